Background: an optimization exercise with open tools, aiming at small area. Do not read the settings as production practice.
RTL that was checked went through simulation tests only; none was proved equivalent to the original.
Runs are listed by start time; runs that overlapped did not see each other's results, and the first one shown may already differ from the original design.
The series may have gaps, and a smaller design here may also do less where the tests do not look.
No functional check of the RTL was part of runs 4 and 11.

$ cat flow/config.mk
export PLATFORM = sky130hd
export DESIGN_NAME = NfiVe32_CORE
export DESIGN_NICKNAME = NfiVe32_CORE
export VERILOG_FILES = /design/flow/design.v
export SDC_FILE = /design/flow/constraint.sdc
export NUM_CORES = 4
export LEC_CHECK = 0
export ABC_AREA = 1
export CAP_MARGIN = 30
export CORE_MARGIN = 2
export CORE_UTILIZATION = 45
export SLEW_MARGIN = 20
$ cat flow/constraint.sdc
create_clock -name core_clock -period 15.0 [get_ports {HCLK}]
set_input_delay 3.0000 -clock core_clock [delete_from_list [all_inputs] [get_ports {HCLK}]]
set_output_delay 3.0000 -clock core_clock [all_outputs]
set_load 0.01 [all_outputs]
$ cat flow/design.v
`timescale          1ns/1ps
`default_nettype    none
module RV32_DECOMP	(	
		input	wire [15:0]  IRi,
		output	wire [31:0]  IRo
);
	reg	[31:0]  Instout;
	wire[15:0]  InstIn;
	assign	InstIn	= 	IRi; 
	assign	IRo		=  	Instout;
	wire [1:0] op   =   InstIn[1:0];
	wire [2:0] fun3 =   InstIn[15:13];
	wire [1:0] fun2 =   InstIn[11:10];
	wire [1:0] fun  =   InstIn[6:5];
	wire [4:0] Brs1 =   InstIn[11:7];
	wire [4:0] Brs2 =   InstIn[6:2];
	always @(*) begin
		Instout = 32'd0;
	    case(op)
	        2'b00:	 
	            	case(fun3)
	                	3'b000:	 
							Instout = {	2'b00, InstIn[10:7], InstIn[12:11], InstIn[5], InstIn[6], 2'b00, 5'b00010, 3'b000, 2'b01, InstIn[4:2], 7'b0010011 };
	                	3'b010:	 
	                    	Instout = { 5'd0, InstIn[5], InstIn[12:10], InstIn[6], 2'b00,2'b01, InstIn[9:7], 3'b010,2'b01, InstIn[4:2], 7'b0000011 };
	                	3'b110:	 
	                    	Instout = { 5'd0, InstIn[5], InstIn[12], 2'b01, InstIn[4:2], 2'b01, InstIn[9:7], 3'b010, InstIn[11:10], InstIn[6], 2'b00, 7'b0100011 };
	            	endcase
	        2'b01:	 
	            	case(fun3)
	                	3'b000:  
	                    	Instout = { {6{InstIn[12]}}, InstIn[12], InstIn[6:2], InstIn[11:7], 3'b000, InstIn[11:7], 7'b0010011 };
	                	3'b001:	 
	                    	Instout = { InstIn[12], InstIn[8], InstIn[10:9], InstIn[6], InstIn[7], InstIn[2], InstIn[11], InstIn[5:3], InstIn[12], {8{InstIn[12]}}, 5'b00001, 7'b1101111 };
	                	3'b010:	 
	                    	Instout = { {6{InstIn[12]}}, InstIn[12], InstIn[6:2], 5'b00000, 3'b000, InstIn[11:7], 7'b0010011 };
	                	3'b011:	 
							case(Brs1)
								5'b00010:  
									Instout = { {3{InstIn[12]}}, InstIn[12], InstIn[4:3], InstIn[5], InstIn[2], InstIn[6], 4'd0, Brs1, 3'b000, Brs1, 7'b0010011 };
								default:   
									Instout = { {14{InstIn[12]}}, InstIn[12], InstIn[6:2], Brs1, 7'b0110111 };
							endcase
	                	3'b100:	 
	                    	case(fun2)
	                    		2'b00:	 
	                        		Instout = { 7'b0000000, InstIn[6:2], 2'b01, InstIn[9:7], 3'b101, 2'b01, InstIn[9:7], 7'b0010011 };
	                    		2'b01:	 
	                        		Instout = { 7'b0100000, InstIn[6:2], 2'b01, InstIn[9:7], 3'b101, 2'b01, InstIn[9:7], 7'b0010011 };
	                    		2'b10:	 
	                        		Instout = { {6{InstIn[12]}}, InstIn[12], InstIn[6:2], 2'b01, InstIn[9:7], 3'b111,2'b01, InstIn[9:7], 7'b0010011	};
	                    		2'b11:
	                        		if(!InstIn[12]) begin
										case(fun)
											2'b11:	 
												Instout = { 7'b0000000, 2'b01, InstIn[4:2], 2'b01, InstIn[9:7], 3'b111,2'b01, InstIn[9:7], 7'b0110011 };
											2'b10:	 
												Instout = { 7'b0000000, 2'b01, InstIn[4:2], 2'b01, InstIn[9:7], 3'b110, 2'b01, InstIn[9:7], 7'b0110011 };
											2'b01:	 
												Instout = { 7'b0000000, 2'b01, InstIn[4:2], 2'b01, InstIn[9:7], 3'b100, 2'b01, InstIn[9:7], 7'b0110011 };
											2'b00:	 
												Instout = { 7'b0100000, 2'b01, InstIn[4:2], 2'b01, InstIn[9:7], 3'b000, 2'b01, InstIn[9:7], 7'b0110011 };
										endcase
	                        		end
	                    	endcase
	                	3'b101:	 
	                    	Instout = { InstIn[12], InstIn[8], InstIn[10:9], InstIn[6], InstIn[7], InstIn[2], InstIn[11], InstIn[5:3], InstIn[12], {8{InstIn[12]}}, 5'b00000, 7'b1101111 };
	                	3'b110:	 
	                    	Instout = { InstIn[12], {2{InstIn[12]}}, InstIn[12], InstIn[6:5], InstIn[2], 5'b00000, 2'b01, InstIn[9:7], 3'b000, InstIn[11:10], InstIn[4:3], InstIn[12], 7'b1100011 };
	                	3'b111:	 
	                    	Instout = { InstIn[12], {2{InstIn[12]}}, InstIn[12], InstIn[6:5], InstIn[2], 5'b00000, 2'b01, InstIn[9:7], 3'b001, InstIn[11:10], InstIn[4:3], InstIn[12], 7'b1100011 };
	            	endcase
	        2'b10:	 
	            	case(fun3)
	                	3'b000:	 
	                    	Instout = { 7'b0000000, InstIn[6:2], InstIn[11:7], 3'b001, InstIn[11:7], 7'b0010011 };
	                	3'b010:	 
	                    	Instout = {	4'd0, InstIn[3:2], InstIn[12], InstIn[6:4],	2'b00, 5'b00010, 3'b010, InstIn[11:7], 7'b000011 };	                
	                	3'b100:	 
	                    	case(InstIn[12])
								1'b0: 
									if(!Brs2)	 
										Instout = {12'd0,Brs1,3'b000,5'b00000,7'b1100111};
									else		 
										Instout = { 7'b0000000,Brs2,5'b00000,3'b000,Brs1,7'b0110011 };
								1'b1: 
									if(!Brs2&&!Brs1)	 
										Instout = { 12'd1,5'd0,3'b000,5'd0,7'b1110011 };
									else if(!Brs2)		 
										Instout = { 12'd0,Brs1,3'b000,5'b00001,7'b1100111 };
									else 				 
										Instout = { 7'b0000000,Brs2,Brs1,3'b000,Brs1,7'b0110011 };
							endcase
	                	3'b110:	 
	                    	Instout = {	4'd0,InstIn[8:7], InstIn[12], InstIn[6:2], 5'b00010,3'b010,	InstIn[11:9], 2'b00,7'b0100011 };
					endcase
	    endcase
	end
endmodule
module mirror (
	input [31:0] in, 
	output reg [31:0] out
);
    integer i;
    always @ *
        for(i=0; i<32; i=i+1)
            out[i] = in[31-i];
endmodule
module shr(
	input [31:0] a, 
	output [31:0] r, 
	input [4:0] shamt, 
	input ar 
);
    wire [31:0] r1, r2, r3, r4;
    wire fill = ar ? a[31] : 1'b0;
    assign r1 = shamt[0] ? {{1{fill}}, a[31:1]} : a;
    assign r2 = shamt[1] ? {{2{fill}}, r1[31:2]} : r1;
    assign r3 = shamt[2] ? {{4{fill}}, r2[31:4]} : r2;
    assign r4 = shamt[3] ? {{8{fill}}, r3[31:8]} : r3;
    assign r = shamt[4] ? {{16{fill}}, r4[31:16]} : r4;
endmodule
module shift(
	input wire [31:0] a,
	input wire [4:0] shamt,
	input wire [1:0] typ,	 
	output wire [31:0] r
);
    wire [31 : 0] ma, my, y, x, sy;
    mirror m1(.in(a), .out(ma));
    mirror m2(.in(y), .out(my));
    assign x = typ[0] ? ma : a;
    shr sh0(.a(x), .r(y), .shamt(shamt), .ar(typ[1]));
    assign r = typ[0] ? my : y;
endmodule
module ALU(
	input   wire [31:0] a, b,
	input   wire [4:0]  shamt,
	output  reg  [31:0] r,
	output  wire        cf, zf, vf, sf,
	input   wire [3:0]  alufn
);
    wire [31:0] add, sub, op_b;
    wire cfa, cfs;
    assign op_b = (~b);
    assign {cf, add} = alufn[0] ? (a + op_b + 1'b1) : (a + b);
    assign zf = (add == 0);
    assign sf = add[31];
    assign vf = (a[31] ^ (op_b[31]) ^ add[31] ^ cf);
    wire[31:0] sh;
    shift shift0 (
        .a(a),
        .shamt(shamt),
        .typ(alufn[1:0]),
        .r(sh)
	);
    always @ * begin
				(* full_case *)
				(* parallel_case *)
        case (alufn)
            4'b00_00 : r = add;
            4'b00_01 : r = add;
            4'b00_11 : r = b;
            4'b01_00:  r = a | b;
            4'b01_01:  r = a & b;
            4'b01_11:  r = a ^ b;
            4'b10_00:  r=sh;
            4'b10_01:  r=sh;
            4'b10_10:  r=sh;
            4'b11_01:  r = {31'b0,(sf != vf)};
            4'b11_11:  r = {31'b0,(~cf)};
			default:	r = add;
        endcase
    end
endmodule
module IMMGEN (
    input  wire [31:0]  INSTR,
    output reg  [31:0]  IMM
);
always @(*) begin
	case (INSTR[6:2])
		5'b00_100   : 	IMM = { {21{INSTR[31]}}, INSTR[30:25], INSTR[24:21], INSTR[20] };
		5'b01_000     :   	IMM = { {21{INSTR[31]}}, INSTR[30:25], INSTR[11:8], INSTR[7] };
		5'b01_101       :   	IMM = { INSTR[31], INSTR[30:20], INSTR[19:12], 12'b0 };
		5'b00_101     :   	IMM = { INSTR[31], INSTR[30:20], INSTR[19:12], 12'b0 };
		5'b11_011       : 	IMM = { {12{INSTR[31]}}, INSTR[19:12], INSTR[20], INSTR[30:25], INSTR[24:21], 1'b0 };
		5'b11_001      : 	IMM = { {21{INSTR[31]}}, INSTR[30:25], INSTR[24:21], INSTR[20] };
		5'b11_000    : 	IMM = { {20{INSTR[31]}}, INSTR[7], INSTR[30:25], INSTR[11:8], 1'b0};
		default           : 	IMM = { {21{INSTR[31]}}, INSTR[30:25], INSTR[24:21], INSTR[20] }; 
	endcase
end
endmodule
module RV32_DEC(
    input [31:0] INSTR,
    output	reg  [3:0]	  alu_fn,
    output alu_op2_src
);
    wire [2:0]  func3       =   INSTR[14:12];
    wire [6:0]  func7       =   INSTR[31:25];
    wire [11:0] csr         =   INSTR[31:20];
    wire [4:0]  opcode      =   INSTR[6:2];
    wire        W32         =   1; 
    wire        I           =   W32 & (opcode == 5'b00_100);
	wire        R           =   W32 & (opcode == 5'b01_100);
	wire        IorR        =   I | R;
	wire        instr_logic = 	((IorR==1'b1) && ((func3==3'b100) || (func3==3'b111) || (func3==3'b110)));
	wire        instr_shift = 	((IorR==1'b1) && ((func3==3'b001) || (func3==3'b101) ));
    wire        instr_slt   = 	((IorR==1'b1) && (func3==3'b010));
	wire        instr_sltu  = 	((IorR==1'b1) && (func3==3'b011));
	wire        instr_store = 	W32 & (opcode == 5'b01_000);
	wire        instr_load  = 	W32 & (opcode == 5'b00_000);
	wire        instr_add   = 	R & (func3 == 3'b000) & (~func7[5]);
	wire        instr_sub   = 	R & (func3 == 3'b000) & (func7[5]);
	wire        instr_addi  = 	I & (func3 == 3'b000);
	wire        instr_lui   = 	W32 & (opcode == 5'b01_101);
	wire        instr_auipc = 	W32 & (opcode == 5'b00_101);
	wire        instr_branch= 	W32 & (opcode == 5'b11_000);
	wire        instr_jalr  = 	W32 & (INSTR[6:2] == 5'b11_001);
	wire        instr_jal   = 	W32 & (INSTR[6:2] == 5'b11_011);
	wire        instr_sll   = 	((IorR==1'b1) && (func3 == 3'b001) && (func7 == 7'b0));
	wire        instr_srl   = 	((IorR==1'b1) && (func3 == 3'b101) && (func7 == 7'b0));
	wire        instr_sra   = 	((IorR==1'b1) && (func3 == 3'b101) && (func7 != 7'b0));
	wire        instr_and   = 	((IorR==1'b1) && (func3 == 3'b111));
	wire        instr_or    = 	((IorR==1'b1) && (func3 == 3'b110));
	wire        instr_xor   = 	((IorR==1'b1) && (func3 == 3'b100));
    assign      alu_op2_src =   R;
    always @ * begin
            case (1'b1)
                instr_load  :   alu_fn = 4'b00_00;
                instr_addi  :   alu_fn = 4'b00_00;
                instr_store :   alu_fn = 4'b00_00;
                instr_add   :   alu_fn = 4'b00_00;
                instr_jalr  :   alu_fn = 4'b00_00;
                instr_lui   :   alu_fn = 4'b00_11;
                instr_sll   :   alu_fn = 4'b10_01;
                instr_srl   :   alu_fn = 4'b10_00;
                instr_sra   :   alu_fn = 4'b10_10;
                instr_slt   :   alu_fn = 4'b11_01;
                instr_sltu  :   alu_fn = 4'b11_11;
                instr_and   :   alu_fn = 4'b01_01;
                instr_or    :   alu_fn = 4'b01_00;
                instr_xor   :   alu_fn = 4'b01_11;
                default     :   alu_fn = 4'b00_01;
            endcase
        end
endmodule
module BRANCH (
		input [2:0] 	cond,
		input [31:0] 	R1, R2,
		output reg		taken
);
	wire 		zf, cf, vf, sf;
	wire [31:0] add, op_b;
	assign op_b         = (~R2);
    assign {cf, add}    = (R1 + op_b + 1'b1);
    assign zf           = (add == 0);
    assign sf           = add[31];
    assign vf           = (R1[31] ^ (op_b[31]) ^ add[31] ^ cf);
	always @ * begin
      (* full_case *)
      case(cond)
          3'b000: 	taken = zf;          	 
          3'b001: 	taken = ~zf;         	 
          3'b100: 	taken = (sf != vf);  	 
          3'b101: 	taken = (sf == vf);  	 
          3'b110: taken = (~cf);      	 
          3'b111: taken = (cf);       	 
          default: 	taken = 1'b0;
      endcase
	end
endmodule
module mrdata_align(
    input wire [31:0] d,
    output wire [31:0] ed,
    input wire [1:0] size,
    input wire [1:0] A,
    input wire sign
);
    wire [31:0] s_ext, u_ext;
    wire [7:0] b;
    wire [15:0] hword;
    assign b = 	(A==2'd0) ? d[7:0] :
                	(A==2'd1) ? d[15:8] :
                	(A==2'd2) ? d[23:16] : d[31:24];
    assign hword = 	(A[1]==0) ? d[15:0] : d[31:16];
    assign u_ext =  (size==2'd0)  ? {24'd0,b}  :
                    (size==2'd1)  ? {16'd0,hword} : d;
    assign s_ext =  (size==2'd0)  ? {{24{b[7]}},b}   :
                    (size==2'd1)  ? {{24{hword[15]}},hword} : d;
    assign ed = sign ? u_ext : s_ext;
endmodule
module mwdata_align(
    input wire [31:0] d,
    output wire [31:0] fd,
    input wire [1:0] size,
    input wire [1:0] A
  );
    wire [7:0] b = d[7:0];
    wire [15:0] hword = d[15:0];
    wire [31:0] byte_word, hw_word;
    assign  byte_word = (A==2'd0) ? d :
                        (A==2'd1) ? {16'd0, b, 8'd0} :
                        (A==2'd2) ? {8'd0, b, 16'd0} : {b, 24'd0} ;
    assign  hw_word   = (~A[1])  ? d : {hword, 16'd0};
    assign fd = (size==2'd0) ? byte_word :
                (size==2'd1) ? hw_word : d;
endmodule
module NfiVe32_FU(
    input wire [31:0]   IDATA0,
    input wire [31:0]   IDATA1,
    input wire [31:0]   PC,
    input wire          C1,
    output wire [31:0]  INSTR,
    output wire         IS32
);
    wire [31:0] instr32;
    wire [31:0] instr   =   (~C1 & ~PC[1]) ? IDATA0 :                    
                            (~C1 & PC[1]) ? {16'h0, IDATA0[31:16]} :     
                            {IDATA0[15:0], IDATA1[31:16]} ;              
    wire        is32    =   instr[0] & instr[1];
    RV32_DECOMP nfive_decomp (.IRi(instr[15:0]), .IRo(instr32));
    assign INSTR    =   is32 ? instr : instr32;
    assign IS32     =   is32;
endmodule
module NfiVe32_XU(
    output wire [31:0]  ALUR,
    output wire [31:0]  NPC,
    output wire [31:0]  PC24,
    output wire [31:0]  PCI,
    input wire [31:0]   PC,
    input wire [31:0]   INSTR,
    input wire [31:0]   R1,
    input wire [31:0]   R2, 
    input wire          IS32
);
    wire        instr_branch    = 	(INSTR[6:2] == 5'b11_000);
	wire        instr_jalr      = 	(INSTR[6:2] == 5'b11_001);
	wire        instr_jal       = 	(INSTR[6:2] == 5'b11_011);
    wire        alu_op2_src;
    wire [31:0] imm;
    wire [31:0] pc4         = PC + 32'h4;
    wire [31:0] pc2         = PC + 32'h2;
    wire [31:0] pci         = PC + imm;
    wire [31:0] alu_op2     = alu_op2_src ? R2 : imm;
    wire [4:0]  alu_shamt 	= alu_op2[4:0]; 
    wire [3:0]  alu_fn;
    wire        branch_taken;
    IMMGEN      immgen      (.INSTR(INSTR), .IMM(imm));
	ALU
				alu         (.a(R1), .b(alu_op2),.shamt(alu_shamt),.r(ALUR),.alufn(alu_fn));
	BRANCH      brunint     (.cond(INSTR[14:12]),.R1(R1),.R2(R2),.taken(branch_taken));
	RV32_DEC    decoder     (.INSTR(INSTR),.alu_fn(alu_fn),.alu_op2_src(alu_op2_src));
    assign NPC = ((branch_taken & instr_branch) | (instr_jal)) ? pci :  (instr_jalr) ? ALUR : IS32 ? pc4 : pc2;
    assign PC24 = IS32 ? pc4 : pc2;
    assign PCI = pci;
endmodule
module NfiVe32_RF (
	input			HCLK,							 
	input			WR,
	input [ 4:0]	RA,
	input [ 4:0]	RB,
	input [ 4:0]	RW,
	input [31:0]	DW, 
	output [31:0]	DA, 
	output [31:0]	DB
);
 	reg [31:0] RF [31:0];
	assign DA = RF[RA] & {32{~(RA==5'd0)}};
	assign DB = RF[RB] & {32{~(RB==5'd0)}};
	always @ (posedge HCLK) 
		if(WR)
			if(RW!=5'd0) begin 
				RF[RW] <= DW;
			end
endmodule
module NfiVe_MDU (
	input clk,
	input rst_n,
	input start,
	output done,
	input [2:0] op,
	input mul_div,
	input [31:0] op1, op2,
	output [31:0] result
);
	wire [31:0] result_m, result_d;
	wire done_m, done_d;
	wire start_m, start_d;
	assign result = mul_div ? result_m : result_d;
	assign done = mul_div ? done_m : done_d;
	assign start_m = mul_div & start;
	assign start_d = ~mul_div & start;
	div div_unit (
		.clk(clk),
		.rst(rst_n),
		.dividend_i(op1),      
		.divisor_i(op2),       
		.start_i(start_d),                 
		.op_i(op),                
		.reg_waddr_i(5'd0),
		.result_o(result_d),        
		.ready_o(done_d)             
	);
	mul mul_unit (
    	.clk(clk),
		.rst_n(rst_n),
    	.op1(op1), 
		.op2(op2),
    	.op(op),
    	.result(result_m),
    	.done(done_m),
    	.start(start_m)
	);
endmodule
module NfiVe32_CORE (
	input					HCLK,							 
	input					HRESETn,						 
	output 	wire [31:0]		HADDR,				 
	output 	wire [ 2:0]  	HSIZE,				 
	output 	wire [ 1:0]  	HTRANS,				 
	output 	wire [31:0]  	HWDATA,				 
	output 	wire         	HWRITE,				 
	input  	wire [31:0]  	HRDATA,				 
	input  	wire         	HREADY,				 
	output	wire			SLEEP,
  	input  	wire         	NMI,				 
  	input  	wire         	IRQ,				 
    input  	wire [4:0]   	IRQ_NUM,			 
  	input  	wire 	    	SYSTICKCLK,			 
	output	wire			SYSTICKINT,
  	output 	wire [31:0]		IRQ_MASK,
	output	wire			SAFE_TO_HALT
);
    reg [1:0]   CYC, NCYC;
    reg         RUN;
    reg         IS32;
    reg         INEXCEPTION;
    reg [31:0]  PC;
	reg [31:0]  PCI;
    reg [31:0]  IDATA;
    reg [31:0]  PC24;
    reg [31:0]  INSTR;
	reg [31:0] ALU_R;
    reg [31:0]  CSR_CYCLE; 
    reg [31:0]  CSR_INSTRET;
    reg [31:0]  CSR_TIME;
    reg [31:0]  CSR_TIMELOAD;
    reg [31:0]  CSR_MIE;
    reg [31:0]  CSR_IRQMASK;
    reg [31:0]  CSR_EPC;
    wire [31:0] instr;
    wire [31:0] hrdata;
    wire [31:0] hwdata;
    wire [31:0] alur;
    wire [31:0] npc;
    wire [31:0] pc24, pci;
    wire        is32;
    wire        tmr_int;
    wire        unaligned = PC[1] & HRDATA[16] & HRDATA[17];
    wire        C0 = (CYC==2'h0), C1 = (CYC==2'h1), C2 = (CYC==2'h2), C3 = (CYC==2'h3);
    wire        shamt 	    =   INSTR[24:20];
	wire [6:0]	func7		=	INSTR[31:25];
	wire [2:0]	func3		=	INSTR[14:12];
    wire        instr_i     =   (INSTR[6:2] == 5'b00_100);
	wire        instr_r     =   (INSTR[6:2] == 5'b01_100);
    wire        instr_lui   = 	(INSTR[6:2] == 5'b01_101);
	wire        instr_auipc = 	(INSTR[6:2] == 5'b00_101);
	wire        instr_branch = 	(INSTR[6:2] == 5'b11_000);
	wire        instr_jalr  = 	(INSTR[6:2] == 5'b11_001);
	wire        instr_jal   = 	(INSTR[6:2] == 5'b11_011);
    wire        instr_store = 	(INSTR[6:2] == 5'b01_000);
	wire        instr_load  = 	(INSTR[6:2] == 5'b00_000);
	wire		instr_muldiv	=	instr_r & (INSTR[31:25] == 7'b1);
    wire [11:0] csr_num     =   INSTR[31:20]; 
    wire        instr_priv  =   (INSTR[6:2] ==  5'h1C);
    wire	    instr_rdcsr	=	instr_priv & (INSTR[14:12] == 3'd2);
    wire        instr_wrcsr =   instr_priv & (INSTR[14:12] == 3'd1);
    wire        instr_ecall =   instr_priv & (INSTR[14:12] == 3'b0) & (csr_num == 12'h0);
    wire        instr_ebreak=   instr_priv & (INSTR[14:12] == 3'b0) & (csr_num == 12'h1);
	wire        instr_mret  =   instr_priv & (INSTR[14:12] == 3'b0) & (csr_num == 12'h302);
	wire        instr_wfi   =   instr_priv & (INSTR[14:12] == 3'b0) & (csr_num == 12'h105);
    wire        rf_wr       =   instr_load | instr_r | instr_i | instr_jal | instr_jalr | instr_lui | instr_auipc;
    wire        exception   =   (CSR_MIE[0] & ((tmr_int & CSR_MIE[1]) | (IRQ & CSR_MIE[2]))) | NMI | instr_ecall;
    wire [31:0] pc_ex       =   instr_ecall ?   32'd12              :
								instr_ebreak?	32'd16				:
                                NMI         ?   32'd4               :
                                tmr_int     ?   32'd8               :
                                IRQ         ?   (32'd64+(IRQ_NUM<<2)) :   32'd60;
    assign IRQ_MASK = CSR_IRQMASK;
	wire [4:0] rs1 	    = 	INSTR[19:15];
	wire [4:0] rs2 	    = 	INSTR[24:20];
	wire [4:0] rd 	    = 	INSTR[11:7];
	wire [31:0] r1, r2;
	wire [31:0] rf_dw	= 	(instr_jal | instr_jalr)    ?   PC24    : 
                            (instr_auipc)               ?   PCI     : 
                            (instr_load)                ?   hrdata  : 
                            (instr_rdcsr)               ?   csr     :   
							(instr_muldiv)				?	mul_div_r : alur;
	NfiVe32_RF RF (
		.HCLK(HCLK),
		.WR(rf_wr & C3),
		.RA(rs1),
		.RB(rs2),
		.RW(rd),
		.DW(rf_dw),
		.DA(r1),
		.DB(r2)
	);
    wire [31:0] csr =   (csr_num==12'hC00) ? CSR_CYCLE      :
                        (csr_num==12'hC01) ? CSR_TIME       :
                        (csr_num==12'hC02) ? CSR_INSTRET    :
                        (csr_num==12'hC03) ? CSR_TIMELOAD   :   
                        (csr_num==12'h304) ? CSR_MIE        :   
                        (csr_num==12'h310) ? CSR_IRQMASK    :   
                        32'hBAAAAAAD;
    assign HADDR        = ~RUN ? 32'h0 : C3 ? {PC[31:2],2'b0} : C0 ? ({PC[31:2],2'b0}+32'h4) : C2 ? alur : 32'd0;
    assign HTRANS[0]    = 1'h0;
    assign HTRANS[1]    = ~RUN | C3 | (C0 & unaligned) | (C2 & (instr_load | instr_store));
    assign HWRITE       = C2 & instr_store;
    assign HSIZE        = {1'b0,INSTR[13:12]};
    assign HWDATA       = (C3 & instr_store) ? hwdata : 32'd0;
	assign SLEEP = C3 & instr_wfi;
    mrdata_align mralign(
        .d(HRDATA),
        .ed(hrdata),
        .size(HSIZE[1:0]),
		.A(ALU_R[1:0]),
        .sign(INSTR[14])
    );
    mwdata_align mwalign(
        .d(r2),
        .fd(hwdata),
        .size(HSIZE[1:0]),
        .A(alur[1:0])
    );
	NfiVe32_FU fetch_unit(
        .IDATA0(HRDATA),
        .IDATA1(IDATA),
        .PC(PC),
        .C1(C1),
        .INSTR(instr),
        .IS32(is32)
    );
    NfiVe32_XU exec_unit(
        .ALUR(alur),
        .NPC(npc),
        .PC24(pc24),
        .PCI(pci),
        .PC(PC),
        .INSTR(INSTR),
        .R1(r1),
        .R2(r2), 
        .IS32(IS32)
    );
	wire [31:0] mul_div_r;
	wire mul_div_start = C2 & instr_muldiv;
	wire mul_div_done;
	NfiVe_MDU MULDIV(
		.clk(HCLK), 
		.rst_n(HRESETn), 
		.start(mul_div_start), 
		.done(mul_div_done), 
		.mul_div(~func3[2]), 
		.op(func3), 
		.op1(r1), 
		.op2(r2), 
		.result(mul_div_r)
	);
    always @*
        case (CYC)
            2'h0:   	if(HREADY) begin
	            			if(~PC[1]) NCYC = 2'h2;                          
	                    	else if(HRDATA[16]&HRDATA[17]) NCYC = 2'h1;      
	                    	else NCYC = 2'h2;                                
                    	end 
                    	else 
                    		NCYC = 2'h0;
            2'h1:   	if(HREADY) 
            				NCYC = 2'h2; 
            			else 
            				NCYC = 2'h1;
            2'h2:   	if(instr_muldiv) begin
							if(mul_div_done)
								NCYC = 2'h3;
							else 
								NCYC = 2'h2;
						end else 
							NCYC = 2'h3;
            2'h3:   	if(HREADY) 
            				NCYC = 2'h0; 
            			else 
            				NCYC = 2'h3; 
            default: 	NCYC = 2'h0;
        endcase
    always @(posedge HCLK or negedge HRESETn)
		if(!HRESETn) RUN <= 0;
		else RUN <= 1;
    always @ (posedge HCLK or negedge HRESETn) if(!HRESETn) CYC <= 2'h0; else begin
        if(RUN) CYC <= NCYC;
    end
    always @ (posedge HCLK or negedge HRESETn) if(!HRESETn) INEXCEPTION <= 1'h0; else begin
		if(exception & C3 & !INEXCEPTION) INEXCEPTION <= 1'h1;
        else if(instr_mret & C3) INEXCEPTION <= 1'h0;
    end
    always @ (posedge HCLK or negedge HRESETn) if(!HRESETn) IDATA <= 32'h0; else begin
        if(C0)    
            IDATA <= HRDATA; 
    end
	always @(posedge HCLK or negedge HRESETn)
		if(!HRESETn) ALU_R <= 0;
		else if(C2) ALU_R <= alur;
    always @ (posedge HCLK or negedge HRESETn) if(!HRESETn) INSTR <= 32'h0; else begin
        if(C0 | C1)    
            INSTR <= instr; 
    end
    always @ (posedge HCLK or negedge HRESETn) if(!HRESETn) IS32 <= 1'h0; else begin
        if(C0 | C1) IS32 <= is32;
    end
    always @ (posedge HCLK or negedge HRESETn) if(!HRESETn) PC24 <= 32'h0; else begin
        if(C2)    
            PC24 <= pc24; 
    end
	always @ (posedge HCLK or negedge HRESETn) if(!HRESETn) PCI <= 32'h0; else begin
        if(C2)    
            PCI <= pci; 
    end
    always @ (posedge HCLK or negedge HRESETn) if(!HRESETn) PC <= 32'h0; else begin
        if(C2 & instr_mret)
            PC <= CSR_EPC;
		else if(C2 & exception & !INEXCEPTION)
            PC <= pc_ex;
        else if(C2 & ~mul_div_start)    
            PC <= npc; 
		else if(C2 & mul_div_start & mul_div_done)    
            PC <= npc; 
    end
    always @ (posedge HCLK or negedge HRESETn) if(!HRESETn) CSR_INSTRET <= 32'h0; else begin
        if(C3 & HREADY)    
            CSR_INSTRET <= CSR_INSTRET + 32'h1;
    end
    always @ (posedge HCLK or negedge HRESETn) if(!HRESETn) CSR_CYCLE <= 32'h0; else begin   
            if(RUN) CSR_CYCLE <= CSR_CYCLE + 32'h1;
    end
    wire    csr_time_zero   =   (CSR_TIME == 32'h0);
    assign  tmr_int         =   csr_time_zero;
	assign	SYSTICKINT		=	tmr_int;
    always @ (posedge HCLK or negedge HRESETn) if(!HRESETn) CSR_TIME <= 32'hFFFF_FFFF; else begin   
        if(instr_wrcsr & (csr_num == 12'hC03))
			CSR_TIME <= r1;	
		else if(SYSTICKCLK)
            if(csr_time_zero)
                CSR_TIME <= CSR_TIMELOAD;
            else 
                CSR_TIME <= CSR_TIME - 32'h1;
    end
    always @ (posedge HCLK or negedge HRESETn) if(!HRESETn) CSR_TIMELOAD <= 32'hFFFF_FFFF; else begin   
        if(instr_wrcsr & (csr_num == 12'hC03))
            CSR_TIMELOAD <= r1;
    end
    always @ (posedge HCLK or negedge HRESETn) if(!HRESETn) CSR_MIE <= 32'h0; else begin   
        if(instr_wrcsr & (csr_num == 12'h304))
            CSR_MIE <= r1;
    end
    always @ (posedge HCLK or negedge HRESETn) if(!HRESETn) CSR_IRQMASK <= 32'h0; else begin   
        if(instr_wrcsr & (csr_num == 12'h310))
            CSR_IRQMASK <= r1;
    end
    always @ (posedge HCLK or negedge HRESETn) if(!HRESETn) CSR_EPC <= 32'h0; else begin   
        if(exception & C2 & !INEXCEPTION)
            CSR_EPC <= npc;
    end
	assign SAFE_TO_HALT = (~(instr_store | instr_load)) & C2;
endmodule
module mul #(parameter size = 32) (
    input clk, 
    input rst_n,
    input [size-1:0] op1, op2,
    input [2:0] op,
    output wire [size-1:0] result,
    output done,
    input start
);
    reg[2*size-1:0] mul_temp;
    reg[2*size-1:0] mul_temp_invert;
    reg [size-1:0] mul_op1, mul_op2;
    wire [size-1:0] reg1_data_invert = ~op1 + 1;
    wire [size-1:0] reg2_data_invert = ~op2 + 1;
    reg [1:0] cntr;
    always @(posedge clk or negedge rst_n)
        if(~rst_n) cntr <= 2'b00;
        else 
            if(start) 
                cntr <= cntr + 1'b1; 
            else 
                cntr <= 2'b00;
    always @ (posedge clk) if(start) begin
        case (op)
                3'b000, 3'b011: begin
                    mul_op1 <= op1;
                    mul_op2 <= op2;
                end
                3'b010: begin
                    mul_op1 <= (op1[31] == 1'b1)? (reg1_data_invert): op1;
                    mul_op2 <= op2;
                end
                3'b001: begin
                    mul_op1 <= (op1[31] == 1'b1)? (reg1_data_invert): op1;
                    mul_op2 <= (op2[31] == 1'b1)? (reg2_data_invert): op2;
                end
                default: begin
                    mul_op1 <= op1;
                    mul_op2 <= op2;
                end
        endcase
    end
    always @(posedge clk) begin
        mul_temp <= mul_op1 * mul_op2;
        mul_temp_invert <= ~mul_temp + 1;
    end
    reg [31:0] reg_wdata;
    always @* begin
        case (op)
            3'b000: reg_wdata = mul_temp[31:0];
            3'b011: reg_wdata = mul_temp[63:32];
            3'b001: 
                case ({op1[31], op2[31]})
                    2'b00: reg_wdata = mul_temp[63:32];
                    2'b11: reg_wdata = mul_temp[63:32];
                    2'b10: reg_wdata = mul_temp_invert[63:32];
                    default: reg_wdata = mul_temp_invert[63:32];
                endcase
            3'b010: begin
                if (op1[31] == 1'b1) begin
                    reg_wdata = mul_temp_invert[63:32];
                end else begin
                    reg_wdata = mul_temp[63:32];
                end
            end
            default: reg_wdata = mul_temp[31:0];
        endcase
    end
    assign result = reg_wdata;
    assign done = (cntr == 2'b10);
endmodule
module div(
    input wire clk,
    input wire rst,
    input wire[31:0] dividend_i,       
    input wire[31:0] divisor_i,        
    input wire start_i,                   
    input wire[2:0] op_i,                 
    input wire[4:0] reg_waddr_i,  
    output reg[31:0] result_o,         
    output reg ready_o,                   
    output reg busy_o,                   
    output reg[4:0] reg_waddr_o   
    );
    localparam STATE_IDLE  = 4'b0001;
    localparam STATE_START = 4'b0010;
    localparam STATE_CALC  = 4'b0100;
    localparam STATE_END   = 4'b1000;
    reg[31:0] dividend_r;
    reg[31:0] divisor_r;
    reg[2:0] op_r;
    reg[3:0] state;
    reg[31:0] count;
    reg[31:0] div_result;
    reg[31:0] div_remain;
    reg[31:0] minuend;
    reg invert_result;
    wire op_div = (op_r == 3'b100);
    wire op_divu = (op_r == 3'b101);
    wire op_rem = (op_r == 3'b110);
    wire op_remu = (op_r == 3'b111);
    wire[31:0] dividend_invert = (-dividend_r);
    wire[31:0] divisor_invert = (-divisor_r);
    wire minuend_ge_divisor = minuend >= divisor_r;
    wire[31:0] minuend_sub_res = minuend - divisor_r;
    wire[31:0] div_result_tmp = minuend_ge_divisor? ({div_result[30:0], 1'b1}): ({div_result[30:0], 1'b0});
    wire[31:0] minuend_tmp = minuend_ge_divisor? minuend_sub_res[30:0]: minuend[30:0];
    always @ (posedge clk) begin
        if (rst == 1'b0) begin
            state <= STATE_IDLE;
            ready_o <= 1'b0;
            result_o <= 32'h0;
            div_result <= 32'h0;
            div_remain <= 32'h0;
            op_r <= 3'h0;
            reg_waddr_o <= 32'h0;
            dividend_r <= 32'h0;
            divisor_r <= 32'h0;
            minuend <= 32'h0;
            invert_result <= 1'b0;
            busy_o <= 1'b0;
            count <= 32'h0;
        end else begin
            case (state)
                STATE_IDLE: begin
                    if (start_i == 1'b1) begin
                        op_r <= op_i;
                        dividend_r <= dividend_i;
                        divisor_r <= divisor_i;
                        reg_waddr_o <= reg_waddr_i;
                        state <= STATE_START;
                        busy_o <= 1'b1;
                    end else begin
                        op_r <= 3'h0;
                        reg_waddr_o <= 32'h0;
                        dividend_r <= 32'h0;
                        divisor_r <= 32'h0;
                        ready_o <= 1'b0;
                        result_o <= 32'h0;
                        busy_o <= 1'b0;
                    end
                end
                STATE_START: begin
                    if (start_i == 1'b1) begin
                        if (divisor_r == 32'h0) begin
                            if (op_div | op_divu) begin
                                result_o <= 32'hffffffff;
                            end else begin
                                result_o <= dividend_r;
                            end
                            ready_o <= 1'b1;
                            state <= STATE_IDLE;
                            busy_o <= 1'b0;
                        end else begin
                            busy_o <= 1'b1;
                            count <= 32'h40000000;
                            state <= STATE_CALC;
                            div_result <= 32'h0;
                            div_remain <= 32'h0;
                            if (op_div | op_rem) begin
                                if (dividend_r[31] == 1'b1) begin
                                    dividend_r <= dividend_invert;
                                    minuend <= dividend_invert[31];
                                end else begin
                                    minuend <= dividend_r[31];
                                end
                                if (divisor_r[31] == 1'b1) begin
                                    divisor_r <= divisor_invert;
                                end
                            end else begin
                                minuend <= dividend_r[31];
                            end
                            if ((op_div && (dividend_r[31] ^ divisor_r[31] == 1'b1))
                                || (op_rem && (dividend_r[31] == 1'b1))) begin
                                invert_result <= 1'b1;
                            end else begin
                                invert_result <= 1'b0;
                            end
                        end
                    end else begin
                        state <= STATE_IDLE;
                        result_o <= 32'h0;
                        ready_o <= 1'b0;
                        busy_o <= 1'b0;
                    end
                end
                STATE_CALC: begin
                    if (start_i == 1'b1) begin
                        dividend_r <= {dividend_r[30:0], 1'b0};
                        div_result <= div_result_tmp;
                        count <= {1'b0, count[31:1]};
                        if (|count) begin
                            minuend <= {minuend_tmp[30:0], dividend_r[30]};
                        end else begin
                            state <= STATE_END;
                            if (minuend_ge_divisor) begin
                                div_remain <= minuend_sub_res;
                            end else begin
                                div_remain <= minuend;
                            end
                        end
                    end else begin
                        state <= STATE_IDLE;
                        result_o <= 32'h0;
                        ready_o <= 1'b0;
                        busy_o <= 1'b0;
                    end
                end
                STATE_END: begin
                    if (start_i == 1'b1) begin
                        ready_o <= 1'b1;
                        state <= STATE_IDLE;
                        busy_o <= 1'b0;
                        if (op_div | op_divu) begin
                            if (invert_result) begin
                                result_o <= (-div_result);
                            end else begin
                                result_o <= div_result;
                            end
                        end else begin
                            if (invert_result) begin
                                result_o <= (-div_remain);
                            end else begin
                                result_o <= div_remain;
                            end
                        end
                    end else begin
                        state <= STATE_IDLE;
                        result_o <= 32'h0;
                        ready_o <= 1'b0;
                        busy_o <= 1'b0;
                    end
                end
            endcase
        end
    end
endmodule
$ cat flow/run.sh
#!/bin/bash
# synth_recipe.tcl (not shown) runs the flow's synth.tcl, then flattens the netlist and writes it again
# the make line also repeats each setting of config.mk as NAME=value (left out here)
make -C /OpenROAD-flow-scripts/flow DESIGN_CONFIG=/design/flow/config.mk WORK_HOME=/design/flow/orfs CLKGATE_MAP_FILE= SYNTH_SCRIPT=/design/flow/synth_recipe.tcl finish
==> impl_metrics.tcl, run 1 <==
set metrics [dict create \
    outcome "timing/DRC/antenna clean" \
    drt_drc_violations_left 0 \
    fin_worst_skew_ps 151.1 \
    yosysWarningCount 10 \
    grt_pass1_vias 126000 \
    clock_sinks 1791 \
    grt_first_pass_wirelength_um 882300 \
    postCtsSetupRepairBufs 0 \
    timing.critical_path.to_type "primary output" \
    floorplan.die.width_um 565.9 \
    grt_antenna_before_repair 37 \
    place.port_buffers 145 \
    clock_path_buffers 4 \
    yosys_register_bits 1791 \
    cts_tree "built" \
    area.growth.synth_to_final_pct 9.047 \
    reg.largest.list "RF.RF: 1024 flops, MULDIV.mul_unit.mul_temp: 64 flops" \
    report.final.hold_viol_count 0 \
    synth_async_sr_flop_share 0.2094 \
    period_share 0.8391 \
    syn_area_um2 142100 \
    largest_register "RF.RF" \
    ant_nets 0 \
    yosysUniqueCellTypes 94 \
    die_h_um 565.9 \
    core_region_area_um2 314500 \
    transition_time_at_the_pin_with_the_least_slew_margin_ps 1281 \
    cts_root_buf "clkbuf_16" \
    cts_inserted_buffers 208 \
    grt-ovfl-total 0 \
    grt_max_degree 169 \
    htree_num_levels 4 \
    syn_avg_cell_area_um2 7.843 \
    track_usage 0.3731 \
    timing.slew.headroom 0.1454 \
    nets 19280 \
    crit_path_frequent_cell "nand2_1" \
    clock_insertion_delay_worst_skew_ps 960 \
    worstSetupPathType "reg -> out" \
    postCtsHoldBufs 0 \
    yosysSeqAreaShare 0.3428 \
    max_freq_mhz 79.45 \
    worstPathArrival_ps 9590 \
    post_synth_main_area_contributors "edfxtp_1 (23%), fa_1 (13%), nand2_1 (13%)" \
    initial_core_util 0.4519 \
    netlist_instances 18120 \
    floorplan.rows 206 \
    rsz_0062_raised_after_global_routing "no" \
    critical_path.max_fanout 94 \
    final_hpwl_from_detailed_placement_um 425900 \
    timing.critical_path.from_type "flip-flop" \
    count_of_flip_flops_with_a_built_in_enable_after_synthesis 1088 \
    critical_path.max_stage_delay_ps 950 \
    worst_setup_hold_path_clk_slew_ps 60 \
    wl_per_cell_um 27.50 \
    share_of_cells_above_drive_strength_1 0.05896 \
    ys.flop_type "edfxtp_1" \
    tns_ps 0 \
    period_minus_slack_ps 12590 \
    timing.critical_path.slowest_stage_cell "dfrtp_1" \
    starting_drt_drc_count 17060 \
    first_pass_iters 7 \
    timing.critical_path.required_ps 12000 \
    detail_route.wirelength_um 611200 \
    number_of_vias_in_the_routed_layout 132700 \
    setup_viol_count_final 0 \
    setup_ws_ps 2413 \
    worst_hold_path_type "reg -> reg" \
    share_of_yosys_cell_area_claimed_by_the_top_area_cell_type 0.2299 \
    synth_top_area_cell "edfxtp_1" \
    mostFrequentLayoutCells "nand2_1 (4771), inv_1 (2607), nand3_1 (1575)" \
    final_common_cell "nand2_1" \
    worst_hold_slack_ps 432.3 \
    viasPerCell 5.971 \
    ioPinCount 148 \
    place_ws_ps 3667 \
    routabilityCongestion 1.076 \
    postCtsResizedCells 0 \
    number_of_flip_flops_in_the_largest_register 1024 \
    die_area_um2 320300 \
    final_max_slew_viol_count 0 \
    drv_cap 0 \
]
-- path summary, 6_finish.rpt --
| path | start | endpoint | slack (ps) | depth (start not counted) |
|---|---|---|---|---|
| max | INSTR[21]$_DFFE_PN0P_ | HWDATA[16] | 2410 | 32 |
| min | MULDIV.mul_unit.cntr[0]$_DFF_PN0_ | MULDIV.mul_unit.cntr[0]$_DFF_PN0_ | 430 | 1 |
| max reg2reg | INSTR[20]$_DFFE_PN0P_ | PC[3]$_DFFE_PN0P_ | 4840 | 35 |
| min reg2reg | MULDIV.mul_unit.cntr[0]$_DFF_PN0_ | MULDIV.mul_unit.cntr[0]$_DFF_PN0_ | 430 | 1 |
| max in group asynchronous | HRESETn | INSTR[17]$_DFFE_PN0P_ | 9930 | 4 |
| min in group asynchronous | HRESETn | CSR_IRQMASK[13]$_DFFE_PN0P_ | 2250 | 1 |
-- through the flow --
stage / cells / utilization / cell area [µm²]
floorplan: 18150 / - / 142200
global placement: 21790 / 0.4694 / 147600
detailed placement: 21800 / 0.4703 / 147900
CTS: 22190 / 0.4916 / 154600
global route: 22210 / 0.4926 / 154900
finish: 22230 / 0.4927 / 154900
-- synthesized netlist by cell type, drive strengths merged, types with 5 or more instances --
cell type and n:
nand2 4803, inv 2672, nand3 1609, edfxtp 1088, nor2 955, o21ai 928
a21oi 922, fa 901, clkbuf 598, ha 466, buf 406, a22oi 381
dfxtp 328, dfrtp 311, xor2 281, nor3 163, o211ai 156, nand4 146
a31oi 125, o221ai 104, a221oi 80, xnor2 80, nor4 73, o2111ai 66
o22ai 65, dfstp 64, o31ai 58, o21a 38, a211oi 33, or2 29
clkinv 23, a21boi 22, a31o 16, nand3b 16, a22o 15, o21bai 11
a21o 9, a311oi 9, and3 9, o32ai 9, mux2i 7, o311ai 6
a41oi 5
-- kinds of logic after synthesis --
family,count (synthesis),share of synthesized area
AOI/OAI and AO/OA,3077,0.1320
xor gates and xnor gates,361,0.02225
adders and majority gates,1367,0.1680
buffers and inverters,3699,0.1027
DFF,1791,0.3428
muxes,8,0.0005724
other,2,0.00005285
and+or+nand+nor,7812,0.2317
-- cell type report --
class | instances | area (µm²)
fillers | 30860 | 159500
multi-input cells | 12660 | 79400
flip-flops and latches | 1791 | 48720
inverters | 2695 | 10160
clock buffers | 272 | 5649
well taps | 4160 | 5205
repair buffers | 516 | 4677
clock inverters | 111 | 1072
diodes | 23 | 57.56
-- critical path, delay by kind of cell (launching register included) --
kind	cells	cell delay, ps
buffers and inverters	7	2710
AND/OR/NAND/NOR	15	2600
AO/OA/AOI/OAI	9	1760
adder cells (fa/ha/maj)	1	480
flip-flops	1	950
-- layer usage --
metal  track usage  vias to the layer above  part of all wire
met5             0                        -           0.00036
met4        0.2223                       20             0.070
met3       0.08356                     1638              0.10
met2        0.5672                     7548              0.43
met1        0.4868                    64530              0.39
li1              -                    58980                 -
Power of run 1 is not shown: the default activity estimate is doubtful for this run.
==> inputs of run 2 (changes only) <==
==> flow/design.v (replaced) <==
`timescale          1ns/1ps
`default_nettype    none
module RV32_DECOMP	(	
		input	wire [15:0]  IRi,
		output	wire [31:0]  IRo
);
	reg	[31:0]  Instout;
	wire[15:0]  InstIn;
	assign	InstIn	= 	IRi; 
	assign	IRo		=  	Instout;
	wire [1:0] op   =   InstIn[1:0];
	wire [2:0] fun3 =   InstIn[15:13];
	wire [1:0] fun2 =   InstIn[11:10];
	wire [1:0] fun  =   InstIn[6:5];
	wire [4:0] Brs1 =   InstIn[11:7];
	wire [4:0] Brs2 =   InstIn[6:2];
	always @(*) begin
		Instout = 32'd0;
	    case(op)
	        2'b00:	 
	            	case(fun3)
	                	3'b000:	 
							Instout = {	2'b00, InstIn[10:7], InstIn[12:11], InstIn[5], InstIn[6], 2'b00, 5'b00010, 3'b000, 2'b01, InstIn[4:2], 7'b0010011 };
	                	3'b010:	 
	                    	Instout = { 5'd0, InstIn[5], InstIn[12:10], InstIn[6], 2'b00,2'b01, InstIn[9:7], 3'b010,2'b01, InstIn[4:2], 7'b0000011 };
	                	3'b110:	 
	                    	Instout = { 5'd0, InstIn[5], InstIn[12], 2'b01, InstIn[4:2], 2'b01, InstIn[9:7], 3'b010, InstIn[11:10], InstIn[6], 2'b00, 7'b0100011 };
	            	endcase
	        2'b01:	 
	            	case(fun3)
	                	3'b000:  
	                    	Instout = { {6{InstIn[12]}}, InstIn[12], InstIn[6:2], InstIn[11:7], 3'b000, InstIn[11:7], 7'b0010011 };
	                	3'b001:	 
	                    	Instout = { InstIn[12], InstIn[8], InstIn[10:9], InstIn[6], InstIn[7], InstIn[2], InstIn[11], InstIn[5:3], InstIn[12], {8{InstIn[12]}}, 5'b00001, 7'b1101111 };
	                	3'b010:	 
	                    	Instout = { {6{InstIn[12]}}, InstIn[12], InstIn[6:2], 5'b00000, 3'b000, InstIn[11:7], 7'b0010011 };
	                	3'b011:	 
							case(Brs1)
								5'b00010:  
									Instout = { {3{InstIn[12]}}, InstIn[12], InstIn[4:3], InstIn[5], InstIn[2], InstIn[6], 4'd0, Brs1, 3'b000, Brs1, 7'b0010011 };
								default:   
									Instout = { {14{InstIn[12]}}, InstIn[12], InstIn[6:2], Brs1, 7'b0110111 };
							endcase
	                	3'b100:	 
	                    	case(fun2)
	                    		2'b00:	 
	                        		Instout = { 7'b0000000, InstIn[6:2], 2'b01, InstIn[9:7], 3'b101, 2'b01, InstIn[9:7], 7'b0010011 };
	                    		2'b01:	 
	                        		Instout = { 7'b0100000, InstIn[6:2], 2'b01, InstIn[9:7], 3'b101, 2'b01, InstIn[9:7], 7'b0010011 };
	                    		2'b10:	 
	                        		Instout = { {6{InstIn[12]}}, InstIn[12], InstIn[6:2], 2'b01, InstIn[9:7], 3'b111,2'b01, InstIn[9:7], 7'b0010011	};
	                    		2'b11:
	                        		if(!InstIn[12]) begin
										case(fun)
											2'b11:	 
												Instout = { 7'b0000000, 2'b01, InstIn[4:2], 2'b01, InstIn[9:7], 3'b111,2'b01, InstIn[9:7], 7'b0110011 };
											2'b10:	 
												Instout = { 7'b0000000, 2'b01, InstIn[4:2], 2'b01, InstIn[9:7], 3'b110, 2'b01, InstIn[9:7], 7'b0110011 };
											2'b01:	 
												Instout = { 7'b0000000, 2'b01, InstIn[4:2], 2'b01, InstIn[9:7], 3'b100, 2'b01, InstIn[9:7], 7'b0110011 };
											2'b00:	 
												Instout = { 7'b0100000, 2'b01, InstIn[4:2], 2'b01, InstIn[9:7], 3'b000, 2'b01, InstIn[9:7], 7'b0110011 };
										endcase
	                        		end
	                    	endcase
	                	3'b101:	 
	                    	Instout = { InstIn[12], InstIn[8], InstIn[10:9], InstIn[6], InstIn[7], InstIn[2], InstIn[11], InstIn[5:3], InstIn[12], {8{InstIn[12]}}, 5'b00000, 7'b1101111 };
	                	3'b110:	 
	                    	Instout = { InstIn[12], {2{InstIn[12]}}, InstIn[12], InstIn[6:5], InstIn[2], 5'b00000, 2'b01, InstIn[9:7], 3'b000, InstIn[11:10], InstIn[4:3], InstIn[12], 7'b1100011 };
	                	3'b111:	 
	                    	Instout = { InstIn[12], {2{InstIn[12]}}, InstIn[12], InstIn[6:5], InstIn[2], 5'b00000, 2'b01, InstIn[9:7], 3'b001, InstIn[11:10], InstIn[4:3], InstIn[12], 7'b1100011 };
	            	endcase
	        2'b10:	 
	            	case(fun3)
	                	3'b000:	 
	                    	Instout = { 7'b0000000, InstIn[6:2], InstIn[11:7], 3'b001, InstIn[11:7], 7'b0010011 };
	                	3'b010:	 
	                    	Instout = {	4'd0, InstIn[3:2], InstIn[12], InstIn[6:4],	2'b00, 5'b00010, 3'b010, InstIn[11:7], 7'b000011 };	                
	                	3'b100:	 
	                    	case(InstIn[12])
								1'b0: 
									if(!Brs2)	 
										Instout = {12'd0,Brs1,3'b000,5'b00000,7'b1100111};
									else		 
										Instout = { 7'b0000000,Brs2,5'b00000,3'b000,Brs1,7'b0110011 };
								1'b1: 
									if(!Brs2&&!Brs1)	 
										Instout = { 12'd1,5'd0,3'b000,5'd0,7'b1110011 };
									else if(!Brs2)		 
										Instout = { 12'd0,Brs1,3'b000,5'b00001,7'b1100111 };
									else 				 
										Instout = { 7'b0000000,Brs2,Brs1,3'b000,Brs1,7'b0110011 };
							endcase
	                	3'b110:	 
	                    	Instout = {	4'd0,InstIn[8:7], InstIn[12], InstIn[6:2], 5'b00010,3'b010,	InstIn[11:9], 2'b00,7'b0100011 };
					endcase
	    endcase
	end
endmodule
module IMMGEN (
    input  wire [31:0]  INSTR,
    output reg  [31:0]  IMM
);
always @(*) begin
	case (INSTR[6:2])
		5'b01_000     :   	IMM = { {21{INSTR[31]}}, INSTR[30:25], INSTR[11:8], INSTR[7] };
		5'b01_101       :   	IMM = { INSTR[31:12], 12'b0 };
		5'b00_101     :   	IMM = { INSTR[31:12], 12'b0 };
		5'b11_011       : 	IMM = { {12{INSTR[31]}}, INSTR[19:12], INSTR[20], INSTR[30:21], 1'b0 };
		5'b11_000    : 	IMM = { {20{INSTR[31]}}, INSTR[7], INSTR[30:25], INSTR[11:8], 1'b0};
		default           : 	IMM = { {21{INSTR[31]}}, INSTR[30:20] };
	endcase
end
endmodule
module RV32_DEC(
    input [31:0] INSTR,
    output	reg  [3:0]	  alu_fn
);
    wire [2:0]  func3       =   INSTR[14:12];
    wire [6:0]  func7       =   INSTR[31:25];
    wire [4:0]  opcode      =   INSTR[6:2];
    wire        I           =   (opcode == 5'b00_100);
	wire        R           =   (opcode == 5'b01_100);
	wire        IorR        =   I | R;
    wire        instr_slt   = 	IorR && (func3==3'b010);
	wire        instr_sltu  = 	IorR && (func3==3'b011);
	wire        instr_store = 	(opcode == 5'b01_000);
	wire        instr_load  = 	(opcode == 5'b00_000);
	wire        instr_add   = 	R & (func3 == 3'b000) & (~func7[5]);
	wire        instr_addi  = 	I & (func3 == 3'b000);
	wire        instr_lui   = 	(opcode == 5'b01_101);
	wire        instr_jalr  = 	(opcode == 5'b11_001);
	wire        instr_sll   = 	IorR && (func3 == 3'b001) && (func7 == 7'b0);
	wire        instr_srl   = 	IorR && (func3 == 3'b101) && (func7 == 7'b0);
	wire        instr_sra   = 	IorR && (func3 == 3'b101) && (func7 != 7'b0);
	wire        instr_and   = 	IorR && (func3 == 3'b111);
	wire        instr_or    = 	IorR && (func3 == 3'b110);
	wire        instr_xor   = 	IorR && (func3 == 3'b100);
    always @ * begin
            case (1'b1)
                instr_load  :   alu_fn = 4'b00_00;
                instr_addi  :   alu_fn = 4'b00_00;
                instr_store :   alu_fn = 4'b00_00;
                instr_add   :   alu_fn = 4'b00_00;
                instr_jalr  :   alu_fn = 4'b00_00;
                instr_lui   :   alu_fn = 4'b00_11;
                instr_sll   :   alu_fn = 4'b10_01;
                instr_srl   :   alu_fn = 4'b10_00;
                instr_sra   :   alu_fn = 4'b10_10;
                instr_slt   :   alu_fn = 4'b11_01;
                instr_sltu  :   alu_fn = 4'b11_11;
                instr_and   :   alu_fn = 4'b01_01;
                instr_or    :   alu_fn = 4'b01_00;
                instr_xor   :   alu_fn = 4'b01_11;
                default     :   alu_fn = 4'b00_01;
            endcase
        end
endmodule
module ALU(
	input   wire [31:0] a, b,
	output  reg  [31:0] r,
	output  wire        zf, lt, ltu,
	input   wire [3:0]  alufn
);
    wire [31:0] add;
    wire        cf;
    assign {cf, add} = {1'b0, a} + {1'b0, alufn[0] ? ~b : b} + {32'd0, alufn[0]};
    assign zf  = (add == 32'd0);
    assign lt  = a[31] ^ ~b[31] ^ cf;
    assign ltu = ~cf;
    reg  [31:0] ma, my;
    wire [31:0] x, y;
    integer i;
    always @* for (i = 0; i < 32; i = i + 1) ma[i] = a[31-i];
    assign x = alufn[0] ? ma : a;
    wire fill = alufn[1] & a[31];
    wire [31:0] r1s = b[0] ? {{1{fill}}, x[31:1]} : x;
    wire [31:0] r2s = b[1] ? {{2{fill}}, r1s[31:2]} : r1s;
    wire [31:0] r3s = b[2] ? {{4{fill}}, r2s[31:4]} : r2s;
    wire [31:0] r4s = b[3] ? {{8{fill}}, r3s[31:8]} : r3s;
    assign y = b[4] ? {{16{fill}}, r4s[31:16]} : r4s;
    always @* for (i = 0; i < 32; i = i + 1) my[i] = y[31-i];
    wire [31:0] sh = alufn[0] ? my : y;
    always @ * begin
        case (alufn)
            4'b00_11 : r = b;
            4'b01_00:  r = a | b;
            4'b01_01:  r = a & b;
            4'b01_11:  r = a ^ b;
            4'b10_00:  r = sh;
            4'b10_01:  r = sh;
            4'b10_10:  r = sh;
            4'b11_01:  r = {31'b0, lt};
            4'b11_11:  r = {31'b0, ltu};
			default:	r = add;
        endcase
    end
endmodule
module NfiVe_MDU (
	input clk,
	input rst_n,
	input start,
	output done,
	input [2:0] op,
	input [31:0] op1, op2,
	output [31:0] result
);
	reg  [5:0]  cnt;
	reg  [63:0] P;
	wire        ismul = ~op[2];
	wire        dz    = (op2 == 32'd0);
	always @(posedge clk or negedge rst_n)
		if (!rst_n) cnt <= 6'd0;
		else if (start) cnt <= cnt + 6'd1;
		else cnt <= 6'd0;
	assign done = ((cnt == 6'd2) & (ismul | dz)) | (cnt == 6'd35);
	wire [63:0] p_mul, p_div;
	wire [31:0] r_mul, r_div;
	mul mul_unit (.cnt(cnt[1:0]), .op(op[1:0]), .op1(op1), .op2(op2), .P(P), .Pn(p_mul), .result(r_mul));
	div div_unit (.cnt(cnt), .op(op[1:0]), .op1(op1), .op2(op2), .dz(dz), .P(P), .Pn(p_div), .result(r_div));
	always @(posedge clk)
		if (start & (ismul | (cnt <= 6'd33)))
			P <= ismul ? p_mul : p_div;
	assign result = ismul ? r_mul : r_div;
endmodule
module NfiVe32_CORE (
	input					HCLK,							 
	input					HRESETn,						 
	output 	wire [31:0]		HADDR,				 
	output 	wire [ 2:0]  	HSIZE,				 
	output 	wire [ 1:0]  	HTRANS,				 
	output 	wire [31:0]  	HWDATA,				 
	output 	wire         	HWRITE,				 
	input  	wire [31:0]  	HRDATA,				 
	input  	wire         	HREADY,				 
	output	wire			SLEEP,
  	input  	wire         	NMI,				 
  	input  	wire         	IRQ,				 
    input  	wire [4:0]   	IRQ_NUM,			 
  	input  	wire 	    	SYSTICKCLK,			 
	output	wire			SYSTICKINT,
  	output 	wire [31:0]		IRQ_MASK,
	output	wire			SAFE_TO_HALT
);
    reg [1:0]   CYC, NCYC;
    reg         RUN;
    reg         IS32;
    reg         INEXCEPTION;
    reg [31:0]  PC;
    reg [15:0]  IDATA;           
    reg [31:0]  INSTR;
    reg [31:0]  R1;              
    reg [31:0]  WB;              
    reg [31:0]  CSR_TIME;
    reg [31:0]  CSR_TIMELOAD;
    reg [2:0]   CSR_MIE;
    reg [31:0]  CSR_IRQMASK;
    reg [31:0]  CSR_EPC;
    wire        C0 = (CYC==2'h0), C1 = (CYC==2'h1), C2 = (CYC==2'h2), C3 = (CYC==2'h3);
	wire [2:0]	func3		=	INSTR[14:12];
    wire        instr_i     =   (INSTR[6:2] == 5'b00_100);
	wire        instr_r     =   (INSTR[6:2] == 5'b01_100);
    wire        instr_lui   = 	(INSTR[6:2] == 5'b01_101);
	wire        instr_auipc = 	(INSTR[6:2] == 5'b00_101);
	wire        instr_branch = 	(INSTR[6:2] == 5'b11_000);
	wire        instr_jalr  = 	(INSTR[6:2] == 5'b11_001);
	wire        instr_jal   = 	(INSTR[6:2] == 5'b11_011);
    wire        instr_store = 	(INSTR[6:2] == 5'b01_000);
	wire        instr_load  = 	(INSTR[6:2] == 5'b00_000);
	wire		instr_muldiv	=	instr_r & (INSTR[31:25] == 7'b1);
    wire [11:0] csr_num     =   INSTR[31:20]; 
    wire        instr_priv  =   (INSTR[6:2] ==  5'h1C);
    wire        instr_wrcsr =   instr_priv & (func3 == 3'd1);
    wire        instr_sys0  =   instr_priv & (func3 == 3'b0);
    wire        instr_ecall =   instr_sys0 & (csr_num == 12'h0);
    wire        instr_ebreak=   instr_sys0 & (csr_num == 12'h1);
	wire        instr_mret  =   instr_sys0 & (csr_num == 12'h302);
	wire        instr_wfi   =   instr_sys0 & (csr_num == 12'h105);
    wire        rf_wr       =   instr_load | instr_r | instr_i | instr_jal | instr_jalr | instr_lui | instr_auipc;
    wire        tmr_int     =   (CSR_TIME == 32'h0);
    wire        exception   =   (CSR_MIE[0] & ((tmr_int & CSR_MIE[1]) | (IRQ & CSR_MIE[2]))) | NMI | instr_ecall;
    wire [7:0]  irq_vec     =   8'd64 + {1'b0, IRQ_NUM, 2'b00};
    wire [31:0] pc_ex       =   instr_ecall ?   32'd12              :
								instr_ebreak?	32'd16				:
                                NMI         ?   32'd4               :
                                tmr_int     ?   32'd8               :
                                IRQ         ?   {24'd0, irq_vec}    :   32'd60;
    wire [31:0] finstr  =   C1 ? {HRDATA[15:0], IDATA} : PC[1] ? {16'h0, HRDATA[31:16]} : HRDATA;
    wire        fis32   =   finstr[0] & finstr[1];
    wire [31:0] fdecomp;
    RV32_DECOMP nfive_decomp (.IRi(finstr[15:0]), .IRo(fdecomp));
    wire [31:0] instr   =   fis32 ? finstr : fdecomp;
    wire        unaligned = PC[1] & HRDATA[16] & HRDATA[17];
	wire [4:0]  rd      = 	INSTR[11:7];
    wire [4:0]  ra      =   (C0 | C1) ? instr[19:15] : INSTR[24:20];
    reg  [31:0] RF [1:31];
    wire [31:0] rport   =   (ra == 5'd0) ? 32'd0 : RF[ra];
    wire [31:0] r1      =   R1;
    wire [31:0] r2      =   rport;
    wire [31:0] imm;
    wire [3:0]  alu_fn;
    wire [31:0] alur;
    wire        zf, lt, ltu;
    IMMGEN      immgen  (.INSTR(INSTR), .IMM(imm));
    RV32_DEC    decoder (.INSTR(INSTR), .alu_fn(alu_fn));
    ALU         alu     (.a(r1), .b((instr_r | instr_branch) ? r2 : imm), .r(alur), .zf(zf), .lt(lt), .ltu(ltu), .alufn(alu_fn));
    reg         taken;
    always @* case (func3)
        3'b000:  taken = zf;
        3'b001:  taken = ~zf;
        3'b100:  taken = lt;
        3'b101:  taken = ~lt;
        3'b110: taken = ltu;
        3'b111: taken = ~ltu;
        default:  taken = 1'b0;
    endcase
    wire [31:0] pci     =   PC + imm;
    wire [31:0] pcinc   =   PC + ((C0 | IS32) ? 32'd4 : 32'd2);
    wire [31:0] npc     =   ((taken & instr_branch) | instr_jal) ? pci : instr_jalr ? alur : pcinc;
	wire [31:0] mul_div_r;
	wire        mul_div_done;
	NfiVe_MDU MULDIV(
		.clk(HCLK), .rst_n(HRESETn), .start(C2 & instr_muldiv), .done(mul_div_done),
		.op(func3), .op1(r1), .op2(r2), .result(mul_div_r)
	);
    wire [1:0]  la      =   alur[1:0];
    wire [7:0]  lb      =   (la==2'd0) ? HRDATA[7:0] : (la==2'd1) ? HRDATA[15:8] : (la==2'd2) ? HRDATA[23:16] : HRDATA[31:24];
    wire [15:0] lh      =   la[1] ? HRDATA[31:16] : HRDATA[15:0];
    wire [31:0] hrdata  =   (func3[1:0]==2'd0) ? {{24{lb[7] & ~func3[2]}}, lb} :
                            (func3[1:0]==2'd1) ? {{16{lh[15] & ~func3[2]}}, lh} : HRDATA;
	wire [31:0] rf_dw	= 	(instr_jal | instr_jalr | instr_auipc) ? WB : 
                            instr_load      ?   hrdata  : 
							instr_muldiv    ?	mul_div_r : alur;
    always @(posedge HCLK)
        if (rf_wr & C3 & (rd != 5'd0))
            RF[rd] <= rf_dw;
    assign HADDR        = ~RUN ? 32'h0 : C3 ? {PC[31:2],2'b0} : C0 ? {pcinc[31:2],2'b0} : alur;
    assign HTRANS[0]    = 1'h0;
    assign HTRANS[1]    = ~RUN | C3 | (C0 & unaligned) | (C2 & (instr_load | instr_store));
    assign HWRITE       = C2 & instr_store;
    assign HSIZE        = {1'b0, INSTR[13:12]};
    assign HWDATA       = INSTR[13] ? r2 : INSTR[12] ? {2{r2[15:0]}} : {4{r2[7:0]}};
	assign SLEEP        = C3 & instr_wfi;
    assign IRQ_MASK     = CSR_IRQMASK;
	assign SYSTICKINT	= tmr_int;
	assign SAFE_TO_HALT = (~(instr_store | instr_load)) & C2;
    always @*
        case (CYC)
            2'h0:    NCYC = ~HREADY ? 2'h0 : unaligned ? 2'h1 : 2'h2;
            2'h1:    NCYC = HREADY ? 2'h2 : 2'h1;
            2'h2:    NCYC = (instr_muldiv & ~mul_div_done) ? 2'h2 : 2'h3;
            default:    NCYC = HREADY ? 2'h0 : 2'h3;
        endcase
    always @(posedge HCLK or negedge HRESETn)
		if(!HRESETn) RUN <= 0;
		else RUN <= 1;
    always @ (posedge HCLK or negedge HRESETn) if(!HRESETn) CYC <= 2'h0; else begin
        if(RUN) CYC <= NCYC;
    end
    always @ (posedge HCLK or negedge HRESETn) if(!HRESETn) INEXCEPTION <= 1'h0; else begin
		if(exception & C3 & !INEXCEPTION) INEXCEPTION <= 1'h1;
        else if(instr_mret & C3) INEXCEPTION <= 1'h0;
    end
    always @(posedge HCLK)
        if (C0) IDATA <= HRDATA[31:16];
    always @(posedge HCLK)
        if (C0 | C1) R1 <= rport;
    always @(posedge HCLK)
        if (C2) WB <= instr_auipc ? pci : pcinc;
    always @ (posedge HCLK or negedge HRESETn) if(!HRESETn) INSTR <= 32'h0; else begin
        if(C0 | C1)    
            INSTR <= instr; 
    end
    always @(posedge HCLK)
        if (C0 | C1) IS32 <= fis32;
    always @ (posedge HCLK or negedge HRESETn) if(!HRESETn) PC <= 32'h0; else begin
        if(C2 & instr_mret)
            PC <= CSR_EPC;
		else if(C2 & exception & !INEXCEPTION)
            PC <= pc_ex;
        else if(C2 & (~instr_muldiv | mul_div_done))
            PC <= npc; 
    end
    always @ (posedge HCLK or negedge HRESETn) if(!HRESETn) CSR_TIME <= 32'hFFFF_FFFF; else begin   
        if(instr_wrcsr & (csr_num == 12'hC03))
			CSR_TIME <= r1;	
		else if(SYSTICKCLK)
            if(tmr_int)
                CSR_TIME <= CSR_TIMELOAD;
            else 
                CSR_TIME <= CSR_TIME - 32'h1;
    end
    always @ (posedge HCLK or negedge HRESETn) if(!HRESETn) CSR_TIMELOAD <= 32'hFFFF_FFFF; else begin   
        if(instr_wrcsr & (csr_num == 12'hC03))
            CSR_TIMELOAD <= r1;
    end
    always @ (posedge HCLK or negedge HRESETn) if(!HRESETn) CSR_MIE <= 3'h0; else begin   
        if(instr_wrcsr & (csr_num == 12'h304))
            CSR_MIE <= r1[2:0];
    end
    always @ (posedge HCLK or negedge HRESETn) if(!HRESETn) CSR_IRQMASK <= 32'h0; else begin   
        if(instr_wrcsr & (csr_num == 12'h310))
            CSR_IRQMASK <= r1;
    end
    always @ (posedge HCLK or negedge HRESETn) if(!HRESETn) CSR_EPC <= 32'h0; else begin   
        if(exception & C2 & !INEXCEPTION)
            CSR_EPC <= npc;
    end
endmodule
module mul (
    input  wire [1:0]  cnt,
    input  wire [1:0]  op,           
    input  wire [31:0] op1, op2,
    input  wire [63:0] P,
    output wire [63:0] Pn,
    output wire [31:0] result
);
    wire        sa = (op == 2'b01) | (op == 2'b10);
    wire        sb = (op == 2'b01);
    wire [32:0] a  = {sa & op1[31], op1};
    reg  [8:0]  c;
    always @*
        case (cnt)
            2'd0:    c = {1'b0, op2[7:0]};
            2'd1:    c = {1'b0, op2[15:8]};
            2'd2:    c = {1'b0, op2[23:16]};
            default: c = {sb & op2[31], op2[31:24]};
        endcase
    wire signed [32:0] as = a;
    wire signed [8:0]  cs = c;
    wire signed [41:0] pp = as * cs;
    wire [33:0] hi = (cnt == 2'd0) ? 34'd0 : P[63:30];
    wire [41:0] t  = pp + {{8{hi[33]}}, hi};
    assign Pn     = {t[41:8], 6'd0, t[7:0], P[23:8]};
    assign result = (op == 2'b00) ? {t[7:0], P[23:0]} : t[39:8];
endmodule
module div (
    input  wire [5:0]  cnt,
    input  wire [1:0]  op,           
    input  wire [31:0] op1, op2,
    input  wire        dz,
    input  wire [63:0] P,
    output reg  [63:0] Pn,
    output wire [31:0] result
);
    wire        sgn   = ~op[0];
    wire        isrem = op[1];
    wire        sneg  = sgn & op1[31];
    wire        dneg  = sgn & op2[31];
    wire [32:0] rs = {P[63:32], P[31]};
    wire [33:0] df = {1'b0, rs} + {2'b11, dneg ? op2 : ~op2} + {33'd0, ~dneg};
    wire        ge = ~df[33];
    wire        first = (cnt == 6'd0);
    wire [31:0] nin   = first ? op1 : isrem ? P[63:32] : P[31:0];
    wire        nc    = first ? sneg : isrem ? sneg : (sneg ^ dneg);
    wire [31:0] nout  = (nin ^ {32{nc}}) + {31'd0, nc};
    always @*
        if (first)              Pn = {32'd0, nout};
        else if (cnt == 6'd33)  Pn = {P[63:32], nout};
        else                    Pn = {ge ? df[31:0] : rs[31:0], P[30:0], ge};
    assign result = dz ? (isrem ? op1 : 32'hFFFF_FFFF) : P[31:0];
endmodule
==> run 2 against run 1 <==
Die area decreased by 39%. Global-route usage decreased by 0.42 points. Final cell count decreased by 42%. Critical path depth increased by 13. Non-clock buffer count increased by 216. Design area decreased by 36%. Hold slack improved by 37 ps. Still clean. Fmax decreased by 13%. Wire length decreased by 40%. Synthesized cell count decreased by 46%. Synthesized area decreased by 39%. Clock skew decreased by 79 ps.
==> impl_metrics.tcl, run 2 <==
set metrics [dict create \
    outcome "timing/DRC/antenna clean" \
    timing.slew.headroom 0.2010 \
    area.growth.synth_to_final_pct 14.85 \
    syn_avg_cell_area_um2 8.749 \
    max_freq_mhz 68.72 \
    die_area_um2 194700 \
    clock_insertion_delay_worst_skew_ps 860 \
    ys.flop_type "edfxtp_1" \
    grt-ovfl-total 0 \
    rsz_0062_raised_after_global_routing "no" \
    timing.critical_path.slowest_stage_cell "clkdlybuf4s50_1" \
    synthTopCellsByCount "nand2_1 (2682), edfxtp_1 (1137), inv_1 (913), nand3_1 (913), o21ai_0 (657)" \
    viasPerCell 5.961 \
    fin_util 0.5201 \
    clock_path_buffers 3 \
    yosysUniqueCellTypes 80 \
    yosysSeqAreaShare 0.4568 \
    postCtsHoldBufs 0 \
    largest_register "RF" \
    number_of_flip_flops_in_the_largest_register 992 \
    post_synth_main_area_contributors "edfxtp_1 (40%), nand2_1 (12%), fa_1 (6.5%)" \
    final_max_slew_viol_count 0 \
    worst_r2r_path_depth 69 \
    synth_async_sr_flop_share 0.1515 \
    period_minus_slack_ps 14550 \
    transition_time_at_the_pin_with_the_least_slew_margin_ps 1186 \
    mostFrequentLayoutCells "nand2_1 (2681), edfxtp_1 (1137), inv_1 (909)" \
    share_of_yosys_cell_area_claimed_by_the_top_area_cell_type 0.3968 \
    cts_inserted_buffers 151 \
    timing.critical_path.from_type "input port" \
    timing.critical_path.required_ps 12000 \
    netlist_instances 9834 \
    grt_pass1_vias 72470 \
    reg2reg_from "CYC[1]$_DFFE_PN0P_" \
    syn_area_um2 86040 \
    rr_endpoint "RF[16][31]$_DFFE_PP_" \
    final_hpwl_from_detailed_placement_um 257700 \
    drt_drc_violations_left 0 \
    htree_num_levels 4 \
    nFillCells 17810 \
    report.final.hold_viol_count 0 \
    cts_root_buf "clkbuf_16" \
    place.port_buffers 145 \
    whs_path_cells 2 \
    grt_max_degree 91 \
    critical_path.max_fanout 34 \
    fin_worst_skew_ps 72.14 \
    most_common_cell_in_the_synthesized_netlist "nand2_1" \
    worst_hold_slack_ps 469.3 \
    worst-r2r-setup-slack_ps 1640 \
    share_of_cells_above_drive_strength_1 0.1060 \
    detail_route.wirelength_um 365100 \
    number_of_vias_in_the_routed_layout 76370 \
    wl_per_cell_um 28.50 \
    grt_antenna_before_repair 21 \
    final_common_cell "nand2_1" \
    starting_drt_drc_count 9720 \
    fin_cells 12810 \
    ioPinCount 148 \
    count_of_flip_flops_with_a_built_in_enable_after_synthesis 1137 \
    worstPathArrival_ps 11550 \
    timing.critical_path.to_type "primary output" \
    clock_sinks 1340 \
    floorplan.rows 160 \
    grt_first_pass_wirelength_um 516700 \
    critical_path.max_stage_delay_ps 540 \
    place.detailed.instances 12520 \
    yosys_register_bits 1340 \
    cts_tree "built" \
    drv_cap 0 \
    worstSetupPathType "in -> out" \
    period_share 0.9701 \
    reg.largest.list "RF: 992 flops, MULDIV.P: 64 flops" \
    crit_end "HADDR[24]" \
    synth_top_area_cell "edfxtp_1" \
    crit_path_start "HRDATA[6]" \
    worst_setup_hold_path_clk_slew_ps 60 \
    initial_core_util 0.4529 \
    track_usage 0.3689 \
    first_pass_iters 9 \
    core_region_area_um2 190000 \
    worst_hold_path_type "reg -> reg" \
    nets 10750 \
    die_h_um 441.3 \
    setup_viol_count_final 0 \
    ant_nets 0 \
    crit_path_frequent_cell "nand2_1" \
    floorplan.die.width_um 441.3 \
    yosysWarningCount 8 \
    routabilityCongestion 1.123 \
]
## run 2: changes by cell type in the layout (fill, tap and decap cells not counted), sizes merged, moves of 94 or more
cell,change
nand2,-2089
inv,-1743
nand3,-682
fa,-622
a21oi,-481
a22oi,-370
nor2,-369
dfxtp,-328
o21ai,-223
buf,+216
ha,-201
dfrtp,-172
xor2,-127
nor3,-94
## run 2: worst min path at each step
stage	from	end	slack (ps)
floorplan	CSR_TIMELOAD[30]$_DFFE_PN1P_	CSR_TIMELOAD[30]$_DFFE_PN1P_	450
global placement	CSR_TIMELOAD[30]$_DFFE_PN1P_	CSR_TIMELOAD[30]$_DFFE_PN1P_	460
detailed placement	CSR_TIMELOAD[30]$_DFFE_PN1P_	CSR_TIMELOAD[30]$_DFFE_PN1P_	460
CTS	CSR_TIMELOAD[30]$_DFFE_PN1P_	CSR_TIMELOAD[30]$_DFFE_PN1P_	470
global route	CSR_TIMELOAD[30]$_DFFE_PN1P_	CSR_TIMELOAD[30]$_DFFE_PN1P_	490
finish	CSR_TIMELOAD[30]$_DFFE_PN1P_	CSR_TIMELOAD[30]$_DFFE_PN1P_	470
## run 2: per-layer routing
metal  global-route usage  wire length, µm
met3              0.07037            33970
met4               0.2464            28720
met2               0.5744           164200
met1               0.4684           138100
met5                    0              145
## run 2: what timing repair did
| item | 4_1_cts | 5_1_grt |
|---|---|---|
| buffers inserted | 0 | 1 |
| gates resized for setup | 0 | 14 |
| setup endpoints to repair | 0 | 190 |
## run 2: stage by stage
stage               instance area (µm²)  TNS (ps)  setup WS, ps
global placement                  93500    -37690        -583.2
finish                            98810         0         448.9
detailed placement                93640    -41460        -525.2
floorplan                         86040         0          1398
global route                      98780         0        0.9415
CTS                               98680         0         244.7
## run 2: cell families (layout without fill, tap and decap cells)
kind of cell | count (synthesis) | count (layout) | synth area share
AOI/OAI and AO/OA | 1731 | 1731 | 0.1207
xor gates and xnor gates | 254 | 254 | 0.02738
adders and majority gates | 544 | 544 | 0.1035
buffers and inverters | 1503 | 1957 | 0.07335
DFF | 1340 | 1340 | 0.4568
muxes | 12 | 12 | 0.001396
other | 2 | 13 | 0.00008729
and+or+nand+nor | 4448 | 4448 | 0.2168
## run 2: final cells by class
cell class                      count  area, µm²  share of cell area
Clock inverter                     86       1015             0.01027
Tap cell                         2511       3142             0.03180
Inverter                          948       3588             0.03632
Multi-Input combinational cell   6992      40900              0.4139
Clock buffer                      191       4021             0.04070
Timing Repair Buffer              732       6812             0.06894
Antenna cell                       10      25.02           0.0002533
Sequential cell                  1340      39310              0.3978
## run 2: critical path, delay by kind of cell
kind / cells / cell delay (ps)
AO/OA/AOI/OAI: 14 / 2900
AND/OR/NAND/NOR: 18 / 2390
adder cells (fa/ha/maj): 1 / 360
buffers and inverters: 10 / 2310
XOR/XNOR: 2 / 550
Power of run 2 is left out: the tool's default activity adds up to more than one toggle a clock period on the data nets, which glitch-free logic cannot reach.
==> inputs of run 3 (changes only) <==
--- a/flow/design.v
+++ b/flow/design.v
@@ -97,6 +97,21 @@
 	    endcase
 	end
 endmodule
+module radd #(parameter W = 32) (
+    input  wire [W-1:0] a, b,
+    input  wire         ci,
+    output wire [W-1:0] s,
+    output wire         co
+);
+    wire [W:0] c;
+    assign c[0] = ci;
+    genvar i;
+    generate for (i = 0; i < W; i = i + 1) begin : bit_
+        assign s[i]   = a[i] ^ b[i] ^ c[i];
+        assign c[i+1] = (a[i] & b[i]) | (c[i] & (a[i] ^ b[i]));
+    end endgenerate
+    assign co = c[W];
+endmodule
 module IMMGEN (
     input  wire [31:0]  INSTR,
     output reg  [31:0]  IMM
@@ -203,7 +218,10 @@
 	output done,
 	input [2:0] op,
 	input [31:0] op1, op2,
-	output [31:0] result
+	output [31:0] result,
+	input         wb_we,
+	input  [31:0] wb_d,
+	output [31:0] wb_q
 );
 	reg  [5:0]  cnt;
 	reg  [63:0] P;
@@ -219,8 +237,11 @@
 	mul mul_unit (.cnt(cnt[1:0]), .op(op[1:0]), .op1(op1), .op2(op2), .P(P), .Pn(p_mul), .result(r_mul));
 	div div_unit (.cnt(cnt), .op(op[1:0]), .op1(op1), .op2(op2), .dz(dz), .P(P), .Pn(p_div), .result(r_div));
 	always @(posedge clk)
-		if (start & (ismul | (cnt <= 6'd33)))
+		if (wb_we)
+			P[31:0] <= wb_d;
+		else if (start & (ismul | (cnt <= 6'd33)))
 			P <= ismul ? p_mul : p_div;
+	assign wb_q = P[31:0];
 	assign result = ismul ? r_mul : r_div;
 endmodule
 module NfiVe32_CORE (
@@ -247,10 +268,8 @@
     reg         IS32;
     reg         INEXCEPTION;
     reg [31:0]  PC;
-    reg [15:0]  IDATA;           
     reg [31:0]  INSTR;
     reg [31:0]  R1;              
-    reg [31:0]  WB;              
     reg [31:0]  CSR_TIME;
     reg [31:0]  CSR_TIMELOAD;
     reg [2:0]   CSR_MIE;
@@ -285,7 +304,7 @@
                                 NMI         ?   32'd4               :
                                 tmr_int     ?   32'd8               :
                                 IRQ         ?   {24'd0, irq_vec}    :   32'd60;
-    wire [31:0] finstr  =   C1 ? {HRDATA[15:0], IDATA} : PC[1] ? {16'h0, HRDATA[31:16]} : HRDATA;
+    wire [31:0] finstr  =   C1 ? {HRDATA[15:0], INSTR[15:0]} : PC[1] ? {16'h0, HRDATA[31:16]} : HRDATA;
     wire        fis32   =   finstr[0] & finstr[1];
     wire [31:0] fdecomp;
     RV32_DECOMP nfive_decomp (.IRi(finstr[15:0]), .IRo(fdecomp));
@@ -315,13 +334,18 @@
         default:  taken = 1'b0;
     endcase
     wire [31:0] pci     =   PC + imm;
-    wire [31:0] pcinc   =   PC + ((C0 | IS32) ? 32'd4 : 32'd2);
+    wire        four    =   C0 | IS32;
+    wire [30:0] pcinc_h;
+    radd #(31) pc_inc  (.a(PC[31:1]), .b({29'd0, four, ~four}), .ci(1'b0), .s(pcinc_h), .co());
+    wire [31:0] pcinc   =   {pcinc_h, PC[0]};
     wire [31:0] npc     =   ((taken & instr_branch) | instr_jal) ? pci : instr_jalr ? alur : pcinc;
 	wire [31:0] mul_div_r;
+	wire [31:0] WB;              
 	wire        mul_div_done;
 	NfiVe_MDU MULDIV(
 		.clk(HCLK), .rst_n(HRESETn), .start(C2 & instr_muldiv), .done(mul_div_done),
-		.op(func3), .op1(r1), .op2(r2), .result(mul_div_r)
+		.op(func3), .op1(r1), .op2(r2), .result(mul_div_r),
+		.wb_we(C2 & ~instr_muldiv), .wb_d(instr_auipc ? pci : pcinc), .wb_q(WB)
 	);
     wire [1:0]  la      =   alur[1:0];
     wire [7:0]  lb      =   (la==2'd0) ? HRDATA[7:0] : (la==2'd1) ? HRDATA[15:8] : (la==2'd2) ? HRDATA[23:16] : HRDATA[31:24];
@@ -362,16 +386,17 @@
         else if(instr_mret & C3) INEXCEPTION <= 1'h0;
     end
     always @(posedge HCLK)
-        if (C0) IDATA <= HRDATA[31:16];
-    always @(posedge HCLK)
         if (C0 | C1) R1 <= rport;
-    always @(posedge HCLK)
-        if (C2) WB <= instr_auipc ? pci : pcinc;
-    always @ (posedge HCLK or negedge HRESETn) if(!HRESETn) INSTR <= 32'h0; else begin
+    always @ (posedge HCLK or negedge HRESETn) if(!HRESETn) INSTR[12] <= 1'h0; else begin
         if(C0 | C1)    
-            INSTR <= instr; 
+            INSTR[12] <= instr[12]; 
     end
     always @(posedge HCLK)
+        if (C0 | C1) begin
+            INSTR[31:13] <= instr[31:13];
+            INSTR[11:0]  <= instr[11:0];
+        end
+    always @(posedge HCLK)
         if (C0 | C1) IS32 <= fis32;
     always @ (posedge HCLK or negedge HRESETn) if(!HRESETn) PC <= 32'h0; else begin
         if(C2 & instr_mret)
@@ -381,6 +406,8 @@
         else if(C2 & (~instr_muldiv | mul_div_done))
             PC <= npc; 
     end
+    wire [31:0] time_dec;
+    radd #(32) tdec (.a(CSR_TIME), .b(32'hFFFF_FFFF), .ci(1'b0), .s(time_dec), .co());
     always @ (posedge HCLK or negedge HRESETn) if(!HRESETn) CSR_TIME <= 32'hFFFF_FFFF; else begin   
         if(instr_wrcsr & (csr_num == 12'hC03))
 			CSR_TIME <= r1;	
@@ -388,7 +415,7 @@
             if(tmr_int)
                 CSR_TIME <= CSR_TIMELOAD;
             else 
-                CSR_TIME <= CSR_TIME - 32'h1;
+                CSR_TIME <= time_dec;
     end
     always @ (posedge HCLK or negedge HRESETn) if(!HRESETn) CSR_TIMELOAD <= 32'hFFFF_FFFF; else begin   
         if(instr_wrcsr & (csr_num == 12'hC03))
@@ -415,22 +442,21 @@
     output wire [63:0] Pn,
     output wire [31:0] result
 );
-    wire        sa = (op == 2'b01) | (op == 2'b10);
-    wire        sb = (op == 2'b01);
-    wire [32:0] a  = {sa & op1[31], op1};
-    reg  [8:0]  c;
+    wire        s1 = ((op == 2'b01) | (op == 2'b10)) & op1[31];
+    wire        s2 = (op == 2'b01) & op2[31] & (cnt == 2'd3);
+    reg  [7:0]  c;
     always @*
         case (cnt)
-            2'd0:    c = {1'b0, op2[7:0]};
-            2'd1:    c = {1'b0, op2[15:8]};
-            2'd2:    c = {1'b0, op2[23:16]};
-            default: c = {sb & op2[31], op2[31:24]};
+            2'd0:    c = op2[7:0];
+            2'd1:    c = op2[15:8];
+            2'd2:    c = op2[23:16];
+            default: c = op2[31:24];
         endcase
-    wire signed [32:0] as = a;
-    wire signed [8:0]  cs = c;
-    wire signed [41:0] pp = as * cs;
     wire [33:0] hi = (cnt == 2'd0) ? 34'd0 : P[63:30];
-    wire [41:0] t  = pp + {{8{hi[33]}}, hi};
+    wire [41:0] t  = {{8{hi[33]}}, hi} + op1 * c
+                   - {2'b0, (s1 ? c : 8'd0), 32'd0}
+                   - {2'b0, (s2 ? op1 : 32'd0), 8'd0}
+                   + {1'b0, s1 & s2, 40'd0};
     assign Pn     = {t[41:8], 6'd0, t[7:0], P[23:8]};
     assign result = (op == 2'b00) ? {t[7:0], P[23:0]} : t[39:8];
 endmodule
@@ -453,7 +479,8 @@
     wire        first = (cnt == 6'd0);
     wire [31:0] nin   = first ? op1 : isrem ? P[63:32] : P[31:0];
     wire        nc    = first ? sneg : isrem ? sneg : (sneg ^ dneg);
-    wire [31:0] nout  = (nin ^ {32{nc}}) + {31'd0, nc};
+    wire [31:0] nout;
+    radd #(32) neg (.a(nin ^ {32{nc}}), .b(32'd0), .ci(nc), .s(nout), .co());
     always @*
         if (first)              Pn = {32'd0, nout};
         else if (cnt == 6'd33)  Pn = {P[63:32], nout};
==> run 3 against run 2 <==
Still clean on timing, DRC and antenna. Worst setup slack lost 68 ps. Fmax shrank 0.46%. Register-to-register slack lost 160 ps. Synthesized cell count shrank 3.6%. Count of clock-buffer cells in the layout shrank 13. Critical path depth grew 32. Critical endpoint is now RF[9][27]$_DFFE_PP_.
==> impl_metrics.tcl, run 3 <==
set metrics [dict create \
    yosysSeqAreaShare 0.4533 \
    gr-usage-met3 0.07639 \
    global_route.usage.met1 0.4628 \
    worst_setup_hold_path_clk_slew_ps 60 \
    synthTopCellsByCount "nand2_1 (1911), edfxtp_1 (1120), nand3_1 (929), nor2_1 (904), inv_1 (882)" \
    drv_cap 0 \
    final_max_slew_viol_count 0 \
    cts_tree "built" \
    worst_r2r_path_depth 77 \
    drt_drc_violations_left 0 \
    synth_top_area_cell "edfxtp_1" \
    ys.flop_type "edfxtp_1" \
    clock_sinks 1294 \
    worstSetupPathType "in -> reg" \
    first_pass_iters 7 \
    place.port_buffers 145 \
    reg.largest.list "RF: 992 flops, MULDIV.P: 64 flops" \
    timing.critical_path.required_ps 15540 \
    core_region_area_um2 185400 \
    report.final.hold_viol_count 0 \
    max_freq_mhz 68.40 \
    place.detailed.instances 12350 \
    wl_per_cell_um 28.17 \
    crit_cells 77 \
    routabilityCongestion 1.108 \
    floorplan.die.width_um 436.0 \
    timing.critical_path.to_type "flip-flop" \
    critical_path.max_stage_delay_ps 540 \
    synth_async_sr_flop_share 0.1345 \
    number_of_vias_in_the_routed_layout 76680 \
    setup_viol_count_final 0 \
    final_common_cell "nand2_1" \
    post_synth_main_area_contributors "edfxtp_1 (40%), nand2_1 (8.5%), ha_1 (5.8%)" \
    grt_pass1_vias 72670 \
    outcome "timing/DRC/antenna clean" \
    share_of_yosys_cell_area_claimed_by_the_top_area_cell_type 0.4005 \
    area.growth.synth_to_final_pct 19.23 \
    die_h_um 436.0 \
    period_minus_slack_ps 14620 \
    timing.critical_path.from_type "input port" \
    viasPerCell 6.044 \
    yosys_register_bits 1294 \
    grt-busiest-layer "met2" \
    grt_max_degree 96 \
    netlist_instances 9479 \
    number_of_flip_flops_in_the_largest_register 992 \
    ioPinCount 148 \
    timing.slew.headroom 0.2551 \
    cts_root_buf "clkbuf_16" \
    final_hpwl_from_detailed_placement_um 250900 \
    crit_path_frequent_cell "buf_4" \
    syn_avg_cell_area_um2 8.859 \
    fin_cells 12690 \
    timing.critical_path.slowest_stage_cell "fa_1" \
    mostFrequentLayoutCells "nand2_1 (1862), edfxtp_1 (1120), nand3_1 (903)" \
    clock_insertion_delay_worst_skew_ps 840 \
    place_ws_ps -1175 \
    share_of_cells_above_drive_strength_1 0.1521 \
    count_of_flip_flops_with_a_built_in_enable_after_synthesis 1120 \
    grt_antenna_before_repair 24 \
    crit_family "adder cells" \
    detail_route.wirelength_um 357400 \
    fin_worst_skew_ps 72.16 \
    worst_hold_path_type "reg -> reg" \
    yosysWarningCount 8 \
    grt-ovfl-total 0 \
    largest_register "RF" \
    worstPathArrival_ps 15160 \
    yosysUniqueCellTypes 83 \
    cts_inserted_buffers 146 \
    grt_first_pass_wirelength_um 508500 \
    initial_core_util 0.4528 \
    ant_nets 0 \
    clock_path_buffers 3 \
    worst-path-buf-inv 22 \
    die_area_um2 190100 \
    period_share 0.9746 \
    nets 10730 \
    setup_ws_ps 380.9 \
    transition_time_at_the_pin_with_the_least_slew_margin_ps 1106 \
    whs_path_cells 2 \
    use_met2 0.5690 \
    floorplan.rows 158 \
    syn_area_um2 83970 \
    critical_path.max_fanout 31 \
    most_common_cell_in_the_synthesized_netlist "nand2_1" \
    starting_drt_drc_count 9974 \
    track_usage 0.3656 \
    htree_num_levels 4 \
]
[run 3: cell types whose count changed after synthesis, moves of 43 or more]
cell,change
nand2_1,-771
nor2_1,+330
fa_1,-53
o221ai_1,+59
ha_1,+121
o211ai_1,-43
[run 3: path summary, 6_finish.rpt]
check                                                  from                     endpoint  slack [ps]
worst max-delay path                             HRDATA[29]          RF[9][27]$_DFFE_PP_         380
worst min-delay path            CSR_IRQMASK[28]$_DFFE_PN0P_  CSR_IRQMASK[28]$_DFFE_PN0P_         480
worst max register to register           CYC[1]$_DFFE_PN0P_          RF[9][27]$_DFFE_PP_        1480
worst min register to register  CSR_IRQMASK[28]$_DFFE_PN0P_  CSR_IRQMASK[28]$_DFFE_PN0P_         480
max in group asynchronous                           HRESETn        INSTR[12]$_DFFE_PN0N_       10750
min in group asynchronous                           HRESETn  CSR_IRQMASK[22]$_DFFE_PN0P_        2260
[run 3: cell families after synthesis]
kind of cell | after synthesis | share of synthesized area
adder cells (fa/ha/maj) | 612 | 0.1114
AND/OR/NAND/NOR | 4079 | 0.2078
flip-flops | 1294 | 0.4533
buffers and inverters | 1475 | 0.07229
AO/OA/AOI/OAI | 1757 | 0.1274
XOR/XNOR | 227 | 0.02377
other | 2 | 0.00008943
multiplexers | 33 | 0.003934
[run 3: worst register-to-register path: cells and delay by family, from the launching register on]
| kind | cells | cell delay, ps |
|---|---|---|
| AO/OA/AOI/OAI | 17 | 2820 |
| XOR/XNOR | 2 | 270 |
| adder cells (fa/ha/maj) | 8 | 3310 |
| buffers and inverters | 21 | 2950 |
| flip-flops | 1 | 430 |
| AND/OR/NAND/NOR | 29 | 3410 |
[run 3: timing repair]
item,CTS,global route
gates resized for setup,15,251
setup buffers,0,44
hold buffers,0,0
endpoints found under the setup margin,279,566
gates cloned,0,10
pin swaps,0,90
[run 3: area by class of cell]
cell class / instances / area (µm²)
repair inverters: 1 / 8.758
clock inverters: 82 / 999.7
fillers: 16980 / 85310
diodes: 16 / 40.04
well taps: 2480 / 3103
inverters: 924 / 3515
multi-input cells: 6713 / 41260
repair buffers: 998 / 9266
clock buffers: 178 / 3855
flip-flops and latches: 1294 / 38070
[run 3: layer usage]
| layer | vias up | wire length (µm) |
|---|---|---|
| li1 | 33900 | - |
| met1 | 37240 | 134500 |
| met2 | 4437 | 159600 |
| met3 | 1090 | 35470 |
| met4 | 14 | 27690 |
| met5 | - | 158 |
[run 3: metrics by stage]
stage / hold slack (ps) / setup TNS [ps] / instance area (µm²) / util
2_1_floorplan: 453.4 / 0 / 83980 / -
3_3_place_gp: 466.3 / -397310 / 93190 / 0.5026
3_5_place_dp: 472.7 / -442160 / 93480 / 0.5041
4_1_cts: 486.1 / 0 / 98400 / 0.5306
5_1_grt: 500.5 / -14660 / 100100 / 0.5397
6_report: 484.2 / 0 / 100100 / 0.5399
Power of run 3 is left out for the same reason.
==> inputs of run 4 (changes only) <==
--- a/flow/design.v
+++ b/flow/design.v
@@ -174,7 +174,7 @@
 module ALU(
 	input   wire [31:0] a, b,
 	output  reg  [31:0] r,
-	output  wire        zf, lt, ltu,
+	output  wire        zf, lt, ltu, co,
 	input   wire [3:0]  alufn
 );
     wire [31:0] add;
@@ -183,6 +183,7 @@
     assign zf  = (add == 32'd0);
     assign lt  = a[31] ^ ~b[31] ^ cf;
     assign ltu = ~cf;
+    assign co  = cf;
     reg  [31:0] ma, my;
     wire [31:0] x, y;
     integer i;
@@ -221,7 +222,11 @@
 	output [31:0] result,
 	input         wb_we,
 	input  [31:0] wb_d,
-	output [31:0] wb_q
+	output [31:0] wb_q,
+	output [31:0] div_a,
+	output        div_sub,
+	input  [31:0] alu_s,
+	input         alu_c
 );
 	reg  [5:0]  cnt;
 	reg  [63:0] P;
@@ -235,7 +240,8 @@
 	wire [63:0] p_mul, p_div;
 	wire [31:0] r_mul, r_div;
 	mul mul_unit (.cnt(cnt[1:0]), .op(op[1:0]), .op1(op1), .op2(op2), .P(P), .Pn(p_mul), .result(r_mul));
-	div div_unit (.cnt(cnt), .op(op[1:0]), .op1(op1), .op2(op2), .dz(dz), .P(P), .Pn(p_div), .result(r_div));
+	div div_unit (.cnt(cnt), .op(op[1:0]), .op1(op1), .op2(op2), .dz(dz), .P(P), .Pn(p_div), .result(r_div),
+	              .sub_a(div_a), .sub(div_sub), .sum(alu_s), .carry(alu_c));
 	always @(posedge clk)
 		if (wb_we)
 			P[31:0] <= wb_d;
@@ -313,7 +319,19 @@
 	wire [4:0]  rd      = 	INSTR[11:7];
     wire [4:0]  ra      =   (C0 | C1) ? instr[19:15] : INSTR[24:20];
     reg  [31:0] RF [1:31];
-    wire [31:0] rport   =   (ra == 5'd0) ? 32'd0 : RF[ra];
+    wire [3:0]  ra_l    =   4'b1 << ra[1:0];
+    wire [7:0]  ra_h    =   8'b1 << ra[4:2];
+    reg  [31:0] rport, rgrp;
+    integer gi, gj;
+    always @* begin
+        rport = 32'd0;
+        for (gi = 0; gi < 8; gi = gi + 1) begin
+            rgrp = 32'd0;
+            for (gj = 0; gj < 4; gj = gj + 1)
+                if (gi*4 + gj > 0) rgrp = rgrp | ({32{ra_l[gj]}} & RF[gi*4 + gj]);
+            rport = rport | ({32{ra_h[gi]}} & rgrp);
+        end
+    end
     wire [31:0] r1      =   R1;
     wire [31:0] r2      =   rport;
     wire [31:0] imm;
@@ -322,7 +340,12 @@
     wire        zf, lt, ltu;
     IMMGEN      immgen  (.INSTR(INSTR), .IMM(imm));
     RV32_DEC    decoder (.INSTR(INSTR), .alu_fn(alu_fn));
-    ALU         alu     (.a(r1), .b((instr_r | instr_branch) ? r2 : imm), .r(alur), .zf(zf), .lt(lt), .ltu(ltu), .alufn(alu_fn));
+    wire        div_run =   instr_muldiv & func3[2];
+    wire [31:0] div_a;
+    wire        div_sub;
+    wire        alu_co;
+    ALU         alu     (.a(div_run ? div_a : r1), .b((instr_r | instr_branch) ? r2 : imm), .r(alur), .zf(zf), .lt(lt), .ltu(ltu), .co(alu_co),
+                         .alufn(div_run ? {3'b000, div_sub} : alu_fn));
     reg         taken;
     always @* case (func3)
         3'b000:  taken = zf;
@@ -345,7 +368,8 @@
 	NfiVe_MDU MULDIV(
 		.clk(HCLK), .rst_n(HRESETn), .start(C2 & instr_muldiv), .done(mul_div_done),
 		.op(func3), .op1(r1), .op2(r2), .result(mul_div_r),
-		.wb_we(C2 & ~instr_muldiv), .wb_d(instr_auipc ? pci : pcinc), .wb_q(WB)
+		.wb_we(C2 & ~instr_muldiv), .wb_d(instr_auipc ? pci : pcinc), .wb_q(WB),
+		.div_a(div_a), .div_sub(div_sub), .alu_s(alur), .alu_c(alu_co)
 	);
     wire [1:0]  la      =   alur[1:0];
     wire [7:0]  lb      =   (la==2'd0) ? HRDATA[7:0] : (la==2'd1) ? HRDATA[15:8] : (la==2'd2) ? HRDATA[23:16] : HRDATA[31:24];
@@ -442,21 +466,22 @@
     output wire [63:0] Pn,
     output wire [31:0] result
 );
-    wire        s1 = ((op == 2'b01) | (op == 2'b10)) & op1[31];
-    wire        s2 = (op == 2'b01) & op2[31] & (cnt == 2'd3);
-    reg  [7:0]  c;
+    wire        sa = (op == 2'b01) | (op == 2'b10);
+    wire        sb = (op == 2'b01);
+    wire [32:0] a  = {sa & op1[31], op1};
+    reg  [8:0]  c;
     always @*
         case (cnt)
-            2'd0:    c = op2[7:0];
-            2'd1:    c = op2[15:8];
-            2'd2:    c = op2[23:16];
-            default: c = op2[31:24];
+            2'd0:    c = {1'b0, op2[7:0]};
+            2'd1:    c = {1'b0, op2[15:8]};
+            2'd2:    c = {1'b0, op2[23:16]};
+            default: c = {sb & op2[31], op2[31:24]};
         endcase
+    wire signed [32:0] as = a;
+    wire signed [8:0]  cs = c;
+    wire signed [41:0] pp = as * cs;
     wire [33:0] hi = (cnt == 2'd0) ? 34'd0 : P[63:30];
-    wire [41:0] t  = {{8{hi[33]}}, hi} + op1 * c
-                   - {2'b0, (s1 ? c : 8'd0), 32'd0}
-                   - {2'b0, (s2 ? op1 : 32'd0), 8'd0}
-                   + {1'b0, s1 & s2, 40'd0};
+    wire [41:0] t  = pp + {{8{hi[33]}}, hi};
     assign Pn     = {t[41:8], 6'd0, t[7:0], P[23:8]};
     assign result = (op == 2'b00) ? {t[7:0], P[23:0]} : t[39:8];
 endmodule
@@ -467,15 +492,20 @@
     input  wire        dz,
     input  wire [63:0] P,
     output reg  [63:0] Pn,
-    output wire [31:0] result
+    output wire [31:0] result,
+    output wire [31:0] sub_a,
+    output wire        sub,
+    input  wire [31:0] sum,
+    input  wire        carry
 );
     wire        sgn   = ~op[0];
     wire        isrem = op[1];
     wire        sneg  = sgn & op1[31];
     wire        dneg  = sgn & op2[31];
     wire [32:0] rs = {P[63:32], P[31]};
-    wire [33:0] df = {1'b0, rs} + {2'b11, dneg ? op2 : ~op2} + {33'd0, ~dneg};
-    wire        ge = ~df[33];
+    assign sub_a = rs[31:0];
+    assign sub   = ~dneg;
+    wire        ge = rs[32] | carry;
     wire        first = (cnt == 6'd0);
     wire [31:0] nin   = first ? op1 : isrem ? P[63:32] : P[31:0];
     wire        nc    = first ? sneg : isrem ? sneg : (sneg ^ dneg);
@@ -484,6 +514,6 @@
     always @*
         if (first)              Pn = {32'd0, nout};
         else if (cnt == 6'd33)  Pn = {P[63:32], nout};
-        else                    Pn = {ge ? df[31:0] : rs[31:0], P[30:0], ge};
+        else                    Pn = {ge ? sum : rs[31:0], P[30:0], ge};
     assign result = dz ? (isrem ? op1 : 32'hFFFF_FFFF) : P[31:0];
 endmodule
--- a/flow/config.mk
+++ b/flow/config.mk
@@ -6,7 +6,11 @@
 export NUM_CORES = 4
 export LEC_CHECK = 0
 export ABC_AREA = 1
-export CAP_MARGIN = 30
+export CAP_MARGIN = 0
 export CORE_MARGIN = 2
-export CORE_UTILIZATION = 45
-export SLEW_MARGIN = 20
+export CORE_UTILIZATION = 65
+export CTS_BUF_LIST = sky130_fd_sc_hd__clkbuf_8
+export CTS_CLUSTER_DIAMETER = 100
+export CTS_CLUSTER_SIZE = 30
+export GPL_TIMING_DRIVEN = 0
+export SLEW_MARGIN = 0
==> run 4 against run 3 <==
The run now fails in 5_1_grt. Synthesized area shrank 4.3%. Synthesized cell count is 7.5% lower.
==> impl_metrics.tcl, run 4 <==
set metrics [dict create \
    outcome "did not finish" \
    last-stage-reached "5_1_grt" \
    firstError "[ERROR GRT-0116] Global routing finished with congestion. Check the congestion regions in the DRC Viewer." \
    synth_top_area_cell "edfxtp_1" \
    grt_pass1_vias 85450 \
    syn_avg_cell_area_um2 9.163 \
    track_usage 0.7080 \
    synth_async_sr_flop_share 0.1345 \
    netlist_instances 8767 \
    most_common_cell_in_the_synthesized_netlist "nand2_1" \
    syn_area_um2 80330 \
    share_of_yosys_cell_area_claimed_by_the_top_area_cell_type 0.4187 \
    grt-ovfl-total 20 \
    cts_inserted_buffers 56 \
    ioPinCount 148 \
    floorplan.die.width_um 355.6 \
    die_h_um 355.6 \
    yosysUniqueCellTypes 75 \
    grt_first_pass_wirelength_um 627000 \
    place_ws_ps -5195 \
    yosysSeqAreaShare 0.4739 \
    synthTopCellsByCount "nand2_1 (2372), edfxtp_1 (1120), inv_1 (830), nand3_1 (555), o21ai_0 (545)" \
    final_hpwl_from_detailed_placement_um 287000 \
    clock_sinks 1294 \
    floorplan.rows 128 \
    yosysWarningCount 8 \
    place.port_buffers 145 \
    place.detailed.instances 10620 \
    htree_num_levels 2 \
    ys.flop_type "edfxtp_1" \
    grt_max_degree 104 \
    initial_core_util 0.6574 \
    post_synth_main_area_contributors "edfxtp_1 (42%), nand2_1 (11%), fa_1 (7.0%)" \
    routabilityCongestion 1.154 \
    yosys_register_bits 1294 \
    postCtsHoldBufs 0 \
    cts_root_buf "clkbuf_8" \
    clock_path_buffers 3 \
    count_of_flip_flops_with_a_built_in_enable_after_synthesis 1120 \
]
-- run 4: changes by cell type after synthesis, moves of 44 or more --
cell / before / now
ha_1: 386 / 318
nor2_1: 904 / 518
inv_1: 882 / 830
o21ai_0: 643 / 545
o221ai_1: 110 / 61
nand3_1: 929 / 555
a41oi_1: 0 / 150
or2_2: 67 / 23
nand2_1: 1911 / 2372
fa_1: 226 / 279
-- run 4: cell families after synthesis --
kind of cell / Yosys count / share of synthesized area
AO/OA/AOI/OAI: 1642 / 0.1271
XOR/XNOR: 158 / 0.01723
adder cells (fa/ha/maj): 597 / 0.1191
buffers and inverters: 1352 / 0.06948
flip-flops: 1294 / 0.4739
multiplexers: 7 / 0.0008878
other: 2 / 0.00009349
AND/OR/NAND/NOR: 3715 / 0.1923
-- run 4: metrics by stage --
stage	hold slack [ps]	instance area, µm²
after CTS	502.1	88440
after floorplan	445.2	80340
after global placement	460.8	83820
after detailed placement	465.6	85660
-- run 4: timing repair --
| item | in CTS |
|---|---|
| resized for setup | 319 |
| buffers inserted | 59 |
| setup endpoints to repair | 1044 |
| hold endpoints to repair | 0 |
| pin swaps | 41 |
| gates cloned | 2 |
-- run 4: routing by layer --
metal | global-route usage | overflow
met3 | 0.5595 | 4
met5 | 0.3645 | 0
met2 | 0.8414 | 5
met4 | 0.6017 | 8
met1 | 0.7655 | 3
-- run 4: worst min-delay path by stage --
stage | from | to | slack (ps)
after global placement | CSR_EPC[7]$_DFFE_PN0P_ | CSR_EPC[7]$_DFFE_PN0P_ | 460
after detailed placement | CSR_EPC[15]$_DFFE_PN0P_ | CSR_EPC[15]$_DFFE_PN0P_ | 470
after CTS | CSR_EPC[17]$_DFFE_PN0P_ | CSR_EPC[17]$_DFFE_PN0P_ | 500
after floorplan | CSR_EPC[7]$_DFFE_PN0P_ | CSR_EPC[7]$_DFFE_PN0P_ | 450
==> inputs of run 5 (changes only) <==
--- a/flow/design.v
+++ b/flow/design.v
@@ -466,22 +466,29 @@
     output wire [63:0] Pn,
     output wire [31:0] result
 );
-    wire        sa = (op == 2'b01) | (op == 2'b10);
-    wire        sb = (op == 2'b01);
-    wire [32:0] a  = {sa & op1[31], op1};
-    reg  [8:0]  c;
+    wire        a32 = ((op == 2'b01) | (op == 2'b10)) & op1[31];    
+    reg  [7:0]  c;
     always @*
         case (cnt)
-            2'd0:    c = {1'b0, op2[7:0]};
-            2'd1:    c = {1'b0, op2[15:8]};
-            2'd2:    c = {1'b0, op2[23:16]};
-            default: c = {sb & op2[31], op2[31:24]};
+            2'd0:    c = op2[7:0];
+            2'd1:    c = op2[15:8];
+            2'd2:    c = op2[23:16];
+            default: c = op2[31:24];
         endcase
-    wire signed [32:0] as = a;
-    wire signed [8:0]  cs = c;
-    wire signed [41:0] pp = as * cs;
+    wire        c8 = (op == 2'b01) & op2[31] & (cnt == 2'd3);         
     wire [33:0] hi = (cnt == 2'd0) ? 34'd0 : P[63:30];
-    wire [41:0] t  = pp + {{8{hi[33]}}, hi};
+    wire [41:0] row0 = {9'd0, ~(a32 & c[0]), op1 & {32{c[0]}}};
+    wire [41:0] row1 = {8'd0, ~(a32 & c[1]), op1 & {32{c[1]}}, 1'd0};
+    wire [41:0] row2 = {7'd0, ~(a32 & c[2]), op1 & {32{c[2]}}, 2'd0};
+    wire [41:0] row3 = {6'd0, ~(a32 & c[3]), op1 & {32{c[3]}}, 3'd0};
+    wire [41:0] row4 = {5'd0, ~(a32 & c[4]), op1 & {32{c[4]}}, 4'd0};
+    wire [41:0] row5 = {4'd0, ~(a32 & c[5]), op1 & {32{c[5]}}, 5'd0};
+    wire [41:0] row6 = {3'd0, ~(a32 & c[6]), op1 & {32{c[6]}}, 6'd0};
+    wire [41:0] row7 = {2'd0, ~(a32 & c[7]), op1 & {32{c[7]}}, 7'd0};
+    wire [41:0] row8 = {1'd0, a32 & c8, ~(op1 & {32{c8}}), 8'd0};
+    wire [41:0] rowh = {8'd0, ~hi[33], hi[32:0]};
+    localparam [41:0] K = 42'h200_0000_0000 + 42'h1_0000_0000 + 42'h100 - 42'h2_0000_0000;
+    wire [41:0] t  = row0 + row1 + row2 + row3 + row4 + row5 + row6 + row7 + row8 + rowh + K;
     assign Pn     = {t[41:8], 6'd0, t[7:0], P[23:8]};
     assign result = (op == 2'b00) ? {t[7:0], P[23:0]} : t[39:8];
 endmodule
==> flow/config.mk (replaced) <==
export PLATFORM = sky130hd
export DESIGN_NAME = NfiVe32_CORE
export DESIGN_NICKNAME = NfiVe32_CORE
export VERILOG_FILES = /design/flow/design.v
export SDC_FILE = /design/flow/constraint.sdc
export NUM_CORES = 4
export LEC_CHECK = 0
export ABC_AREA = 1
export CAP_MARGIN = 20
export CORE_MARGIN = 2
export CORE_UTILIZATION = 50
export CTS_BUF_LIST = sky130_fd_sc_hd__clkbuf_16
export CTS_CLUSTER_DIAMETER = 60
export CTS_CLUSTER_SIZE = 25
export GPL_TIMING_DRIVEN = 0
export SLEW_MARGIN = 10
==> run 5 against run 4 <==
Now fails the layout checks on negative setup slack. Synthesized area fell by 1.2%. Synthesized cell count decreased by 1.9%.
==> impl_metrics.tcl, run 5 <==
set metrics [dict create \
    outcome "finished with violations" \
    layout.failed_checks "negative setup slack" \
    max_freq_mhz 66.36 \
    count_of_flip_flops_with_a_built_in_enable_after_synthesis 1120 \
    cts_inserted_buffers 91 \
    detail_route.wirelength_um 388500 \
    worst_r2r_path_depth 58 \
    ioPinCount 148 \
    core_region_area_um2 158000 \
    drt_drc_violations_left 0 \
    nets 9723 \
    period_share 1.005 \
    worstPathArrival_ps 12070 \
    largest_register "RF" \
    grt-busiest-layer "met1" \
    hp-start "CSR_EPC[25]$_DFFE_PN0P_" \
    timing.critical_path.to_type "primary output" \
    place.port_buffers 145 \
    whs_path_cells 2 \
    share_of_cells_above_drive_strength_1 0.1207 \
    grt_pass1_vias 68530 \
    mostFrequentLayoutCells "nand2_1 (2183), edfxtp_1 (1120), inv_1 (784)" \
    clock_path_buffers 3 \
    track_usage 0.4670 \
    final_common_cell "nand2_1" \
    cts_tree "built" \
    initial_core_util 0.5021 \
    number_of_flip_flops_in_the_largest_register 992 \
    routabilityCongestion 1.105 \
    report.final.hold_viol_count 0 \
    viasPerCell 6.614 \
    setup_viol_count_final 1 \
    timing.critical_path.required_ps 12000 \
    worst_hold_slack_ps 482.6 \
    starting_drt_drc_count 13010 \
    post_synth_main_area_contributors "edfxtp_1 (42%), nand2_1 (11%), fa_1 (6.4%)" \
    final_hpwl_from_detailed_placement_um 293600 \
    timing.slew.headroom 0.1055 \
    fin_worst_skew_ps 63.23 \
    wl_per_cell_um 34.46 \
    worst-r2r-setup-slack_ps 1730 \
    die_area_um2 161900 \
    gr-usage-met3 0.1615 \
    timing.critical_path.slowest_stage_cell "o221ai_1" \
    place.detailed.instances 10980 \
    yosys_register_bits 1294 \
    transition_time_at_the_pin_with_the_least_slew_margin_ps 1328 \
    worst_hold_path_type "reg -> reg" \
    worst_setup_hold_path_clk_slew_ps 60 \
    critical_path.max_stage_delay_ps 550 \
    nFillCells 13550 \
    fin_util 0.5848 \
    use_met2 0.6377 \
    fin_cells 11270 \
    netlist_instances 8603 \
    synth_async_sr_flop_share 0.1345 \
    number_of_vias_in_the_routed_layout 74560 \
    rr_endpoint "MULDIV.P[31]$_DFFE_PP_" \
    floorplan.die.width_um 402.3 \
    rsz_0062_raised_after_global_routing "yes" \
    clock_insertion_delay_worst_skew_ps 790 \
    place_ws_ps -5251 \
    worstSetupPathType "in -> out" \
    syn_avg_cell_area_um2 9.222 \
    yosysUniqueCellTypes 77 \
    yosysWarningCount 8 \
    grt_first_pass_wirelength_um 526700 \
    htree_num_levels 3 \
    ant_nets 0 \
    yosysSeqAreaShare 0.4798 \
    drv_cap 0 \
    share_of_yosys_cell_area_claimed_by_the_top_area_cell_type 0.4239 \
    first_pass_iters 9 \
    setup_ws_ps -68.69 \
    area.growth.synth_to_final_pct 16.48 \
    ys.flop_type "edfxtp_1" \
    critical_path.max_fanout 19 \
    reg2reg_from "INSTR[12]$_DFFE_PN0N_" \
    floorplan.rows 146 \
    timing.critical_path.from_type "input port" \
    clock_sinks 1294 \
    synthTopCellsByCount "nand2_1 (2221), edfxtp_1 (1120), inv_1 (785), nand3_1 (628), o21ai_0 (548)" \
    grt_max_degree 104 \
    die_h_um 402.3 \
    period_minus_slack_ps 15070 \
    worstHoldEndpoint "CSR_EPC[25]$_DFFE_PN0P_" \
    synth_top_area_cell "edfxtp_1" \
    grt-ovfl-total 0 \
    most_common_cell_in_the_synthesized_netlist "nand2_1" \
    crit_path_frequent_cell "nand2_1" \
    syn_area_um2 79340 \
    grt_antenna_before_repair 34 \
    final_max_slew_viol_count 0 \
    cts_root_buf "clkbuf_16" \
    reg.largest.list "RF: 992 flops, MULDIV.P: 64 flops" \
    global_route.usage.met1 0.6389 \
]
-- run 5: cell types whose count changed after synthesis, moves of 19 or more --
cell | previous run | this run
fa_1 | 279 | 254
buf_6 | 36 | 15
a22o_1 | 50 | 31
nor2_1 | 518 | 498
inv_1 | 830 | 785
nand3_1 | 555 | 628
nand2_1 | 2372 | 2221
-- run 5: logic make-up (layout without fill, tap and decap cells) --
logic type,count (synthesis),after routing,share of synthesized area
mux,5,5,0.0006309
other cells,2,27,0.00009466
buf+inv,1309,1877,0.06677
xor+xnor,149,149,0.01645
compound gates,1634,1637,0.1287
fa+ha+maj,579,579,0.1153
flops,1294,1294,0.4798
simple gates,3631,3634,0.1922
-- run 5: worst max path at each step --
stage	startpoint	endpoint	slack [ps]	depth (start not counted)
finish	HRDATA[31]	HADDR[19]	-70	41
global placement	HRDATA[31]	RF[16][29]$_DFFE_PP_	-5950	63
floorplan	HRDATA[15]	RF[10][26]$_DFFE_PP_	1400	61
CTS	HRDATA[31]	HADDR[30]	-50	47
detailed placement	HRDATA[31]	RF[6][31]$_DFFE_PP_	-5250	68
global route	HRDATA[31]	HADDR[28]	-90	44
-- run 5: what timing repair did --
action / in CTS / in global routing
gates cloned: 5 / 1
gates resized for setup: 373 / 193
endpoints found under the setup margin: 1118 / 424
hold buffers: 0 / 0
pin swaps: 42 / 52
setup buffers: 65 / 37
-- run 5: layout make-up --
class                      instances  area, µm²  share of cell area
antenna                           24      60.06           0.0006499
clock inverter                    78      958.4             0.01037
sequential                      1294      38070              0.4119
multi-input combinational       6007      37960              0.4108
timing repair buffer             404       4538             0.04911
buffer                           467       2731             0.02956
clock buffer                      92       2302             0.02491
inverter                         836       3201             0.03463
tap                             2072       2592             0.02805
-- run 5: worst max-delay path: cells and delay by family --
kind                       cells  cell delay (ps)
xor gates and xnor gates       2              570
adders and majority gates      1              390
buffers and inverters         12             2710
AOI/OAI and AO/OA              9             2620
and+or+nand+nor               17             2700
-- run 5: stage by stage --
step                      setup TNS [ps]  instance area [µm²]
after detailed placement        -3066430                86090
after floorplan                        0                79340
after global placement          -4515440                83390
after global routing               -2474                92360
final                             -68.69                92410
after CTS                         -87.45                91240
-- run 5: metal layers --
metal | wire (µm) | up-vias
met2 | 153600 | 6337
met5 | 222 | -
met3 | 61410 | 1218
met4 | 28830 | 16
li1 | - | 30720
met1 | 144400 | 36270
Power of run 5 is left out for the same reason.
==> inputs of run 6 (changes only) <==
==> flow/flow/run.sh (new file) <==
#!/bin/bash
set -e
export CTS_ARGS="-sink_clustering_enable -repair_clock_nets -dont_use_dummy_load -sink_clustering_size 15 -sink_clustering_max_diameter 50 -buf_list sky130_fd_sc_hd__clkbuf_8"
bash standard.sh > standard_flow.log 2>&1
==> flow/standard.sh (new file) <==
#!/bin/bash
# synth_recipe.tcl (not shown) runs the flow's synth.tcl, then flattens the netlist and writes it again
# the make line also repeats each setting of config.mk as NAME=value (left out here)
make -C /OpenROAD-flow-scripts/flow DESIGN_CONFIG=/design/flow/config.mk WORK_HOME=/design/flow/orfs CLKGATE_MAP_FILE= SYNTH_SCRIPT=/design/flow/synth_recipe.tcl "${@:-finish}"
--- a/flow/config.mk
+++ b/flow/config.mk
@@ -9,8 +9,7 @@
 export CAP_MARGIN = 20
 export CORE_MARGIN = 2
 export CORE_UTILIZATION = 50
-export CTS_BUF_LIST = sky130_fd_sc_hd__clkbuf_16
-export CTS_CLUSTER_DIAMETER = 60
-export CTS_CLUSTER_SIZE = 25
-export GPL_TIMING_DRIVEN = 0
+export CTS_BUF_LIST = sky130_fd_sc_hd__clkbuf_8
+export CTS_CLUSTER_DIAMETER = 50
+export CTS_CLUSTER_SIZE = 15
 export SLEW_MARGIN = 10
removed: flow/run.sh
==> run 6 against run 5 <==
Now clean on timing, DRC and antenna. Utilization decreased by 1.2 points. Flip-flop and latch count stayed put. Design area shrank 2.1%. Sequential share of layout area is 0.89 points higher. Hold slack got worse by 7.1 ps. Clock skew rose by 100 ps. Via count shrank 3.8%. First-iteration DRC count shrank 14%. Count of clock-buffer cells in the layout grew 46. Critical endpoint is now HADDR[28].
==> impl_metrics.tcl, run 6 <==
set metrics [dict create \
    drv_cap 0 \
    multi_input_comb_area_um2 36520 \
    crit_path_start "HRDATA[31]" \
    yosys_register_bits 1294 \
    number_of_vias_in_the_routed_layout 71770 \
    report.final.hold_viol_count 0 \
    wl_per_cell_um 31.35 \
    timing.critical_path.slowest_stage_cell "clkdlybuf4s50_1" \
    worst_r2r_path_depth 74 \
    setup_viol_count_final 0 \
    timing.critical_path.required_ps 12000 \
    rr_endpoint "RF[22][31]$_DFFE_PP_" \
    worst_hold_slack_ps 475.5 \
    reg2reg_from "CYC[1]$_DFFE_PN0P_" \
    crit_end "HADDR[28]" \
    clock_path_buffers 3 \
    core_region_area_um2 158000 \
    critical_path.max_stage_delay_ps 550 \
    tns_ps 0 \
    nFillCells 14040 \
    detail_route.wirelength_um 353400 \
    outcome "timing/DRC/antenna clean" \
    mostFrequentLayoutCells "nand2_1 (2216), edfxtp_1 (1120), inv_1 (782)" \
    area.growth.synth_to_final_pct 14.03 \
    synth_top_area_cell "edfxtp_1" \
    floorplan.die.width_um 402.3 \
    first_pass_iters 9 \
    yosysUniqueCellTypes 77 \
    grt_max_degree 75 \
    placed_cell_area_um2 88360 \
    most_common_cell_in_the_synthesized_netlist "nand2_1" \
    yosysWarningCount 8 \
    cts_tree "built" \
    grt_antenna_before_repair 18 \
    transition_time_at_the_pin_with_the_least_slew_margin_ps 1314 \
    viasPerCell 6.368 \
    critical_path.max_fanout 29 \
    grt_first_pass_wirelength_um 493300 \
    synthTopCellsByCount "nand2_1 (2221), edfxtp_1 (1120), inv_1 (785), nand3_1 (628), o21ai_0 (548)" \
    crit_cells 49 \
    post_synth_main_area_contributors "edfxtp_1 (42%), nand2_1 (11%), fa_1 (6.4%)" \
    synth_async_sr_flop_share 0.1345 \
    netlist_instances 8603 \
    worst_setup_hold_path_clk_slew_ps 30 \
    drt_drc_violations_left 0 \
    fin_worst_skew_ps 167.2 \
    worst-path-buf-inv 13 \
    fin_util 0.5725 \
    final_instance_area_um2 90470 \
    worst-r2r-setup-slack_ps 1840 \
    cts_root_buf "clkbuf_8" \
    place.port_buffers 145 \
    yosysSeqAreaShare 0.4798 \
    period_minus_slack_ps 14650 \
    timing.slew.headroom 0.1145 \
    period_share 0.9766 \
    layout.area.seq_um2 38070 \
    ant_nets 0 \
    max_freq_mhz 68.27 \
    grt-ovfl-total 0 \
    grt_pass1_vias 67470 \
    worst_hold_path_type "reg -> reg" \
    nets 9811 \
    share_of_yosys_cell_area_claimed_by_the_top_area_cell_type 0.4239 \
    share_of_cells_above_drive_strength_1 0.1336 \
    htree_num_levels 4 \
    reg.largest.list "RF: 992 flops, MULDIV.P: 64 flops" \
    floorplan.rows 146 \
    largest_register "RF" \
    syn_avg_cell_area_um2 9.222 \
    starting_drt_drc_count 11130 \
    postCtsHoldBufs 0 \
    clock_sinks 1294 \
    worstSetupPathType "in -> out" \
    count_of_flip_flops_with_a_built_in_enable_after_synthesis 1120 \
    ys.flop_type "edfxtp_1" \
    final_hpwl_from_detailed_placement_um 254900 \
    routabilityCongestion 1.080 \
    worstPathArrival_ps 11650 \
    timing.critical_path.to_type "primary output" \
    timing.critical_path.from_type "input port" \
    final_common_cell "nand2_1" \
    track_usage 0.4291 \
    die_area_um2 161900 \
    cts_inserted_buffers 138 \
    syn_area_um2 79340 \
    clock_insertion_delay_worst_skew_ps 990 \
    number_of_flip_flops_in_the_largest_register 992 \
    ioPinCount 148 \
    crit_family "buffers and inverters" \
    initial_core_util 0.5021 \
    die_h_um 402.3 \
    final_max_slew_viol_count 0 \
]
[run 6: worst register-to-register path: cells and delay by family, from the launching register on]
kind	cells	cell delay, ps
simple gates	25	2780
buf+inv	25	3240
flops	1	770
compound gates	18	3290
fa+ha+maj	6	2760
[run 6: layout make-up]
class / count / area share
diodes: 11 / 0.0003043
clock buffers: 138 / 0.02099
inverters: 836 / 0.03476
multi-input cells: 6001 / 0.4036
flip-flops and latches: 1294 / 0.4208
well taps: 2072 / 0.02866
repair buffers: 918 / 0.09087
[run 6: worst min-delay path by stage]
stage                     depth (start not counted)                          end  slack [ps]                         from
after global routing                              2      CSR_EPC[24]$_DFFE_PN0P_         500      CSR_EPC[24]$_DFFE_PN0P_
after detailed placement                          2       CSR_EPC[7]$_DFFE_PN0P_         470       CSR_EPC[7]$_DFFE_PN0P_
after CTS                                         2      CSR_EPC[12]$_DFFE_PN0P_         480      CSR_EPC[12]$_DFFE_PN0P_
after global placement                            2      CSR_EPC[23]$_DFFE_PN0P_         460      CSR_EPC[23]$_DFFE_PN0P_
final                                             2  CSR_IRQMASK[15]$_DFFE_PN0P_         480  CSR_IRQMASK[15]$_DFFE_PN0P_
after floorplan                                   2      CSR_EPC[11]$_DFFE_PN0P_         450      CSR_EPC[11]$_DFFE_PN0P_
[run 6: metrics by stage]
step	worst slack [ps]	cells
floorplan	1402	8604
CTS	23.86	11250
global placement	-138.2	11110
global route	-31.68	11260
finish	351.4	11270
detailed placement	-144.9	11110
[run 6: what timing repair did]
item                                    CTS  global route
gates resized for setup                   2            24
endpoints found under the setup margin    3           194
pin swaps                                 0             4
endpoints found under the hold margin     0             0
setup buffers                             0             5
[run 6: cells by family (layout without fill, tap and decap cells)]
family	Yosys count	in the layout	share of synthesized area
other	2	14	0.00009466
muxes	5	5	0.0006309
buffers and inverters	1309	1892	0.06677
and+or+nand+nor	3631	3631	0.1922
AOI/OAI and AO/OA	1634	1634	0.1287
DFF	1294	1294	0.4798
xor gates and xnor gates	149	149	0.01645
adders and majority gates	579	579	0.1153
[run 6: routing by layer]
layer  track usage  up-vias  share of wire
met2        0.6087     5184           0.41
met1        0.5932    34970           0.39
li1              -    30710              -
met4        0.2379       12          0.067
met3        0.1191      892           0.13
met5             0        -        0.00022
Power of run 6 is left out for the same reason.
==> inputs of run 7 (changes only) <==
==> flow/flow/run.sh (replaced) <==
#!/bin/bash
# The standard layout with two changes:
#  - synthesis maps with an area-first ABC script (flow/abc_area.script:
#    "map -a" in place of "map -B 0.9"); everything else in ORFS is unchanged,
#    the scripts are used from a copy so that only that one file differs;
#  - clock tree synthesis adds no dummy loads and uses clkbuf_8 leaf clusters.
set -euo pipefail
W=$(pwd)
rm -rf "$W/orfs_scripts"
cp -r "$FLOW_HOME/scripts" "$W/orfs_scripts"
cp "$W/flow/abc_area.script" "$W/orfs_scripts/abc_area.script"
export SCRIPTS_DIR="$W/orfs_scripts"
export CTS_ARGS="-sink_clustering_enable -repair_clock_nets -dont_use_dummy_load -sink_clustering_size 15 -sink_clustering_max_diameter 50 -buf_list sky130_fd_sc_hd__clkbuf_8"
bash standard.sh > "$W/standard_flow.log" 2>&1
==> flow/flow/abc_area.script (new file) <==
strash
dch
map -a
topo
stime -c
buffer -c
upsize -c
dnsize -c
==> run 7 against run 6 <==
Critical path type unchanged. Sequential share of layout area grew 0.17 points. Count of clock-buffer cells in the layout shrank 4. Design area shrank 0.41%. Wire length shrank 5.1%. Critical endpoint is now HADDR[30]. Global-route usage shrank 0.87 points. Register-to-register slack gained 60 ps. Non-clock buffer count grew 176.
==> impl_metrics.tcl, run 7 <==
set metrics [dict create \
    worst_setup_hold_path_clk_slew_ps 50 \
    grt_max_degree 106 \
    clock_sinks 1294 \
    routabilityCongestion 1.104 \
    timing.critical_path.to_type "primary output" \
    timing.critical_path.required_ps 12000 \
    viasPerCell 6.422 \
    wl_per_cell_um 31.63 \
    hp-start "CSR_IRQMASK[17]$_DFFE_PN0P_" \
    cts_root_buf "clkbuf_8" \
    final_max_slew_viol_count 0 \
    worst_r2r_path_depth 74 \
    most_common_cell_in_the_synthesized_netlist "nand2_1" \
    worstSetupPathType "in -> out" \
    syn_area_um2 76860 \
    area.growth.synth_to_final_pct 17.21 \
    final_instance_area_um2 90100 \
    main_combinational_cell_family_by_area_after_synthesis "compound AO/OA/AOI/OAI gates" \
    share_of_yosys_cell_area_claimed_by_the_top_area_cell_type 0.4376 \
    yosysSeqAreaShare 0.4952 \
    htree_num_levels 4 \
    critical_path.max_fanout 26 \
    share_of_cells_above_drive_strength_1 0.1714 \
    worst-r2r-setup-slack_ps 1900 \
    reg2reg_from "CYC[0]$_DFFE_PN0P_" \
    timing.critical_path.slowest_stage_cell "clkdlybuf4s50_1" \
    clock_path_buffers 3 \
    synth_top_area_cell "edfxtp_1" \
    syn_avg_cell_area_um2 9.863 \
    largest_register "RF" \
    die_h_um 396.1 \
    worst_hold_slack_ps 484.2 \
    synth_xor_xnor_area_share 0.01835 \
    core_region_area_um2 152300 \
    number_of_vias_in_the_routed_layout 68110 \
    synth_async_sr_flop_share 0.1345 \
    clock_insertion_delay_worst_skew_ps 980 \
    ant_nets 0 \
    worst-path-buf-inv 17 \
    synth-compound-area-share 0.1870 \
    report.final.hold_viol_count 0 \
    final_hpwl_from_detailed_placement_um 244000 \
    cts_tree "built" \
    worstPathArrival_ps 11670 \
    detail_route.wirelength_um 335500 \
    yosysWarningCount 8 \
    number_of_flip_flops_in_the_largest_register 992 \
    outcome "timing/DRC/antenna clean" \
    synth_mux_area_frac 0.001188 \
    yosys_register_bits 1294 \
    setup_ws_ps 327.9 \
    crit_path_frequent_cell "nand2_1" \
    critical_path.max_stage_delay_ps 440 \
    drv_cap 0 \
    synthTopCellsByCount "nand2_1 (1196), edfxtp_1 (1120), inv_1 (729), nor2_1 (673), o21ai_0 (611)" \
    ioPinCount 148 \
    grt_pass1_vias 64040 \
    final_common_cell "nand2_1" \
    postCtsHoldBufs 0 \
    ys.flop_type "edfxtp_1" \
    nets 9188 \
    drt_drc_violations_left 0 \
    rsz_0062_raised_after_global_routing "yes" \
    first_pass_iters 10 \
    die_area_um2 156900 \
    yosysUniqueCellTypes 81 \
    rr_endpoint "RF[6][28]$_DFFE_PP_" \
    fin_worst_skew_ps 186.5 \
    place_ws_ps -875.8 \
    period_share 0.9781 \
    fin_util 0.5917 \
    post_synth_main_area_contributors "edfxtp_1 (44%), fa_1 (6.6%), nand2_1 (5.8%)" \
    max_freq_mhz 68.16 \
    placed_cell_area_um2 87410 \
    synth-simple-area-share 0.1146 \
    transition_time_at_the_pin_with_the_least_slew_margin_ps 1278 \
    nFillCells 13030 \
    grt-ovfl-total 0 \
    whs_path_cells 2 \
    setup_viol_count_final 0 \
    initial_core_util 0.5048 \
    synth_fa_ha_area_frac 0.1191 \
    grt_antenna_before_repair 20 \
    worst_hold_path_type "reg -> reg" \
    count_of_flip_flops_with_a_built_in_enable_after_synthesis 1120 \
    worstHoldEndpoint "CSR_IRQMASK[17]$_DFFE_PN0P_" \
    grt_first_pass_wirelength_um 470300 \
    floorplan.rows 143 \
    timing.critical_path.from_type "input port" \
    mostFrequentLayoutCells "nand2_1 (1182), edfxtp_1 (1120), buf_4 (859)" \
    reg.largest.list "RF: 992 flops, MULDIV.P: 64 flops" \
    timing.slew.headroom 0.1393 \
    crit_family "buffers and inverters" \
    floorplan.die.width_um 396.1 \
    netlist_instances 7793 \
    period_minus_slack_ps 14670 \
    cts_inserted_buffers 134 \
    place.port_buffers 145 \
    starting_drt_drc_count 10540 \
    track_usage 0.4204 \
]
[run 7: layer usage]
metal	wire length, µm	track usage	vias to the layer above	part of all wire
met2	138800	0.5949	4763	0.41
li1	-	-	29050	-
met3	44790	0.1175	898	0.13
met1	133100	0.5989	33400	0.40
met5	86	0	-	0.00026
met4	18690	0.1915	8	0.056
[run 7: area by class of cell]
cell class / count / area, µm² / area share
repair buffers: 1094 / 9597 / 0.1065
diodes: 12 / 30.03 / 0.0003333
multi-input cells: 5219 / 34880 / 0.3872
clock buffers: 134 / 1844 / 0.02047
repair inverters: 1 / 7.507 / 0.00008333
inverters: 822 / 3129 / 0.03473
well taps: 2030 / 2540 / 0.02819
flip-flops and latches: 1294 / 38070 / 0.4225
[run 7: cell families after synthesis]
family | Yosys count
compound gates | 2293
simple gates | 2173
flops | 1294
buf+inv | 1282
fa+ha+maj | 579
xor+xnor | 161
mux | 9
other cells | 2
[run 7: worst max path at each step]
stage / from / to / slack, ps / depth (start not counted)
after floorplan: HRDATA[30] / RF[10][31]$_DFFE_PP_ / 70 / 70
after global placement: HRDATA[16] / RF[31][28]$_DFFE_PP_ / -910 / 69
after detailed placement: HRDATA[29] / RF[19][28]$_DFFE_PP_ / -880 / 77
after CTS: HRDATA[14] / HADDR[0] / -30 / 65
after global routing: HRDATA[14] / HADDR[0] / -110 / 65
final: HRDATA[14] / HADDR[30] / 330 / 63
[run 7: through the flow]
| step | std cells | TNS [ps] |
|---|---|---|
| 6_report | 10610 | 0 |
| 5_1_grt | 10600 | -2633 |
| 4_1_cts | 10570 | -30.16 |
| 3_5_place_dp | 10430 | -197550 |
| 3_3_place_gp | 10430 | -192650 |
| 2_1_floorplan | 7794 | 0 |
[run 7: timing repair]
| action | in CTS | in global routing |
|---|---|---|
| buffers inserted | 7 | 11 |
| endpoints found under the setup margin | 9 | 334 |
| gates resized for setup | 11 | 111 |
| cloned | 0 | 4 |
| pin swaps | 1 | 27 |
[run 7: worst register-to-register path: cells and delay by family, from the launching register on]
kind	cells	cell delay, ps
AO/OA/AOI/OAI	20	3460
flip-flops	1	420
XOR/XNOR	1	240
adder cells (fa/ha/maj)	6	2730
AND/OR/NAND/NOR	27	2720
buffers and inverters	20	3230
Power of run 7 is left out for the same reason.
==> inputs of run 8 (changes only) <==
==> flow/run.sh (new file) <==
#!/bin/bash
# synth_recipe.tcl (not shown) runs the flow's synth.tcl, then flattens the netlist and writes it again
# the make line also repeats each setting of config.mk as NAME=value (left out here)
make -C /OpenROAD-flow-scripts/flow DESIGN_CONFIG=/design/flow/config.mk WORK_HOME=/design/flow/orfs CLKGATE_MAP_FILE= SYNTH_SCRIPT=/design/flow/synth_recipe.tcl finish
removed: flow/flow/run.sh
removed: flow/flow/abc_area.script
removed: flow/standard.sh
==> run 8 against run 7 <==
Count of clock-buffer cells in the layout grew 6. Synthesized area grew 3.2%. Critical path depth shrank 14. Flip-flop and latch count is the same. Hold slack lost 1.8 ps. Fmax grew 0.26%. Die area grew 3.2%. Worst setup slack gained 38 ps. Register-to-register slack lost 150 ps. Global-route usage grew 0.92 points. Wire length grew 5.6%. Sequential share of layout area shrank 0.60 points.
==> impl_metrics.tcl, run 8 <==
set metrics [dict create \
    nets 9812 \
    wl_per_cell_um 31.17 \
    cts_inserted_buffers 138 \
    grt_antenna_before_repair 22 \
    clock_insertion_delay_worst_skew_ps 1010 \
    timing.critical_path.slowest_stage_cell "clkdlybuf4s50_1" \
    critical_path.max_stage_delay_ps 550 \
    nFillCells 13970 \
    share_of_cells_above_drive_strength_1 0.1392 \
    die_h_um 402.3 \
    final_hpwl_from_detailed_placement_um 254900 \
    largest_register "RF" \
    yosysSeqAreaShare 0.4798 \
    synth_top_area_cell "edfxtp_1" \
    track_usage 0.4296 \
    drv_cap 0 \
    grt-ovfl-total 0 \
    syn_area_um2 79340 \
    yosysWarningCount 8 \
    floorplan.die.width_um 402.3 \
    timing.critical_path.required_ps 12000 \
    outcome "timing/DRC/antenna clean" \
    yosysUniqueCellTypes 77 \
    viasPerCell 6.335 \
    ys.flop_type "edfxtp_1" \
    reg.largest.list "RF: 992 flops, MULDIV.P: 64 flops" \
    htree_num_levels 4 \
    report.final.hold_viol_count 0 \
    grt_pass1_vias 67640 \
    transition_time_at_the_pin_with_the_least_slew_margin_ps 1305 \
    synthTopCellsByCount "nand2_1 (2221), edfxtp_1 (1120), inv_1 (785), nand3_1 (628), o21ai_0 (548)" \
    max_freq_mhz 68.34 \
    first_pass_iters 9 \
    period_minus_slack_ps 14630 \
    area.growth.synth_to_final_pct 15.20 \
    clock_path_buffers 3 \
    share_of_yosys_cell_area_claimed_by_the_top_area_cell_type 0.4239 \
    initial_core_util 0.5021 \
    die_area_um2 161900 \
    netlist_instances 8603 \
    worstPathArrival_ps 11630 \
    grt_max_degree 75 \
    cts_tree "built" \
    multi_input_comb_area_um2 36500 \
    period_share 0.9756 \
    most_common_cell_in_the_synthesized_netlist "nand2_1" \
    worst-path-buf-inv 13 \
    fin_worst_skew_ps 79.57 \
    yosys_register_bits 1294 \
    timing.critical_path.to_type "primary output" \
    core_region_area_um2 158000 \
    syn_avg_cell_area_um2 9.222 \
    grt_first_pass_wirelength_um 494000 \
    ant_nets 0 \
    ioPinCount 148 \
    timing.critical_path.from_type "input port" \
    detail_route.wirelength_um 354100 \
    setup_viol_count_final 0 \
    worst_hold_slack_ps 482.4 \
    place.port_buffers 145 \
    clock_sinks 1294 \
    mostFrequentLayoutCells "nand2_1 (2216), edfxtp_1 (1120), inv_1 (791)" \
    post_synth_main_area_contributors "edfxtp_1 (42%), nand2_1 (11%), fa_1 (6.4%)" \
    crit_family "buffers and inverters" \
    critical_path.max_fanout 29 \
    count_of_flip_flops_with_a_built_in_enable_after_synthesis 1120 \
    worst_setup_hold_path_clk_slew_ps 60 \
    layout.area.seq_um2 38070 \
    floorplan.rows 146 \
    number_of_flip_flops_in_the_largest_register 992 \
    starting_drt_drc_count 11820 \
    final_max_slew_viol_count 0 \
    cts_root_buf "clkbuf_8" \
    drt_drc_violations_left 0 \
    synth_async_sr_flop_share 0.1345 \
    worstSetupPathType "in -> out" \
    worst_hold_path_type "reg -> reg" \
    timing.slew.headroom 0.1209 \
    number_of_vias_in_the_routed_layout 71970 \
    final_common_cell "nand2_1" \
    routabilityCongestion 1.080 \
]
[run 8: cell families (layout without fill, tap and decap cells)]
family / Yosys count / in the layout / share of synthesized area
AO/OA/AOI/OAI: 1634 / 1634 / 0.1287
XOR/XNOR: 149 / 149 / 0.01645
adder cells (fa/ha/maj): 579 / 579 / 0.1153
buffers and inverters: 1309 / 1979 / 0.06677
flip-flops: 1294 / 1294 / 0.4798
multiplexers: 5 / 5 / 0.0006309
other: 2 / 18 / 0.00009466
AND/OR/NAND/NOR: 3631 / 3631 / 0.1922
[run 8: repair_timing]
action,in CTS,in global routing
endpoints found under the setup margin,3,172
buffers inserted,0,5
hold endpoints to repair,0,0
pin swaps,0,4
cloned,0,0
hold buffers,0,0
gates resized for setup,2,20
[run 8: worst min-delay path: stages, from the launching register on]
cell and delay [ps]:
dfrtp_1 350, nand2_1 50, nand2_1 50
[run 8: metal layers]
| metal | routed length (µm) | vias to the layer above | GRT usage | part of all wire |
|---|---|---|---|---|
| li1 | - | 30810 | - | - |
| met1 | 136400 | 34990 | 0.5938 | 0.39 |
| met2 | 145200 | 5248 | 0.6057 | 0.41 |
| met3 | 48590 | 903 | 0.1220 | 0.14 |
| met4 | 23820 | 14 | 0.2418 | 0.067 |
| met5 | 125 | - | 0 | 0.00035 |
[run 8: layout make-up]
cell class	instances	share of cell area
sequential	1294	0.4165
tap	2072	0.02837
multi-input combinational	6001	0.3994
timing repair buffer	919	0.08998
clock inverter	84	0.009898
antenna	15	0.0004107
clock buffer	140	0.02108
inverter	836	0.03440
[run 8: path summary, 6_finish.rpt]
| kind | depth (start not counted) | startpoint | slack (ps) | endpoint |
|---|---|---|---|---|
| max | 49 | HRDATA[31] | 370 | HADDR[28] |
| min | 2 | CSR_EPC[7]$_DFFE_PN0P_ | 480 | CSR_EPC[7]$_DFFE_PN0P_ |
| max reg2reg | 63 | CYC[1]$_DFFE_PN0P_ | 1750 | RF[14][24]$_DFFE_PP_ |
| min reg2reg | 2 | CSR_EPC[7]$_DFFE_PN0P_ | 480 | CSR_EPC[7]$_DFFE_PN0P_ |
| max in group asynchronous | 2 | HRESETn | 11610 | PC[1]$_DFFE_PN0P_ |
| min in group asynchronous | 1 | HRESETn | 2080 | CSR_IRQMASK[18]$_DFFE_PN0P_ |
[run 8: per-stage QoR]
| step | setup TNS (ps) | std cells | worst slack (ps) | utilization | cell area (µm²) |
|---|---|---|---|---|---|
| after floorplan | 0 | 8604 | 1402 | - | 79340 |
| after global placement | -4838 | 11110 | -138.2 | 0.5592 | 88360 |
| after detailed placement | -17620 | 11110 | -144.9 | 0.5592 | 88360 |
| after CTS | 0 | 11340 | 23.83 | 0.5772 | 91210 |
| after global routing | -334.4 | 11350 | -25.24 | 0.5782 | 91360 |
| final | 0 | 11360 | 366.4 | 0.5784 | 91400 |
Power of run 8 is left out for the same reason.
==> inputs of run 9 (changes only) <==
==> flow/flow/run.sh (new file) <==
#!/bin/bash
set -e
export CTS_ARGS="-sink_clustering_enable -repair_clock_nets -dont_use_dummy_load -sink_clustering_size 15 -sink_clustering_max_diameter 50 -buf_list sky130_fd_sc_hd__clkbuf_8"
bash standard.sh > standard_flow.log 2>&1
==> flow/standard.sh (new file) <==
#!/bin/bash
# synth_recipe.tcl (not shown) runs the flow's synth.tcl, then flattens the netlist and writes it again
# the make line also repeats each setting of config.mk as NAME=value (left out here)
make -C /OpenROAD-flow-scripts/flow DESIGN_CONFIG=/design/flow/config.mk WORK_HOME=/design/flow/orfs CLKGATE_MAP_FILE= SYNTH_SCRIPT=/design/flow/synth_recipe.tcl "${@:-finish}"
--- a/flow/config.mk
+++ b/flow/config.mk
@@ -8,7 +8,7 @@
 export ABC_AREA = 1
 export CAP_MARGIN = 20
 export CORE_MARGIN = 2
-export CORE_UTILIZATION = 50
+export CORE_UTILIZATION = 55
 export CTS_BUF_LIST = sky130_fd_sc_hd__clkbuf_8
 export CTS_CLUSTER_DIAMETER = 50
 export CTS_CLUSTER_SIZE = 15
removed: flow/run.sh
==> run 9 against run 8 <==
Global-route usage up 1.9 points. Design area down 2.4%. Hold slack about the same. Critical path depth up 1. Flip-flop and latch count unchanged. Critical path type unchanged. Largest cell class unchanged.
==> impl_metrics.tcl, run 9 <==
set metrics [dict create \
    starting_drt_drc_count 11670 \
    ant_nets 0 \
    final_common_cell "nand2_1" \
    number_of_flip_flops_in_the_largest_register 992 \
    yosysSeqAreaShare 0.4798 \
    critical_path.max_fanout 8 \
    yosysWarningCount 8 \
    nFillCells 12120 \
    ys.flop_type "edfxtp_1" \
    netlist_instances 8603 \
    drt_drc_violations_left 0 \
    post_synth_main_area_contributors "edfxtp_1 (42%), nand2_1 (11%), fa_1 (6.4%)" \
    largest_register "RF" \
    grt_antenna_before_repair 17 \
    worst-path-buf-inv 15 \
    number_of_vias_in_the_routed_layout 71580 \
    htree_num_levels 4 \
    core_region_area_um2 143500 \
    drv_cap 0 \
    viasPerCell 6.519 \
    detail_route.wirelength_um 333600 \
    setup_viol_count_final 0 \
    timing.critical_path.slowest_stage_cell "clkdlybuf4s50_1" \
    clock_insertion_delay_worst_skew_ps 970 \
    outcome "timing/DRC/antenna clean" \
    report.final.hold_viol_count 0 \
    yosysUniqueCellTypes 77 \
    yosys_register_bits 1294 \
    wl_per_cell_um 30.38 \
    fin_worst_skew_ps 150.2 \
    timing.critical_path.from_type "input port" \
    nets 9688 \
    share_of_yosys_cell_area_claimed_by_the_top_area_cell_type 0.4239 \
    initial_core_util 0.5529 \
    share_of_cells_above_drive_strength_1 0.1217 \
    grt_max_degree 112 \
    area.growth.synth_to_final_pct 12.46 \
    timing.slew.headroom 0.1424 \
    ioPinCount 148 \
    synthTopCellsByCount "nand2_1 (2221), edfxtp_1 (1120), inv_1 (785), nand3_1 (628), o21ai_0 (548)" \
    cts_tree "built" \
    period_minus_slack_ps 14590 \
    grt-ovfl-total 0 \
    track_usage 0.4491 \
    floorplan.rows 139 \
    crit_path_frequent_cell "nand2_1" \
    final_hpwl_from_detailed_placement_um 238600 \
    crit_family "buffers and inverters" \
    fin_util 0.6219 \
    grt_first_pass_wirelength_um 473800 \
    most_common_cell_in_the_synthesized_netlist "nand2_1" \
    synth_top_area_cell "edfxtp_1" \
    cts_root_buf "clkbuf_8" \
    critical_path.max_stage_delay_ps 560 \
    grt_pass1_vias 67250 \
    place.port_buffers 145 \
    first_pass_iters 9 \
    cts_inserted_buffers 138 \
    worstSetupPathType "in -> out" \
    worst_hold_path_type "reg -> reg" \
    timing.critical_path.required_ps 12000 \
    timing.critical_path.to_type "primary output" \
    die_area_um2 147300 \
    routabilityCongestion 1.116 \
    worst_setup_hold_path_clk_slew_ps 30 \
    reg.largest.list "RF: 992 flops, MULDIV.P: 64 flops" \
    max_freq_mhz 68.56 \
    worstPathArrival_ps 11590 \
    count_of_flip_flops_with_a_built_in_enable_after_synthesis 1120 \
    syn_area_um2 79340 \
    final_max_slew_viol_count 0 \
    transition_time_at_the_pin_with_the_least_slew_margin_ps 1278 \
    die_h_um 383.8 \
    period_share 0.9724 \
    synth_async_sr_flop_share 0.1345 \
    floorplan.die.width_um 383.8 \
    clock_path_buffers 3 \
    clock_sinks 1294 \
    mostFrequentLayoutCells "nand2_1 (2218), edfxtp_1 (1120), inv_1 (780)" \
    postCtsHoldBufs 0 \
    syn_avg_cell_area_um2 9.222 \
]
[run 9: path summary, 6_finish.rpt]
path,from,end,slack (ps),cells past startpoint
max,HRDATA[28],HADDR[28],410,50
min,CSR_EPC[12]$_DFFE_PN0P_,CSR_EPC[12]$_DFFE_PN0P_,480,2
max reg2reg,PC[1]$_DFFE_PN0P_,RF[20][26]$_DFFE_PP_,2180,67
min reg2reg,CSR_EPC[12]$_DFFE_PN0P_,CSR_EPC[12]$_DFFE_PN0P_,480,2
max in group asynchronous,HRESETn,RUN$_DFF_PN0_,11210,2
min in group asynchronous,HRESETn,CSR_IRQMASK[17]$_DFFE_PN0P_,2220,1
[run 9: worst min-delay path, delay by kind of cell, from the launching register on]
| kind | cells | cell delay [ps] |
|---|---|---|
| flops | 1 | 330 |
| simple gates | 2 | 120 |
[run 9: area by class of cell]
class / instances / area (µm²) / area share
clock buffers: 138 / 1899 / 0.02129
repair buffers: 795 / 7191 / 0.08059
inverters: 836 / 3154 / 0.03535
flip-flops and latches: 1294 / 38070 / 0.4266
multi-input cells: 6001 / 36500 / 0.4091
well taps: 1903 / 2381 / 0.02669
diodes: 14 / 35.03 / 0.0003926
[run 9: kinds of logic (layout without fill, tap and decap cells)]
group | count (synthesis) | in the layout | synth area share
simple gates | 3631 | 3631 | 0.1922
other cells | 2 | 17 | 0.00009466
xor+xnor | 149 | 149 | 0.01645
mux | 5 | 5 | 0.0006309
fa+ha+maj | 579 | 579 | 0.1153
compound gates | 1634 | 1634 | 0.1287
buf+inv | 1309 | 1769 | 0.06677
flops | 1294 | 1294 | 0.4798
[run 9: metal layers]
layer / part of all wire / global-route usage / up-vias / routed length, µm
li1: - / - / 30450 / -
met1: 0.37 / 0.6093 / 34520 / 123600
met2: 0.41 / 0.6305 / 5542 / 135600
met3: 0.15 / 0.1389 / 1057 / 49050
met4: 0.075 / 0.2701 / 14 / 25030
met5: 0.00077 / 0.006498 / - / 256
[run 9: repair_timing]
| item | in CTS | in global routing |
|---|---|---|
| buffers inserted | 0 | 5 |
| setup endpoints to repair | 0 | 320 |
| gates resized for setup | 0 | 32 |
[run 9: through the flow]
step                cells  setup WS, ps  area (µm²)  hold WS (ps)  TNS (ps)
finish              10980         413.3       89220         482.7         0
CTS                 10960         257.1       88970         481.1         0
global route        10970        -1.533       89200         498.3    -4.457
floorplan            8604          1402       79340         449.4         0
global placement    10820        -161.3       87070         463.8    -14800
detailed placement  10820        -272.5       87070         466.9    -36120
Power of run 9 is left out for the same reason.
==> inputs of run 10 (changes only) <==
--- a/flow/config.mk
+++ b/flow/config.mk
@@ -8,8 +8,9 @@
 export ABC_AREA = 1
 export CAP_MARGIN = 20
 export CORE_MARGIN = 2
-export CORE_UTILIZATION = 55
+export CORE_UTILIZATION = 50
 export CTS_BUF_LIST = sky130_fd_sc_hd__clkbuf_8
 export CTS_CLUSTER_DIAMETER = 50
 export CTS_CLUSTER_SIZE = 15
+export PLACE_DENSITY_LB_ADDON = 0.2
 export SLEW_MARGIN = 10
==> run 10 against run 9 <==
Wire length increased by 3.4%. Hold slack got worse by 5.3 ps. Critical path depth unchanged. Fmax decreased by 0.48%. Via count decreased by 0.77%. Design area increased by 0.30%. Worst setup slack got worse by 71 ps. Register-to-register slack got worse by 560 ps.
==> impl_metrics.tcl, run 10 <==
set metrics [dict create \
    rr_endpoint "RF[11][31]$_DFFE_PP_" \
    setup_viol_count_final 0 \
    core_region_area_um2 158000 \
    grt_max_degree 76 \
    clock_insertion_delay_worst_skew_ps 950 \
    ioPinCount 148 \
    worst_r2r_path_depth 77 \
    critical_path.max_fanout 6 \
    multi_input_comb_area_um2 36440 \
    reg.largest.list "RF: 992 flops, MULDIV.P: 64 flops" \
    floorplan.rows 146 \
    share_of_yosys_cell_area_claimed_by_the_top_area_cell_type 0.4239 \
    routabilityCongestion 1.081 \
    most_common_cell_in_the_synthesized_netlist "nand2_1" \
    synth_async_sr_flop_share 0.1345 \
    yosysSeqAreaShare 0.4798 \
    wl_per_cell_um 30.92 \
    timing.slew.headroom 0.02405 \
    worst_setup_hold_path_clk_slew_ps 50 \
    outcome "timing/DRC/antenna clean" \
    starting_drt_drc_count 11030 \
    crit_path_start "HRDATA[30]" \
    cts_tree "built" \
    yosysWarningCount 8 \
    grt-ovfl-total 0 \
    netlist_instances 8603 \
    clock_path_buffers 3 \
    final_hpwl_from_detailed_placement_um 247200 \
    yosysUniqueCellTypes 77 \
    worst-path-buf-inv 12 \
    post_synth_main_area_contributors "edfxtp_1 (42%), nand2_1 (11%), fa_1 (6.4%)" \
    number_of_flip_flops_in_the_largest_register 992 \
    final_max_slew_viol_count 0 \
    synth_top_area_cell "edfxtp_1" \
    timing.critical_path.slowest_stage_cell "clkdlybuf4s50_1" \
    rsz_0062_raised_after_global_routing "no" \
    largest_register "RF" \
    cts_root_buf "clkbuf_8" \
    nFillCells 14090 \
    final_common_cell "nand2_1" \
    grt_antenna_before_repair 27 \
    crit_family "compound AO/OA/AOI/OAI gates" \
    clock_sinks 1294 \
    timing.critical_path.required_ps 12000 \
    crit_cells 50 \
    cts_inserted_buffers 142 \
    timing.critical_path.from_type "input port" \
    postCtsHoldBufs 0 \
    layout.area.seq_um2 38070 \
    share_of_cells_above_drive_strength_1 0.1214 \
    initial_core_util 0.5021 \
    floorplan.die.width_um 402.3 \
    place.port_buffers 145 \
    synthTopCellsByCount "nand2_1 (2221), edfxtp_1 (1120), inv_1 (785), nand3_1 (628), o21ai_0 (548)" \
    syn_area_um2 79340 \
    period_minus_slack_ps 14660 \
    report.final.hold_viol_count 0 \
    period_share 0.9772 \
    drv_cap 0 \
    count_of_flip_flops_with_a_built_in_enable_after_synthesis 1120 \
    ys.flop_type "edfxtp_1" \
    track_usage 0.4202 \
    max_freq_mhz 68.22 \
    syn_avg_cell_area_um2 9.222 \
    crit_path_frequent_cell "nand2_1" \
    transition_time_at_the_pin_with_the_least_slew_margin_ps 1449 \
    worstPathArrival_ps 11660 \
    viasPerCell 6.367 \
    grt_first_pass_wirelength_um 485200 \
    reg2reg_from "CYC[1]$_DFFE_PN0P_" \
    worst-r2r-setup-slack_ps 1620 \
    critical_path.max_stage_delay_ps 650 \
    timing.critical_path.to_type "primary output" \
    detail_route.wirelength_um 345000 \
    worst_hold_path_type "reg -> reg" \
    htree_num_levels 4 \
    grt_pass1_vias 66340 \
    final_instance_area_um2 89490 \
    first_pass_iters 9 \
    area.growth.synth_to_final_pct 12.80 \
    crit_end "HADDR[30]" \
    die_area_um2 161900 \
    fin_worst_skew_ps 132.5 \
    die_h_um 402.3 \
    mostFrequentLayoutCells "nand2_1 (2220), edfxtp_1 (1120), inv_1 (782)" \
    ant_nets 0 \
    placed_cell_area_um2 87360 \
    yosys_register_bits 1294 \
    drt_drc_violations_left 0 \
    nets 9702 \
    worstSetupPathType "in -> out" \
    number_of_vias_in_the_routed_layout 71030 \
]
run 10: cell counts after synthesis:
No cell type changed its count.
run 10: final cells by class:
class | instances | share of cell area
Antenna cell | 7 | 0.0001957
Clock buffer | 142 | 0.02184
Inverter | 836 | 0.03518
Multi-Input combinational cell | 6001 | 0.4072
Sequential cell | 1294 | 0.4254
Tap cell | 2072 | 0.02897
Timing Repair Buffer | 805 | 0.08130
run 10: routing by layer:
metal / share of wire / track usage
met1: 0.39 / 0.5932
met2: 0.41 / 0.5879
met3: 0.14 / 0.1268
met4: 0.057 / 0.2031
met5: 0.00034 / 0
run 10: metrics by stage:
| step | cells | setup TNS [ps] | setup slack, ps | utilization | hold slack [ps] |
|---|---|---|---|---|---|
| after floorplan | 8604 | 0 | 1402 | - | 449.4 |
| after global placement | 11000 | -15190 | -283.6 | 0.5528 | 463.5 |
| after detailed placement | 11000 | -22170 | -257.7 | 0.5529 | 466.8 |
| after CTS | 11140 | 0 | 315.0 | 0.5652 | 480.0 |
| after global routing | 11150 | 0 | 2.910 | 0.5663 | 502.3 |
| final | 11160 | 0 | 342.4 | 0.5664 | 477.4 |
run 10: logic make-up (layout without fill, tap and decap cells):
| logic type | Yosys count | after routing | share of synthesized area |
|---|---|---|---|
| DFF | 1294 | 1294 | 0.4798 |
| buffers and inverters | 1309 | 1783 | 0.06677 |
| muxes | 5 | 5 | 0.0006309 |
| AOI/OAI and AO/OA | 1634 | 1634 | 0.1287 |
| and+or+nand+nor | 3631 | 3631 | 0.1922 |
| xor gates and xnor gates | 149 | 149 | 0.01645 |
| other | 2 | 10 | 0.00009466 |
| adders and majority gates | 579 | 579 | 0.1153 |
run 10: worst min-delay path by stage:
| stage | slack, ps | startpoint | cells after the start | endpoint |
|---|---|---|---|---|
| after floorplan | 450 | CSR_EPC[11]$_DFFE_PN0P_ | 2 | CSR_EPC[11]$_DFFE_PN0P_ |
| after global placement | 460 | CSR_EPC[18]$_DFFE_PN0P_ | 2 | CSR_EPC[18]$_DFFE_PN0P_ |
| after detailed placement | 470 | CSR_EPC[18]$_DFFE_PN0P_ | 2 | CSR_EPC[18]$_DFFE_PN0P_ |
| after CTS | 480 | CSR_EPC[18]$_DFFE_PN0P_ | 2 | CSR_EPC[18]$_DFFE_PN0P_ |
| after global routing | 500 | CSR_EPC[11]$_DFFE_PN0P_ | 2 | CSR_EPC[11]$_DFFE_PN0P_ |
| final | 480 | CSR_EPC[18]$_DFFE_PN0P_ | 2 | CSR_EPC[18]$_DFFE_PN0P_ |
run 10: tightest hold or removal path: cells and delay by family, from the launching register on:
family	cells	cell delay (ps)
and+or+nand+nor	2	100
DFF	1	340
run 10: timing repair:
item,4_1_cts,5_1_grt
endpoints found under the hold margin,0,0
setup endpoints to repair,0,145
setup buffers,0,6
gates resized for setup,0,11
Power of run 10 is left out for the same reason.
==> inputs of run 11 (changes only) <==
--- a/flow/design.v
+++ b/flow/design.v
@@ -356,22 +356,22 @@
         3'b111: taken = ~ltu;
         default:  taken = 1'b0;
     endcase
-    wire [31:0] pci     =   PC + imm;
+    wire [31:0] agu     =   ((instr_load | instr_store | instr_jalr) ? r1 : PC) + imm;
     wire        four    =   C0 | IS32;
     wire [30:0] pcinc_h;
     radd #(31) pc_inc  (.a(PC[31:1]), .b({29'd0, four, ~four}), .ci(1'b0), .s(pcinc_h), .co());
     wire [31:0] pcinc   =   {pcinc_h, PC[0]};
-    wire [31:0] npc     =   ((taken & instr_branch) | instr_jal) ? pci : instr_jalr ? alur : pcinc;
+    wire [31:0] npc     =   ((taken & instr_branch) | instr_jal | instr_jalr) ? agu : pcinc;
 	wire [31:0] mul_div_r;
 	wire [31:0] WB;              
 	wire        mul_div_done;
 	NfiVe_MDU MULDIV(
 		.clk(HCLK), .rst_n(HRESETn), .start(C2 & instr_muldiv), .done(mul_div_done),
 		.op(func3), .op1(r1), .op2(r2), .result(mul_div_r),
-		.wb_we(C2 & ~instr_muldiv), .wb_d(instr_auipc ? pci : pcinc), .wb_q(WB),
+		.wb_we(C2 & ~instr_muldiv), .wb_d(instr_auipc ? agu : pcinc), .wb_q(WB),
 		.div_a(div_a), .div_sub(div_sub), .alu_s(alur), .alu_c(alu_co)
 	);
-    wire [1:0]  la      =   alur[1:0];
+    wire [1:0]  la      =   agu[1:0];
     wire [7:0]  lb      =   (la==2'd0) ? HRDATA[7:0] : (la==2'd1) ? HRDATA[15:8] : (la==2'd2) ? HRDATA[23:16] : HRDATA[31:24];
     wire [15:0] lh      =   la[1] ? HRDATA[31:16] : HRDATA[15:0];
     wire [31:0] hrdata  =   (func3[1:0]==2'd0) ? {{24{lb[7] & ~func3[2]}}, lb} :
@@ -382,7 +382,7 @@
     always @(posedge HCLK)
         if (rf_wr & C3 & (rd != 5'd0))
             RF[rd] <= rf_dw;
-    assign HADDR        = ~RUN ? 32'h0 : C3 ? {PC[31:2],2'b0} : C0 ? {pcinc[31:2],2'b0} : alur;
+    assign HADDR        = ~RUN ? 32'h0 : C3 ? {PC[31:2],2'b0} : C0 ? {pcinc[31:2],2'b0} : agu;
     assign HTRANS[0]    = 1'h0;
     assign HTRANS[1]    = ~RUN | C3 | (C0 & unaligned) | (C2 & (instr_load | instr_store));
     assign HWRITE       = C2 & instr_store;
--- a/flow/config.mk
+++ b/flow/config.mk
@@ -12,5 +12,4 @@
 export CTS_BUF_LIST = sky130_fd_sc_hd__clkbuf_8
 export CTS_CLUSTER_DIAMETER = 50
 export CTS_CLUSTER_SIZE = 15
-export PLACE_DENSITY_LB_ADDON = 0.2
 export SLEW_MARGIN = 10
==> run 11 against run 10 <==
Global-route usage is 0.17 points higher. Still clean on timing, DRC and antenna. Utilization is 0.36 points lower. Hold slack better by 3.8 ps. Wire length is 0.75% higher. Worst setup slack better by 240 ps. Critical endpoint is now RF[5][29]$_DFFE_PP_. Count of clock-buffer cells in the layout is 2 lower. Non-clock buffer count is 68 lower.
==> impl_metrics.tcl, run 11 <==
set metrics [dict create \
    final_common_cell "nand2_1" \
    setup_viol_count_final 0 \
    postCtsHoldBufs 0 \
    post_synth_main_area_contributors "edfxtp_1 (42%), nand2_1 (10%), fa_1 (6.4%)" \
    timing.critical_path.required_ps 15670 \
    yosys_register_bits 1294 \
    routabilityCongestion 1.090 \
    nFillCells 14080 \
    worst-r2r-setup-slack_ps 1620 \
    crit_path_start "HRDATA[1]" \
    count_of_flip_flops_with_a_built_in_enable_after_synthesis 1120 \
    crit_path_frequent_cell "inv_1" \
    setup_ws_ps 581.9 \
    share_of_cells_above_drive_strength_1 0.1180 \
    fin_worst_skew_ps 116.3 \
    yosysSeqAreaShare 0.4792 \
    die_area_um2 162100 \
    clock_path_buffers 3 \
    starting_drt_drc_count 11420 \
    place.port_buffers 145 \
    critical_path.max_stage_delay_ps 560 \
    area.growth.synth_to_final_pct 11.94 \
    final_max_slew_viol_count 0 \
    nets 9570 \
    hp-start "CSR_IRQMASK[21]$_DFFE_PN0P_" \
    final_hpwl_from_detailed_placement_um 251300 \
    reg2reg_from "CYC[1]$_DFFE_PN0P_" \
    report.final.hold_viol_count 0 \
    worstHoldEndpoint "CSR_IRQMASK[21]$_DFFE_PN0P_" \
    cts_root_buf "clkbuf_8" \
    synth_async_sr_flop_share 0.1345 \
    synthTopCellsByCount "nand2_1 (2196), edfxtp_1 (1120), inv_1 (821), o21ai_0 (660), nor2_1 (449)" \
    clock_sinks 1294 \
    place_ws_ps -178.7 \
    timing.critical_path.to_type "flip-flop" \
    yosysWarningCount 8 \
    ys.flop_type "edfxtp_1" \
    number_of_flip_flops_in_the_largest_register 992 \
    cts_inserted_buffers 140 \
    wl_per_cell_um 31.50 \
    worst_r2r_path_depth 65 \
    core_region_area_um2 158000 \
    place.detailed.instances 10870 \
    reg.largest.list "RF: 992 flops, MULDIV.P: 64 flops" \
    period_share 0.9612 \
    period_minus_slack_ps 14420 \
    grt_max_degree 99 \
    most_common_cell_in_the_synthesized_netlist "nand2_1" \
    critical_path.max_fanout 31 \
    clock_insertion_delay_worst_skew_ps 940 \
    yosysUniqueCellTypes 78 \
    rsz_0062_raised_after_global_routing "no" \
    drt_drc_violations_left 0 \
    first_pass_iters 8 \
    detail_route.wirelength_um 347600 \
    transition_time_at_the_pin_with_the_least_slew_margin_ps 1366 \
    mostFrequentLayoutCells "nand2_1 (2193), edfxtp_1 (1120), inv_1 (818)" \
    ant_nets 0 \
    fin_cells 11030 \
    timing.critical_path.from_type "input port" \
    number_of_vias_in_the_routed_layout 70220 \
    track_usage 0.4218 \
    floorplan.rows 146 \
    ioPinCount 148 \
    drv_cap 0 \
    worstPathArrival_ps 15080 \
    outcome "timing/DRC/antenna clean" \
    max_freq_mhz 69.36 \
    largest_register "RF" \
    synth_top_area_cell "edfxtp_1" \
    tns_ps 0 \
    syn_area_um2 79440 \
    grt_antenna_before_repair 31 \
    timing.critical_path.slowest_stage_cell "o2111ai_1" \
    grt-ovfl-total 0 \
    htree_num_levels 4 \
    cts_tree "built" \
    syn_avg_cell_area_um2 9.290 \
    worstSetupPathType "in -> reg" \
    viasPerCell 6.364 \
    grt_pass1_vias 65400 \
    floorplan.die.width_um 402.6 \
    rr_endpoint "RF[5][29]$_DFFE_PP_" \
    worst_setup_hold_path_clk_slew_ps 50 \
    share_of_yosys_cell_area_claimed_by_the_top_area_cell_type 0.4234 \
    netlist_instances 8551 \
    worst_hold_path_type "reg -> reg" \
    whs_path_cells 2 \
    initial_core_util 0.5027 \
    die_h_um 402.6 \
    timing.slew.headroom 0.07972 \
    grt_first_pass_wirelength_um 486100 \
]
## run 11: cell type report
cell class              count  area [µm²]  area share
diodes                     16       40.04   0.0004503
clock buffers             140        1927     0.02167
inverters                 865        3266     0.03672
multi-input cells        5910       36290      0.4081
flip-flops and latches   1294       38070      0.4281
well taps                2072        2592     0.02915
repair buffers            737        6739     0.07579
## run 11: metrics by stage
| stage | util | area (µm²) | hold WS, ps |
|---|---|---|---|
| 2_1_floorplan | - | 79440 | 449.4 |
| 3_3_place_gp | 0.5494 | 86810 | 462.1 |
| 3_5_place_dp | 0.5496 | 86840 | 466.5 |
| 4_1_cts | 0.5617 | 88760 | 482.0 |
| 5_1_grt | 0.5626 | 88900 | 499.4 |
| 6_report | 0.5627 | 88920 | 481.2 |
## run 11: timing repair
item                       CTS  global route
resized for setup            0             4
setup buffers                0             4
setup endpoints to repair    0           156
## run 11: cells by family after synthesis
family | Yosys count | synth area share
muxes | 3 | 0.0003780
adders and majority gates | 579 | 0.1152
buffers and inverters | 1349 | 0.07030
xor gates and xnor gates | 142 | 0.01566
DFF | 1294 | 0.4792
and+or+nand+nor | 3388 | 0.1802
AOI/OAI and AO/OA | 1794 | 0.1390
other | 2 | 0.00009454
## run 11: how the worst max path moves through the flow
| stage | endpoint | slack, ps | depth (start not counted) |
|---|---|---|---|
| final | RF[5][29]$_DFFE_PP_ | 580 | 66 |
| after global routing | RF[5][29]$_DFFE_PP_ | 80 | 70 |
| after CTS | RF[30][30]$_DFFE_PP_ | 730 | 69 |
| after detailed placement | RF[27][30]$_DFFE_PP_ | -180 | 69 |
| after global placement | RF[12][31]$_DFFE_PP_ | -120 | 67 |
| after floorplan | RF[10][31]$_DFFE_PP_ | 1510 | 67 |
## run 11: metal layers
metal	part of all wire	vias to the layer above	GRT usage
li1	-	30100	-
met1	0.40	34490	0.6017
met2	0.42	4843	0.6076
met3	0.13	782	0.1182
met4	0.049	12	0.1662
met5	0.00021	-	0
## run 11: critical path: cells and delay by family
| kind | cells | cell delay, ps |
|---|---|---|
| AOI/OAI and AO/OA | 21 | 4090 |
| buffers and inverters | 24 | 3220 |
| adders and majority gates | 6 | 2790 |
| and+or+nand+nor | 15 | 1840 |
Power of run 11 is left out for the same reason.
==> inputs of run 12 (changes only) <==
--- a/flow/design.v
+++ b/flow/design.v
@@ -239,7 +239,7 @@
 	assign done = ((cnt == 6'd2) & (ismul | dz)) | (cnt == 6'd35);
 	wire [63:0] p_mul, p_div;
 	wire [31:0] r_mul, r_div;
-	mul mul_unit (.cnt(cnt[1:0]), .op(op[1:0]), .op1(op1), .op2(op2), .P(P), .Pn(p_mul), .result(r_mul));
+	mul mul_unit (.cnt(start ? cnt[1:0] : 2'd3), .op(op[1:0]), .op1(op1), .op2(op2), .P(P), .Pn(p_mul), .result(r_mul));
 	div div_unit (.cnt(cnt), .op(op[1:0]), .op1(op1), .op2(op2), .dz(dz), .P(P), .Pn(p_div), .result(r_div),
 	              .sub_a(div_a), .sub(div_sub), .sum(alu_s), .carry(alu_c));
 	always @(posedge clk)
==> flow/flow/run.sh (replaced) <==
#!/bin/bash
set -e
export CTS_ARGS="-sink_clustering_enable -repair_clock_nets -dont_use_dummy_load -sink_clustering_size 10 -sink_clustering_max_diameter 50 -buf_list sky130_fd_sc_hd__clkbuf_4"
bash standard.sh > standard_flow.log 2>&1
--- a/flow/config.mk
+++ b/flow/config.mk
@@ -8,8 +8,8 @@
 export ABC_AREA = 1
 export CAP_MARGIN = 20
 export CORE_MARGIN = 2
-export CORE_UTILIZATION = 50
-export CTS_BUF_LIST = sky130_fd_sc_hd__clkbuf_8
+export CORE_UTILIZATION = 55
+export CTS_BUF_LIST = sky130_fd_sc_hd__clkbuf_4
 export CTS_CLUSTER_DIAMETER = 50
-export CTS_CLUSTER_SIZE = 15
+export CTS_CLUSTER_SIZE = 10
 export SLEW_MARGIN = 10
==> run 12 against run 11 <==
Clock skew rose by 56 ps. Worst setup slack improved by 80 ps. Hold slack better by 5.2 ps. Non-clock buffer count down 114. Global-route usage up 1.8 points. Largest cell class unchanged.
==> impl_metrics.tcl, run 12 <==
set metrics [dict create \
    outcome "timing/DRC/antenna clean" \
    clock_insertion_delay_worst_skew_ps 1320 \
    netlist_instances 8659 \
    synth_async_sr_flop_share 0.1345 \
    number_of_flip_flops_in_the_largest_register 992 \
    drv_cap 0 \
    multi_input_comb_area_um2 36190 \
    postCtsHoldBufs 0 \
    htree_num_levels 4 \
    place.port_buffers 145 \
    ant_nets 0 \
    viasPerCell 6.478 \
    count_of_flip_flops_with_a_built_in_enable_after_synthesis 1120 \
    most_common_cell_in_the_synthesized_netlist "nand2_1" \
    clock_sinks 1294 \
    synthTopCellsByCount "nand2_1 (2351), edfxtp_1 (1120), inv_1 (800), o21ai_0 (647), nor2_1 (539)" \
    critical_path.max_fanout 31 \
    transition_time_at_the_pin_with_the_least_slew_margin_ps 1304 \
    detail_route.wirelength_um 327900 \
    share_of_cells_above_drive_strength_1 0.1008 \
    final_common_cell "nand2_1" \
    worst_setup_hold_path_clk_slew_ps 100 \
    period_share 0.9559 \
    first_pass_iters 7 \
    cts_tree "built" \
    ys.flop_type "edfxtp_1" \
    reg.largest.list "RF: 992 flops, MULDIV.P: 64 flops" \
    syn_area_um2 79120 \
    worst_r2r_path_depth 67 \
    timing.slew.headroom 0.1214 \
    crit_path_frequent_cell "nand2_1" \
    worstSetupPathType "in -> reg" \
    whs_path_cells 2 \
    worst_hold_path_type "reg -> reg" \
    grt_pass1_vias 65850 \
    drt_drc_violations_left 0 \
    layout.area.seq_um2 38070 \
    die_area_um2 146900 \
    die_h_um 383.3 \
    final_max_slew_viol_count 0 \
    placed_cell_area_um2 85500 \
    worstPathArrival_ps 15350 \
    yosysUniqueCellTypes 73 \
    mostFrequentLayoutCells "nand2_1 (2350), edfxtp_1 (1120), inv_1 (796)" \
    grt_antenna_before_repair 20 \
    nets 9599 \
    postCtsResizedCells 0 \
    wl_per_cell_um 30.06 \
    cts_inserted_buffers 162 \
    clock_path_buffers 3 \
    yosys_register_bits 1294 \
    timing.critical_path.to_type "flip-flop" \
    grt_max_degree 100 \
    number_of_vias_in_the_routed_layout 70650 \
    track_usage 0.4401 \
    yosysSeqAreaShare 0.4811 \
    area.growth.synth_to_final_pct 9.777 \
    postCtsSetupRepairBufs 0 \
    syn_avg_cell_area_um2 9.138 \
    timing.critical_path.from_type "input port" \
    synth_top_area_cell "edfxtp_1" \
    ioPinCount 148 \
    grt_first_pass_wirelength_um 463000 \
    report.final.hold_viol_count 0 \
    critical_path.max_stage_delay_ps 570 \
    tns_ps 0 \
    cts_root_buf "clkbuf_4" \
    grt-ovfl-total 0 \
    floorplan.die.width_um 383.3 \
    rsz_0062_raised_after_global_routing "no" \
    final_hpwl_from_detailed_placement_um 230000 \
    starting_drt_drc_count 11340 \
    final_instance_area_um2 86860 \
    nFillCells 12450 \
    timing.critical_path.required_ps 16010 \
    setup_viol_count_final 0 \
    yosysWarningCount 8 \
    core_region_area_um2 143100 \
    worst_hold_slack_ps 486.3 \
    initial_core_util 0.5528 \
    place_ws_ps -228.8 \
    post_synth_main_area_contributors "edfxtp_1 (43%), nand2_1 (11%), fa_1 (6.4%)" \
    period_minus_slack_ps 14340 \
    max_freq_mhz 69.74 \
    share_of_yosys_cell_area_claimed_by_the_top_area_cell_type 0.4251 \
    floorplan.rows 139 \
    setup_ws_ps 661.8 \
    routabilityCongestion 1.100 \
    largest_register "RF" \
    fin_worst_skew_ps 172.1 \
    timing.critical_path.slowest_stage_cell "fa_1" \
]
-- run 12: changes by cell type after synthesis, sizes merged, moves of 16 or more --
| cell | change |
|---|---|
| nand2 | +102 |
| a22o | -63 |
| a31oi | +34 |
| a21oi | -17 |
| inv | -16 |
| a41oi | +17 |
| nor2 | +88 |
| nand3 | -39 |
| nor4 | +24 |
-- run 12: layer usage --
metal,track usage,up-vias,wire (µm)
met5,0.01124,-,320
met4,0.2162,16,20490
met3,0.1496,996,48420
met2,0.6240,5371,134800
met1,0.6012,34010,123800
li1,-,30260,-
-- run 12: critical path, delay by kind of cell --
kind / cells / cell delay (ps)
compound gates: 16 / 2660
fa+ha+maj: 6 / 2630
buf+inv: 16 / 2750
simple gates: 33 / 4270
-- run 12: metrics by stage --
step                utilization  instances
global route             0.6066      10890
detailed placement       0.5974      10710
floorplan                     -       8660
CTS                      0.6059      10870
finish                   0.6068      10910
global placement         0.5972      10710
-- run 12: cells by family (layout without fill, tap and decap cells) --
kind of cell / count (synthesis) / in the layout / synth area share
and+or+nand+nor: 3566 / 3566 / 0.1858
AOI/OAI and AO/OA: 1742 / 1742 / 0.1336
buffers and inverters: 1327 / 1642 / 0.06713
DFF: 1294 / 1294 / 0.4811
adders and majority gates: 579 / 579 / 0.1157
xor gates and xnor gates: 141 / 141 / 0.01561
muxes: 8 / 8 / 0.001012
other: 2 / 31 / 0.00009492
-- run 12: layout make-up --
| cell class | count | share of cell area |
|---|---|---|
| multi-input combinational | 6039 | 0.4166 |
| tap | 1903 | 0.02741 |
| clock buffer | 162 | 0.01400 |
| antenna | 28 | 0.0008067 |
| timing repair buffer | 623 | 0.06574 |
| sequential | 1294 | 0.4383 |
| inverter | 857 | 0.03717 |
-- run 12: worst paths after layout --
check	slack [ps]	from	to
max reg2reg	1450	CYC[1]$_DFFE_PN0P_	RF[14][31]$_DFFE_PP_
min reg2reg	490	CSR_IRQMASK[25]$_DFFE_PN0P_	CSR_IRQMASK[25]$_DFFE_PN0P_
max in group asynchronous	11360	HRESETn	CSR_EPC[26]$_DFFE_PN0P_
min	490	CSR_IRQMASK[25]$_DFFE_PN0P_	CSR_IRQMASK[25]$_DFFE_PN0P_
max	660	HRDATA[11]	RF[4][30]$_DFFE_PP_
min in group asynchronous	1800	HRESETn	CSR_IRQMASK[9]$_DFFE_PN0P_
Power of run 12 is left out for the same reason.
==> inputs of run 13 (changes only) <==
==> flow/flow/run.sh (replaced) <==
#!/bin/bash
set -e
export CTS_ARGS="-sink_clustering_enable -repair_clock_nets -dont_use_dummy_load -sink_clustering_size 15 -sink_clustering_max_diameter 50 -buf_list sky130_fd_sc_hd__clkbuf_8"
bash standard.sh > standard_flow.log 2>&1
--- a/flow/config.mk
+++ b/flow/config.mk
@@ -9,7 +9,7 @@
 export CAP_MARGIN = 20
 export CORE_MARGIN = 2
 export CORE_UTILIZATION = 55
-export CTS_BUF_LIST = sky130_fd_sc_hd__clkbuf_4
+export CTS_BUF_LIST = sky130_fd_sc_hd__clkbuf_8
 export CTS_CLUSTER_DIAMETER = 50
-export CTS_CLUSTER_SIZE = 10
+export CTS_CLUSTER_SIZE = 15
 export SLEW_MARGIN = 10
==> run 13 against run 12 <==
Synthesized area unchanged. Count of clock-buffer cells in the layout decreased by 28. First-iteration DRC count rose by 0.90%. Critical endpoint is now RF[30][30]$_DFFE_PP_. Still clean on timing, DRC and antenna. Synthesized cell count did not move. Critical path type unchanged. Die area did not move.
==> impl_metrics.tcl, run 13 <==
set metrics [dict create \
    outcome "timing/DRC/antenna clean" \
    ioPinCount 148 \
    die_area_um2 146900 \
    drt_drc_violations_left 0 \
    yosysSeqAreaShare 0.4811 \
    yosysWarningCount 8 \
    die_h_um 383.3 \
    worst_setup_hold_path_clk_slew_ps 80 \
    grt_pass1_vias 65680 \
    starting_drt_drc_count 11450 \
    tns_ps 0 \
    period_share 0.9621 \
    worst_hold_path_type "reg -> reg" \
    grt_first_pass_wirelength_um 462300 \
    syn_area_um2 79120 \
    synth_top_area_cell "edfxtp_1" \
    final_hpwl_from_detailed_placement_um 230000 \
    timing.critical_path.slowest_stage_cell "clkdlybuf4s50_1" \
    mostFrequentLayoutCells "nand2_1 (2348), edfxtp_1 (1120), inv_1 (795)" \
    cts_tree "built" \
    critical_path.max_fanout 31 \
    grt-ovfl-total 0 \
    core_region_area_um2 143100 \
    drv_cap 0 \
    timing.critical_path.to_type "flip-flop" \
    grt_antenna_before_repair 15 \
    grt_max_degree 100 \
    timing.slew.headroom 0.1501 \
    critical_path.max_stage_delay_ps 620 \
    share_of_cells_above_drive_strength_1 0.09951 \
    post_synth_main_area_contributors "edfxtp_1 (43%), nand2_1 (11%), fa_1 (6.4%)" \
    place.port_buffers 145 \
    max_freq_mhz 69.30 \
    count_of_flip_flops_with_a_built_in_enable_after_synthesis 1120 \
    first_pass_iters 10 \
    ant_nets 0 \
    setup_viol_count_final 0 \
    viasPerCell 6.484 \
    track_usage 0.4392 \
    final_common_cell "nand2_1" \
    synth_async_sr_flop_share 0.1345 \
    netlist_instances 8659 \
    area.growth.synth_to_final_pct 10.61 \
    number_of_vias_in_the_routed_layout 70450 \
    clock_sinks 1294 \
    clock_path_buffers 3 \
    fin_worst_skew_ps 154.9 \
    floorplan.rows 139 \
    share_of_yosys_cell_area_claimed_by_the_top_area_cell_type 0.4251 \
    initial_core_util 0.5528 \
    syn_avg_cell_area_um2 9.138 \
    timing.critical_path.from_type "input port" \
    wl_per_cell_um 30.10 \
    number_of_flip_flops_in_the_largest_register 992 \
    htree_num_levels 4 \
    clock_insertion_delay_worst_skew_ps 950 \
    rsz_0062_raised_after_global_routing "no" \
    synthTopCellsByCount "nand2_1 (2351), edfxtp_1 (1120), inv_1 (800), o21ai_0 (647), nor2_1 (539)" \
    final_max_slew_viol_count 0 \
    yosys_register_bits 1294 \
    yosysUniqueCellTypes 73 \
    ys.flop_type "edfxtp_1" \
    floorplan.die.width_um 383.3 \
    period_minus_slack_ps 14430 \
    worstPathArrival_ps 15130 \
    cts_inserted_buffers 134 \
    timing.critical_path.required_ps 15700 \
    most_common_cell_in_the_synthesized_netlist "nand2_1" \
    largest_register "RF" \
    nets 9578 \
    worstSetupPathType "in -> reg" \
    transition_time_at_the_pin_with_the_least_slew_margin_ps 1261 \
    detail_route.wirelength_um 327000 \
    routabilityCongestion 1.100 \
    reg.largest.list "RF: 992 flops, MULDIV.P: 64 flops" \
    cts_root_buf "clkbuf_8" \
    report.final.hold_viol_count 0 \
    crit_path_frequent_cell "nand2_1" \
]
-- run 13: cell counts after synthesis --
Identical to the previous run, type by type.
-- run 13: area by class of cell --
| type | count | area, µm² |
|---|---|---|
| multi-input cells | 6039 | 36220 |
| fillers | 12350 | 55610 |
| repair buffers | 630 | 5754 |
| diodes | 8 | 20.02 |
| well taps | 1903 | 2381 |
| clock buffers | 134 | 1844 |
| inverters | 857 | 3236 |
| flip-flops and latches | 1294 | 38070 |
-- run 13: final timing paths --
kind / startpoint / to / slack, ps / depth (start not counted)
worst max-delay path: HRDATA[11] / RF[30][30]$_DFFE_PP_ / 570 / 72
worst min-delay path: CSR_IRQMASK[5]$_DFFE_PN0P_ / CSR_IRQMASK[5]$_DFFE_PN0P_ / 480 / 2
worst max register to register: CYC[1]$_DFFE_PN0P_ / RF[30][30]$_DFFE_PP_ / 1760 / 73
worst min register to register: CSR_IRQMASK[5]$_DFFE_PN0P_ / CSR_IRQMASK[5]$_DFFE_PN0P_ / 480 / 2
max in group asynchronous: HRESETn / MULDIV.cnt[3]$_DFF_PN0_ / 10960 / 3
min in group asynchronous: HRESETn / CSR_IRQMASK[19]$_DFFE_PN0P_ / 2180 / 1
-- run 13: metal layers --
layer	vias to the layer above	part of all wire	global-route usage
li1	30150	-	-
met1	34040	0.38	0.6051
met2	5298	0.41	0.6265
met3	950	0.15	0.1400
met4	20	0.060	0.2136
met5	-	0.00057	0
-- run 13: cell families after synthesis --
kind of cell | after synthesis | share of synthesized area
buffers and inverters | 1327 | 0.06713
multiplexers | 8 | 0.001012
adder cells (fa/ha/maj) | 579 | 0.1157
AND/OR/NAND/NOR | 3566 | 0.1858
flip-flops | 1294 | 0.4811
AO/OA/AOI/OAI | 1742 | 0.1336
other | 2 | 0.00009492
XOR/XNOR | 141 | 0.01561
-- run 13: metrics by stage --
step | cell area, µm² | hold slack (ps) | std cells | setup slack, ps | util
after floorplan | 79130 | 449.4 | 8660 | 1613 | -
final | 87520 | 480.5 | 10870 | 569.1 | 0.6115
after detailed placement | 85500 | 472.1 | 10710 | -228.8 | 0.5974
after CTS | 87350 | 487.6 | 10850 | 610.3 | 0.6103
after global placement | 85480 | 463.9 | 10710 | -175.0 | 0.5972
after global routing | 87500 | 502.3 | 10860 | 9.793 | 0.6113
-- run 13: critical path, delay by kind of cell --
family / cells / cell delay (ps)
compound gates: 17 / 2900
fa+ha+maj: 6 / 2630
buf+inv: 16 / 2590
simple gates: 33 / 3930
-- run 13: timing repair --
action / in CTS / in global routing
buffers inserted: 0 / 7
hold endpoints to repair: 0 / 0
resized for setup: 0 / 15
hold buffers: 0 / 0
endpoints found under the setup margin: 0 / 123
Power of run 13 is left out for the same reason.
==> inputs of run 14 (changes only) <==
==> flow/flow/run.sh (replaced) <==
#!/bin/bash
set -e
export CTS_ARGS="-sink_clustering_enable -repair_clock_nets -dont_use_dummy_load -sink_clustering_size 8 -sink_clustering_max_diameter 40 -buf_list sky130_fd_sc_hd__clkbuf_4"
bash standard.sh > standard_flow.log 2>&1
--- a/flow/config.mk
+++ b/flow/config.mk
@@ -9,7 +9,7 @@
 export CAP_MARGIN = 20
 export CORE_MARGIN = 2
 export CORE_UTILIZATION = 55
-export CTS_BUF_LIST = sky130_fd_sc_hd__clkbuf_8
-export CTS_CLUSTER_DIAMETER = 50
-export CTS_CLUSTER_SIZE = 15
+export CTS_BUF_LIST = sky130_fd_sc_hd__clkbuf_4
+export CTS_CLUSTER_DIAMETER = 40
+export CTS_CLUSTER_SIZE = 8
 export SLEW_MARGIN = 10
==> run 14 against run 13 <==
Count of clock-buffer cells in the layout rose by 70. Register-to-register slack got worse by 250 ps. Synthesized area did not move. Design area decreased by 0.42%. Non-clock buffer count is 7 lower. Fmax grew 0.61%. Global-route usage increased by 0.11 points. Utilization is 0.26 points lower. First-iteration DRC count fell by 3.1%. Largest cell class unchanged.
==> impl_metrics.tcl, run 14 <==
set metrics [dict create \
    outcome "timing/DRC/antenna clean" \
    transition_time_at_the_pin_with_the_least_slew_margin_ps 1319 \
    largest_register "RF" \
    cts_inserted_buffers 204 \
    synth_top_area_cell "edfxtp_1" \
    yosysSeqAreaShare 0.4811 \
    starting_drt_drc_count 11090 \
    number_of_flip_flops_in_the_largest_register 992 \
    netlist_instances 8659 \
    initial_core_util 0.5528 \
    drv_cap 0 \
    die_h_um 383.3 \
    final_common_cell "nand2_1" \
    htree_num_levels 4 \
    worst_hold_path_type "reg -> reg" \
    ant_nets 0 \
    nets 9641 \
    fin_util 0.6089 \
    cts_tree "built" \
    timing.critical_path.slowest_stage_cell "clkdlybuf4s50_1" \
    most_common_cell_in_the_synthesized_netlist "nand2_1" \
    floorplan.rows 139 \
    timing.critical_path.from_type "input port" \
    post_synth_main_area_contributors "edfxtp_1 (43%), nand2_1 (11%), fa_1 (6.4%)" \
    routabilityCongestion 1.100 \
    final_max_slew_viol_count 0 \
    grt_pass1_vias 66380 \
    grt_first_pass_wirelength_um 463700 \
    worst_hold_slack_ps 485.2 \
    period_minus_slack_ps 14340 \
    yosys_register_bits 1294 \
    detail_route.wirelength_um 327700 \
    core_region_area_um2 143100 \
    fin_worst_skew_ps 238.7 \
    number_of_vias_in_the_routed_layout 70790 \
    clock_insertion_delay_worst_skew_ps 1290 \
    cts_root_buf "clkbuf_4" \
    worst_setup_hold_path_clk_slew_ps 80 \
    wl_per_cell_um 29.95 \
    yosysUniqueCellTypes 73 \
    setup_viol_count_final 0 \
    mostFrequentLayoutCells "nand2_1 (2350), edfxtp_1 (1120), inv_1 (796)" \
    report.final.hold_viol_count 0 \
    grt_antenna_before_repair 13 \
    critical_path.max_stage_delay_ps 610 \
    postCtsSetupRepairBufs 0 \
    track_usage 0.4404 \
    max_freq_mhz 69.72 \
    ioPinCount 148 \
    place.port_buffers 145 \
    syn_area_um2 79120 \
    met2_length_um 134900 \
    share_of_cells_above_drive_strength_1 0.1050 \
    clock_path_buffers 3 \
    timing.slew.headroom 0.1113 \
    floorplan.die.width_um 383.3 \
    yosysWarningCount 8 \
    synth_async_sr_flop_share 0.1345 \
    worst_r2r_path_depth 67 \
    topRoutingLayerUsed "met5" \
    worstSetupPathType "in -> reg" \
    timing.critical_path.to_type "flip-flop" \
    crit_path_frequent_cell "nand2_1" \
    drt_drc_violations_left 0 \
    syn_avg_cell_area_um2 9.138 \
    grt-ovfl-total 0 \
    final_hpwl_from_detailed_placement_um 230000 \
    viasPerCell 6.470 \
    share_of_yosys_cell_area_claimed_by_the_top_area_cell_type 0.4251 \
    period_share 0.9563 \
    worstPathArrival_ps 15320 \
    grt_max_degree 100 \
    rsz_0062_raised_after_global_routing "no" \
    timing.critical_path.required_ps 15970 \
    count_of_flip_flops_with_a_built_in_enable_after_synthesis 1120 \
    whs_path_cells 2 \
    synthTopCellsByCount "nand2_1 (2351), edfxtp_1 (1120), inv_1 (800), o21ai_0 (647), nor2_1 (539)" \
    first_pass_iters 7 \
    clock_sinks 1294 \
    area.growth.synth_to_final_pct 10.14 \
    critical_path.max_fanout 31 \
    met1_length_um 123000 \
    die_area_um2 146900 \
    met3RoutedLength_um 49770 \
    reg.largest.list "RF: 992 flops, MULDIV.P: 64 flops" \
    ys.flop_type "edfxtp_1" \
]
## run 14: metrics by stage
stage	setup WS (ps)	std cells	area (µm²)	TNS, ps
after floorplan	1613	8660	79130	0
after global placement	-175.0	10710	85480	-14900
after detailed placement	-228.8	10710	85500	-18710
after CTS	941.7	10920	87030	0
after global routing	41.62	10930	87110	0
final	656.0	10940	87150	0
## run 14: final timing paths
| check | from | slack [ps] | to |
|---|---|---|---|
| worst min-delay path | CSR_IRQMASK[5]$_DFFE_PN0P_ | 490 | CSR_IRQMASK[5]$_DFFE_PN0P_ |
| worst max register to register | CYC[1]$_DFFE_PN0P_ | 1510 | RF[31][31]$_DFFE_PP_ |
| worst max-delay path | HRDATA[12] | 660 | RF[2][30]$_DFFE_PP_ |
| max in group asynchronous | HRESETn | 11230 | MULDIV.cnt[5]$_DFF_PN0_ |
| min in group asynchronous | HRESETn | 1840 | CSR_IRQMASK[11]$_DFFE_PN0P_ |
| worst min register to register | CSR_IRQMASK[5]$_DFFE_PN0P_ | 490 | CSR_IRQMASK[5]$_DFFE_PN0P_ |
## run 14: area by class of cell
cell class                      count  area (µm²)
Fill cell                       12470       55990
Sequential cell                  1294       38070
Multi-Input combinational cell   6039       36190
Timing Repair Buffer              623        5702
Inverter                          857        3228
Tap cell                         1903        2381
Clock buffer                      204        1531
Antenna cell                       21       52.55
## run 14: worst max-delay path: cells and delay by family
family	cells	cell delay [ps]
and+or+nand+nor	31	3990
buffers and inverters	17	2860
AOI/OAI and AO/OA	17	2790
adders and majority gates	6	2630
## run 14: timing repair
action	CTS	global route
endpoints found under the setup margin	0	22
hold buffers	0	0
gates resized for setup	0	1
## run 14: kinds of logic after synthesis
kind of cell             count (synthesis)  synth area share
XOR/XNOR                               141           0.01561
AO/OA/AOI/OAI                         1742            0.1336
flip-flops                            1294            0.4811
multiplexers                             8          0.001012
adder cells (fa/ha/maj)                579            0.1157
buffers and inverters                 1327           0.06713
AND/OR/NAND/NOR                       3566            0.1858
other                                    2        0.00009492
## run 14: layer usage
| metal | global-route usage | vias to the layer above |
|---|---|---|
| li1 | - | 30380 |
| met1 | 0.6013 | 34030 |
| met2 | 0.6221 | 5360 |
| met3 | 0.1529 | 1008 |
| met4 | 0.2196 | 12 |
| met5 | 0 | - |
Power of run 14 is left out for the same reason.
==> inputs of run 15 (changes only) <==
==> flow/flow/run.sh (replaced) <==
#!/bin/bash
set -e
export CTS_ARGS="-sink_clustering_enable -repair_clock_nets -dont_use_dummy_load -sink_clustering_size 15 -sink_clustering_max_diameter 50 -buf_list sky130_fd_sc_hd__clkbuf_8"
bash standard.sh > standard_flow.log 2>&1
--- a/flow/config.mk
+++ b/flow/config.mk
@@ -8,8 +8,8 @@
 export ABC_AREA = 1
 export CAP_MARGIN = 20
 export CORE_MARGIN = 2
-export CORE_UTILIZATION = 55
-export CTS_BUF_LIST = sky130_fd_sc_hd__clkbuf_4
-export CTS_CLUSTER_DIAMETER = 40
-export CTS_CLUSTER_SIZE = 8
+export CORE_UTILIZATION = 60
+export CTS_BUF_LIST = sky130_fd_sc_hd__clkbuf_8
+export CTS_CLUSTER_DIAMETER = 50
+export CTS_CLUSTER_SIZE = 15
 export SLEW_MARGIN = 10
==> run 15 against run 14 <==
Register-to-register slack worse by 260 ps. Design area is 0.37% lower. Critical path depth is 2 lower. Die area shrank 8.2%. Hold slack got worse by 1.2 ps. First-iteration DRC count increased by 15%. Final cell count shrank 2.7%. Fmax shrank 0.88%. Utilization up 5.3 points. Wire length is 0.56% lower. Critical endpoint is now RF[30][30]$_DFFE_PP_. Highest routed layer unchanged.
==> impl_metrics.tcl, run 15 <==
set metrics [dict create \
    outcome "timing/DRC/antenna clean" \
    crit_path_frequent_cell "nand2_1" \
    worst_hold_slack_ps 484.0 \
    cts_tree "built" \
    track_usage 0.4728 \
    wl_per_cell_um 30.61 \
    rsz_0062_raised_after_global_routing "no" \
    whs_path_cells 2 \
    mostFrequentLayoutCells "nand2_1 (2347), edfxtp_1 (1120), inv_1 (793)" \
    yosysUniqueCellTypes 73 \
    period_minus_slack_ps 14470 \
    worst-r2r-setup-slack_ps 1250 \
    placed_cell_area_um2 84760 \
    timing.critical_path.required_ps 15690 \
    cts_inserted_buffers 131 \
    die_h_um 367.1 \
    period_share 0.9647 \
    reg2reg_from "CYC[1]$_DFFE_PN0P_" \
    final_common_cell "nand2_1" \
    syn_area_um2 79120 \
    viasPerCell 6.717 \
    final_max_slew_viol_count 0 \
    critical_path.max_fanout 31 \
    grt-busiest-layer "met2" \
    worst_r2r_path_depth 66 \
    clock_path_buffers 3 \
    share_of_yosys_cell_area_claimed_by_the_top_area_cell_type 0.4251 \
    grt_max_degree 100 \
    timing.critical_path.from_type "input port" \
    ioPinCount 148 \
    reg.largest.list "RF: 992 flops, MULDIV.P: 64 flops" \
    rr_endpoint "RF[7][31]$_DFFE_PP_" \
    post_synth_main_area_contributors "edfxtp_1 (43%), nand2_1 (11%), fa_1 (6.4%)" \
    ant_nets 0 \
    place_ws_ps -160.6 \
    area.growth.synth_to_final_pct 9.738 \
    final_instance_area_um2 86830 \
    use_met2 0.6563 \
    nets 9502 \
    cts_root_buf "clkbuf_8" \
    final_hpwl_from_detailed_placement_um 230500 \
    largest_register "RF" \
    place.port_buffers 145 \
    drt_drc_violations_left 0 \
    netlist_instances 8659 \
    grt_antenna_before_repair 21 \
    number_of_flip_flops_in_the_largest_register 992 \
    number_of_vias_in_the_routed_layout 71510 \
    ys.flop_type "edfxtp_1" \
    setup_ws_ps 528.9 \
    count_of_flip_flops_with_a_built_in_enable_after_synthesis 1120 \
    hp-start "CSR_IRQMASK[21]$_DFFE_PN0P_" \
    floorplan.die.width_um 367.1 \
    global_route.usage.met1 0.6482 \
    worstSetupPathType "in -> reg" \
    transition_time_at_the_pin_with_the_least_slew_margin_ps 1307 \
    gr-usage-met3 0.1800 \
    timing.slew.headroom 0.1258 \
    worst_setup_hold_path_clk_slew_ps 90 \
    timing.critical_path.to_type "flip-flop" \
    most_common_cell_in_the_synthesized_netlist "nand2_1" \
    yosysSeqAreaShare 0.4811 \
    grt_first_pass_wirelength_um 460800 \
    worstHoldEndpoint "CSR_IRQMASK[21]$_DFFE_PN0P_" \
    grt-ovfl-total 0 \
    synth_async_sr_flop_share 0.1345 \
    floorplan.rows 133 \
    starting_drt_drc_count 12780 \
    tns_ps 0 \
    setup_viol_count_final 0 \
    clock_sinks 1294 \
    core_region_area_um2 131100 \
    layout.area.seq_um2 38070 \
    critical_path.max_stage_delay_ps 550 \
    nFillCells 10390 \
    initial_core_util 0.6034 \
    timing.critical_path.slowest_stage_cell "fa_1" \
    max_freq_mhz 69.10 \
    grt_pass1_vias 66950 \
    share_of_cells_above_drive_strength_1 0.09236 \
    detail_route.wirelength_um 325900 \
    worstPathArrival_ps 15160 \
    yosys_register_bits 1294 \
    synthTopCellsByCount "nand2_1 (2351), edfxtp_1 (1120), inv_1 (800), o21ai_0 (647), nor2_1 (539)" \
    report.final.hold_viol_count 0 \
    drv_cap 0 \
    clock_insertion_delay_worst_skew_ps 920 \
    yosysWarningCount 8 \
    multi_input_comb_area_um2 36250 \
    fin_worst_skew_ps 125.3 \
    synth_top_area_cell "edfxtp_1" \
    worst_hold_path_type "reg -> reg" \
    routabilityCongestion 1.082 \
    htree_num_levels 4 \
    die_area_um2 134800 \
    first_pass_iters 8 \
    syn_avg_cell_area_um2 9.138 \
]
[run 15: cell counts after synthesis]
Identical to the previous run, type by type.
[run 15: final cells by class]
| class | instances | area share |
|---|---|---|
| inverters | 857 | 0.03726 |
| repair buffers | 556 | 0.06042 |
| well taps | 1755 | 0.02529 |
| clock buffers | 131 | 0.02077 |
| multi-input cells | 6040 | 0.4175 |
| flip-flops and latches | 1294 | 0.4384 |
| diodes | 13 | 0.0003747 |
[run 15: logic make-up after synthesis]
logic type      after synthesis  synth area share
fa+ha+maj                   579            0.1157
simple gates               3566            0.1858
mux                           8          0.001012
other cells                   2        0.00009492
buf+inv                    1327           0.06713
compound gates             1742            0.1336
xor+xnor                    141           0.01561
flops                      1294            0.4811
[run 15: per-layer routing]
metal / vias to the layer above / part of all wire
met4: 30 / 0.063
met5: - / 0.00075
met1: 34090 / 0.36
met2: 6266 / 0.40
met3: 1114 / 0.17
li1: 30000 / -
[run 15: worst max-delay path by stage]
stage | from | endpoint | slack, ps | cells past startpoint
global placement | HRDATA[5] | RF[5][30]$_DFFE_PP_ | 30 | 67
global route | HRDATA[15] | RF[9][30]$_DFFE_PP_ | 2 | 71
floorplan | HRDATA[29] | RF[10][30]$_DFFE_PP_ | 1610 | 68
finish | HRDATA[5] | RF[30][30]$_DFFE_PP_ | 530 | 69
detailed placement | HRDATA[5] | RF[4][30]$_DFFE_PP_ | -160 | 69
CTS | HRDATA[5] | RF[9][30]$_DFFE_PP_ | 680 | 69
[run 15: per-stage QoR]
step                      cells  utilization
after floorplan            8660            -
after global placement    10490       0.6461
after detailed placement  10490       0.6464
after CTS                 10620       0.6601
after global routing      10630       0.6619
final                     10650       0.6621
[run 15: what timing repair did]
action	in CTS	in global routing
setup buffers	0	2
resized for setup	0	20
hold buffers	0	0
endpoints found under the setup margin	0	113
[run 15: critical path, delay by kind of cell]
kind                     cells  cell delay, ps
AO/OA/AOI/OAI               19            3680
buffers and inverters       12            1890
adder cells (fa/ha/maj)      6            2490
AND/OR/NAND/NOR             32            4010
Power of run 15 is left out for the same reason.

[static timing again, ports no longer ideal]
The results above use ideal ports. As a check the final layouts listed here were re-extracted and re-timed, cells and wires unchanged. Step 1 assumes that a clkbuf_16 drives the clock port and a buf_2 every other input. Step 2 also shifts input and output timing later by t, the mid clock arrival at the registers, as if the neighbouring blocks saw the same clock. Three values: ideal, step 1, step 2; two values: the first two.
run | t, ns | slack for setup (ns) | clock arrival spread, ns
run 1 | 0.998 | 2.413 / 2.296 / 3.294 | 0.152 / 0.152
run 2 | 0.915 | 0.449 / 0.420 / -0.226 | 0.074 / 0.073
run 3 | 0.899 | 0.381 / 0.451 / -0.448 | 0.073 / 0.072
run 5 | 0.849 | -0.069 / -0.093 / -0.635 | 0.063 / 0.064
run 6 | 1.000 | 0.351 / 0.324 / -0.234 | 0.168 / 0.167
run 7 | 0.970 | 0.328 / 0.267 / -0.472 | 0.186 / 0.187
run 8 | 1.051 | 0.366 / 0.339 / -0.317 | 0.080 / 0.079
run 9 | 0.968 | 0.413 / 0.390 / -0.163 | 0.150 / 0.150
run 10 | 0.965 | 0.342 / 0.319 / -0.269 | 0.132 / 0.132
run 11 | 0.974 | 0.582 / 0.570 / -0.404 | 0.116 / 0.116
run 12 | 1.313 | 0.662 / 0.626 / -0.687 | 0.172 / 0.172
run 13 | 0.945 | 0.569 / 0.521 / -0.424 | 0.155 / 0.154
run 14 | 1.246 | 0.656 / 0.610 / -0.636 | 0.238 / 0.238
run 15 | 0.930 | 0.529 / 0.583 / -0.347 | 0.131 / 0.130
With both steps, setup timing fails in 12 of these runs, where it was met with ideal ports. The setup slack of run 12, which loses most, moves by -0.036 ns with the drivers and by -1.349 ns with both steps.
